Background: an optimization exercise with open tools, aiming at small area. Do not read the settings as production practice.
Where RTL was checked, it was by simulation tests only, not by an equivalence proof against the original.
The runs stand in the order in which they began. Some may have run side by side, so a run need not build on the results above it, and the first need not be the original design.
Some runs may be left out. An edit can pass the tests and still lose a function that they never use.
For run 5, only the layout was checked, not whether the RTL still works.
No driver is modelled on the clock port, so clock power and skew are understated where the tree is cut down; a real chip needs a root buffer or a tree.
Power figures rest on the tool's default switching activity, not on a simulated workload.

`design/flow/config.mk`:
```
export PLATFORM = sky130hd
export DESIGN_NAME = parking_meter
export DESIGN_NICKNAME = parking_meter
export VERILOG_FILES = /design/flow/design.v
export SDC_FILE = /design/flow/constraint.sdc
export NUM_CORES = 4
export LEC_CHECK = 0
export CAP_MARGIN = 20
export CORE_MARGIN = 2
export CORE_UTILIZATION = 40
export SLEW_MARGIN = 20
```
`design/flow/constraint.sdc`:
```
create_clock -name core_clock -period 15.0 [get_ports {clk}]
set_input_delay 3.0000 -clock core_clock [delete_from_list [all_inputs] [get_ports {clk}]]
set_output_delay 3.0000 -clock core_clock [all_outputs]
set_load 0.01 [all_outputs]
```
`design/flow/design.v`:
```
module parking_meter(input add1,
		     input add2,
		     input add3,
		     input add4,
		     input rst1,
		     input rst2,
		     input clk,
		     input rst,
		     output reg [6:0] led_seg,
		     output a1, 
		     output a2,
		     output a3,
		     output a4,
		     output [3:0] val1,
		     output [3:0] val2,
		     output [3:0] val3,
		     output [3:0] val4
		     );
   reg [3:0] 			      a;
   parameter INITIAL = 2'd0;
   parameter ONE = 2'd1;
   parameter TWO = 2'd2;
   reg [1:0] 			      current_state;
   reg [1:0] 			      next_state;
   reg [13:0] 			      counter;
   always@ (posedge clk) begin
      if (rst)
	current_state <= INITIAL;
      else if (rst1 || rst2)
	current_state <= ONE;
      else
	current_state <= next_state;
   end
   always @(*) begin
      case (current_state)
	INITIAL: begin
	   if (add4) begin
	      next_state = ONE;
	   end else if (add1 || add2 || add3) begin
	      next_state = TWO;
	   end else begin
	      next_state = INITIAL; end
	end
	ONE: begin
	   if (counter <= 14'd180) begin
	      next_state = TWO;
	   end else
	     next_state = ONE;
	end
	TWO: begin
	   if (counter > 14'd180) begin
	      next_state = ONE;
	   end else if (counter == 0) begin
	      next_state = INITIAL;
           end else begin
	      next_state = TWO;
	   end
	end
	default:
	  next_state = INITIAL;
      endcase  
   end
   reg [14:0] sec1;
   always @(posedge clk) begin
      if (add1) begin
	 counter <= ((counter + 14'd60) > 14'd9999) ? 14'd9999 : (counter + 14'd60);
	 sec1 <= 0;
      end else if (add2) begin
	 counter <= ((counter + 14'd120) > 14'd9999) ? 14'd9999 : (counter + 14'd120);
	 sec1 <= 0;
      end else if (add3) begin
	 counter <= ((counter + 14'd180) > 14'd9999) ? 14'd9999 : (counter + 14'd180);
	 sec1 <= 0;
      end else if (add4) begin
	 counter <= ((counter + 14'd300) > 14'd9999) ? 14'd9999 : (counter + 14'd300);
	 sec1 <= 0;
      end else if (rst) begin
	 counter <= 0;
	 sec1 <= 0;
      end else if (rst1) begin
	 counter <= 14'd16;
	 sec1 <= 0;
      end else if (rst2) begin
	 counter <= 14'd150;
	 sec1 <= 0;
      end else begin
	 if ((counter != 0) && (sec1 == 14'd99)) begin
	    counter <= counter - 14'd1;
	    sec1 <= 0;
	 end else if (!rst) begin
	    counter <= counter;
	    sec1 <= sec1 + 14'd1;
	 end else begin
	    counter <= 0;
	    sec1 <= 0;
	 end
      end
   end
   assign val1 = counter % 10;
   assign val2 = (counter/10) % 10;
   assign val3 = (counter/100) % 10;
   assign val4 = (counter/1000) % 10;
   reg [6:0] cath1;
   reg [6:0] cath2;
   reg [6:0] cath3;
   reg [6:0] cath4;
   always @(*) begin
      cath1 = find_cath(val1);
      cath2 = find_cath(val2);
      cath3 = find_cath(val3);
      cath4 = find_cath(val4);
   end
   function [6:0] find_cath (input [3:0] val);
      begin
	 find_cath = 7'b0000001;
	 case (val)
	   0: find_cath = 7'b0000001;
	   1: find_cath = 7'b1001111;
           2: find_cath = 7'b0010010;
           3: find_cath = 7'b0000110;
           4: find_cath = 7'b1001100;
           5: find_cath = 7'b0100100;
           6: find_cath = 7'b0100000;
           7: find_cath = 7'b0001111;
           8: find_cath = 7'b0000000;
           9: find_cath = 7'b0001100;
	 endcase  
      end
   endfunction  
   reg [3:0] anodes;
   reg [1:0] digI;
   reg [14:0] fast_cycle;
   reg [14:0] slow_cycle;
   assign a1 = anodes[0];
   assign a2 = anodes[1];
   assign a3 = anodes[2];
   assign a4 = anodes[3];
   always @(posedge clk) begin
      if (rst) begin
	 digI <= 0;
	 anodes <= 4'b1111;
	 led_seg <= 7'b0000001;
	 slow_cycle <= 0;
	 fast_cycle <= 0;
      end else begin
	 if (rst1 || rst2 || add1 || add2 || add3 || add4) begin
	    slow_cycle <= 0;
	    fast_cycle <= 0;
	 end
	 else begin
	    if (slow_cycle == 15'd199)
	      slow_cycle <= 0;
	    else
	      slow_cycle <= slow_cycle + 1'b1;
	    if (fast_cycle == 15'd99)
	      fast_cycle <= 0;
	    else
	      fast_cycle <= fast_cycle + 1'b1;
	    digI <= digI + 1'b1;
	 end
	 anodes <= 4'b1111;
	 led_seg <= 7'b1111111;
	 case (current_state)
	   TWO: begin
	      if (slow_cycle < 100) begin
		 case (digI)
		   0: begin
		      anodes <= 4'b1110;
		      led_seg <= cath4;
		   end
		   1: begin
		      anodes <= 4'b1101;
		      led_seg <= cath3;
		   end
		   2: begin
		      anodes <= 4'b1011;
		      led_seg <= cath2;
		   end
		   3: begin
		      anodes <= 4'b0111;
		      led_seg <= cath1;
		   end
		 endcase  
	      end
	   end
	   default: begin
	      if (fast_cycle < 50) begin
		 case (digI)
		   0: begin
		      anodes <= 4'b1110;
		      led_seg <= cath4;
		   end
		   1: begin
		      anodes <= 4'b1101;
		      led_seg <= cath3;
		   end
		   2: begin
		      anodes <= 4'b1011;
		      led_seg <= cath2;
		   end
		   3: begin
		      anodes <= 4'b0111;
		      led_seg <= cath1;
		   end
		 endcase  
	      end
	   end
	 endcase  
      end
   end
endmodule  
```
`design/flow/run.sh`:
```
#!/bin/bash
# synth_recipe.tcl (not shown) runs the flow's synth.tcl, then flattens the netlist and writes it again
# the make line also repeats each setting of config.mk as NAME=value (left out here)
make -C /OpenROAD-flow-scripts/flow DESIGN_CONFIG=/design/flow/config.mk WORK_HOME=/design/flow/orfs CLKGATE_MAP_FILE= SYNTH_SCRIPT=/design/flow/synth_recipe.tcl finish
```
==> flow_summary_export.csv, run 1 <==
group,metric,value,unit
clock_network,clock_sinks,74,
finish,layout.cells.most_common,"sky130_fd_sc_hd__nor2_1",
synth,avgSynthCellArea,6.78,um^2
setup_path,max_stage_delay,630,ps
die,die_h,182,um
placement,detailedPlace.worstSlack,1120,ps
clock_network,cts_hold_repair.buffers,0,
finish,filler_cell_count,3222,
synth,flop_and_latch_count_out_of_synthesis,74,
drt,routedWlPerCell,19.0,um
finish,diodes,0,
die,initial_core_util,0.405,
finish,multiInputGateArea,10300,um^2
sta,timing.final.hold_violations,0,
hold_path,timing.hold.worst.class,"register to register",
drt,routed_wirelength,42500,um
sta,post_route_clock_period_utilization,0.943,
clock_network,htree_levels,3,
clock_network,clk_path_buf_depth,2,
status,run_status,"timing/DRC/antenna clean",
setup_path,timing.critical_path.mode_cell,"sky130_fd_sc_hd__nand2_1",
die,rows,65,
global_routing,grt_antenna_before_repair,0,
drt,post-route-drc-count,0,
finish,final_layout_size_suffix_gt1_frac,0.0673,
setup_path,crit_fanout,17,
sta,timing.final.setup_violations,0,
clock_network,clockRootBuffer,"sky130_fd_sc_hd__clkbuf_16",
global_routing,number_of_global_route_vias_before_repair,12800,
drt,post_drt_via_cell_ratio,6.43,
global_routing,wire_length_of_the_first_global_routing_pass,68000,um
drt,drt_pass1_iterations,5,
clock_network,clkTransAtPathRegs,60,ps
global_routing,grt_start_max_net_pins,41,
synth,synth_enable_flop_cells,14,
synth,synth_fp_nets,1940,
drt,final_antenna_net_count,0,
placement,portBuffers,34,
setup_path,endpoint_kind,"output port",
sta,max_freq,0.0707,GHz
setup_path,start_kind,"register",
clock_network,clock_latency,360,ps
synth,seq_area_frac_synth,0.127,
global_routing,gr-usage-all-layers,0.247,
sta,post-route-min-period,14140,ps
sta,actual_slew_at_the_worst_max_slew_pin,946,ps
placement,gpl.final_weighted_congestion,0.924,
finish,ff_latch_area,1620,um^2
drt,vias,14400,
clock_network,tritoncts,"done",
synth,async_set_or_reset_register_ratio_after_synthesis,0,
sta,timing.final.max_slew_violations,0,
flow_run,max-cap-violations,0,
sta,relSlewSlack,0.367,
finish,area_delta_synth_final,6.66,%
die,placeableCoreArea,31500,um^2
setup_path,cp_data_required_time,12000,ps
drt,drt-initial-drc-count,1509,
setup_path,worst_ep_arrival_time,11140,ps
finish,final_cell_mix,"sky130_fd_sc_hd__nor2_1 (213), sky130_fd_sc_hd__nand2_1 (199), sky130_fd_sc_hd__a21oi_1 (132)",
synth,synth_warnings,1,
synth,synth_cell_types,115,
finish,num-nets-final,1899,
sta,grt_setup_unrepaired,"no",
placement,dp.final_hpwl,31700,um
setup_path,timing.critical_path.slowest_stage_cell,"sky130_fd_sc_hd__and3_1",
sta,finalWorstSetupSlack,861,ps
setup_path,critPathKind,"register to output port",
die,die_area,33300,um^2
global_routing,grt_overflow,0,
die,top_level_ports,35,
synth,syn-cell-area,12700,um^2
synth,yosys_most_used_dff,"sky130_fd_sc_hd__dfxtp_1",
clock_network,numCtsBuffers,9,
sta,setup_total_negative_slack,0,ps
synth,synthCells,1878,
sta,finalClockSkew,13.7,ps
die,die_wd,182,um
## layer usage
layer	wire (um)	part of all wire	vias up	GRT usage
li1	-	-	6941	-
met1	19400	0.46	6809	0.347
met2	19000	0.45	631	0.394
met3	3110	0.073	59	0.0313
met4	987	0.023	0	0.0735
met5	0	0	-	0
## worst max-delay path: cells and delay by family (launching register included)
kind / cells / cell delay [ps]
AOI/OAI and AO/OA: 18 / 5610
and+or+nand+nor: 11 / 3320
buffers and inverters: 3 / 750
adders and majority gates: 2 / 700
DFF: 1 / 380
## area by class of cell
type                            instances  area share
Timing Repair Buffer                   68      0.0443
Inverter                               64      0.0177
Tap cell                              402      0.0370
Multi-Input combinational cell       1620       0.760
Clock inverter                          7     0.00488
Sequential cell                        74       0.119
Clock buffer                            9      0.0166
## synthesized netlist by cell type (14+ instances only)
| library cell | number | area [um^2] |
|---|---|---|
| sky130_fd_sc_hd__o31ai_1 | 17 | 128 |
| sky130_fd_sc_hd__nand3_1 | 92 | 460 |
| sky130_fd_sc_hd__o21ai_1 | 14 | 70.1 |
| sky130_fd_sc_hd__clkbuf_1 | 76 | 285 |
| sky130_fd_sc_hd__ha_1 | 54 | 676 |
| sky130_fd_sc_hd__edfxtp_1 | 14 | 420 |
| sky130_fd_sc_hd__nor4_1 | 20 | 125 |
| sky130_fd_sc_hd__inv_1 | 56 | 210 |
| sky130_fd_sc_hd__o22ai_1 | 22 | 138 |
| sky130_fd_sc_hd__or3_1 | 22 | 138 |
| sky130_fd_sc_hd__mux2i_1 | 18 | 180 |
| sky130_fd_sc_hd__nand2_1 | 199 | 747 |
| sky130_fd_sc_hd__nand4_1 | 22 | 138 |
| sky130_fd_sc_hd__xor2_1 | 41 | 359 |
| sky130_fd_sc_hd__o21ai_0 | 114 | 571 |
| sky130_fd_sc_hd__a211oi_1 | 20 | 150 |
| sky130_fd_sc_hd__and2_1 | 21 | 131 |
| sky130_fd_sc_hd__a21oi_1 | 132 | 661 |
| sky130_fd_sc_hd__dfxtp_1 | 60 | 1200 |
| sky130_fd_sc_hd__o221ai_1 | 17 | 149 |
| sky130_fd_sc_hd__nor3_1 | 80 | 400 |
| sky130_fd_sc_hd__a31oi_1 | 31 | 194 |
| sky130_fd_sc_hd__xnor2_1 | 85 | 744 |
| sky130_fd_sc_hd__buf_2 | 16 | 80.1 |
| sky130_fd_sc_hd__o211ai_1 | 22 | 165 |
| sky130_fd_sc_hd__nand2b_1 | 22 | 138 |
| sky130_fd_sc_hd__nor2_1 | 213 | 800 |
| sky130_fd_sc_hd__and3_1 | 30 | 188 |
## worst paths after layout
check                                               from                        to  slack (ps)  depth (start not counted)
worst min register to register  fast_cycle[0]$_SDFF_PP0_  fast_cycle[0]$_SDFF_PP0_         440                          1
worst max register to register     counter[11]$_DFFE_PP_     led_seg[0]$_SDFF_PP1_        3980                         35
worst min-delay path            fast_cycle[0]$_SDFF_PP0_  fast_cycle[0]$_SDFF_PP0_         440                          1
worst max-delay path               counter[11]$_DFFE_PP_                   val2[2]         860                         34
## kinds of logic (layout without fill, tap and decap cells)
group                    after synthesis  count (layout)  synth area share
multiplexers                          23              23            0.0186
AO/OA/AOI/OAI                        603             603             0.332
XOR/XNOR                             128             128            0.0892
AND/OR/NAND/NOR                      801             801             0.308
buffers and inverters                184             148            0.0638
adder cells (fa/ha/maj)               65              65            0.0617
flip-flops                            74              74             0.127
## per-stage QoR
stage                util  cell area, um^2  hold slack, ps  cells
finish              0.432            13600             441   2244
global route        0.432            13600             473   2244
CTS                 0.431            13600             444   2243
detailed placement  0.422            13300             433   2227
global placement    0.422            13300             429   2227
floorplan               -            12700             413   1878
## repair_timing
item | CTS | global route
resized for setup | 0 | 1
setup buffers | 0 | 1
endpoints found under the setup margin | 0 | 1
## sequential cells by signal, summed over array words and instances, names as in the netlist
signal,cells
fast_cycle,15
digI,2
led_seg,7
counter,14
sec1,15
anodes,4
slow_cycle,15
current_state,2
Power of run 1 is left out: the tool's default activity adds up to more than one toggle a clock period on the data nets, which glitch-free logic cannot reach.
==> run 2, diff against run 1 <==
==> design/flow/design.v (replaced) <==
module parking_meter(input add1,
		     input add2,
		     input add3,
		     input add4,
		     input rst1,
		     input rst2,
		     input clk,
		     input rst,
		     output [6:0] led_seg,
		     output a1,
		     output a2,
		     output a3,
		     output a4,
		     output [3:0] val1,
		     output [3:0] val2,
		     output [3:0] val3,
		     output [3:0] val4
		     );
   reg [3:0] d0, d1, d2, d3;
   reg act, tw;
   reg [5:0] r;
   reg q, h;
   reg [1:0] digI;
   reg [3:0] code;
   reg [1:0] idx;
   assign val1 = d0;
   assign val2 = d1;
   assign val3 = d2;
   assign val4 = d3;
   wire anyadd = add1 | add2 | add3 | add4;
   wire anyb = anyadd | rst1 | rst2;
   wire clr = anyb | rst;
   wire zero = (d3 == 4'd0) & (d2 == 4'd0) & (d1 == 4'd0) & (d0 == 4'd0);
   wire le180 = (d3 == 4'd0) & ((d2 == 4'd0) | ((d2 == 4'd1) & ((d1 < 4'd8) | ((d1 == 4'd8) & (d0 == 4'd0)))));
   wire end50 = (r == 6'd49);
   wire tick = q & end50 & ~zero;
   wire [3:0] kt = add1 ? 4'd6 : add2 ? 4'd2 : add3 ? 4'd8 : 4'd0;
   wire [1:0] kh = add1 ? 2'd0 : (add2 | add3) ? 2'd1 : 2'd3;
   wire [4:0] s1 = d1 + kt;
   wire c1 = (s1 >= 5'd10);
   wire [3:0] a1n = c1 ? s1 - 5'd10 : s1;
   wire [4:0] s2 = d2 + kh + c1;
   wire c2 = (s2 >= 5'd10);
   wire [3:0] a2n = c2 ? s2 - 5'd10 : s2;
   wire ovf = c2 & (d3 == 4'd9);
   wire [3:0] a3n = d3 + c2;
   wire b0 = (d0 == 4'd0);
   wire b1 = b0 & (d1 == 4'd0);
   wire b2 = b1 & (d2 == 4'd0);
   always @(posedge clk) begin
      if (anyadd) begin
	 if (ovf) begin
	    d0 <= 4'd9; d1 <= 4'd9; d2 <= 4'd9; d3 <= 4'd9;
	 end else begin
	    d1 <= a1n; d2 <= a2n; d3 <= a3n;
	 end
      end else if (rst) begin
	 d0 <= 4'd0; d1 <= 4'd0; d2 <= 4'd0; d3 <= 4'd0;
      end else if (rst1) begin
	 d0 <= 4'd6; d1 <= 4'd1; d2 <= 4'd0; d3 <= 4'd0;
      end else if (rst2) begin
	 d0 <= 4'd0; d1 <= 4'd5; d2 <= 4'd1; d3 <= 4'd0;
      end else if (tick) begin
	 d0 <= b0 ? 4'd9 : d0 - 4'd1;
	 if (b0) d1 <= b1 ? 4'd9 : d1 - 4'd1;
	 if (b1) d2 <= b2 ? 4'd9 : d2 - 4'd1;
	 if (b2) d3 <= d3 - 4'd1;
      end
   end
   always @(posedge clk) begin
      if (rst) begin
	 act <= 1'b0; tw <= 1'b0;
      end else if (rst1 | rst2) begin
	 act <= 1'b1; tw <= 1'b0;
      end else if (!act) begin
	 act <= anyadd;
	 tw <= anyadd & ~add4;
      end else begin
	 act <= ~(tw & zero);
	 tw <= le180 & ~(tw & zero);
      end
   end
   always @(posedge clk) begin
      if (clr) begin
	 r <= 6'd0; q <= 1'b0; h <= 1'b0;
      end else if (end50) begin
	 r <= 6'd0; q <= ~q; h <= h ^ q;
      end else
	r <= r + 6'd1;
      if (rst)
	digI <= 2'd0;
      else if (!anyb)
	digI <= digI + 2'd1;
   end
   wire lit = tw ? ~h : ~q;
   wire [3:0] sel = digI[1] ? (digI[0] ? d0 : d1) : (digI[0] ? d2 : d3);
   always @(posedge clk) begin
      idx <= digI;
      if (rst)
	code <= 4'b1100;
      else if (lit)
	code <= sel;
      else
	code <= 4'b1111;
   end
   wire on = ~(code[3] & code[2]);
   assign a1 = ~(on & (idx == 2'd0));
   assign a2 = ~(on & (idx == 2'd1));
   assign a3 = ~(on & (idx == 2'd2));
   assign a4 = ~(on & (idx == 2'd3));
   function [6:0] seg7(input [3:0] c);
      case (c)
	4'd0: seg7 = 7'b0000001;
	4'd1: seg7 = 7'b1001111;
	4'd2: seg7 = 7'b0010010;
	4'd3: seg7 = 7'b0000110;
	4'd4: seg7 = 7'b1001100;
	4'd5: seg7 = 7'b0100100;
	4'd6: seg7 = 7'b0100000;
	4'd7: seg7 = 7'b0001111;
	4'd8: seg7 = 7'b0000000;
	4'd9: seg7 = 7'b0001100;
	4'd12: seg7 = 7'b0000001;
	4'd15: seg7 = 7'b1111111;
	default: seg7 = 7'b1111111;
      endcase
   endfunction
   assign led_seg = seg7(code);
endmodule
==> run 2 against run 1 <==
Flip-flop and latch count is 40 lower. Still clean. Non-clock buffer count is 33 lower. Core utilization grew 6.7 points.
==> flow_summary_export.csv, run 2 <==
group,metric,value,unit
drt,vias,2179,
sta,timing.final.setup_violations,0,
drt,post_drt_via_cell_ratio,5.39,
clock_network,cts_hold_repair.buffers,0,
clock_network,numCtsBuffers,5,
sta,post-route-min-period,7690,ps
setup_path,cp_data_required_time,14980,ps
setup_path,timing.reg2reg.setup_slack,10330,ps
synth,avgSynthCellArea,9.16,um^2
die,rows,29,
placement,dp.final_hpwl,4680,um
synth,syn-cell-area,2670,um^2
synth,synth_cell_types,59,
setup_path,crit_fanout,8,
pwr,powerDensity,181,nW/um^2
sta,setup_total_negative_slack,0,ps
drt,routedWlPerCell,14.9,um
clock_network,cts_setup_buffers,0,
synth,synth_area_leader_cell,"sky130_fd_sc_hd__edfxtp_1",
drt,post-route-drc-count,0,
pwr,power.ir.vdd_worst,0.0000886,V
setup_path,start_kind,"input port",
drt,drt-initial-drc-count,99,
synth,yosys_most_used_dff,"sky130_fd_sc_hd__dfxtp_1",
synth,flop_and_latch_count_out_of_synthesis,34,
sta,relSlewSlack,0.652,
synth,synthCells,292,
setup_path,timing.critical_path.from,"add1",
die,die_wd,85.8,um
die,initial_core_util,0.416,
clock_network,clock_latency,290,ps
synth,synth.top_cells.by_area,"sky130_fd_sc_hd__edfxtp_1 (18%), sky130_fd_sc_hd__dfxtp_1 (13%), sky130_fd_sc_hd__ha_1 (12%)",
finish,area_delta_synth_final,19.8,%
finish,final_layout_size_suffix_gt1_frac,0.0979,
sta,max_freq,0.130,GHz
setup_path,critical_path.reg2reg.endpoint,"d0[0]$_SDFFCE_PN1P_",
clock_network,htree_levels,2,
setup_path,critPathKind,"input port to register",
synth,seq_area_frac_synth,0.314,
die,placeableCoreArea,6420,um^2
synth,synth_fp_nets,328,
finish,diodes,0,
global_routing,grt_overflow,0,
placement,portBuffers,34,
flow_run,max-cap-violations,0,
setup_path,endpoint_kind,"register",
synth,synth_warnings,1,
finish,layout.cells.most_common,"sky130_fd_sc_hd__clkdlybuf4s50_1",
setup_path,r2r_cells,15,
synth,synth_enable_flop_cells,16,
synth,async_set_or_reset_register_ratio_after_synthesis,0,
sta,grt_setup_unrepaired,"no",
placement,gpl.final_weighted_congestion,0.825,
setup_path,rr_startpoint,"d1[1]$_DFFE_PP_",
clock_network,post_cts_resize_count,0,
drt,routed_wirelength,6010,um
status,run_status,"timing/DRC/antenna clean",
die,top_level_ports,35,
global_routing,grt_start_max_net_pins,18,
pwr,total_power,0.000582,W
sta,timing.final.hold_violations,0,
synth,netlist.area_leader.share,0.180,
setup_path,worst_ep_arrival_time,7670,ps
clock_network,clk_path_buf_depth,2,
die,die_h,85.8,um
sta,actual_slew_at_the_worst_max_slew_pin,521,ps
global_routing,gr-usage-all-layers,0.182,
finish,finish.utilization,0.499,
finish,regMostFlops,"r",
finish,filler_cell_count,616,
synth,netlist_top_cells_count,"sky130_fd_sc_hd__nor2_1 (30), sky130_fd_sc_hd__ha_1 (25), sky130_fd_sc_hd__inv_1 (20)",
drt,drt_pass1_iterations,6,
clock_network,clock_sinks,34,
finish,largest_register_ff_count,6,
clock_network,clockRootBuffer,"sky130_fd_sc_hd__clkbuf_8",
finish,num-nets-final,362,
finish,multiInputGateArea,1720,um^2
finish,ff_latch_area,841,um^2
hold_path,timing.hold.worst.class,"register to register",
die,die_area,7350,um^2
pwr,leakage_power,1.27,nW
setup_path,crit_end,"d0[0]$_SDFFCE_PN1P_",
sta,timing.final.max_slew_violations,0,
clock_network,clkTransAtPathRegs,70,ps
global_routing,wire_length_of_the_first_global_routing_pass,10500,um
clock_network,tritoncts,"done",
synth,most_frequent_cell_after_synthesis,"sky130_fd_sc_hd__nor2_1",
drt,final_antenna_net_count,0,
global_routing,number_of_global_route_vias_before_repair,2213,
finish,final_cell_mix,"sky130_fd_sc_hd__clkdlybuf4s50_1 (34), sky130_fd_sc_hd__nor2_1 (30), sky130_fd_sc_hd__ha_1 (25)",
sta,post_route_clock_period_utilization,0.513,
sta,finalClockSkew,9.47,ps
global_routing,grt_antenna_before_repair,0,
-- run 2: cell count changes after synthesis, sizes merged, moves of 42 or more --
cell,delta
a21oi,-117
nand2,-185
clkbuf,-71
dfxtp,-42
nor3,-74
nand3,-83
nor2,-183
o21ai,-112
xnor2,-79
-- run 2: layer usage --
layer,vias up,track usage,part of all wire
li1,1110,-,-
met5,-,0,0
met4,0,0.0649,0.0098
met3,4,0.0279,0.038
met2,47,0.317,0.50
met1,1018,0.228,0.46
-- run 2: how the worst min path moves through the flow --
stage	depth (start not counted)	slack [ps]	startpoint	to
after CTS	1	470	r[0]$_SDFF_PP0_	r[0]$_SDFF_PP0_
after detailed placement	1	460	r[0]$_SDFF_PP0_	r[0]$_SDFF_PP0_
after global placement	1	450	r[0]$_SDFF_PP0_	r[0]$_SDFF_PP0_
after global routing	0	510	digI[1]$_SDFFE_PP0N_	idx[1]$_DFF_P_
final	1	460	r[0]$_SDFF_PP0_	r[0]$_SDFF_PP0_
after floorplan	0	330	digI[0]$_SDFFE_PP0N_	idx[0]$_DFF_P_
-- run 2: through the flow --
step                worst slack [ps]  area (um^2)  instances  hold WS (ps)
floorplan                       8020         2670        292           329
global placement                7170         3080        396           453
detailed placement              7040         3080        396           456
CTS                             7340         3200        404           475
global route                    6950         3200        404           510
finish                          7310         3200        404           463
-- run 2: critical path, cell delays in order --
cell and delay, ps:
sky130_fd_sc_hd__clkdlybuf4s50_1 550, sky130_fd_sc_hd__or2_1 320, sky130_fd_sc_hd__ha_1 220, sky130_fd_sc_hd__fa_1 500
sky130_fd_sc_hd__inv_1 60, sky130_fd_sc_hd__ha_1 210, sky130_fd_sc_hd__a21oi_1 250, sky130_fd_sc_hd__a2111oi_4 120
sky130_fd_sc_hd__fa_1 440, sky130_fd_sc_hd__fa_1 430, sky130_fd_sc_hd__xnor2_1 290, sky130_fd_sc_hd__inv_1 80
sky130_fd_sc_hd__ha_1 240, sky130_fd_sc_hd__o211ai_1 100, sky130_fd_sc_hd__or2b_2 350, sky130_fd_sc_hd__o21ai_4 250
sky130_fd_sc_hd__o21a_1 270
-- run 2: layout make-up --
| class | count | share of cell area |
|---|---|---|
| clock buffer | 7 | 0.0371 |
| multi-input combinational | 230 | 0.536 |
| clock inverter | 1 | 0.00273 |
| tap | 77 | 0.0301 |
| inverter | 20 | 0.0234 |
| timing repair buffer | 35 | 0.109 |
| sequential | 34 | 0.262 |
-- run 2: cell families (layout without fill, tap and decap cells) --
family,after synthesis,in the layout,synth area share
mux,6,6,0.0426
fa+ha+maj,28,28,0.139
xor+xnor,16,16,0.0524
flops,34,34,0.314
simple gates,114,114,0.240
compound gates,66,66,0.168
buf+inv,28,63,0.0435
-- run 2: where the power goes --
part / switching (W) / leakage, nW / internal [W] / total (W)
clock: 0.0000353 / 0.0647 / 0.0000532 / 0.0000884
sequential: 0.0000444 / 0.312 / 0.000129 / 0.000173
combinational: 0.000152 / 0.891 / 0.000168 / 0.000320
total: 0.000231 / 1.27 / 0.000350 / 0.000582
==> run 3, diff against run 2 <==
--- a/design/flow/design.v
+++ b/design/flow/design.v
@@ -31,21 +31,61 @@
    wire anyb = anyadd | rst1 | rst2;
    wire clr = anyb | rst;
-   wire zero = (d3 == 4'd0) & (d2 == 4'd0) & (d1 == 4'd0) & (d0 == 4'd0);
-   wire le180 = (d3 == 4'd0) & ((d2 == 4'd0) | ((d2 == 4'd1) & ((d1 < 4'd8) | ((d1 == 4'd8) & (d0 == 4'd0)))));
-   wire end50 = (r == 6'd49);
+   wire z0 = ~(d0[3] | d0[2] | d0[1] | d0[0]);
+   wire z1 = ~(d1[3] | d1[2] | d1[1] | d1[0]);
+   wire z2 = ~(d2[3] | d2[2] | d2[1] | d2[0]);
+   wire z3 = ~(d3[3] | d3[2] | d3[1] | d3[0]);
+   wire zero = z0 & z1 & z2 & z3;
+   wire le180 = z3 & (z2 | ((d2 == 4'd1) & (~d1[3] | (~d1[0] & z0))));
+   wire end50 = (r == 6'd9);
    wire tick = q & end50 & ~zero;
-   wire [3:0] kt = add1 ? 4'd6 : add2 ? 4'd2 : add3 ? 4'd8 : 4'd0;
-   wire [1:0] kh = add1 ? 2'd0 : (add2 | add3) ? 2'd1 : 2'd3;
-   wire [4:0] s1 = d1 + kt;
-   wire c1 = (s1 >= 5'd10);
-   wire [3:0] a1n = c1 ? s1 - 5'd10 : s1;
-   wire [4:0] s2 = d2 + kh + c1;
-   wire c2 = (s2 >= 5'd10);
-   wire [3:0] a2n = c2 ? s2 - 5'd10 : s2;
-   wire ovf = c2 & (d3 == 4'd9);
-   wire [3:0] a3n = d3 + c2;
-   wire b0 = (d0 == 4'd0);
-   wire b1 = b0 & (d1 == 4'd0);
-   wire b2 = b1 & (d2 == 4'd0);
+   function [3:0] dec(input [3:0] b);
+      dec = {(b[3] & b[0]) | ~(b[3] | b[2] | b[1] | b[0]),
+	     (b[2] & (b[1] | b[0])) | (b[3] & ~b[0]),
+	     (b[1] & b[0]) | (~b[1] & ~b[0] & (b[3] | b[2])),
+	     ~b[0]};
+   endfunction
+   function [3:0] inc(input [3:0] b);
+      inc = {(b[3] & ~b[0]) | (b[2] & b[1] & b[0]),
+	     b[2] ^ (b[1] & b[0]),
+	     (b[1] ^ b[0]) & ~b[3],
+	     ~b[0]};
+   endfunction
+   wire [2:0] e = d1[3:1];
+   function [3:0] tens(input p1, input p2, input p3, input [2:0] e);
+      if (p1)
+	case (e)
+	  3'd0: tens = 4'd3; 3'd1: tens = 4'd4; 3'd2: tens = 4'd8; 3'd3: tens = 4'd9;
+	  default: tens = 4'd10;
+	endcase
+      else if (p2)
+	case (e)
+	  3'd0: tens = 4'd1; 3'd1: tens = 4'd2; 3'd2: tens = 4'd3; 3'd3: tens = 4'd4;
+	  default: tens = 4'd8;
+	endcase
+      else if (p3)
+	case (e)
+	  3'd0: tens = 4'd4; 3'd1: tens = 4'd8; 3'd2: tens = 4'd9; 3'd3: tens = 4'd10;
+	  default: tens = 4'd11;
+	endcase
+      else
+	tens = {1'b0, e};
+   endfunction
+   wire [3:0] tr = tens(add1, add2, add3, e);
+   wire [2:0] en = tr[2:0];
+   wire c1 = tr[3];
+   wire [3:0] a1n = {en, d1[0]};
+   wire [3:0] h1 = inc(d2);
+   wire [3:0] h2 = inc(h1);
+   wire [3:0] h3 = inc(h2);
+   wire hc1 = d2[3] & d2[0];
+   wire hc2 = d2[3];
+   wire hc3 = d2[3] | (d2[2] & d2[1] & d2[0]);
+   wire m1 = add1 ? c1 : 1'b1;            
+   wire m2 = ~add1 & (c1 | ~(add2 | add3));  
+   wire m3 = ~add1 & ~add2 & ~add3;       
+   wire [3:0] a2n = m3 ? h3 : m2 ? h2 : m1 ? h1 : d2;
+   wire c2 = m3 ? hc3 : m2 ? hc2 : m1 & hc1;
+   wire ovf = c2 & d3[3] & d3[0];
+   wire [3:0] a3n = c2 ? inc(d3) : d3;
    always @(posedge clk) begin
       if (anyadd) begin
@@ -62,8 +102,8 @@
 	 d0 <= 4'd0; d1 <= 4'd5; d2 <= 4'd1; d3 <= 4'd0;
       end else if (tick) begin
-	 d0 <= b0 ? 4'd9 : d0 - 4'd1;
-	 if (b0) d1 <= b1 ? 4'd9 : d1 - 4'd1;
-	 if (b1) d2 <= b2 ? 4'd9 : d2 - 4'd1;
-	 if (b2) d3 <= d3 - 4'd1;
+	 d0 <= dec(d0);
+	 if (z0) d1 <= dec(d1);
+	 if (z0 & z1) d2 <= dec(d2);
+	 if (z0 & z1 & z2) d3 <= dec(d3);
       end
    end
@@ -87,5 +127,5 @@
 	 r <= 6'd0; q <= ~q; h <= h ^ q;
       end else
-	r <= r + 6'd1;
+	r <= {r[4:0], ~(r[5] ^ r[4])};
       if (rst)
 	digI <= 2'd0;
==> design/flow/flow/run.sh (new file) <==
#!/bin/bash
# Own layout flow: the standard synthesis, then an area re-mapping of the
# combinational logic only (registers kept as synthesized, same names and
# cells), then the standard layout with 1x port buffers and a small clock
# tree. Each tool writes its full output to a log in this folder.
set -euo pipefail
W=$(pwd)
F=$W/flow
R=$W/orfs/results/$FLOW_PLATFORM/parking_meter/base
YOSYS=$FLOW_HOME/../tools/install/yosys/bin/yosys
LIB=$FLOW_HOME/platforms/sky130hd/lib/sky130_fd_sc_hd__tt_025C_1v80.lib

bash standard.sh synth > $W/std_synth.log 2>&1

# combinational cells of the library as Verilog, to flatten into gates
python3 $F/libfuncs.py $LIB $W/comb_cells.v > $W/libfuncs.log 2>&1
DU=$(sed -n '/DONT_USE_CELLS/,/^#/p' $FLOW_HOME/platforms/sky130hd/config.mk | grep -o 'sky130_fd_sc_hd__[a-z0-9_]*' | sed 's/^/-dont_use /' | tr '\n' ' ')
cp $R/1_2_yosys.v $W/std_1_2_yosys.v
printf '&get -n\n&deepsyn -T %s\n&put\ndch -f\nmap -a\n' "${DEEPSYN_T:-60}" > $W/reopt.abc
$YOSYS -l $W/reopt.log -p "read_liberty -lib $LIB; read_verilog -overwrite $W/comb_cells.v; read_verilog $W/std_1_2_yosys.v; hierarchy -top $FLOW_TOP; flatten; techmap; opt -fast; opt_clean; abc -liberty $LIB $DU -script $W/reopt.abc; opt_clean -purge; read_liberty -lib -ignore_redef $LIB; rename -hide w:*.*; opt_clean -purge; hilomap -singleton -hicell sky130_fd_sc_hd__conb_1 HI -locell sky130_fd_sc_hd__conb_1 LO; stat -liberty $LIB; check -assert; write_verilog -noattr -nohex -nodec $W/reopt_1_2_yosys.v" > /dev/null 2>&1
cp $W/reopt_1_2_yosys.v $R/1_2_yosys.v
rm -f $R/1_synth.odb $R/1_synth.sdc

bash standard.sh \
  BUFFER_PORTS_ARGS="-buffer_cell sky130_fd_sc_hd__buf_1" \
  CTS_ARGS="${CTS_ARGS_OVERRIDE:--sink_clustering_enable -repair_clock_nets -buf_list sky130_fd_sc_hd__clkbuf_8 -root_buf sky130_fd_sc_hd__clkbuf_8 -dont_use_dummy_load -sink_clustering_size 60 -sink_clustering_max_diameter 300}" \
  finish > $W/std_layout.log 2>&1
==> design/flow/flow/libfuncs.py (new file) <==
import re,sys
lib=open(sys.argv[1]).read()
out=[]
# split cells
for m in re.finditer(r'\n\s*cell\s*\(\s*"?([\w]+)"?\s*\)\s*\{', lib):
    name=m.group(1); start=m.end()
    # find matching brace
    depth=1;i=start
    while depth:
        c=lib[i]
        if c=='{':depth+=1
        elif c=='}':depth-=1
        i+=1
    body=lib[start:i]
    if re.search(r'\bff\s*\(|\blatch\s*\(|statetable',body): continue
    pins=[]; funcs={}
    for pm in re.finditer(r'\bpin\s*\(\s*"?(\w+)"?\s*\)\s*\{',body):
        ps=pm.end(); d=1; j=ps
        while d:
            c=body[j]
            if c=='{':d+=1
            elif c=='}':d-=1
            j+=1
        pb=body[ps:j]
        dm=re.search(r'direction\s*:\s*"?(\w+)"?',pb)
        fm=re.search(r'\bfunction\s*:\s*"([^"]*)"',pb)
        pins.append((pm.group(1),dm.group(1) if dm else None))
        if fm: funcs[pm.group(1)]=fm.group(1)
    outs=[p for p,d in pins if d=='output']
    ins=[p for p,d in pins if d=='input']
    if not outs or any(o not in funcs for o in outs): continue
    def conv(f):
        f=f.replace('!','~').replace('+','|').replace('*','&')
        f=re.sub(r'(\w+)\s*\'',r'(~\1)',f)
        f=re.sub(r'\)\s*\'',') ^ 1\'b1',f)  # rare
        # implicit AND: space between operands
        f=re.sub(r'([\w\)])\s+(?=[\w\(~])',r'\1 & ',f)
        return f
    s='module %s(%s);\n'%(name,', '.join(ins+outs))
    for p in ins: s+='  input %s;\n'%p
    for o in outs: s+='  output %s;\n  assign %s = %s;\n'%(o,o,conv(funcs[o]))
    s+='endmodule\n'
    out.append(s)
open(sys.argv[2],'w').write('\n'.join(out))
print(len(out))
==> design/flow/standard.sh (new file) <==
#!/bin/bash
# synth_recipe.tcl (not shown) runs the flow's synth.tcl, then flattens the netlist and writes it again
# the make line also repeats each setting of config.mk as NAME=value (left out here)
make -C /OpenROAD-flow-scripts/flow DESIGN_CONFIG=/design/flow/config.mk WORK_HOME=/design/flow/orfs CLKGATE_MAP_FILE= SYNTH_SCRIPT=/design/flow/synth_recipe.tcl "${@:-finish}"
removed: design/flow/run.sh
==> run 3 against run 2 <==
Power shrank 39%. Critical endpoint is now d1[3]$_DFFE_PP_. Largest power group is now sequential cells. Sequential share of layout area grew 12 points. Area after synthesis shrank 27%. Critical path type unchanged. Clock power shrank 34%. Sequential power shrank 9.8%. Non-clock buffer count shrank 1. Global-route usage grew 1.8 points.
==> flow_summary_export.csv, run 3 <==
group,metric,value,unit
clock_network,numCtsBuffers,5,
sta,setup_total_negative_slack,0,ps
clock_network,clkTransAtPathRegs,60,ps
hold_path,timing.hold.worst.class,"register to register",
setup_path,cp_data_required_time,15030,ps
pwr,p_comb_frac,0.396,
setup_path,timing.critical_path.mode_cell,"sky130_fd_sc_hd__nor2_1",
finish,layout.cells.most_common,"sky130_fd_sc_hd__nor2_1",
finish,largest_register_ff_count,6,
die,die_area,5440,um^2
drt,post_drt_via_cell_ratio,5.45,
setup_path,rr_startpoint,"d1[2]$_DFFE_PP_",
drt,routed.top_layer,"met4",
drt,routed_wirelength,4960,um
sta,timing.final.setup_violations,0,
pwr,p_switching,0.000152,W
pwr,leakage_power,0.749,nW
sta,relSlewSlack,0.484,
drt,drt_pass1_iterations,4,
global_routing,wire_length_of_the_first_global_routing_pass,8220,um
drt,final_antenna_net_count,0,
setup_path,endpoint_kind,"register",
clock_network,clock_sinks,34,
clock_network,clock_latency,280,ps
drt,routed-wl-met2,2340,um
pwr,sw_frac_of_total,0.429,
drt,met1Wirelength,2250,um
placement,cell_area_placed,2140,um^2
setup_path,start_kind,"input port",
setup_path,max_stage_delay,670,ps
clock_network,clockRootBuffer,"sky130_fd_sc_hd__clkbuf_8",
die,top_level_ports,35,
clock_network,post_cts_resize_count,0,
setup_path,timing.critical_path.from,"add2",
setup_path,crit_path_cell_trace,"buf_1 > nor2_1 > nand2_1 > nor2_1 > clkinv_1 > nor2_1 > clkinv_1 > a31oi_1 > nor3_1 > or2_2",
synth,synth_warnings,1,
setup_path,timing.critical_path.slowest_stage_cell,"sky130_fd_sc_hd__nor2_1",
synth,syn-cell-area,1950,um^2
finish,regMostFlops,"r",
placement,dp.final_hpwl,3920,um
clock_network,tritoncts,"done",
setup_path,critPathKind,"input port to register",
drt,met3WireLength,279,um
sta,timing.final.max_slew_violations,0,
die,placeableCoreArea,4690,um^2
finish,filler_cell_count,494,
setup_path,crit_fanout,12,
sta,post-route-min-period,6050,ps
drt,post-route-drc-count,0,
sta,max_freq,0.165,GHz
synth,synthCells,275,
finish,ff_latch_area,841,um^2
sta,actual_slew_at_the_worst_max_slew_pin,770,ps
placement,portBuffers,34,
synth,synth_fp_nets,283,
status,run_status,"timing/DRC/antenna clean",
drt,drt-initial-drc-count,254,
sta,post_route_clock_period_utilization,0.403,
pwr,powerDensity,161,nW/um^2
drt,vias,2006,
global_routing,grt_overflow,0,
global_routing,number_of_global_route_vias_before_repair,1828,
finish,diodes,0,
die,rows,25,
synth,avgSynthCellArea,7.07,um^2
finish,num-nets-final,324,
die,initial_core_util,0.415,
sta,finalClockSkew,12.2,ps
clock_network,clk_path_buf_depth,2,
clock_network,htree_levels,2,
flow_run,max-cap-violations,0,
global_routing,grt_start_max_net_pins,13,
finish,final_area,2210,um^2
global_routing,gr-usage-all-layers,0.199,
placement,gpl.final_weighted_congestion,0.904,
pwr,power.ir.vdd_worst,0.0000873,V
setup_path,timing.reg2reg.setup_slack,12200,ps
global_routing,grt_antenna_before_repair,0,
clock_network,cts_hold_repair.buffers,0,
die,die_h,73.7,um
sta,grt_setup_unrepaired,"no",
setup_path,worst_ep_arrival_time,6080,ps
pwr,clockPowerShare,0.165,
hold_path,holdCritStartpoint,"r[0]$_SDFF_PP0_",
die,die_wd,73.7,um
finish,multiInputGateArea,925,um^2
setup_path,critPathTopFamily,"simple AND/OR/NAND/NOR gates",
finish,area_delta_synth_final,13.6,%
setup_path,crit_buf_inv,3,
pwr,power_report.internal_total,0.000203,W
sta,timing.final.hold_violations,0,
finish,final_layout_size_suffix_gt1_frac,0.0191,
drt,routedWlPerCell,13.5,um
pwr,share_seq_of_total_power,0.439,
clock_network,cts_setup_buffers,0,
finish,final_cell_mix,"sky130_fd_sc_hd__nor2_1 (58), sky130_fd_sc_hd__clkinv_1 (48), sky130_fd_sc_hd__nand2_1 (34), sky130_fd_sc_hd__buf_1 (34)",
-- run 3: stage by stage --
stage	instances	hold slack (ps)	setup slack, ps	total power, W	util
finish	368	417	8950	0.000355	0.471
floorplan	275	401	9650	0.000247	-
global placement	363	413	8950	0.000299	0.456
CTS	368	421	9020	0.000358	0.471
global route	368	435	8700	0.000385	0.471
detailed placement	363	412	8740	0.000298	0.456
-- run 3: tightest hold or removal path, delay by kind of cell, from the launching register on --
kind,cells,cell delay (ps)
flip-flops,1,310
buffers and inverters,1,40
AND/OR/NAND/NOR,1,30
-- run 3: path summary, 6_finish.rpt --
check,to,cells after the start
max,d1[3]$_DFFE_PP_,10
min,r[1]$_SDFF_PP0_,2
max reg2reg,d1[3]$_DFFE_PP_,11
min reg2reg,r[1]$_SDFF_PP0_,2
-- run 3: area by class of cell --
type	count	share of cell area
multi-input cells	193	0.418
repair buffers	34	0.0578
clock buffers	5	0.0311
well taps	54	0.0306
flip-flops and latches	34	0.381
inverters	48	0.0815
-- run 3: layer usage --
layer | vias up | global-route usage
li1 | 1036 | -
met1 | 898 | 0.263
met2 | 63 | 0.316
met3 | 9 | 0.0453
met4 | 0 | 0.0768
met5 | - | 0
-- run 3: power by group through the flow --
stage / clock [W] / combinational, W / sequential (W)
2_1_floorplan: 0 / 0.0000932 / 0.000154
3_3_place_gp: 0 / 0.000141 / 0.000158
3_5_place_dp: 0 / 0.000140 / 0.000158
4_1_cts: 0.0000607 / 0.000142 / 0.000156
5_1_grt: 0.0000641 / 0.000161 / 0.000160
6_report: 0.0000587 / 0.000141 / 0.000156
==> run 4, diff against run 3 <==
--- a/design/flow/flow/run.sh
+++ b/design/flow/flow/run.sh
@@ -24,4 +24,4 @@
 bash standard.sh \
   BUFFER_PORTS_ARGS="-buffer_cell sky130_fd_sc_hd__buf_1" \
-  CTS_ARGS="${CTS_ARGS_OVERRIDE:--sink_clustering_enable -repair_clock_nets -buf_list sky130_fd_sc_hd__clkbuf_8 -root_buf sky130_fd_sc_hd__clkbuf_8 -dont_use_dummy_load -sink_clustering_size 60 -sink_clustering_max_diameter 300}" \
+  CTS_ARGS="${CTS_ARGS_OVERRIDE:--sink_clustering_enable -repair_clock_nets -buf_list sky130_fd_sc_hd__clkbuf_4 -root_buf sky130_fd_sc_hd__clkbuf_4 -dont_use_dummy_load}" \
   finish > $W/std_layout.log 2>&1
==> run 4 against run 3 <==
Clock skew up 5.7 ps. Flip-flop and latch count unchanged. Sequential share of layout area is 0.15 points lower. Maximum frequency grew 6.5%. Clock power down 26%. Non-clock buffer count is the same. Sequential power barely moved. Largest cell class unchanged. Setup slack improved by 370 ps. Via count shrank 1.3%. Die area rose by 1.2%. Synthesized cell count up 0.73%. First-iteration DRC count down 42%.
==> flow_summary_export.csv, run 4 <==
group,metric,value,unit
synth,syn-cell-area,1970,um^2
global_routing,wire_length_of_the_first_global_routing_pass,8300,um
flow_run,max-cap-violations,0,
drt,routed_wirelength,5090,um
die,die_h,74.2,um
clock_network,cts_hold_repair.buffers,0,
finish,regMostFlops,"r",
finish,area_delta_synth_final,12.6,%
finish,final_layout_size_suffix_gt1_frac,0.0158,
setup_path,crit_fanout,12,
clock_network,tritoncts,"done",
clock_network,clk_path_buf_depth,2,
clock_network,cts_setup_buffers,0,
drt,routedWlPerCell,13.3,um
finish,final_cell_mix,"sky130_fd_sc_hd__clkinv_1 (55), sky130_fd_sc_hd__nor2_1 (55), sky130_fd_sc_hd__nand2_1 (36)",
placement,dp.final_hpwl,4050,um
hold_path,timing.hold.worst.class,"register to register",
finish,largest_register_ff_count,6,
setup_path,endpoint_kind,"register",
sta,timing.final.hold_violations,0,
finish,num-nets-final,326,
setup_path,timing.critical_path.slowest_stage_cell,"sky130_fd_sc_hd__nor2_1",
sta,finalClockSkew,17.9,ps
global_routing,number_of_global_route_vias_before_repair,1729,
setup_path,critical_path.reg2reg.endpoint,"d1[1]$_DFFE_PP_",
synth,synth_warnings,1,
clock_network,numCtsBuffers,5,
hold_path,holdCritStartpoint,"r[1]$_SDFF_PP0_",
drt,drt_pass1_iterations,4,
clock_network,post_cts_resize_count,0,
pwr,power.ir.vdd_worst,0.0000834,V
global_routing,grt_start_max_net_pins,13,
die,top_level_ports,35,
drt,final_antenna_net_count,0,
drt,post_drt_via_cell_ratio,5.17,
clock_network,clock_latency,330,ps
status,run_status,"timing/DRC/antenna clean",
sta,post_route_clock_period_utilization,0.379,
clock_network,clock_sinks,34,
setup_path,timing.reg2reg.setup_slack,11840,ps
synth,synth_fp_nets,285,
sta,actual_slew_at_the_worst_max_slew_pin,725,ps
global_routing,gr-usage-all-layers,0.199,
sta,timing.final.max_slew_violations,0,
placement,gpl.final_weighted_congestion,0.899,
clock_network,htree_levels,2,
die,placeableCoreArea,4720,um^2
die,die_wd,74.2,um
setup_path,start_kind,"input port",
setup_path,crit_path_cell_trace,"buf_1 > nor2_1 > nand2_1 > nor2_1 > clkinv_1 > nor2_1 > clkinv_1 > nor2_1 > nor3_1 > a21boi_0",
hold_path,hold-path-endpoint,"r[2]$_SDFF_PP0_",
sta,grt_setup_unrepaired,"no",
drt,drt-initial-drc-count,147,
sta,post-route-min-period,5680,ps
drt,post-route-drc-count,0,
synth,avgSynthCellArea,7.11,um^2
die,die_area,5500,um^2
sta,timing.final.setup_violations,0,
setup_path,critPathKind,"input port to register",
pwr,powerDensity,154,nW/um^2
setup_path,rr_startpoint,"d1[1]$_DFFE_PP_",
finish,final_area,2220,um^2
global_routing,grt_overflow,0,
placement,portBuffers,34,
synth,synthCells,277,
sta,max_freq,0.176,GHz
setup_path,r2r_cells,16,
finish,diodes,0,
drt,vias,1979,
clock_network,clockRootBuffer,"sky130_fd_sc_hd__clkbuf_4",
placement,cell_area_placed,2180,um^2
global_routing,grt_antenna_before_repair,0,
pwr,leakage_power,0.734,nW
clock_network,clkTransAtPathRegs,110,ps
die,initial_core_util,0.417,
sta,setup_total_negative_slack,0,ps
finish,finish.utilization,0.470,
hold_path,min_path_cells,2,
die,rows,25,
sta,relSlewSlack,0.514,
setup_path,timing.critical_path.mode_cell,"sky130_fd_sc_hd__nor2_1",
setup_path,cp_data_required_time,15070,ps
setup_path,max_stage_delay,570,ps
setup_path,worst_ep_arrival_time,5750,ps
-- run 4: worst max-delay path by stage --
stage / endpoint / slack (ps) / from
2_1_floorplan: d2[0]$_DFFE_PP_ / 9880 / add2
3_3_place_gp: d2[0]$_DFFE_PP_ / 9130 / add1
3_5_place_dp: d2[0]$_DFFE_PP_ / 8990 / add1
4_1_cts: d2[0]$_DFFE_PP_ / 9300 / add1
5_1_grt: d2[0]$_DFFE_PP_ / 8980 / add1
6_report: d2[0]$_DFFE_PP_ / 9320 / add1
-- run 4: report_power, final --
| part | internal, W | total (W) | switching [W] |
|---|---|---|---|
| clock network | 0.0000157 | 0.0000432 | 0.0000276 |
| registers | 0.000124 | 0.000154 | 0.0000303 |
| logic | 0.0000507 | 0.000144 | 0.0000934 |
-- run 4: final cells by class --
cell class              count  area (um^2)
well taps                  67         83.8
fillers                   505         2500
multi-input cells         188          922
flip-flops and latches     34          841
inverters                  55          206
clock buffers               5         37.5
repair buffers             34          128
-- run 4: metal layers --
layer / track usage / share of wire / vias to the layer above
met5: 0 / 0 / -
met2: 0.313 / 0.48 / 66
li1: - / - / 1023
met1: 0.273 / 0.45 / 888
met4: 0.0606 / 0.0047 / 0
met3: 0.0447 / 0.067 / 2
-- run 4: through the flow --
| step | power [W] | hold WS, ps | worst slack, ps | instances |
|---|---|---|---|---|
| 6_report | 0.000341 | 428 | 9320 | 383 |
| 5_1_grt | 0.000371 | 446 | 8980 | 383 |
| 4_1_cts | 0.000343 | 434 | 9300 | 383 |
| 3_5_place_dp | 0.000299 | 417 | 8990 | 378 |
| 3_3_place_gp | 0.000299 | 413 | 9130 | 378 |
| 2_1_floorplan | 0.000250 | 392 | 9880 | 277 |
-- run 4: worst max-delay path: cells and delay by family --
| family | cells | cell delay [ps] |
|---|---|---|
| and+or+nand+nor | 6 | 1630 |
| buffers and inverters | 3 | 950 |
| AOI/OAI and AO/OA | 1 | 170 |
==> run 5, diff against run 4 <==
--- a/design/flow/design.v
+++ b/design/flow/design.v
@@ -37,5 +37,5 @@
    wire zero = z0 & z1 & z2 & z3;
    wire le180 = z3 & (z2 | ((d2 == 4'd1) & (~d1[3] | (~d1[0] & z0))));
-   wire end50 = (r == 6'd9);
+   wire end50 = r[0] & r[1] & r[2] & ~r[3] & ~r[4];
    wire tick = q & end50 & ~zero;
    function [3:0] dec(input [3:0] b);
@@ -122,10 +122,13 @@
    end
    always @(posedge clk) begin
+      if (clr | end50)
+	r <= 6'd0;
+      else
+	r <= {~r[4:0], ~(r[5] ^ r[4])};
       if (clr) begin
-	 r <= 6'd0; q <= 1'b0; h <= 1'b0;
+	 q <= 1'b0; h <= 1'b0;
       end else if (end50) begin
-	 r <= 6'd0; q <= ~q; h <= h ^ q;
-      end else
-	r <= {r[4:0], ~(r[5] ^ r[4])};
+	 q <= ~q; h <= h ^ q;
+      end
       if (rst)
 	digI <= 2'd0;
==> design/flow/flow/run.sh (replaced) <==
#!/bin/bash
# Own layout flow: the standard synthesis, then an area re-mapping of the
# combinational logic only (registers kept as synthesized, same names and
# cells; several ABC runs, the smallest kept), then the standard layout
# with 1x port buffers and a small clock tree. Each tool writes its full
# output to a log in this folder.
set -euo pipefail
W=$(pwd)
F=$W/flow
R=$W/orfs/results/$FLOW_PLATFORM/parking_meter/base
YOSYS=$FLOW_HOME/../tools/install/yosys/bin/yosys
LIB=$FLOW_HOME/platforms/sky130hd/lib/sky130_fd_sc_hd__tt_025C_1v80.lib

bash standard.sh synth > $W/std_synth.log 2>&1

# combinational cells of the library as Verilog, to flatten into gates
python3 $F/libfuncs.py $LIB $W/comb_cells.v > $W/libfuncs.log 2>&1
DU=$(sed -n '/DONT_USE_CELLS/,/^#/p' $FLOW_HOME/platforms/sky130hd/config.mk | grep -o 'sky130_fd_sc_hd__[a-z0-9_]*' | sed 's/^/-dont_use /' | tr '\n' ' ')
cp $R/1_2_yosys.v $W/std_1_2_yosys.v

reopt() { # seed
  local s=$1
  printf '&get -n\n&deepsyn -T %s -S %s\n&put\ndch -f\nmap -a\n' "${DEEPSYN_T:-30}" "$s" > $W/reopt_$s.abc
  $YOSYS -l $W/reopt_$s.log -p "read_liberty -lib $LIB; read_verilog -overwrite $W/comb_cells.v; read_verilog $W/std_1_2_yosys.v; hierarchy -top $FLOW_TOP; flatten; techmap; opt -fast; opt_clean; abc -liberty $LIB $DU -script $W/reopt_$s.abc; opt_clean -purge; read_liberty -lib -ignore_redef $LIB; rename -hide w:*.*; opt_clean -purge; hilomap -singleton -hicell sky130_fd_sc_hd__conb_1 HI -locell sky130_fd_sc_hd__conb_1 LO; tee -o $W/reopt_$s.stat stat -liberty $LIB; check -assert; write_verilog -noattr -nohex -nodec $W/reopt_$s.v" > /dev/null 2>&1 || true
}
for s in 1 2 3 4; do reopt $s & done; wait
for s in 5 6 7 8; do reopt $s & done; wait
best=""; barea=1e12
for s in 1 2 3 4 5 6 7 8; do
  [[ -s $W/reopt_$s.v && -s $W/reopt_$s.stat ]] || continue
  grep -q "Found and reported 0 problems" $W/reopt_$s.log || continue
  a=$(grep "Chip area" $W/reopt_$s.stat | awk '{print $NF}')
  if python3 -c "import sys; sys.exit(0 if $a < $barea else 1)"; then barea=$a; best=$s; fi
done
echo "best seed $best area $barea" > $W/reopt_choice.log
if [[ -n $best ]]; then
  cp $W/reopt_$best.v $R/1_2_yosys.v
  rm -f $R/1_synth.odb $R/1_synth.sdc
fi

bash standard.sh \
  BUFFER_PORTS_ARGS="-buffer_cell sky130_fd_sc_hd__buf_1" \
  CTS_ARGS="-sink_clustering_enable -repair_clock_nets -buf_list sky130_fd_sc_hd__clkbuf_4 -root_buf sky130_fd_sc_hd__clkbuf_4 -dont_use_dummy_load" \
  finish > $W/std_layout.log 2>&1
==> run 5 against run 4 <==
Still clean. Cell count decreased by 6.5%. Global-route usage decreased by 0.23 points. Setup slack got worse by 800 ps. Clock power about the same. Sequential share of layout area increased by 1.3 points. Core utilization decreased by 0.98 points.
==> flow_summary_export.csv, run 5 <==
group,metric,value,unit
placement,dp.final_hpwl,3980,um
status,run_status,"timing/DRC/antenna clean",
sta,setup_total_negative_slack,0,ps
global_routing,grt_start_max_net_pins,13,
sta,timing.final.hold_violations,0,
finish,layout.cells.most_common,"sky130_fd_sc_hd__nor2_1",
sta,max_freq,0.154,GHz
sta,finalWorstSetupSlack,8520,ps
drt,met3WireLength,237,um
clock_network,clockRootBuffer,"sky130_fd_sc_hd__clkbuf_4",
flow_run,max-cap-violations,0,
sta,timing.final.max_slew_violations,0,
clock_network,cts_setup_buffers,0,
drt,drt-initial-drc-count,63,
finish,diodes,0,
sta,post-route-min-period,6480,ps
synth,synth_fp_nets,273,
drt,post-route-drc-count,0,
setup_path,crit_fanout,12,
die,die_h,73.1,um
finish,num-nets-final,314,
pwr,leakage_power,0.766,nW
drt,routedWlPerCell,13.7,um
global_routing,gr-usage-all-layers,0.197,
sta,timing.final.setup_violations,0,
global_routing,number_of_global_route_vias_before_repair,1807,
drt,post_drt_via_cell_ratio,5.49,
sta,post_route_clock_period_utilization,0.432,
sta,actual_slew_at_the_worst_max_slew_pin,815,ps
clock_network,clk_path_buf_depth,2,
synth,synth_warnings,1,
hold_path,timing.hold.worst.class,"register to register",
pwr,powerDensity,159,nW/um^2
sta,finalClockSkew,25.3,ps
global_routing,wire_length_of_the_first_global_routing_pass,8050,um
die,placeableCoreArea,4660,um^2
clock_network,clkTransAtPathRegs,110,ps
die,rows,25,
placement,detailedPlace.worstSlack,8230,ps
finish,final_layout_size_suffix_gt1_frac,0.0263,
placement,gpl.final_weighted_congestion,0.907,
drt,drt_pass1_iterations,4,
die,die_area,5350,um^2
clock_network,tritoncts,"done",
clock_network,clock_sinks,34,
placement,portBuffers,34,
drt,final_antenna_net_count,0,
drt,routed.top_layer,"met4",
sta,relSlewSlack,0.454,
finish,final_cell_mix,"sky130_fd_sc_hd__nor2_1 (49), sky130_fd_sc_hd__clkinv_1 (43), sky130_fd_sc_hd__nand2_1 (40)",
clock_network,clock_latency,340,ps
clock_network,cts_hold_repair.buffers,0,
pwr,power.ir.vdd_worst,0.0000545,V
global_routing,grt_antenna_before_repair,0,
global_routing,grt_overflow,0,
finish,regMostFlops,"r",
die,top_level_ports,35,
drt,vias,1966,
setup_path,critPathKind,"input port to register",
clock_network,post_cts_resize_count,0,
die,die_wd,73.1,um
setup_path,worst_ep_arrival_time,6590,ps
synth,syn-cell-area,1910,um^2
die,initial_core_util,0.410,
drt,met1Wirelength,2200,um
setup_path,endpoint_kind,"register",
setup_path,cp_data_required_time,15110,ps
finish,area_delta_synth_final,12.2,%
sta,grt_setup_unrepaired,"no",
drt,routed-wl-met2,2360,um
synth,avgSynthCellArea,7.21,um^2
finish,largest_register_ff_count,6,
clock_network,htree_levels,2,
drt,routed_wirelength,4920,um
synth,synthCells,265,
clock_network,numCtsBuffers,5,
setup_path,start_kind,"input port",
run 5: where the power goes:
group	internal, W	switching (W)	leakage (nW)
clock network	0.0000156	0.0000277	0.0230
registers	0.000125	0.0000294	0.304
logic	0.0000498	0.0000928	0.439
total	0.000190	0.000150	0.766
run 5: final timing paths:
check / start / endpoint / slack (ps) / cells after the start
min: digI[1]$_SDFFE_PP0N_ / idx[1]$_DFF_P_ / 400 / 0
max reg2reg: d1[3]$_DFFE_PP_ / d1[1]$_DFFE_PP_ / 12090 / 11
min reg2reg: digI[1]$_SDFFE_PP0N_ / idx[1]$_DFF_P_ / 400 / 0
max: add1 / d1[1]$_DFFE_PP_ / 8520 / 12
run 5: layout make-up:
type / instances / area [um^2]
Fill cell: 491 / 2520
Multi-Input combinational cell: 188 / 908
Sequential cell: 34 / 841
Inverter: 43 / 161
Timing Repair Buffer: 34 / 128
Tap cell: 54 / 67.6
Clock buffer: 5 / 37.5
run 5: layer usage:
layer  vias to the layer above  GRT usage
met5                         -          0
met1                       897      0.245
met4                         0     0.0761
met3                        12     0.0401
met2                        59      0.332
li1                        998          -
run 5: per-stage QoR:
stage | power (W) | utilization | hold WS, ps | std cells | cell area (um^2)
finish | 0.000340 | 0.460 | 403 | 358 | 2140
CTS | 0.000342 | 0.460 | 404 | 358 | 2140
global route | 0.000367 | 0.460 | 425 | 358 | 2140
global placement | 0.000301 | 0.452 | 400 | 353 | 2110
floorplan | 0.000249 | - | 380 | 265 | 1910
detailed placement | 0.000299 | 0.452 | 401 | 353 | 2110
run 5: critical path, cell delays in order:
cell and delay [ps]:
sky130_fd_sc_hd__buf_1 120, sky130_fd_sc_hd__clkinv_1 80, sky130_fd_sc_hd__o21ai_0 90, sky130_fd_sc_hd__nor2_1 210, sky130_fd_sc_hd__clkinv_1 130, sky130_fd_sc_hd__nor2_1 440, sky130_fd_sc_hd__clkinv_1 360, sky130_fd_sc_hd__nor2_1 710
sky130_fd_sc_hd__clkinv_1 570, sky130_fd_sc_hd__nor2_1 390, sky130_fd_sc_hd__nor3_1 140, sky130_fd_sc_hd__or2_2 340
==> run 6, diff against run 5 <==
--- a/design/flow/design.v
+++ b/design/flow/design.v
@@ -21,5 +21,5 @@
    reg [5:0] r;
    reg q, h;
-   reg [1:0] digI;
+   reg hb;
    reg [3:0] code;
    reg [1:0] idx;
@@ -131,9 +131,8 @@
 	 q <= ~q; h <= h ^ q;
       end
-      if (rst)
-	digI <= 2'd0;
-      else if (!anyb)
-	digI <= digI + 2'd1;
+      hb <= anyb & ~rst;
    end
+   wire rprev = code[3] & code[2] & ~code[0];
+   wire [1:0] digI = rprev ? 2'd0 : hb ? idx : idx + 2'd1;
    wire lit = tw ? ~h : ~q;
    wire [3:0] sel = digI[1] ? (digI[0] ? d0 : d1) : (digI[0] ? d2 : d3);
==> run 6 against run 5 <==
Setup slack better by 320 ps. Flip-flop and latch count is 1 lower. Final area is 0.12% lower. Power is 15% higher. Wire length is 5.5% higher. Area after synthesis is 0.13% lower. Register-to-register slack worse by 250 ps. Critical endpoint is now d1[2]$_DFFE_PP_.
==> flow_summary_export.csv, run 6 <==
group,metric,value,unit
finish,filler_cell_count,496,
finish,regMostFlops,"r",
global_routing,wire_length_of_the_first_global_routing_pass,8470,um
status,run_status,"timing/DRC/antenna clean",
setup_path,crit_fanout,10,
finish,multiInputGateArea,933,um^2
drt,vias,1965,
global_routing,gr-usage-all-layers,0.208,
die,die_wd,73.1,um
drt,drt_pass1_iterations,4,
placement,dp.final_hpwl,4050,um
synth,synth_warnings,1,
placement,detailedPlace.worstSlack,8600,ps
sta,post_route_clock_period_utilization,0.411,
synth,synth_fp_nets,277,
clock_network,cts_hold_repair.buffers,0,
setup_path,timing.critical_path.slowest_stage_cell,"sky130_fd_sc_hd__nor2_1",
die,placeableCoreArea,4660,um^2
drt,final_antenna_net_count,0,
global_routing,grt_overflow,0,
sta,hold_slack,426,ps
placement,portBuffers,34,
hold_path,timing.hold.worst.class,"register to register",
sta,timing.final.max_slew_violations,0,
clock_network,numCtsBuffers,5,
finish,final_area,2140,um^2
sta,relSlewSlack,0.507,
clock_network,clock_sinks,33,
clock_network,htree_levels,2,
flow_run,max-cap-violations,0,
clock_network,clk_path_buf_depth,2,
clock_network,post_cts_resize_count,0,
setup_path,endpoint_kind,"register",
drt,routedWlPerCell,14.3,um
finish,num-nets-final,318,
global_routing,grt_antenna_before_repair,0,
clock_network,clockRootBuffer,"sky130_fd_sc_hd__clkbuf_4",
pwr,powerDensity,183,nW/um^2
sta,timing.final.hold_violations,0,
drt,routed_wirelength,5190,um
placement,gpl.final_weighted_congestion,0.962,
clock_network,clkTransAtPathRegs,110,ps
global_routing,number_of_global_route_vias_before_repair,1822,
setup_path,cp_data_required_time,15070,ps
finish,ff_latch_area,821,um^2
hold_path,holdCritStartpoint,"r[1]$_SDFF_PP0_",
drt,post_drt_via_cell_ratio,5.43,
finish,final_cell_mix,"sky130_fd_sc_hd__nor2_1 (55), sky130_fd_sc_hd__nand2_1 (42), sky130_fd_sc_hd__clkinv_1 (41)",
sta,max_freq,0.162,GHz
sta,grt_setup_unrepaired,"no",
synth,synthCells,269,
global_routing,grt_start_max_net_pins,12,
die,initial_core_util,0.409,
clock_network,clock_latency,330,ps
sta,actual_slew_at_the_worst_max_slew_pin,735,ps
setup_path,worst_ep_arrival_time,6230,ps
die,die_h,73.1,um
setup_path,crit_buf_inv,5,
setup_path,critPathTopFamily,"simple AND/OR/NAND/NOR gates",
finish,diodes,0,
finish,largest_register_ff_count,6,
drt,post-route-drc-count,0,
setup_path,timing.critical_path.from,"add2",
setup_path,rr_startpoint,"d1[3]$_DFFE_PP_",
setup_path,crit_path_cell_trace,"buf_1 > nor2_1 > clkinv_1 > nor2_1 > clkinv_1 > nor2_1 > clkinv_1 > nor2_1 > clkinv_1 > a31oi_1 > nor3_1 > or2_2",
die,rows,25,
finish,area_delta_synth_final,12.2,%
sta,timing.final.setup_violations,0,
sta,finalWorstSetupSlack,8840,ps
finish,finish.utilization,0.459,
sta,finalClockSkew,22.0,ps
finish,final_layout_size_suffix_gt1_frac,0.0325,
clock_network,cts_setup_buffers,0,
sta,post-route-min-period,6160,ps
setup_path,max_stage_delay,510,ps
setup_path,critPathKind,"input port to register",
sta,setup_total_negative_slack,0,ps
drt,drt-initial-drc-count,176,
placement,cell_area_placed,2100,um^2
setup_path,start_kind,"input port",
synth,syn-cell-area,1910,um^2
pwr,leakage_power,0.760,nW
die,top_level_ports,35,
pwr,power.ir.vdd_worst,0.0000737,V
die,die_area,5340,um^2
synth,avgSynthCellArea,7.09,um^2
finish,layout.cells.most_common,"sky130_fd_sc_hd__nor2_1",
clock_network,tritoncts,"done",
run 6: area by class of cell:
type / count / area share
inverters: 41 / 0.0719
well taps: 54 / 0.0316
multi-input cells: 195 / 0.436
flip-flops and latches: 33 / 0.383
repair buffers: 34 / 0.0596
clock buffers: 5 / 0.0175
run 6: path summary, 6_finish.rpt:
check	to	slack, ps	depth (start not counted)
setup reg to reg	d3[3]$_DFFE_PP_	11840	12
hold / removal	r[2]$_SDFF_PP0_	430	1
setup / recovery	d1[2]$_DFFE_PP_	8840	12
hold reg to reg	r[2]$_SDFF_PP0_	430	1
run 6: routing by layer:
metal	share of wire	track usage
met1	0.47	0.266
met3	0.044	0.0428
met4	0.014	0.0761
met5	0	0
met2	0.47	0.344
run 6: per-stage QoR:
stage / power [W] / instances
floorplan: 0.000287 / 269
CTS: 0.000393 / 362
global placement: 0.000349 / 357
global route: 0.000427 / 362
finish: 0.000393 / 362
detailed placement: 0.000348 / 357
run 6: where the power goes:
group	internal, W	leakage (nW)	total, W	switching (W)
registers	0.000126	0.297	0.000161	0.0000352
clock network	0.0000157	0.0230	0.0000439	0.0000282
logic	0.0000645	0.440	0.000188	0.000123
==> run 7, diff against run 6 <==
--- a/design/flow/flow/run.sh
+++ b/design/flow/flow/run.sh
@@ -21,11 +21,13 @@
 reopt() { # seed
   local s=$1
-  printf '&get -n\n&deepsyn -T %s -S %s\n&put\ndch -f\nmap -a\n' "${DEEPSYN_T:-30}" "$s" > $W/reopt_$s.abc
+  printf '&get -n\n&deepsyn -T %s -S %s\n&put\ndch -f\nmap -a\n' "${DEEPSYN_T:-60}" "$s" > $W/reopt_$s.abc
   $YOSYS -l $W/reopt_$s.log -p "read_liberty -lib $LIB; read_verilog -overwrite $W/comb_cells.v; read_verilog $W/std_1_2_yosys.v; hierarchy -top $FLOW_TOP; flatten; techmap; opt -fast; opt_clean; abc -liberty $LIB $DU -script $W/reopt_$s.abc; opt_clean -purge; read_liberty -lib -ignore_redef $LIB; rename -hide w:*.*; opt_clean -purge; hilomap -singleton -hicell sky130_fd_sc_hd__conb_1 HI -locell sky130_fd_sc_hd__conb_1 LO; tee -o $W/reopt_$s.stat stat -liberty $LIB; check -assert; write_verilog -noattr -nohex -nodec $W/reopt_$s.v" > /dev/null 2>&1 || true
 }
-for s in 1 2 3 4; do reopt $s & done; wait
-for s in 5 6 7 8; do reopt $s & done; wait
+SEEDS=$(seq 1 16)
+for g in 0 1 2 3; do
+  for k in 1 2 3 4; do reopt $((g*4+k)) & done; wait
+done
 best=""; barea=1e12
-for s in 1 2 3 4 5 6 7 8; do
+for s in $SEEDS; do
   [[ -s $W/reopt_$s.v && -s $W/reopt_$s.stat ]] || continue
   grep -q "Found and reported 0 problems" $W/reopt_$s.log || continue
==> run 7 against run 6 <==
Cell count fell by 1.7%. Critical path depth down 2. Highest routed layer unchanged. Via count is 1.8% lower. Clock skew decreased by 11 ps. Critical endpoint is now d1[1]$_DFFE_PP_. Still clean. Global-route usage decreased by 1.7 points. Area after synthesis down 0.26%.
==> flow_summary_export.csv, run 7 <==
group,metric,value,unit
status,run_status,"timing/DRC/antenna clean",
clock_network,post_cts_resize_count,0,
clock_network,clkTransAtPathRegs,100,ps
drt,drt_pass1_iterations,5,
sta,timing.final.max_slew_violations,0,
pwr,power_report.internal_total,0.000216,W
clock_network,cts_hold_repair.buffers,0,
placement,gpl.final_weighted_congestion,0.910,
setup_path,timing.reg2reg.setup_slack,12290,ps
global_routing,grt_start_max_net_pins,12,
global_routing,number_of_global_route_vias_before_repair,1630,
finish,instances_no_fill,356,
global_routing,wire_length_of_the_first_global_routing_pass,7620,um
finish,layout.cells.most_common,"sky130_fd_sc_hd__nor2_1",
sta,post-route-min-period,5990,ps
pwr,sw_frac_of_total,0.471,
placement,dp.final_hpwl,3820,um
sta,actual_slew_at_the_worst_max_slew_pin,676,ps
drt,post-route-drc-count,0,
finish,diodes,0,
die,top_level_ports,35,
synth,synth_warnings,1,
setup_path,cp_data_required_time,15090,ps
drt,routedWlPerCell,13.5,um
finish,area_delta_synth_final,12.2,%
synth,syn-cell-area,1900,um^2
setup_path,worst_ep_arrival_time,6080,ps
finish,largest_register_ff_count,6,
sta,finalClockSkew,11.1,ps
finish,regMostFlops,"r",
drt,met1Wirelength,2170,um
drt,final_antenna_net_count,0,
drt,routed_wirelength,4790,um
finish,final_layout_size_suffix_gt1_frac,0.0298,
finish,final_cell_mix,"sky130_fd_sc_hd__nor2_1 (49), sky130_fd_sc_hd__clkinv_1 (41), sky130_fd_sc_hd__nand2_1 (35)",
global_routing,grt_overflow,0,
drt,vias,1930,
die,die_wd,73.0,um
synth,synthCells,263,
drt,met3WireLength,304,um
sta,timing.final.setup_violations,0,
pwr,p_comb_frac,0.494,
pwr,clockPowerShare,0.107,
clock_network,numCtsBuffers,5,
sta,hold_slack,426,ps
clock_network,clock_latency,340,ps
sta,timing.final.hold_violations,0,
placement,portBuffers,34,
setup_path,crit_fanout,11,
finish,final_area,2140,um^2
die,placeableCoreArea,4660,um^2
synth,avgSynthCellArea,7.24,um^2
drt,drt-initial-drc-count,222,
pwr,p_switching,0.000193,W
global_routing,gr-usage-all-layers,0.190,
clock_network,clock_sinks,33,
pwr,power.ir.vdd_worst,0.0000625,V
clock_network,cts_setup_buffers,0,
die,die_h,73.0,um
sta,relSlewSlack,0.550,
drt,routed.top_layer,"met4",
drt,post_drt_via_cell_ratio,5.42,
sta,max_freq,0.167,GHz
clock_network,htree_levels,2,
sta,setup_total_negative_slack,0,ps
clock_network,tritoncts,"done",
die,die_area,5330,um^2
sta,post_route_clock_period_utilization,0.399,
setup_path,endpoint_kind,"register",
finish,num-nets-final,312,
setup_path,critPathKind,"input port to register",
setup_path,start_kind,"input port",
die,rows,25,
pwr,share_seq_of_total_power,0.399,
synth,synth_fp_nets,271,
die,initial_core_util,0.408,
global_routing,grt_antenna_before_repair,0,
sta,grt_setup_unrepaired,"no",
hold_path,timing.hold.worst.class,"register to register",
flow_run,max-cap-violations,0,
placement,cell_area_placed,2100,um^2
placement,inst_count_dp,351,
pwr,leakage_power,0.759,nW
pwr,powerDensity,191,nW/um^2
drt,routed-wl-met2,2260,um
clock_network,clk_path_buf_depth,2,
clock_network,clockRootBuffer,"sky130_fd_sc_hd__clkbuf_4",
[run 7: final timing paths]
| check | start | to | cells after the start |
|---|---|---|---|
| setup reg to reg | d1[2]$_DFFE_PP_ | d2[2]$_DFFE_PP_ | 11 |
| hold reg to reg | r[3]$_SDFF_PP0_ | r[4]$_SDFF_PP0_ | 1 |
| setup / recovery | add2 | d1[1]$_DFFE_PP_ | 10 |
| hold / removal | r[3]$_SDFF_PP0_ | r[4]$_SDFF_PP0_ | 1 |
[run 7: layout make-up]
| cell class | count | area, um^2 |
|---|---|---|
| fill | 468 | 2520 |
| multi-input combinational | 189 | 928 |
| clock buffer | 5 | 37.5 |
| timing repair buffer | 34 | 128 |
| sequential | 33 | 821 |
| tap | 54 | 67.6 |
| inverter | 41 | 154 |
[run 7: power groups by stage]
stage	registers, W	logic [W]	clock network (W)
2_1_floorplan	0.000163	0.000140	0
3_3_place_gp	0.000165	0.000203	0
3_5_place_dp	0.000165	0.000201	0
4_1_cts	0.000163	0.000202	0.0000451
5_1_grt	0.000168	0.000227	0.0000488
6_report	0.000163	0.000202	0.0000439
[run 7: metal layers]
metal / vias up / GRT usage
li1: 1006 / -
met2: 61 / 0.301
met5: - / 0
met3: 6 / 0.0428
met4: 0 / 0.0617
met1: 857 / 0.259
[run 7: critical path, stage by stage]
cell                       delay [ps]
sky130_fd_sc_hd__buf_1            120
sky130_fd_sc_hd__nor3_1           270
sky130_fd_sc_hd__clkinv_1         210
sky130_fd_sc_hd__nor2_1           350
sky130_fd_sc_hd__clkinv_1         300
sky130_fd_sc_hd__nor2_1           500
sky130_fd_sc_hd__clkinv_1         440
sky130_fd_sc_hd__a21oi_1          420
sky130_fd_sc_hd__nor3_1           130
sky130_fd_sc_hd__or2_2            330
[run 7: per-stage QoR]
stage               power, W  setup WS, ps  utilization
global route        0.000445          8670        0.458
floorplan           0.000303          9550            -
global placement    0.000368          8860        0.450
detailed placement  0.000366          8700        0.450
finish              0.000409          9010        0.458
CTS                 0.000409          9060        0.458
==> run 8, diff against run 7 <==
--- a/design/flow/design.v
+++ b/design/flow/design.v
@@ -75,15 +75,15 @@
    wire c1 = tr[3];
    wire [3:0] a1n = {en, d1[0]};
-   wire [3:0] h1 = inc(d2);
-   wire [3:0] h2 = inc(h1);
-   wire [3:0] h3 = inc(h2);
-   wire hc1 = d2[3] & d2[0];
-   wire hc2 = d2[3];
-   wire hc3 = d2[3] | (d2[2] & d2[1] & d2[0]);
-   wire m1 = add1 ? c1 : 1'b1;            
-   wire m2 = ~add1 & (c1 | ~(add2 | add3));  
-   wire m3 = ~add1 & ~add2 & ~add3;       
-   wire [3:0] a2n = m3 ? h3 : m2 ? h2 : m1 ? h1 : d2;
-   wire c2 = m3 ? hc3 : m2 ? hc2 : m1 & hc1;
+   wire [1:0] m = add1 ? {1'b0, c1} : (add2 | add3) ? {c1, ~c1} : 2'd3;
+   function [4:0] hadd(input [3:0] d, input [1:0] k);
+      reg [4:0] s;
+      begin
+	 s = (d[3] ? {4'd4, d[0]} : {1'b0, d}) + k;
+	 hadd = (s >= 5'd10) ? {1'b1, s[3:0] - 4'd10} : s;
+      end
+   endfunction
+   wire [4:0] hr = hadd(d2, m);
+   wire [3:0] a2n = hr[3:0];
+   wire c2 = hr[4];
    wire ovf = c2 & d3[3] & d3[0];
    wire [3:0] a3n = c2 ? inc(d3) : d3;
--- a/design/flow/flow/run.sh
+++ b/design/flow/flow/run.sh
@@ -3,5 +3,6 @@
 # combinational logic only (registers kept as synthesized, same names and
 # cells; several ABC runs, the smallest kept), then the standard layout
-# with 1x port buffers and a small clock tree. Each tool writes its full
+# with 1x port buffers and a small clock tree (its root buffer dropped, so
+# the clock port drives the 4 leaf buffers). Each tool writes its full
 # output to a log in this folder.
 set -euo pipefail
@@ -43,4 +44,5 @@
 bash standard.sh \
   BUFFER_PORTS_ARGS="-buffer_cell sky130_fd_sc_hd__buf_1" \
+  POST_CTS_TCL=$F/post_cts.tcl \
   CTS_ARGS="-sink_clustering_enable -repair_clock_nets -buf_list sky130_fd_sc_hd__clkbuf_4 -root_buf sky130_fd_sc_hd__clkbuf_4 -dont_use_dummy_load" \
   finish > $W/std_layout.log 2>&1
==> design/flow/flow/post_cts.tcl (new file) <==
set block [ord::get_db_block]
set port_net [[$block findBTerm clk] getNet]
set roots {}
foreach it [$port_net getITerms] { lappend roots [$it getInst] }
if {[llength $roots] == 1} {
  set root [lindex $roots 0]
  set out [[$root findITerm X] getNet]
  set loads {}
  set ok 1
  foreach it [$out getITerms] {
    if {[$it getInst] == $root} continue
    if {![string match "sky130_fd_sc_hd__clkbuf_*" [[[$it getInst] getMaster] getName]]} { set ok 0 }
    lappend loads $it
  }
  if {$ok && [llength $loads] <= 4 && [string match "sky130_fd_sc_hd__clkbuf_*" [[$root getMaster] getName]]} {
    foreach it $loads { $it disconnect; $it connect $port_net }
    [$root findITerm A] disconnect
    [$root findITerm X] disconnect
    odb::dbInst_destroy $root
    odb::dbNet_destroy $out
    puts "post_cts: removed root clock buffer, port drives [llength $loads] buffers"
  }
}
==> run 8 against run 7 <==
Register-to-register slack got worse by 270 ps. Still clean. Clock power decreased by 21%. Sequential share of layout area increased by 0.69 points. Setup slack got worse by 400 ps. Critical path depth unchanged. Sequential power decreased by 6%. Clock skew decreased by 1.7 ps. Largest cell class unchanged.
==> flow_summary_export.csv, run 8 <==
group,metric,value,unit
status,run_status,"timing/DRC/antenna clean",
drt,vias,1893,
finish,layout.cells.most_common,"sky130_fd_sc_hd__nor2_1",
pwr,leakage_power,0.754,nW
global_routing,wire_length_of_the_first_global_routing_pass,7720,um
sta,actual_slew_at_the_worst_max_slew_pin,731,ps
placement,gpl.final_weighted_congestion,0.941,
die,die_h,72.5,um
setup_path,r2r_cells,10,
global_routing,groute.layer.met2.usage,0.330,
synth,synthCells,255,
global_routing,top_usage_layer,"met2",
global_routing,met3_usage,0.0292,
drt,final_antenna_net_count,0,
finish,diodes,0,
setup_path,rr_startpoint,"d1[3]$_DFFE_PP_",
setup_path,timing.critical_path.mode_cell,"sky130_fd_sc_hd__clkinv_1",
placement,cell_area_placed,2070,um^2
sta,post-route-min-period,6380,ps
drt,routed_wirelength,4810,um
sta,timing.final.setup_violations,0,
synth,syn-cell-area,1880,um^2
synth,avgSynthCellArea,7.36,um^2
pwr,share_seq_of_total_power,0.407,
setup_path,cp_data_required_time,14910,ps
global_routing,gr-usage-all-layers,0.190,
setup_path,crit_path_cell_trace,"buf_1 > nor3_1 > clkinv_1 > nor2_1 > clkinv_1 > nor2_1 > clkinv_1 > o31ai_1 > nor3_1 > or2_2",
pwr,total_power,0.000379,W
setup_path,critPathTopFamily,"simple AND/OR/NAND/NOR gates",
clock_network,clock_sinks,33,
pwr,sw_frac_of_total,0.471,
pwr,p_comb_frac,0.501,
setup_path,endpoint_kind,"register",
setup_path,crit_buf_inv,4,
global_routing,grt_start_max_net_pins,12,
setup_path,timing.critical_path.slowest_stage_cell,"sky130_fd_sc_hd__o31ai_1",
pwr,power.ir.vdd_worst,0.0000799,V
pwr,powerDensity,181,nW/um^2
synth,synth_warnings,1,
die,placeableCoreArea,4440,um^2
finish,ff_latch_area,821,um^2
finish,instances_no_fill,345,
die,die_wd,72.5,um
finish,num-nets-final,303,
finish,final_cell_mix,"sky130_fd_sc_hd__nor2_1 (44), sky130_fd_sc_hd__nand2_1 (42), sky130_fd_sc_hd__clkinv_1 (38)",
finish,multiInputGateArea,912,um^2
pwr,power_report.internal_total,0.000200,W
pwr,p_switching,0.000178,W
global_routing,grt_overflow,0,
placement,dp.final_hpwl,3830,um
global_routing,grt_use_met1,0.248,
setup_path,crit_end,"d1[2]$_DFFE_PP_",
hold_path,holdCritStartpoint,"r[1]$_SDFF_PP0_",
setup_path,max_stage_delay,640,ps
drt,drt_pass1_iterations,5,
sta,post_route_clock_period_utilization,0.426,
sta,relSlewSlack,0.513,
die,die_area,5250,um^2
synth,synth_fp_nets,263,
finish,final_area,2100,um^2
finish,final_layout_size_suffix_gt1_frac,0.0307,
placement,inst_count_dp,341,
drt,post_drt_via_cell_ratio,5.49,
setup_path,timing.critical_path.from,"add3",
setup_path,critPathKind,"input port to register",
clock_network,clock_latency,160,ps
setup_path,start_kind,"input port",
sta,setup_total_negative_slack,0,ps
setup_path,worst_ep_arrival_time,6290,ps
flow_run,max-cap-violations,0,
setup_path,critical_path.reg2reg.endpoint,"d1[2]$_DFFE_PP_",
finish,largest_register_ff_count,6,
hold_path,timing.hold.worst.class,"register to register",
setup_path,stages_on_worst_setup_path,10,
drt,post-route-drc-count,0,
finish,regMostFlops,"r",
drt,drt-initial-drc-count,164,
sta,max_freq,0.157,GHz
global_routing,grt_antenna_before_repair,0,
die,rows,24,
sta,timing.final.hold_violations,0,
setup_path,crit_fanout,11,
setup_path,timing.reg2reg.setup_slack,12020,ps
placement,portBuffers,34,
die,top_level_ports,35,
clock_network,clkTransAtPathRegs,90,ps
sta,finalClockSkew,9.42,ps
die,initial_core_util,0.422,
global_routing,number_of_global_route_vias_before_repair,1661,
finish,finish.utilization,0.472,
finish,filler_cell_count,473,
sta,timing.final.max_slew_violations,0,
pwr,clockPowerShare,0.092,
drt,routedWlPerCell,13.9,um
finish,area_delta_synth_final,11.9,%
sta,grt_setup_unrepaired,"no",
run 8: worst register-to-register path: stages, from the launching register on:
cell and delay (ps):
sky130_fd_sc_hd__edfxtp_1 460, sky130_fd_sc_hd__nor2_1 320, sky130_fd_sc_hd__a311oi_1 150, sky130_fd_sc_hd__clkinv_1 80
sky130_fd_sc_hd__a21oi_1 80, sky130_fd_sc_hd__o21ai_0 300, sky130_fd_sc_hd__a21oi_1 180, sky130_fd_sc_hd__nor3_1 480
sky130_fd_sc_hd__nor2_1 220, sky130_fd_sc_hd__nor3_1 250, sky130_fd_sc_hd__or2_2 190
run 8: layer usage:
layer,up-vias,wire [um]
met4,0,30
met3,5,407
met1,853,2000
met2,70,2370
li1,965,-
met5,-,0
run 8: power groups by stage:
| stage | Clock (W) | Combinational, W | Sequential, W |
|---|---|---|---|
| 6_report | 0.0000347 | 0.000190 | 0.000154 |
| 5_1_grt | 0.0000392 | 0.000218 | 0.000159 |
| 3_3_place_gp | 0 | 0.000191 | 0.000157 |
| 3_5_place_dp | 0 | 0.000189 | 0.000156 |
| 2_1_floorplan | 0 | 0.000131 | 0.000154 |
run 8: worst min path at each step:
stage / end / cells past startpoint
global placement: r[2]$_SDFF_PP0_ / 1
finish: r[2]$_SDFF_PP0_ / 1
global route: r[2]$_SDFF_PP0_ / 1
detailed placement: r[2]$_SDFF_PP0_ / 1
floorplan: r[1]$_SDFF_PP0_ / 1
run 8: cell type report:
type,instances,share of cell area
timing repair buffer,34,0.0608
clock buffer,4,0.0143
inverter,38,0.0680
sequential,33,0.391
tap,52,0.0310
multi-input combinational,184,0.435
run 8: through the flow:
stage	hold slack (ps)	worst slack, ps
2_1_floorplan	384	9410
3_3_place_gp	402	8720
3_5_place_dp	398	8570
5_1_grt	422	8410
6_report	409	8620
==> run 9, diff against run 8 <==
--- a/design/flow/flow/run.sh
+++ b/design/flow/flow/run.sh
@@ -25,6 +25,6 @@
   $YOSYS -l $W/reopt_$s.log -p "read_liberty -lib $LIB; read_verilog -overwrite $W/comb_cells.v; read_verilog $W/std_1_2_yosys.v; hierarchy -top $FLOW_TOP; flatten; techmap; opt -fast; opt_clean; abc -liberty $LIB $DU -script $W/reopt_$s.abc; opt_clean -purge; read_liberty -lib -ignore_redef $LIB; rename -hide w:*.*; opt_clean -purge; hilomap -singleton -hicell sky130_fd_sc_hd__conb_1 HI -locell sky130_fd_sc_hd__conb_1 LO; tee -o $W/reopt_$s.stat stat -liberty $LIB; check -assert; write_verilog -noattr -nohex -nodec $W/reopt_$s.v" > /dev/null 2>&1 || true
 }
-SEEDS=$(seq 1 16)
-for g in 0 1 2 3; do
+SEEDS=$(seq 1 32)
+for g in $(seq 0 7); do
   for k in 1 2 3 4; do reopt $((g*4+k)) & done; wait
 done
==> run 9 against run 8 <==
Clock-buffer cell count stayed put. Via count fell by 0.74%. Cell count up 0.58%. Sequential power grew 3%. Die area is 0.19% higher. Largest power group unchanged. First-iteration DRC count shrank 55%. Maximum frequency grew 0.24%. Critical path depth did not move.
==> flow_summary_export.csv, run 9 <==
group,metric,value,unit
sta,timing.final.max_slew_violations,0,
finish,final_area,2100,um^2
setup_path,endpoint_kind,"register",
global_routing,number_of_global_route_vias_before_repair,1700,
drt,post-route-drc-count,0,
clock_network,clock_latency,170,ps
die,placeableCoreArea,4440,um^2
global_routing,gr-usage-all-layers,0.189,
die,top_level_ports,35,
pwr,powerDensity,180,nW/um^2
sta,relSlewSlack,0.586,
sta,post-route-min-period,6370,ps
global_routing,grt_overflow,0,
placement,cell_area_placed,2070,um^2
sta,setup_total_negative_slack,0,ps
setup_path,rr_startpoint,"d1[3]$_DFFE_PP_",
hold_path,hold-path-endpoint,"r[4]$_SDFF_PP0_",
clock_network,clock_sinks,33,
setup_path,worst_ep_arrival_time,6260,ps
flow_run,max-cap-violations,0,
drt,routedWlPerCell,13.1,um
synth,synthCells,257,
setup_path,crit_path_cell_trace,"buf_1 > nor2_1 > nand2_1 > nor2_1 > clkinv_1 > nor2_1 > clkinv_1 > o31ai_1 > nor3_1 > or2_2",
die,die_wd,72.5,um
setup_path,critPathKind,"input port to register",
finish,diodes,0,
sta,actual_slew_at_the_worst_max_slew_pin,617,ps
synth,synth_fp_nets,265,
die,rows,24,
setup_path,timing.reg2reg.setup_slack,11850,ps
placement,portBuffers,34,
die,initial_core_util,0.423,
clock_network,clkTransAtPathRegs,110,ps
setup_path,start_kind,"input port",
global_routing,wire_length_of_the_first_global_routing_pass,7900,um
die,die_area,5260,um^2
global_routing,grt_start_max_net_pins,13,
finish,area_delta_synth_final,11.9,%
synth,syn-cell-area,1880,um^2
setup_path,critPathTopFamily,"simple AND/OR/NAND/NOR gates",
finish,instances_no_fill,347,
sta,finalClockSkew,29.8,ps
sta,timing.final.setup_violations,0,
finish,final_layout_size_suffix_gt1_frac,0.0305,
drt,post_drt_via_cell_ratio,5.41,
finish,num-nets-final,305,
global_routing,grt_antenna_before_repair,0,
placement,gpl.final_weighted_congestion,0.844,
sta,grt_setup_unrepaired,"no",
finish,largest_register_ff_count,6,
drt,drt_pass1_iterations,4,
hold_path,min_path_cells,1,
setup_path,critical_path.reg2reg.endpoint,"d1[1]$_DFFE_PP_",
setup_path,cp_data_required_time,14890,ps
hold_path,timing.hold.worst.class,"register to register",
die,die_h,72.5,um
synth,avgSynthCellArea,7.31,um^2
sta,max_freq,0.157,GHz
setup_path,timing.critical_path.slowest_stage_cell,"sky130_fd_sc_hd__o31ai_1",
sta,post_route_clock_period_utilization,0.425,
drt,final_antenna_net_count,0,
setup_path,crit_fanout,12,
setup_path,crit_buf_inv,3,
drt,routed_wirelength,4550,um
sta,timing.final.hold_violations,0,
setup_path,timing.critical_path.mode_cell,"sky130_fd_sc_hd__nor2_1",
drt,drt-initial-drc-count,74,
pwr,leakage_power,0.746,nW
placement,dp.final_hpwl,3630,um
placement,inst_count_dp,343,
synth,synth_warnings,1,
drt,vias,1879,
finish,regMostFlops,"r",
hold_path,holdCritStartpoint,"r[3]$_SDFF_PP0_",
setup_path,max_stage_delay,600,ps
finish,final_cell_mix,"sky130_fd_sc_hd__clkinv_1 (43), sky130_fd_sc_hd__nor2_1 (43), sky130_fd_sc_hd__nand2_1 (34), sky130_fd_sc_hd__buf_1 (34), sky130_fd_sc_hd__o21ai_0 (26)",
setup_path,r2r_cells,13,
pwr,power.ir.vdd_worst,0.0000777,V
status,run_status,"timing/DRC/antenna clean",
[run 9: area by class of cell]
class                           instances  area (um^2)
Timing Repair Buffer                   34          128
Tap cell                               52         65.1
Clock buffer                            4         30.0
Sequential cell                        33          821
Multi-Input combinational cell        181          897
Inverter                               43          161
Fill cell                             478         2340
[run 9: worst max-delay path by stage]
stage,start,to,slack [ps],cells past startpoint
final,add1,d1[1]$_DFFE_PP_,8630,10
after global routing,add1,d1[3]$_DFFE_PP_,8280,10
after detailed placement,add1,d1[1]$_DFFE_PP_,8460,10
after global placement,add1,d1[1]$_DFFE_PP_,8740,10
after floorplan,add2,d1[1]$_DFFE_PP_,9430,9
[run 9: routing by layer]
layer | global-route usage | vias to the layer above | part of all wire
met4 | 0.0453 | 0 | 0.0086
met1 | 0.261 | 841 | 0.48
li1 | - | 980 | -
met3 | 0.0319 | 5 | 0.039
met2 | 0.309 | 53 | 0.47
met5 | 0 | - | 0
[run 9: stage by stage]
| stage | setup WS, ps | hold WS, ps | utilization | power [W] |
|---|---|---|---|---|
| final | 8630 | 428 | 0.473 | 0.000378 |
| after global routing | 8280 | 449 | 0.473 | 0.000415 |
| after detailed placement | 8460 | 414 | 0.466 | 0.000345 |
| after global placement | 8740 | 403 | 0.466 | 0.000348 |
| after floorplan | 9430 | 384 | - | 0.000286 |
[run 9: power by group]
group / internal [W] / total [W] / switching (W)
Combinational: 0.0000656 / 0.000186 / 0.000121
Clock: 0.0000127 / 0.0000338 / 0.0000211
Sequential: 0.000124 / 0.000158 / 0.0000345
Total: 0.000202 / 0.000378 / 0.000176
==> run 10, diff against run 9 <==
==> design/flow/flow/run.sh (replaced) <==
#!/bin/bash
# Own layout flow: the standard synthesis, then an area re-mapping of the
# combinational logic only (registers kept as synthesized, same names and
# cells; see flow/opt_netlist.v below), then the standard layout
# with 1x port buffers and a small clock tree (its root buffer dropped, so
# the clock port drives the 4 leaf buffers). Each tool writes its full
# output to a log in this folder.
set -euo pipefail
W=$(pwd)
F=$W/flow
R=$W/orfs/results/$FLOW_PLATFORM/parking_meter/base
YOSYS=$FLOW_HOME/../tools/install/yosys/bin/yosys
LIB=$FLOW_HOME/platforms/sky130hd/lib/sky130_fd_sc_hd__tt_025C_1v80.lib

bash standard.sh synth > $W/std_synth.log 2>&1

# combinational cells of the library as Verilog, to flatten into gates
python3 $F/libfuncs.py $LIB $W/comb_cells.v > $W/libfuncs.log 2>&1
DU=$(sed -n '/DONT_USE_CELLS/,/^#/p' $FLOW_HOME/platforms/sky130hd/config.mk | grep -o 'sky130_fd_sc_hd__[a-z0-9_]*' | sed 's/^/-dont_use /' | tr '\n' ' ')
cp $R/1_2_yosys.v $W/std_1_2_yosys.v

# flow/opt_netlist.v: the result of an earlier, longer run of the same
# re-mapping on this design's standard synthesis (see gen/). Used when its
# ports and registers match this run's standard synthesis; otherwise the
# re-mapping runs here.
if [[ -f $F/opt_netlist.v ]] && python3 $F/flops.py $W/std_1_2_yosys.v $F/opt_netlist.v > $W/opt_netlist_check.log 2>&1; then
  echo "using flow/opt_netlist.v" > $W/reopt_choice.log
  cp $F/opt_netlist.v $R/1_2_yosys.v
  rm -f $R/1_synth.odb $R/1_synth.sdc
else
  reopt() { # seed
    local s=$1
    printf '&get -n\n&deepsyn -T %s -S %s\n&put\ndch -f\nmap -a\n' "${DEEPSYN_T:-60}" "$s" > $W/reopt_$s.abc
    $YOSYS -l $W/reopt_$s.log -p "read_liberty -lib $LIB; read_verilog -overwrite $W/comb_cells.v; read_verilog $W/std_1_2_yosys.v; hierarchy -top $FLOW_TOP; flatten; techmap; opt -fast; opt_clean; abc -liberty $LIB $DU -script $W/reopt_$s.abc; opt_clean -purge; read_liberty -lib -ignore_redef $LIB; rename -hide w:*.*; opt_clean -purge; hilomap -singleton -hicell sky130_fd_sc_hd__conb_1 HI -locell sky130_fd_sc_hd__conb_1 LO; tee -o $W/reopt_$s.stat stat -liberty $LIB; check -assert; write_verilog -noattr -nohex -nodec $W/reopt_$s.v" > /dev/null 2>&1 || true
  }
  SEEDS=$(seq 1 32)
  for g in $(seq 0 7); do
    for k in 1 2 3 4; do reopt $((g*4+k)) & done; wait
  done
  best=""; barea=1e12
  for s in $SEEDS; do
    [[ -s $W/reopt_$s.v && -s $W/reopt_$s.stat ]] || continue
    grep -q "Found and reported 0 problems" $W/reopt_$s.log || continue
    a=$(grep "Chip area" $W/reopt_$s.stat | awk '{print $NF}')
    if python3 -c "import sys; sys.exit(0 if $a < $barea else 1)"; then barea=$a; best=$s; fi
  done
  echo "best seed $best area $barea" > $W/reopt_choice.log
  if [[ -n $best ]]; then
    cp $W/reopt_$best.v $R/1_2_yosys.v
    rm -f $R/1_synth.odb $R/1_synth.sdc
  fi

fi

bash standard.sh \
  BUFFER_PORTS_ARGS="-buffer_cell sky130_fd_sc_hd__buf_1" \
  POST_CTS_TCL=$F/post_cts.tcl \
  CTS_ARGS="-sink_clustering_enable -repair_clock_nets -buf_list sky130_fd_sc_hd__clkbuf_4 -root_buf sky130_fd_sc_hd__clkbuf_4 -dont_use_dummy_load" \
  finish > $W/std_layout.log 2>&1
==> design/flow/flow/flops.py (new file) <==
# flops.py A.v B.v: exit 0 when both netlists have the same ports and the
# same flip-flop instances (name and cell type)
import re, sys
def sig(f):
    s = open(f).read()
    ff = sorted(re.findall(r'(sky130_fd_sc_hd__e?df\w+)\s+(\\\S+|\w+)\s*\(', s))
    ports = sorted(re.findall(r'^\s*(input|output)\s+(\[[^\]]*\]\s*)?(\w+);', s, re.M))
    return ff, ports
a, b = sig(sys.argv[1]), sig(sys.argv[2])
print(len(a[0]), len(b[0]), len(a[1]), len(b[1]))
sys.exit(0 if a == b and a[0] else 1)
==> design/flow/flow/opt_netlist.v (new file) <==
/* Generated by Yosys 0.63+post (git sha1 UNKNOWN-dirty, g++ 11.4.0-1ubuntu1~22.04.3 -fPIC -O3) */

module parking_meter(add1, add2, add3, add4, rst1, rst2, clk, rst, led_seg, a1, a2, a3, a4, val1, val2, val3, val4);
  input add1;
  wire add1;
  input add2;
  wire add2;
  input add3;
  wire add3;
  input add4;
  wire add4;
  input rst1;
  wire rst1;
  input rst2;
  wire rst2;
  input clk;
  wire clk;
  input rst;
  wire rst;
  output [6:0] led_seg;
  wire [6:0] led_seg;
  output a1;
  wire a1;
  output a2;
  wire a2;
  output a3;
  wire a3;
  output a4;
  wire a4;
  output [3:0] val1;
  wire [3:0] val1;
  output [3:0] val2;
  wire [3:0] val2;
  output [3:0] val3;
  wire [3:0] val3;
  output [3:0] val4;
  wire [3:0] val4;
  wire _470_;
  wire _471_;
  wire _472_;
  wire _473_;
  wire _474_;
  wire _475_;
  wire _476_;
  wire _477_;
  wire _478_;
  wire _479_;
  wire _480_;
  wire _481_;
  wire _482_;
  wire _483_;
  wire _484_;
  wire _485_;
  wire _486_;
  wire _487_;
  wire _488_;
  wire _000_;
  wire _001_;
  wire _002_;
  wire _003_;
  wire _004_;
  wire _005_;
  wire _006_;
  wire _007_;
  wire _008_;
  wire _009_;
  wire _010_;
  wire _011_;
  wire _012_;
  wire _013_;
  wire _014_;
  wire _015_;
  wire _016_;
  wire _017_;
  wire _053_;
  wire _054_;
  wire _055_;
  wire _056_;
  wire _057_;
  wire _058_;
  wire _059_;
  wire _060_;
  wire _061_;
  wire _062_;
  wire _063_;
  wire _064_;
  wire _065_;
  wire _066_;
  wire _067_;
  wire _068_;
  wire _069_;
  wire _070_;
  wire _071_;
  wire _072_;
  wire _073_;
  wire _074_;
  wire _075_;
  wire _076_;
  wire _077_;
  wire _078_;
  wire _079_;
  wire _080_;
  wire _081_;
  wire _082_;
  wire _083_;
  wire _084_;
  wire _085_;
  wire _086_;
  wire _087_;
  wire _088_;
  wire _089_;
  wire _090_;
  wire _091_;
  wire _092_;
  wire _093_;
  wire _094_;
  wire _095_;
  wire _096_;
  wire _097_;
  wire _098_;
  wire _099_;
  wire _100_;
  wire _101_;
  wire _102_;
  wire _103_;
  wire _104_;
  wire _105_;
  wire _106_;
  wire _107_;
  wire _108_;
  wire _109_;
  wire _110_;
  wire _111_;
  wire _112_;
  wire _113_;
  wire _114_;
  wire _115_;
  wire _116_;
  wire _117_;
  wire _118_;
  wire _119_;
  wire _120_;
  wire _121_;
  wire _122_;
  wire _123_;
  wire _124_;
  wire _125_;
  wire _126_;
  wire _127_;
  wire _128_;
  wire _129_;
  wire _130_;
  wire _131_;
  wire _132_;
  wire _133_;
  wire _134_;
  wire _135_;
  wire _136_;
  wire _137_;
  wire _138_;
  wire _139_;
  wire _140_;
  wire _141_;
  wire _142_;
  wire _143_;
  wire _144_;
  wire _145_;
  wire _146_;
  wire _147_;
  wire _148_;
  wire _149_;
  wire _150_;
  wire _151_;
  wire _152_;
  wire _153_;
  wire _154_;
  wire _155_;
  wire _156_;
  wire _157_;
  wire _158_;
  wire _159_;
  wire _160_;
  wire _161_;
  wire _162_;
  wire _163_;
  wire _164_;
  wire _165_;
  wire _166_;
  wire _167_;
  wire _168_;
  wire _169_;
  wire _170_;
  wire _171_;
  wire _172_;
  wire _173_;
  wire _174_;
  wire _175_;
  wire _176_;
  wire _177_;
  wire _178_;
  wire _179_;
  wire _180_;
  wire _181_;
  wire _182_;
  wire _183_;
  wire _184_;
  wire _185_;
  wire _186_;
  wire _187_;
  wire _188_;
  wire _189_;
  wire _190_;
  wire _191_;
  wire _192_;
  wire _193_;
  wire _194_;
  wire _195_;
  wire _196_;
  wire _197_;
  wire _198_;
  wire _199_;
  wire _200_;
  wire _201_;
  wire _202_;
  wire _203_;
  wire _204_;
  wire _205_;
  wire _206_;
  wire _207_;
  wire _208_;
  wire _209_;
  wire _210_;
  wire _211_;
  wire _212_;
  wire _213_;
  wire _214_;
  wire _215_;
  wire _216_;
  wire _217_;
  wire _218_;
  wire _219_;
  wire _220_;
  wire _221_;
  wire _222_;
  wire _223_;
  wire _224_;
  wire _225_;
  wire _226_;
  wire _227_;
  wire _228_;
  wire _229_;
  wire _230_;
  wire _231_;
  wire _232_;
  wire _233_;
  wire _234_;
  wire _235_;
  wire _236_;
  wire _237_;
  wire _238_;
  wire _239_;
  wire _240_;
  wire _241_;
  wire _242_;
  wire _243_;
  wire _244_;
  wire _245_;
  sky130_fd_sc_hd__clkinv_1 _246_ (
    .A(add3),
    .Y(_236_)
  );
  sky130_fd_sc_hd__nor2_1 _247_ (
    .A(add2),
    .B(add1),
    .Y(_237_)
  );
  sky130_fd_sc_hd__nand2_1 _248_ (
    .A(_237_),
    .B(_236_),
    .Y(_238_)
  );
  sky130_fd_sc_hd__nor2_1 _249_ (
    .A(add4),
    .B(_238_),
    .Y(_239_)
  );
  sky130_fd_sc_hd__clkinv_1 _250_ (
    .A(_239_),
    .Y(_240_)
  );
  sky130_fd_sc_hd__nor2_1 _251_ (
    .A(rst1),
    .B(rst),
    .Y(_241_)
  );
  sky130_fd_sc_hd__clkinv_1 _252_ (
    .A(rst2),
    .Y(_242_)
  );
  sky130_fd_sc_hd__nand2_1 _253_ (
    .A(_242_),
    .B(val3[0]),
    .Y(_243_)
  );
  sky130_fd_sc_hd__a21oi_1 _254_ (
    .A1(_241_),
    .A2(_243_),
    .B1(_240_),
    .Y(_244_)
  );
  sky130_fd_sc_hd__clkinv_1 _255_ (
    .A(val4[3]),
    .Y(_245_)
  );
  sky130_fd_sc_hd__clkinv_1 _256_ (
    .A(val4[0]),
    .Y(_071_)
  );
  sky130_fd_sc_hd__clkinv_1 _257_ (
    .A(add1),
    .Y(_072_)
  );
  sky130_fd_sc_hd__nor2_1 _258_ (
    .A(val2[3]),
    .B(val2[2]),
    .Y(_073_)
  );
  sky130_fd_sc_hd__clkinv_1 _259_ (
    .A(_073_),
    .Y(_074_)
  );
  sky130_fd_sc_hd__nor2_1 _260_ (
    .A(val2[1]),
    .B(_074_),
    .Y(_075_)
  );
  sky130_fd_sc_hd__clkinv_1 _261_ (
    .A(_075_),
    .Y(_076_)
  );
  sky130_fd_sc_hd__clkinv_1 _262_ (
    .A(val2[3]),
    .Y(_077_)
  );
  sky130_fd_sc_hd__nand3_1 _263_ (
    .A(_077_),
    .B(_072_),
    .C(add2),
    .Y(_078_)
  );
  sky130_fd_sc_hd__clkinv_1 _264_ (
    .A(_078_),
    .Y(_079_)
  );
  sky130_fd_sc_hd__o21ai_0 _265_ (
    .A1(_072_),
    .A2(_073_),
    .B1(_238_),
    .Y(_080_)
  );
  sky130_fd_sc_hd__nor2_1 _266_ (
    .A(_080_),
    .B(_079_),
    .Y(_081_)
  );
  sky130_fd_sc_hd__nand3_1 _267_ (
    .A(_076_),
    .B(_081_),
    .C(_072_),
    .Y(_082_)
  );
  sky130_fd_sc_hd__o21ai_0 _268_ (
    .A1(add1),
    .A2(_076_),
    .B1(_081_),
    .Y(_083_)
  );
  sky130_fd_sc_hd__nand2_1 _269_ (
    .A(_083_),
    .B(val3[0]),
    .Y(_084_)
  );
  sky130_fd_sc_hd__nand3_1 _270_ (
    .A(_084_),
    .B(_082_),
    .C(_238_),
    .Y(_085_)
  );
  sky130_fd_sc_hd__clkinv_1 _271_ (
    .A(val3[0]),
    .Y(_086_)
  );
  sky130_fd_sc_hd__nor2_1 _272_ (
    .A(_086_),
    .B(_238_),
    .Y(_087_)
  );
  sky130_fd_sc_hd__a32oi_1 _273_ (
    .A1(val3[2]),
    .A2(val3[1]),
    .A3(_087_),
    .B1(_085_),
    .B2(val3[3]),
    .Y(_088_)
  );
  sky130_fd_sc_hd__nor3_1 _274_ (
    .A(_245_),
    .B(_071_),
    .C(_088_),
    .Y(_089_)
  );
  sky130_fd_sc_hd__nor2_1 _275_ (
    .A(_239_),
    .B(_089_),
    .Y(_090_)
  );
  sky130_fd_sc_hd__xor2_1 _276_ (
    .A(_086_),
    .B(_083_),
    .X(_091_)
  );
  sky130_fd_sc_hd__a21oi_1 _277_ (
    .A1(_090_),
    .A2(_091_),
    .B1(_244_),
    .Y(_004_)
  );
  sky130_fd_sc_hd__clkinv_1 _278_ (
    .A(val3[3]),
    .Y(_092_)
  );
  sky130_fd_sc_hd__o21ai_0 _279_ (
    .A1(val3[1]),
    .A2(_087_),
    .B1(_085_),
    .Y(_093_)
  );
  sky130_fd_sc_hd__nand2_1 _280_ (
    .A(_093_),
    .B(_092_),
    .Y(_094_)
  );
  sky130_fd_sc_hd__nor2_1 _281_ (
    .A(val3[1]),
    .B(_085_),
    .Y(_095_)
  );
  sky130_fd_sc_hd__clkinv_1 _282_ (
    .A(val3[2]),
    .Y(_096_)
  );
  sky130_fd_sc_hd__a21oi_1 _283_ (
    .A1(_096_),
    .A2(val3[1]),
    .B1(val3[3]),
    .Y(_097_)
  );
  sky130_fd_sc_hd__o32ai_1 _284_ (
    .A1(_086_),
    .A2(_238_),
    .A3(_097_),
    .B1(_095_),
    .B2(_094_),
    .Y(_098_)
  );
  sky130_fd_sc_hd__nor2_1 _285_ (
    .A(rst2),
    .B(rst1),
    .Y(_099_)
  );
  sky130_fd_sc_hd__clkinv_1 _286_ (
    .A(_099_),
    .Y(_100_)
  );
  sky130_fd_sc_hd__nor2_1 _287_ (
    .A(rst),
    .B(_100_),
    .Y(_101_)
  );
  sky130_fd_sc_hd__clkinv_1 _288_ (
    .A(_101_),
    .Y(_102_)
  );
  sky130_fd_sc_hd__nor2_1 _289_ (
    .A(_240_),
    .B(_102_),
    .Y(_103_)
  );
  sky130_fd_sc_hd__nor2_1 _290_ (
    .A(val3[2]),
    .B(val3[3]),
    .Y(_104_)
  );
  sky130_fd_sc_hd__o21ai_0 _291_ (
    .A1(val3[1]),
    .A2(_104_),
    .B1(_086_),
    .Y(_105_)
  );
  sky130_fd_sc_hd__clkinv_1 _292_ (
    .A(val3[1]),
    .Y(_106_)
  );
  sky130_fd_sc_hd__nand2_1 _293_ (
    .A(_106_),
    .B(val3[0]),
    .Y(_107_)
  );
  sky130_fd_sc_hd__a32o_1 _294_ (
    .A1(_103_),
    .A2(_105_),
    .A3(_107_),
    .B1(_090_),
    .B2(_098_),
    .X(_005_)
  );
  sky130_fd_sc_hd__clkinv_1 _295_ (
    .A(_486_),
    .Y(_108_)
  );
  sky130_fd_sc_hd__nor3b_1 _296_ (
    .A(_487_),
    .B(_473_),
    .C_N(_488_),
    .Y(_109_)
  );
  sky130_fd_sc_hd__and3_2 _297_ (
    .A(_109_),
    .B(_471_),
    .C(_472_),
    .X(_110_)
  );
  sky130_fd_sc_hd__clkinv_1 _298_ (
    .A(_110_),
    .Y(_111_)
  );
  sky130_fd_sc_hd__nor2_1 _299_ (
    .A(_108_),
    .B(_111_),
    .Y(_112_)
  );
  sky130_fd_sc_hd__o21ai_0 _300_ (
    .A1(_485_),
    .A2(_112_),
    .B1(_103_),
    .Y(_113_)
  );
  sky130_fd_sc_hd__a21oi_1 _301_ (
    .A1(_485_),
    .A2(_112_),
    .B1(_113_),
    .Y(_067_)
  );
  sky130_fd_sc_hd__o21ai_0 _302_ (
    .A1(_096_),
    .A2(_093_),
    .B1(_092_),
    .Y(_114_)
  );
  sky130_fd_sc_hd__o21ai_0 _303_ (
    .A1(val3[2]),
    .A2(_094_),
    .B1(_240_),
    .Y(_115_)
  );
  sky130_fd_sc_hd__o211ai_1 _304_ (
    .A1(val3[2]),
    .A2(_086_),
    .B1(_103_),
    .C1(_114_),
    .Y(_116_)
  );
  sky130_fd_sc_hd__o21ai_0 _305_ (
    .A1(_114_),
    .A2(_115_),
    .B1(_116_),
    .Y(_006_)
  );
  sky130_fd_sc_hd__nand2_1 _306_ (
    .A(_103_),
    .B(_111_),
    .Y(_117_)
  );
  sky130_fd_sc_hd__or2_2 _307_ (
    .A(_487_),
    .B(_470_),
    .X(_118_)
  );
  sky130_fd_sc_hd__nand2_1 _308_ (
    .A(_487_),
    .B(_470_),
    .Y(_119_)
  );
  sky130_fd_sc_hd__a21oi_1 _309_ (
    .A1(_118_),
    .A2(_119_),
    .B1(_117_),
    .Y(_066_)
  );
  sky130_fd_sc_hd__nand2_1 _310_ (
    .A(_071_),
    .B(val4[3]),
    .Y(_120_)
  );
  sky130_fd_sc_hd__clkinv_1 _311_ (
    .A(val4[1]),
    .Y(_121_)
  );
  sky130_fd_sc_hd__nor2_1 _312_ (
    .A(_071_),
    .B(_121_),
    .Y(_122_)
  );
  sky130_fd_sc_hd__a211oi_1 _313_ (
    .A1(val4[2]),
    .A2(_122_),
    .B1(_239_),
    .C1(_089_),
    .Y(_123_)
  );
  sky130_fd_sc_hd__nor2_1 _314_ (
    .A(_101_),
    .B(_240_),
    .Y(_124_)
  );
  sky130_fd_sc_hd__nor2_1 _315_ (
    .A(val4[0]),
    .B(val4[1]),
    .Y(_125_)
  );
  sky130_fd_sc_hd__clkinv_1 _316_ (
    .A(_125_),
    .Y(_126_)
  );
  sky130_fd_sc_hd__nor3_1 _317_ (
    .A(val4[2]),
    .B(val4[3]),
    .C(_126_),
    .Y(_127_)
  );
  sky130_fd_sc_hd__a21oi_1 _318_ (
    .A1(val4[3]),
    .A2(val4[0]),
    .B1(_127_),
    .Y(_128_)
  );
  sky130_fd_sc_hd__a221oi_1 _319_ (
    .A1(_239_),
    .A2(_128_),
    .B1(_123_),
    .B2(_120_),
    .C1(_124_),
    .Y(_011_)
  );
  sky130_fd_sc_hd__clkinv_1 _320_ (
    .A(_103_),
    .Y(_129_)
  );
  sky130_fd_sc_hd__nor2_1 _321_ (
    .A(_488_),
    .B(_129_),
    .Y(_065_)
  );
  sky130_fd_sc_hd__nor2_1 _322_ (
    .A(_471_),
    .B(_129_),
    .Y(_064_)
  );
  sky130_fd_sc_hd__clkinv_1 _323_ (
    .A(_482_),
    .Y(_130_)
  );
  sky130_fd_sc_hd__clkinv_1 _324_ (
    .A(_481_),
    .Y(_131_)
  );
  sky130_fd_sc_hd__nor2_1 _325_ (
    .A(_130_),
    .B(_131_),
    .Y(_132_)
  );
  sky130_fd_sc_hd__clkinv_1 _326_ (
    .A(_132_),
    .Y(_133_)
  );
  sky130_fd_sc_hd__nand3_1 _327_ (
    .A(_133_),
    .B(_477_),
    .C(_480_),
    .Y(a4)
  );
  sky130_fd_sc_hd__clkinv_1 _328_ (
    .A(_477_),
    .Y(_134_)
  );
  sky130_fd_sc_hd__nand3_1 _329_ (
    .A(_133_),
    .B(_134_),
    .C(_480_),
    .Y(a3)
  );
  sky130_fd_sc_hd__nor2_1 _330_ (
    .A(_472_),
    .B(_129_),
    .Y(_063_)
  );
  sky130_fd_sc_hd__clkinv_1 _331_ (
    .A(_480_),
    .Y(_135_)
  );
  sky130_fd_sc_hd__nand3_1 _332_ (
    .A(_133_),
    .B(_477_),
    .C(_135_),
    .Y(a2)
  );
  sky130_fd_sc_hd__nand3_1 _333_ (
    .A(_133_),
    .B(_134_),
    .C(_135_),
    .Y(a1)
  );
  sky130_fd_sc_hd__nor2_1 _334_ (
    .A(val3[1]),
    .B(_105_),
    .Y(_136_)
  );
  sky130_fd_sc_hd__clkinv_1 _335_ (
    .A(val2[0]),
    .Y(_137_)
  );
  sky130_fd_sc_hd__clkinv_1 _336_ (
    .A(val1[2]),
    .Y(_138_)
  );
  sky130_fd_sc_hd__clkinv_1 _337_ (
    .A(val1[3]),
    .Y(_139_)
  );
  sky130_fd_sc_hd__nor2_1 _338_ (
    .A(val1[0]),
    .B(val1[1]),
    .Y(_140_)
  );
  sky130_fd_sc_hd__nand3_1 _339_ (
    .A(_140_),
    .B(_138_),
    .C(_139_),
    .Y(_141_)
  );
  sky130_fd_sc_hd__clkinv_1 _340_ (
    .A(_141_),
    .Y(_142_)
  );
  sky130_fd_sc_hd__nand2_1 _341_ (
    .A(_142_),
    .B(_137_),
    .Y(_143_)
  );
  sky130_fd_sc_hd__nor2_1 _342_ (
    .A(_143_),
    .B(_076_),
    .Y(_144_)
  );
  sky130_fd_sc_hd__a311oi_1 _343_ (
    .A1(_144_),
    .A2(_127_),
    .A3(_136_),
    .B1(_108_),
    .C1(_111_),
    .Y(_145_)
  );
  sky130_fd_sc_hd__nand2_1 _344_ (
    .A(_145_),
    .B(_144_),
    .Y(_146_)
  );
  sky130_fd_sc_hd__nand2_1 _345_ (
    .A(_146_),
    .B(_103_),
    .Y(_013_)
  );
  sky130_fd_sc_hd__o21ai_0 _346_ (
    .A1(_129_),
    .A2(_136_),
    .B1(_013_),
    .Y(_147_)
  );
  sky130_fd_sc_hd__a21oi_1 _347_ (
    .A1(_240_),
    .A2(_088_),
    .B1(_147_),
    .Y(_017_)
  );
  sky130_fd_sc_hd__o21ai_0 _348_ (
    .A1(val1[0]),
    .A2(_102_),
    .B1(_239_),
    .Y(_062_)
  );
  sky130_fd_sc_hd__nor2_1 _349_ (
    .A(rst),
    .B(_240_),
    .Y(_148_)
  );
  sky130_fd_sc_hd__clkinv_1 _350_ (
    .A(_148_),
    .Y(_149_)
  );
  sky130_fd_sc_hd__o22ai_1 _351_ (
    .A1(val1[0]),
    .A2(_139_),
    .B1(_138_),
    .B2(_140_),
    .Y(_150_)
  );
  sky130_fd_sc_hd__a21oi_1 _352_ (
    .A1(_150_),
    .A2(_242_),
    .B1(rst1),
    .Y(_151_)
  );
  sky130_fd_sc_hd__nor2_1 _353_ (
    .A(_151_),
    .B(_149_),
    .Y(_061_)
  );
  sky130_fd_sc_hd__nor2_1 _354_ (
    .A(_129_),
    .B(_145_),
    .Y(_152_)
  );
  sky130_fd_sc_hd__nor2_1 _355_ (
    .A(_152_),
    .B(_090_),
    .Y(_016_)
  );
  sky130_fd_sc_hd__nor2_1 _356_ (
    .A(_142_),
    .B(_129_),
    .Y(_153_)
  );
  sky130_fd_sc_hd__nor3_1 _357_ (
    .A(_152_),
    .B(_153_),
    .C(_090_),
    .Y(_015_)
  );
  sky130_fd_sc_hd__nand2_1 _358_ (
    .A(val1[0]),
    .B(val1[1]),
    .Y(_154_)
  );
  sky130_fd_sc_hd__o21ai_0 _359_ (
    .A1(val1[2]),
    .A2(val1[3]),
    .B1(_140_),
    .Y(_155_)
  );
  sky130_fd_sc_hd__nand2_1 _360_ (
    .A(_155_),
    .B(_154_),
    .Y(_156_)
  );
  sky130_fd_sc_hd__a21oi_1 _361_ (
    .A1(_156_),
    .A2(_242_),
    .B1(rst1),
    .Y(_157_)
  );
  sky130_fd_sc_hd__nor2_1 _362_ (
    .A(_157_),
    .B(_149_),
    .Y(_060_)
  );
  sky130_fd_sc_hd__or2_2 _363_ (
    .A(_238_),
    .B(_015_),
    .X(_014_)
  );
  sky130_fd_sc_hd__nor2_1 _364_ (
    .A(_473_),
    .B(_117_),
    .Y(_059_)
  );
  sky130_fd_sc_hd__nand2_1 _365_ (
    .A(_089_),
    .B(_240_),
    .Y(_158_)
  );
  sky130_fd_sc_hd__a21oi_1 _366_ (
    .A1(_158_),
    .A2(val4[0]),
    .B1(_124_),
    .Y(_008_)
  );
  sky130_fd_sc_hd__clkinv_1 _367_ (
    .A(_475_),
    .Y(_159_)
  );
  sky130_fd_sc_hd__nand2_1 _368_ (
    .A(_483_),
    .B(_481_),
    .Y(_160_)
  );
  sky130_fd_sc_hd__nand2_1 _369_ (
    .A(_159_),
    .B(_160_),
    .Y(_161_)
  );
  sky130_fd_sc_hd__nand2_1 _370_ (
    .A(_161_),
    .B(_482_),
    .Y(_162_)
  );
  sky130_fd_sc_hd__clkinv_1 _371_ (
    .A(_161_),
    .Y(_163_)
  );
  sky130_fd_sc_hd__nor2_1 _372_ (
    .A(_483_),
    .B(_481_),
    .Y(_164_)
  );
  sky130_fd_sc_hd__nor2_1 _373_ (
    .A(_482_),
    .B(_164_),
    .Y(_165_)
  );
  sky130_fd_sc_hd__nand2_1 _374_ (
    .A(_163_),
    .B(_165_),
    .Y(_166_)
  );
  sky130_fd_sc_hd__nand2_1 _375_ (
    .A(_166_),
    .B(_162_),
    .Y(led_seg[6])
  );
  sky130_fd_sc_hd__o21ai_0 _376_ (
    .A1(_137_),
    .A2(_100_),
    .B1(_148_),
    .Y(_167_)
  );
  sky130_fd_sc_hd__nand2_1 _377_ (
    .A(_158_),
    .B(_167_),
    .Y(_000_)
  );
  sky130_fd_sc_hd__or2_2 _378_ (
    .A(_479_),
    .B(_134_),
    .X(_168_)
  );
  sky130_fd_sc_hd__o22ai_1 _379_ (
    .A1(_135_),
    .A2(_168_),
    .B1(_483_),
    .B2(_133_),
    .Y(_169_)
  );
  sky130_fd_sc_hd__a21oi_1 _380_ (
    .A1(_135_),
    .A2(_168_),
    .B1(_169_),
    .Y(_478_)
  );
  sky130_fd_sc_hd__nor2_1 _381_ (
    .A(_483_),
    .B(_133_),
    .Y(_170_)
  );
  sky130_fd_sc_hd__nand2_1 _382_ (
    .A(_134_),
    .B(_479_),
    .Y(_171_)
  );
  sky130_fd_sc_hd__nand2_1 _383_ (
    .A(_168_),
    .B(_171_),
    .Y(_172_)
  );
  sky130_fd_sc_hd__nor2_1 _384_ (
    .A(_172_),
    .B(_170_),
    .Y(_476_)
  );
  sky130_fd_sc_hd__nor2_1 _385_ (
    .A(_476_),
    .B(_478_),
    .Y(_173_)
  );
  sky130_fd_sc_hd__nand2_1 _386_ (
    .A(_173_),
    .B(val4[2]),
    .Y(_174_)
  );
  sky130_fd_sc_hd__and2_2 _387_ (
    .A(_478_),
    .B(_172_),
    .X(_175_)
  );
  sky130_fd_sc_hd__nand2_1 _388_ (
    .A(_175_),
    .B(val2[2]),
    .Y(_176_)
  );
  sky130_fd_sc_hd__nand2_1 _389_ (
    .A(_485_),
    .B(_484_),
    .Y(_177_)
  );
  sky130_fd_sc_hd__o21ai_0 _390_ (
    .A1(_484_),
    .A2(_108_),
    .B1(_177_),
    .Y(_178_)
  );
  sky130_fd_sc_hd__nor2_1 _391_ (
    .A(rst),
    .B(_178_),
    .Y(_179_)
  );
  sky130_fd_sc_hd__clkinv_1 _392_ (
    .A(_476_),
    .Y(_180_)
  );
  sky130_fd_sc_hd__a21oi_1 _393_ (
    .A1(_096_),
    .A2(_135_),
    .B1(_180_),
    .Y(_181_)
  );
  sky130_fd_sc_hd__o21ai_0 _394_ (
    .A1(_135_),
    .A2(val1[2]),
    .B1(_181_),
    .Y(_182_)
  );
  sky130_fd_sc_hd__nand4_1 _395_ (
    .A(_182_),
    .B(_174_),
    .C(_176_),
    .D(_179_),
    .Y(_058_)
  );
  sky130_fd_sc_hd__a21oi_1 _396_ (
    .A1(_130_),
    .A2(_160_),
    .B1(_159_),
    .Y(_183_)
  );
  sky130_fd_sc_hd__nor2_1 _397_ (
    .A(_132_),
    .B(_183_),
    .Y(_184_)
  );
  sky130_fd_sc_hd__nand2_1 _398_ (
    .A(_184_),
    .B(_481_),
    .Y(_185_)
  );
  sky130_fd_sc_hd__o21a_1 _399_ (
    .A1(_475_),
    .A2(led_seg[6]),
    .B1(_185_),
    .X(led_seg[1])
  );
  sky130_fd_sc_hd__nand2_1 _400_ (
    .A(_077_),
    .B(val2[1]),
    .Y(_186_)
  );
  sky130_fd_sc_hd__nand2_1 _401_ (
    .A(_237_),
    .B(add3),
    .Y(_187_)
  );
  sky130_fd_sc_hd__o21ai_0 _402_ (
    .A1(_073_),
    .A2(_187_),
    .B1(_078_),
    .Y(_188_)
  );
  sky130_fd_sc_hd__a21oi_1 _403_ (
    .A1(val2[1]),
    .A2(val2[2]),
    .B1(val2[3]),
    .Y(_189_)
  );
  sky130_fd_sc_hd__nand2_1 _404_ (
    .A(_076_),
    .B(_189_),
    .Y(_190_)
  );
  sky130_fd_sc_hd__nand2_1 _405_ (
    .A(_190_),
    .B(add1),
    .Y(_191_)
  );
  sky130_fd_sc_hd__nor2_1 _406_ (
    .A(val2[3]),
    .B(_191_),
    .Y(_192_)
  );
  sky130_fd_sc_hd__a21oi_1 _407_ (
    .A1(_186_),
    .A2(_188_),
    .B1(_192_),
    .Y(_193_)
  );
  sky130_fd_sc_hd__nor2_1 _408_ (
    .A(val2[1]),
    .B(val2[0]),
    .Y(_194_)
  );
  sky130_fd_sc_hd__clkinv_1 _409_ (
    .A(_194_),
    .Y(_195_)
  );
  sky130_fd_sc_hd__nor2_1 _410_ (
    .A(_073_),
    .B(_195_),
    .Y(_196_)
  );
  sky130_fd_sc_hd__a21oi_1 _411_ (
    .A1(val2[1]),
    .A2(val2[0]),
    .B1(_196_),
    .Y(_197_)
  );
  sky130_fd_sc_hd__o22ai_1 _412_ (
    .A1(_129_),
    .A2(_197_),
    .B1(_193_),
    .B2(_089_),
    .Y(_001_)
  );
  sky130_fd_sc_hd__clkinv_1 _413_ (
    .A(_483_),
    .Y(_198_)
  );
  sky130_fd_sc_hd__nor3_1 _414_ (
    .A(_164_),
    .B(_161_),
    .C(_132_),
    .Y(_199_)
  );
  sky130_fd_sc_hd__nor2_1 _415_ (
    .A(_183_),
    .B(_199_),
    .Y(_200_)
  );
  sky130_fd_sc_hd__nand2_1 _416_ (
    .A(_200_),
    .B(_198_),
    .Y(led_seg[2])
  );
  sky130_fd_sc_hd__a21oi_1 _417_ (
    .A1(_195_),
    .A2(val2[2]),
    .B1(rst2),
    .Y(_201_)
  );
  sky130_fd_sc_hd__o21ai_0 _418_ (
    .A1(val2[0]),
    .A2(_077_),
    .B1(_201_),
    .Y(_202_)
  );
  sky130_fd_sc_hd__nand3_1 _419_ (
    .A(_202_),
    .B(_239_),
    .C(_241_),
    .Y(_203_)
  );
  sky130_fd_sc_hd__o22ai_1 _420_ (
    .A1(_187_),
    .A2(_189_),
    .B1(_078_),
    .B2(_190_),
    .Y(_204_)
  );
  sky130_fd_sc_hd__a31oi_1 _421_ (
    .A1(add1),
    .A2(_186_),
    .A3(_190_),
    .B1(_204_),
    .Y(_205_)
  );
  sky130_fd_sc_hd__o21ai_0 _422_ (
    .A1(_205_),
    .A2(_089_),
    .B1(_203_),
    .Y(_002_)
  );
  sky130_fd_sc_hd__nand2_1 _423_ (
    .A(_200_),
    .B(_162_),
    .Y(led_seg[3])
  );
  sky130_fd_sc_hd__nor2_1 _424_ (
    .A(_165_),
    .B(_163_),
    .Y(led_seg[4])
  );
  sky130_fd_sc_hd__a21oi_1 _425_ (
    .A1(_185_),
    .A2(_162_),
    .B1(_199_),
    .Y(led_seg[5])
  );
  sky130_fd_sc_hd__o31ai_1 _426_ (
    .A1(_475_),
    .A2(_482_),
    .A3(_481_),
    .B1(_184_),
    .Y(led_seg[0])
  );
  sky130_fd_sc_hd__nand2_1 _427_ (
    .A(_173_),
    .B(val4[0]),
    .Y(_206_)
  );
  sky130_fd_sc_hd__nor2_1 _428_ (
    .A(val1[0]),
    .B(_135_),
    .Y(_207_)
  );
  sky130_fd_sc_hd__a21oi_1 _429_ (
    .A1(_135_),
    .A2(_086_),
    .B1(_207_),
    .Y(_208_)
  );
  sky130_fd_sc_hd__a221oi_1 _430_ (
    .A1(_476_),
    .A2(_208_),
    .B1(_175_),
    .B2(val2[0]),
    .C1(_178_),
    .Y(_209_)
  );
  sky130_fd_sc_hd__a21oi_1 _431_ (
    .A1(_209_),
    .A2(_206_),
    .B1(rst),
    .Y(_057_)
  );
  sky130_fd_sc_hd__nor2_1 _432_ (
    .A(_125_),
    .B(_122_),
    .Y(_210_)
  );
  sky130_fd_sc_hd__nand3_1 _433_ (
    .A(_240_),
    .B(_245_),
    .C(_210_),
    .Y(_211_)
  );
  sky130_fd_sc_hd__o31ai_1 _434_ (
    .A1(_127_),
    .A2(_210_),
    .A3(_129_),
    .B1(_211_),
    .Y(_009_)
  );
  sky130_fd_sc_hd__a22oi_1 _435_ (
    .A1(val4[3]),
    .A2(_071_),
    .B1(_126_),
    .B2(val4[2]),
    .Y(_212_)
  );
  sky130_fd_sc_hd__o21ai_0 _436_ (
    .A1(val4[2]),
    .A2(_122_),
    .B1(_123_),
    .Y(_213_)
  );
  sky130_fd_sc_hd__o21ai_0 _437_ (
    .A1(_129_),
    .A2(_212_),
    .B1(_213_),
    .Y(_010_)
  );
  sky130_fd_sc_hd__nand4_1 _438_ (
    .A(_127_),
    .B(_474_),
    .C(_106_),
    .D(_104_),
    .Y(_214_)
  );
  sky130_fd_sc_hd__nand3_1 _439_ (
    .A(_144_),
    .B(_086_),
    .C(_484_),
    .Y(_215_)
  );
  sky130_fd_sc_hd__o22ai_1 _440_ (
    .A1(_474_),
    .A2(_240_),
    .B1(_214_),
    .B2(_215_),
    .Y(_216_)
  );
  sky130_fd_sc_hd__a21oi_1 _441_ (
    .A1(_216_),
    .A2(_099_),
    .B1(rst),
    .Y(_056_)
  );
  sky130_fd_sc_hd__nor2_1 _442_ (
    .A(add4),
    .B(_474_),
    .Y(_217_)
  );
  sky130_fd_sc_hd__a31oi_1 _443_ (
    .A1(val2[3]),
    .A2(val3[0]),
    .A3(_143_),
    .B1(_214_),
    .Y(_218_)
  );
  sky130_fd_sc_hd__a22oi_1 _444_ (
    .A1(_238_),
    .A2(_217_),
    .B1(_215_),
    .B2(_218_),
    .Y(_219_)
  );
  sky130_fd_sc_hd__nor2_1 _445_ (
    .A(_102_),
    .B(_219_),
    .Y(_055_)
  );
  sky130_fd_sc_hd__nand2_1 _446_ (
    .A(_173_),
    .B(val4[3]),
    .Y(_220_)
  );
  sky130_fd_sc_hd__nand2_1 _447_ (
    .A(_175_),
    .B(val2[3]),
    .Y(_221_)
  );
  sky130_fd_sc_hd__a21oi_1 _448_ (
    .A1(_092_),
    .A2(_135_),
    .B1(_180_),
    .Y(_222_)
  );
  sky130_fd_sc_hd__o21ai_0 _449_ (
    .A1(_135_),
    .A2(val1[3]),
    .B1(_222_),
    .Y(_223_)
  );
  sky130_fd_sc_hd__nand4_1 _450_ (
    .A(_223_),
    .B(_179_),
    .C(_220_),
    .D(_221_),
    .Y(_054_)
  );
  sky130_fd_sc_hd__nand2_1 _451_ (
    .A(_173_),
    .B(val4[1]),
    .Y(_224_)
  );
  sky130_fd_sc_hd__nor2_1 _452_ (
    .A(val1[1]),
    .B(_135_),
    .Y(_225_)
  );
  sky130_fd_sc_hd__a21oi_1 _453_ (
    .A1(_135_),
    .A2(_106_),
    .B1(_225_),
    .Y(_226_)
  );
  sky130_fd_sc_hd__a221oi_1 _454_ (
    .A1(_476_),
    .A2(_226_),
    .B1(_175_),
    .B2(val2[1]),
    .C1(_178_),
    .Y(_227_)
  );
  sky130_fd_sc_hd__a21oi_1 _455_ (
    .A1(_227_),
    .A2(_224_),
    .B1(rst),
    .Y(_053_)
  );
  sky130_fd_sc_hd__nor2_1 _456_ (
    .A(_487_),
    .B(_117_),
    .Y(_069_)
  );
  sky130_fd_sc_hd__nor2_1 _457_ (
    .A(rst),
    .B(_103_),
    .Y(_012_)
  );
  sky130_fd_sc_hd__o211ai_1 _458_ (
    .A1(val2[3]),
    .A2(_191_),
    .B1(_081_),
    .C1(_082_),
    .Y(_228_)
  );
  sky130_fd_sc_hd__o22ai_1 _459_ (
    .A1(_137_),
    .A2(_077_),
    .B1(_074_),
    .B2(_195_),
    .Y(_229_)
  );
  sky130_fd_sc_hd__nand2_1 _460_ (
    .A(_103_),
    .B(_229_),
    .Y(_230_)
  );
  sky130_fd_sc_hd__nand3_1 _461_ (
    .A(_079_),
    .B(val2[1]),
    .C(val2[2]),
    .Y(_231_)
  );
  sky130_fd_sc_hd__nand4_1 _462_ (
    .A(_158_),
    .B(_228_),
    .C(_230_),
    .D(_231_),
    .Y(_003_)
  );
  sky130_fd_sc_hd__o211ai_1 _463_ (
    .A1(_088_),
    .A2(_089_),
    .B1(_240_),
    .C1(_114_),
    .Y(_232_)
  );
  sky130_fd_sc_hd__a21oi_1 _464_ (
    .A1(val3[3]),
    .A2(val3[0]),
    .B1(_136_),
    .Y(_233_)
  );
  sky130_fd_sc_hd__o21ai_0 _465_ (
    .A1(_129_),
    .A2(_233_),
    .B1(_232_),
    .Y(_007_)
  );
  sky130_fd_sc_hd__nand2_1 _466_ (
    .A(val1[0]),
    .B(val1[3]),
    .Y(_234_)
  );
  sky130_fd_sc_hd__a21oi_1 _467_ (
    .A1(_153_),
    .A2(_234_),
    .B1(_124_),
    .Y(_070_)
  );
  sky130_fd_sc_hd__nor2_1 _468_ (
    .A(_486_),
    .B(_110_),
    .Y(_235_)
  );
  sky130_fd_sc_hd__nor3_1 _469_ (
    .A(_112_),
    .B(_235_),
    .C(_129_),
    .Y(_068_)
  );
  sky130_fd_sc_hd__dfxtp_1 \act$_SDFF_PP0_  (
    .CLK(clk),
    .D(_056_),
    .Q(_474_)
  );
  sky130_fd_sc_hd__dfxtp_1 \code[0]$_SDFF_PP0_  (
    .CLK(clk),
    .D(_057_),
    .Q(_483_)
  );
  sky130_fd_sc_hd__dfxtp_1 \code[1]$_SDFF_PP0_  (
    .CLK(clk),
    .D(_053_),
    .Q(_475_)
  );
  sky130_fd_sc_hd__dfxtp_1 \code[2]$_SDFF_PP1_  (
    .CLK(clk),
    .D(_058_),
    .Q(_481_)
  );
  sky130_fd_sc_hd__dfxtp_1 \code[3]$_SDFF_PP1_  (
    .CLK(clk),
    .D(_054_),
    .Q(_482_)
  );
  sky130_fd_sc_hd__edfxtp_1 \d0[0]$_SDFFCE_PN1P_  (
    .CLK(clk),
    .D(_062_),
    .DE(_016_),
    .Q(val1[0])
  );
  sky130_fd_sc_hd__edfxtp_1 \d0[1]$_SDFFCE_PP0P_  (
    .CLK(clk),
    .D(_060_),
    .DE(_016_),
    .Q(val1[1])
  );
  sky130_fd_sc_hd__edfxtp_1 \d0[2]$_SDFFCE_PP0P_  (
    .CLK(clk),
    .D(_061_),
    .DE(_016_),
    .Q(val1[2])
  );
  sky130_fd_sc_hd__edfxtp_1 \d0[3]$_SDFFCE_PN1P_  (
    .CLK(clk),
    .D(_070_),
    .DE(_016_),
    .Q(val1[3])
  );
  sky130_fd_sc_hd__edfxtp_1 \d1[0]$_DFFE_PP_  (
    .CLK(clk),
    .D(_000_),
    .DE(_015_),
    .Q(val2[0])
  );
  sky130_fd_sc_hd__edfxtp_1 \d1[1]$_DFFE_PP_  (
    .CLK(clk),
    .D(_001_),
    .DE(_014_),
    .Q(val2[1])
  );
  sky130_fd_sc_hd__edfxtp_1 \d1[2]$_DFFE_PP_  (
    .CLK(clk),
    .D(_002_),
    .DE(_014_),
    .Q(val2[2])
  );
  sky130_fd_sc_hd__edfxtp_1 \d1[3]$_DFFE_PP_  (
    .CLK(clk),
    .D(_003_),
    .DE(_014_),
    .Q(val2[3])
  );
  sky130_fd_sc_hd__edfxtp_1 \d2[0]$_DFFE_PP_  (
    .CLK(clk),
    .D(_004_),
    .DE(_013_),
    .Q(val3[0])
  );
  sky130_fd_sc_hd__edfxtp_1 \d2[1]$_DFFE_PP_  (
    .CLK(clk),
    .D(_005_),
    .DE(_013_),
    .Q(val3[1])
  );
  sky130_fd_sc_hd__edfxtp_1 \d2[2]$_DFFE_PP_  (
    .CLK(clk),
    .D(_006_),
    .DE(_013_),
    .Q(val3[2])
  );
  sky130_fd_sc_hd__edfxtp_1 \d2[3]$_DFFE_PP_  (
    .CLK(clk),
    .D(_007_),
    .DE(_013_),
    .Q(val3[3])
  );
  sky130_fd_sc_hd__edfxtp_1 \d3[0]$_DFFE_PP_  (
    .CLK(clk),
    .D(_008_),
    .DE(_017_),
    .Q(val4[0])
  );
  sky130_fd_sc_hd__edfxtp_1 \d3[1]$_DFFE_PP_  (
    .CLK(clk),
    .D(_009_),
    .DE(_017_),
    .Q(val4[1])
  );
  sky130_fd_sc_hd__edfxtp_1 \d3[2]$_DFFE_PP_  (
    .CLK(clk),
    .D(_010_),
    .DE(_017_),
    .Q(val4[2])
  );
  sky130_fd_sc_hd__edfxtp_1 \d3[3]$_DFFE_PP_  (
    .CLK(clk),
    .D(_011_),
    .DE(_017_),
    .Q(val4[3])
  );
  sky130_fd_sc_hd__dfxtp_1 \h$_SDFFE_PP0P_  (
    .CLK(clk),
    .D(_067_),
    .Q(_485_)
  );
  sky130_fd_sc_hd__dfxtp_1 \hb$_DFF_P_  (
    .CLK(clk),
    .D(_012_),
    .Q(_479_)
  );
  sky130_fd_sc_hd__dfxtp_1 \idx[0]$_DFF_P_  (
    .CLK(clk),
    .D(_476_),
    .Q(_477_)
  );
  sky130_fd_sc_hd__dfxtp_1 \idx[1]$_DFF_P_  (
    .CLK(clk),
    .D(_478_),
    .Q(_480_)
  );
  sky130_fd_sc_hd__dfxtp_1 \q$_SDFFE_PP0P_  (
    .CLK(clk),
    .D(_068_),
    .Q(_486_)
  );
  sky130_fd_sc_hd__dfxtp_1 \r[0]$_SDFF_PP0_  (
    .CLK(clk),
    .D(_066_),
    .Q(_488_)
  );
  sky130_fd_sc_hd__dfxtp_1 \r[1]$_SDFF_PP0_  (
    .CLK(clk),
    .D(_065_),
    .Q(_471_)
  );
  sky130_fd_sc_hd__dfxtp_1 \r[2]$_SDFF_PP0_  (
    .CLK(clk),
    .D(_064_),
    .Q(_472_)
  );
  sky130_fd_sc_hd__dfxtp_1 \r[3]$_SDFF_PP0_  (
    .CLK(clk),
    .D(_063_),
    .Q(_473_)
  );
  sky130_fd_sc_hd__dfxtp_1 \r[4]$_SDFF_PP0_  (
    .CLK(clk),
    .D(_059_),
    .Q(_487_)
  );
  sky130_fd_sc_hd__dfxtp_1 \r[5]$_SDFF_PP0_  (
    .CLK(clk),
    .D(_069_),
    .Q(_470_)
  );
  sky130_fd_sc_hd__dfxtp_1 \tw$_SDFF_PP0_  (
    .CLK(clk),
    .D(_055_),
    .Q(_484_)
  );
endmodule
==> run 10 against run 9 <==
First-iteration DRC count increased by 120%. Still clean. Clock power increased by 4%. Non-clock buffer count unchanged. Clock-buffer cell count unchanged. Setup slack improved by 550 ps. Flip-flop and latch count unchanged. Sequential power about the same. Sequential share of layout area increased by 0.26 points. Cell count unchanged. Critical endpoint is now d1[3]$_DFFE_PP_.
==> flow_summary_export.csv, run 10 <==
group,metric,value,unit
status,run_status,"timing/DRC/antenna clean",
hold_path,timing.hold.worst.class,"register to register",
sta,timing.final.max_slew_violations,0,
finish,num-nets-final,305,
clock_network,clock_latency,170,ps
drt,final_antenna_net_count,0,
clock_network,clock_sinks,33,
placement,dp.final_hpwl,3720,um
synth,synth_warnings,1,
global_routing,gr-usage-all-layers,0.188,
placement,gpl.final_weighted_congestion,0.958,
global_routing,grt_overflow,0,
finish,area_delta_synth_final,11.9,%
setup_path,crit_buf_inv,3,
placement,portBuffers,34,
setup_path,worst_ep_arrival_time,5730,ps
setup_path,crit_fanout,11,
setup_path,timing.critical_path.mode_cell,"sky130_fd_sc_hd__nor2_1",
sta,finalClockSkew,25.4,ps
sta,post_route_clock_period_utilization,0.388,
drt,post-route-drc-count,0,
setup_path,critPathKind,"input port to register",
setup_path,max_stage_delay,500,ps
finish,layout.cells.most_common,"sky130_fd_sc_hd__nor2_1",
die,initial_core_util,0.423,
die,die_h,72.3,um
sta,post-route-min-period,5820,ps
drt,drt_pass1_iterations,7,
sta,grt_setup_unrepaired,"no",
setup_path,timing.critical_path.slowest_stage_cell,"sky130_fd_sc_hd__nor2_1",
die,top_level_ports,35,
finish,filler_cell_count,472,
global_routing,grt_antenna_before_repair,0,
pwr,leakage_power,0.758,nW
sta,relSlewSlack,0.534,
sta,setup_total_negative_slack,0,ps
finish,regMostFlops,"r",
pwr,powerDensity,188,nW/um^2
synth,syn-cell-area,1870,um^2
pwr,power.ir.vdd_worst,0.0000761,V
setup_path,crit_path_cell_trace,"buf_1 > nor2_1 > nand2_1 > nor2_1 > clkinv_1 > nor2_1 > clkinv_1 > nor2_1 > nor3_1 > or2_2",
finish,diodes,0,
die,die_area,5230,um^2
setup_path,start_kind,"input port",
flow_run,max-cap-violations,0,
finish,finish.utilization,0.473,
global_routing,number_of_global_route_vias_before_repair,1671,
sta,actual_slew_at_the_worst_max_slew_pin,694,ps
die,placeableCoreArea,4410,um^2
clock_network,clkTransAtPathRegs,90,ps
drt,routed_wirelength,4680,um
die,die_wd,72.3,um
global_routing,wire_length_of_the_first_global_routing_pass,7670,um
sta,timing.final.hold_violations,0,
drt,drt-initial-drc-count,163,
drt,routedWlPerCell,13.5,um
finish,largest_register_ff_count,6,
die,rows,24,
synth,avgSynthCellArea,7.26,um^2
sta,max_freq,0.172,GHz
setup_path,critPathTopFamily,"simple AND/OR/NAND/NOR gates",
drt,post_drt_via_cell_ratio,5.44,
sta,hold_slack,408,ps
global_routing,grt_start_max_net_pins,13,
drt,vias,1889,
finish,final_cell_mix,"sky130_fd_sc_hd__nor2_1 (51), sky130_fd_sc_hd__nand2_1 (38), sky130_fd_sc_hd__clkinv_1 (36)",
finish,final_layout_size_suffix_gt1_frac,0.0305,
synth,synthCells,257,
pwr,total_power,0.000392,W
setup_path,endpoint_kind,"register",
setup_path,cp_data_required_time,14910,ps
sta,timing.final.setup_violations,0,
synth,synth_fp_nets,265,
run 10: area by class of cell:
cell class                 count  area (um^2)  share of cell area
clock buffer                   4         30.0              0.0144
timing repair buffer          34          128              0.0611
sequential                    33          821               0.393
tap                           52         65.1              0.0312
multi-input combinational    188          910               0.436
inverter                      36          135              0.0647
run 10: report_power, final:
part           internal [W]  leakage (nW)  switching [W]  total (W)
Combinational     0.0000684         0.440       0.000130   0.000199
Sequential         0.000124         0.299      0.0000333   0.000158
Clock             0.0000128        0.0184      0.0000224  0.0000352
run 10: final timing paths:
check	start	end	slack [ps]	cells after the start
setup / recovery	add1	d1[3]$_DFFE_PP_	9180	10
hold reg to reg	r[0]$_SDFF_PP0_	r[1]$_SDFF_PP0_	410	1
setup reg to reg	d1[3]$_DFFE_PP_	d1[3]$_DFFE_PP_	11690	12
hold / removal	r[0]$_SDFF_PP0_	r[1]$_SDFF_PP0_	410	1
run 10: routing by layer:
layer,vias to the layer above,wire [um],share of wire,GRT usage
li1,972,-,-,-
met1,844,2190,0.47,0.259
met2,67,2170,0.46,0.306
met3,6,276,0.059,0.0333
met4,0,40,0.0086,0.0482
met5,-,0,0,0
run 10: stage by stage:
stage               cell area (um^2)  worst slack, ps  std cells
floorplan                       1870             9810        257
global route                    2090             8860        347
global placement                2060             9240        343
finish                          2090             9180        347
detailed placement              2060             9060        343

-- separate check: timing with driven ports --
Ports are ideal in the flow. The routed layouts listed here were re-timed in OpenROAD.
Step 1, drivers: a clkbuf_16 drives clk and a buf_2 each remaining input, both assumed.
Step 2 adds t to the input delays and takes it off the output delays; t is the mean of the earliest and latest rising clock arrival at the registers after step 1. Input paths then give back, and output paths get back, about the clock's delay inside the block.
a / b / c = ideal ports / drivers / drivers and shift; a / b = the first two.
run | t (ns) | setup WS [ns] | hold WS [ns] | worst setup path after step 2 | worst data-port slew with drivers (ns)
run 1 | 0.392 | 0.861 / 0.819 / 1.211 | 0.441 / 0.441 / 0.441 | register to output | 0.05
run 2 | 0.311 | 7.305 / 7.312 / 7.001 | 0.463 / 0.463 / 0.463 | input to register | 0.04
run 3 | 0.305 | 8.951 / 8.959 / 8.654 | 0.417 / 0.417 / 0.417 | input to register | 0.03
run 4 | 0.342 | 9.322 / 9.322 / 8.980 | 0.428 / 0.428 / 0.428 | input to register | 0.03
run 5 | 0.358 | 8.518 / 8.525 / 8.166 | 0.403 / 0.403 / 0.403 | input to register | 0.03
run 6 | 0.347 | 8.839 / 8.838 / 8.491 | 0.426 / 0.426 / 0.426 | input to register | 0.03
run 7 | 0.360 | 9.012 / 9.016 / 8.655 | 0.426 / 0.426 / 0.426 | input to register | 0.03
run 8 | 0.198 | 8.617 / 8.642 / 8.444 | 0.409 / 0.409 / 0.409 | input to register | 0.03
run 9 | 0.193 | 8.632 / 8.654 / 8.461 | 0.428 / 0.428 / 0.428 | input to register | 0.03
run 10 | 0.199 | 9.184 / 9.207 / 9.008 | 0.408 / 0.408 / 0.408 | input to register | 0.03
After both steps setup and hold are still met in every run listed. The setup slack of run 7, which loses most, moves by +0.004 ns with the drivers and by -0.357 ns with both steps.
